From an optimization exercise on the open Yosys and OpenROAD flow, aimed at small area; shortcuts taken in it are not production practice. RTL that was checked went through simulation tests only; none was proved equivalent to the original. Runs are listed by start time; runs that overlapped did not see each other's results, and the first one shown may already differ from the original design. The series may have gaps, and a smaller design here may also do less where the tests do not look. For runs 4, 6 and 7, only the layout was checked, not whether the RTL still works. The clock cells of runs 8 and 10 to 17 come from the design's own scripts or RTL, not from TritonCTS. The clock input has no modelled driver; a real chip could not lean on it and would need a root buffer or a full tree. Power and IR drop assume default switching activity.

`flow/design.v`:
```
`timescale 1ns / 1ps
module tick_gen(
    input               clk,         
    input               reset,       
    output reg          tick_1us     
);
    parameter COUNT_MAX = 50;
    reg [5:0] counter;  
    always @(posedge clk or posedge reset) begin
        if (reset) begin
            counter <= 6'd0;
            tick_1us <= 1'b0;
        end else begin
            if (counter >= COUNT_MAX - 1) begin
                counter <= 6'd0;
                tick_1us <= 1'b1;   
            end else begin
                counter <= counter + 1'b1;
                tick_1us <= 1'b0;   
            end
        end
    end
endmodule
`timescale 1ns / 1ps
module hscr04_controller(
    input               clk,         
    input               reset,       
    input               tick_1us,    
    input               btn_start,   
    output reg          trigger,     
    output reg          tick_start   
);
    localparam          IDLE = 2'b00;
    localparam          START = 2'b01;
    localparam          WAIT = 2'b10;
    reg [1:0]           state;
    reg [1:0]           next_state;
    reg [3:0]           trigger_counter;
    reg [19:0]          wait_counter;  
    parameter           WAIT_500MS = 2000;
    reg                 btn_start_r1, btn_start_r2;
    wire                btn_start_posedge;
    always @(posedge clk or posedge reset) begin
        if (reset) begin
            btn_start_r1 <= 1'b0;
            btn_start_r2 <= 1'b0;
        end else begin
            btn_start_r1 <= btn_start;
            btn_start_r2 <= btn_start_r1;
        end
    end
    assign btn_start_posedge = btn_start_r1 & ~btn_start_r2;
    always @(posedge clk or posedge reset) begin
        if (reset) begin
            state <= IDLE;
        end else begin
            state <= next_state;
        end
    end
    always @(*) begin
        next_state = state;
        case (state)
            IDLE: begin
                if (btn_start_posedge)
                    next_state = START;
            end
            START: begin
                if (trigger_counter >= 4'd10)  
                    next_state = WAIT;
            end
            WAIT: begin
                if (wait_counter >= WAIT_500MS)  
                    next_state = IDLE;
            end
            default: next_state = IDLE;
        endcase
    end
    always @(posedge clk or posedge reset) begin
        if (reset) begin
            trigger <= 1'b0;
            trigger_counter <= 4'd0;
            wait_counter <= 20'd0;
            tick_start <= 1'b0;
        end else begin
            tick_start <= 1'b0;
            case (state)
                IDLE: begin
                    trigger <= 1'b0;
                    trigger_counter <= 4'd0;
                    wait_counter <= 20'd0;
                    if (btn_start_posedge) begin
                        tick_start <= 1'b1;
                    end
                end
                START: begin
                    trigger <= 1'b1;  
                    if (tick_1us) begin
                        trigger_counter <= trigger_counter + 1'b1;
                    end
                end
                WAIT: begin
                    trigger <= 1'b0;  
                    trigger_counter <= 4'd0;
                    if (tick_1us) begin
                        wait_counter <= wait_counter + 1'b1;
                    end
                end
            endcase
        end
    end
endmodule
`timescale 1ns / 1ps
module dist_calculator(
    input               clk,         
    input               reset,       
    input               tick_1us,    
    input               echo,        
    input               tick_start,  
    output reg [15:0]   distance,
    output reg          done         
);
    localparam IDLE = 2'b00;
    localparam HIGH_LEVEL_COUNT = 2'b01;
    localparam DIST_CALC = 2'b10;
    localparam DONE_STATE = 2'b11;
    reg [1:0] state;
    reg [1:0] next_state;
    reg [19:0] echo_time_counter;  
    parameter ECHO_TIMEOUT = 38000;
    reg echo_reg1, echo_reg2;
    wire echo_rising, echo_falling;
    always @(posedge clk) begin
        if (reset) begin
            echo_reg1 <= 1'b0;
            echo_reg2 <= 1'b0;
        end else begin
            echo_reg1 <= echo;
            echo_reg2 <= echo_reg1;
        end
    end
    assign echo_rising = echo_reg1 & ~echo_reg2;    
    assign echo_falling = ~echo_reg1 & echo_reg2;   
    always @(posedge clk or posedge reset) begin
        if (reset) begin
            state <= IDLE;
        end else begin
            state <= next_state;
        end
    end
    always @(*) begin
        next_state = state;
        case (state)
            IDLE: begin
                if (tick_start)
                    next_state = HIGH_LEVEL_COUNT;
            end
            HIGH_LEVEL_COUNT: begin
                if ((echo_falling && echo_time_counter > 0) || echo_time_counter >= ECHO_TIMEOUT)
                    next_state = DIST_CALC;
            end
            DIST_CALC: begin
                next_state = DONE_STATE;
            end
            DONE_STATE: begin
                next_state = IDLE;
            end
            default: next_state = IDLE;
        endcase
    end
    always @(posedge clk or posedge reset) begin
        if (reset) begin
            echo_time_counter <= 20'd0;
            distance <= 16'd0;
            done <= 1'b0;
        end else begin
            case (state)
                IDLE: begin
                    echo_time_counter <= 20'd0;
                    done <= 1'b0;
                end
                HIGH_LEVEL_COUNT: begin
                    if (echo_reg1 && tick_1us) begin
                        echo_time_counter <= echo_time_counter + 1'b1;
                    end
                end
                DIST_CALC: begin
                if (echo_time_counter >= ECHO_TIMEOUT) begin
                    distance <= 16'd9999;
                end else begin
                    distance <= (echo_time_counter * 100) / (58 * 120);
                    end
                end
                DONE_STATE: begin
                    done <= 1'b1;
                end
            endcase
        end
    end
endmodule
`timescale 1ns / 1ps
module top_ultrasonic(
    input               clk,         
    input               reset,       
    input               btn_start,   
    input               echo,        
    output              trigger,     
    output [15:0]       distance,
    output              data_valid   
);
    wire                tick_1us;    
    wire                tick_start;  
    wire                done;        
    tick_gen U_Tick_Gen(
        .clk            (clk),
        .reset          (reset),
        .tick_1us       (tick_1us)
    );
    hscr04_controller U_CTRL(
        .clk            (clk),        
        .reset          (reset),      
        .tick_1us       (tick_1us),   
        .btn_start      (btn_start),  
        .trigger        (trigger),    
        .tick_start     (tick_start)  
    );
    dist_calculator U_Dist_Calc(
        .clk            (clk),
        .reset          (reset),
        .tick_1us       (tick_1us),
        .echo           (echo),
        .tick_start     (tick_start),
        .distance           (distance),
        .done           (data_valid)
    );
endmodule
`timescale 1ns / 1ps
module btn_debounce(
    input       i_btn, 
    input       clk,
    input       reset,
    output      o_btn
    );
    reg         [7:0] q_reg, q_next;  
    reg         edge_detect;
    wire        btn_debounce;
    parameter   SAMPLE_COUNT = 1000;
    reg         [$clog2(SAMPLE_COUNT)-1:0] counter;
    reg         r_1kHz;
    always @(posedge clk, posedge reset) begin
        if (reset) begin
            counter <= 0;
            r_1kHz <= 0;
        end else begin
            if (counter == SAMPLE_COUNT - 1) begin
                counter <= 0;
                r_1kHz <= 1'b1;
            end else begin  
                counter <= counter + 1;
                r_1kHz <= 1'b0;
            end
        end
    end
    always @(posedge clk, posedge reset) begin
        if (reset) begin
            q_reg <= 0;
        end else if (r_1kHz) q_reg <= q_next;
    end
    always @(i_btn, r_1kHz) begin  
        q_next = {i_btn,q_reg[7:1]};  
    end
    assign btn_debounce = &q_reg;
    always @(posedge clk, posedge reset) begin
        if (reset) begin
            edge_detect <= 1'b0;
        end else edge_detect <= btn_debounce;
    end
    assign o_btn = btn_debounce & (~edge_detect);
endmodule
`timescale 1ns / 1ps
module fnd_controller(
    input           clk,
    input           reset,
    input   [15:0]  data,
    output  [7:0]   fnd_font,
    output  [3:0]   fnd_comm
);
    wire    [3:0]   w_digit_1, w_digit_10, w_digit_100, w_digit_1000;
    wire    [3:0]   w_seg_sel;
    wire            w_clk_100Hz;
    wire    [3:0]   w_bcd;
    parameter       VDD = 4'hf, VSS = 0;
    clk_divider U_Clk_Divider(
        .clk        (clk),
        .reset      (reset),
        .o_clk      (w_clk_100Hz)
    );
    counter_8 U_Counter_8(
        .clk        (clk),
        .en         (w_clk_100Hz),
        .reset      (reset),
        .o_sel      (w_seg_sel)
    );
    decoder_3x8 U_Decoder_3x8(
        .seg_sel    (w_seg_sel),
        .seg_comm   (fnd_comm)
    );
    digit_splitter U_Dist_ds(
        .data       (data),
        .digit_1    (w_digit_1),
        .digit_10   (w_digit_10),
        .digit_100  (w_digit_100),
        .digit_1000 (w_digit_1000)
    );
    mux_8x1 U_MUX_8x1(
        .sel        (w_seg_sel),
        .x0         (w_digit_1),
        .x1         (w_digit_10),
        .x2         (w_digit_100),
        .x3         (w_digit_1000),
        .x4         (VDD),
        .x5         (VDD),
        .x6         (VDD),
        .x7         (VDD),
        .y          (w_bcd)
    );
    bcdtoseg U_bcdtoseg(
        .bcd        (w_bcd),  
        .seg        (fnd_font)
    );
endmodule
module bcdtoseg (
    input           [3:0] bcd,
    output          reg [7:0] seg
);
    always @(bcd) begin
        case (bcd)
            4'h0: seg = 8'hc0;
            4'h1: seg = 8'hf9;
            4'h2: seg = 8'ha4;
            4'h3: seg = 8'hb0;
            4'h4: seg = 8'h99;
            4'h5: seg = 8'h92;
            4'h6: seg = 8'h82;
            4'h7: seg = 8'hf8;
            4'h8: seg = 8'h80;
            4'h9: seg = 8'h90;
            4'ha: seg = 8'h88;
            4'hb: seg = 8'h83;
            4'hc: seg = 8'hc6;
            4'hd: seg = 8'ha1;
            4'he: seg = 8'h86;  
            4'hf: seg = 8'hff;  
            default: seg = 8'hff;
        endcase
    end
endmodule
module digit_splitter(
    input   [15:0]      data,
    output  [3:0]       digit_1, digit_10, digit_100, digit_1000
);
    assign          digit_1 = data % 10;
    assign          digit_10 = (data / 10) % 10;
    assign          digit_100 = (data / 100) % 10;
    assign          digit_1000 = (data / 1000) % 10;
endmodule
module mux_8x1 (
    input           [2:0] sel,
    input           [3:0] x0, x1, x2, x3, x4, x5, x6, x7,
    output          reg [3:0] y
);
    always @(*) begin
        case (sel)
            3'b000: y = x0; 
            3'b001: y = x1; 
            3'b010: y = x2; 
            3'b011: y = x3; 
            3'b100: y = x4;
            3'b101: y = x5;
            3'b110: y = x6;
            3'b111: y = x7; 
            default: y = 4'hf;
        endcase
    end
endmodule
module clk_divider #(parameter FCOUNT = 2500)(
    input           clk, reset,
    output          o_clk
);
    reg             [$clog2(FCOUNT)-1:0] r_counter;  
    reg             r_clk;
    assign          o_clk = r_clk;
    always @(posedge clk, posedge reset) begin
        if(reset) begin
            r_counter <= 0;  
            r_clk <= 1'b0;
        end else begin
            if (r_counter == FCOUNT - 1) begin  
                r_counter <= 0;
                r_clk <= 1'b1;  
            end else begin
                r_counter <= r_counter + 1;
                r_clk <= 1'b0;  
            end
        end
    end
endmodule
module counter_8 (
    input           clk, reset,
    input           en,
    output          [2:0] o_sel
);
    reg             [2:0] r_counter;
    assign          o_sel = r_counter;
    always @(posedge clk, posedge reset) begin
        if (reset) begin
            r_counter <= 0;
        end      
        else if (en) begin
            r_counter <= r_counter + 1;
        end  
    end
endmodule
module decoder_3x8 (
    input           [2:0] seg_sel,
    output          reg [3:0] seg_comm
);
    always @(*) begin
        case (seg_sel)
            3'b000 : seg_comm = 4'b1110;
            3'b001 : seg_comm = 4'b1101;
            3'b010 : seg_comm = 4'b1011;
            3'b011 : seg_comm = 4'b0111;
            3'b100 : seg_comm = 4'b1110;
            3'b101 : seg_comm = 4'b1101;
            3'b110 : seg_comm = 4'b1011;
            3'b111 : seg_comm = 4'b0111;
            default: seg_comm = 4'b1111;
        endcase
    end
endmodule
`timescale 1ns / 1ps
module ultrasonic(
    input               clk,
    input               rst,
    input               btn_start,
    input               echo,
    output              trigger,     
    output  [7:0]       fnd_font,
    output  [3:0]       fnd_comm
    );
    wire    [15:0]      distance;
    wire                done;
    wire                w_start;
    btn_debounce U_BTN(
        .clk            (clk),
        .reset          (rst),
        .i_btn          (btn_start), 
        .o_btn          (w_start)
    );
    top_ultrasonic U_UltraSonic(
        .clk            (clk),        
        .reset          (rst),      
        .btn_start      (w_start),  
        .echo           (echo),        
        .trigger        (trigger),     
        .distance           (distance),
        .data_valid     (done)  
    );
    fnd_controller U_FND_Ctrl_US(
        .clk            (clk),
        .reset          (rst),
        .data           (distance),
        .fnd_font       (fnd_font),
        .fnd_comm       (fnd_comm)
    );
endmodule
```
`flow/run.sh`:
```
#!/bin/bash
# synth_recipe.tcl (not shown) runs the flow's synth.tcl, then flattens the netlist and writes it again
# the make line also repeats each setting of config.mk as NAME=value (left out here)
make -C /OpenROAD-flow-scripts/flow DESIGN_CONFIG=/design/flow/config.mk WORK_HOME=/design/flow/orfs CLKGATE_MAP_FILE= SYNTH_SCRIPT=/design/flow/synth_recipe.tcl finish
```
`flow/config.mk`:
```
export PLATFORM = sky130hd
export DESIGN_NAME = ultrasonic
export DESIGN_NICKNAME = ultrasonic
export VERILOG_FILES = /design/flow/design.v
export SDC_FILE = /design/flow/constraint.sdc
export NUM_CORES = 4
export LEC_CHECK = 0
export CAP_MARGIN = 20
export CORE_MARGIN = 2
export CORE_UTILIZATION = 40
export SLEW_MARGIN = 20
```
`flow/constraint.sdc`:
```
create_clock -name core_clock -period 120.0 [get_ports {clk}]
set_input_delay 24.0000 -clock core_clock [delete_from_list [all_inputs] [get_ports {clk}]]
set_output_delay 24.0000 -clock core_clock [all_outputs]
set_load 0.01 [all_outputs]
```
==> results of run 1 <==
-- logic make-up (layout without fill, tap and decap cells) --
| family | after synthesis | after routing | synth area share |
|---|---|---|---|
| and+or+nand+nor | 2235 | 2235 | 0.311 |
| AOI/OAI and AO/OA | 1615 | 1615 | 0.301 |
| xor gates and xnor gates | 427 | 427 | 0.102 |
| buffers and inverters | 420 | 339 | 0.0448 |
| adders and majority gates | 346 | 346 | 0.121 |
| muxes | 153 | 153 | 0.0442 |
| DFF | 112 | 112 | 0.0760 |
| other | 2 | 18 | 0.000204 |
-- worst max-delay path, delay by kind of cell, from the launching register on --
family	cells	cell delay, ps
AND/OR/NAND/NOR	119	30710
buffers and inverters	14	2310
adder cells (fa/ha/maj)	31	9930
XOR/XNOR	2	460
multiplexers	12	4500
AO/OA/AOI/OAI	116	27490
flip-flops	1	420
-- cells in the mapped netlist, drive strengths merged, types with 20 or more instances --
master | instances | area [um2]
a2111oi | 22 | 231
a211o | 27 | 236
a211oi | 69 | 561
a21boi | 44 | 345
a21o | 73 | 548
a21oi | 368 | 1850
a31o | 29 | 254
a31oi | 66 | 425
and2 | 84 | 526
and3 | 83 | 519
and4 | 27 | 239
buf | 39 | 215
clkbuf | 107 | 402
dfrtp | 110 | 2750
ha | 325 | 4070
inv | 273 | 1020
mux2 | 57 | 649
mux2i | 95 | 951
nand2 | 456 | 1730
nand2b | 88 | 551
nand3 | 173 | 871
nand3b | 25 | 188
nand4 | 85 | 544
nor2 | 642 | 2420
nor2b | 69 | 432
nor3 | 187 | 1030
nor4 | 70 | 512
o211a | 24 | 240
o211ai | 59 | 477
o21a | 77 | 578
o21ai | 361 | 1820
o21bai | 20 | 150
o22ai | 34 | 219
o31a | 32 | 282
o31ai | 72 | 569
or2 | 60 | 375
or3 | 75 | 484
or4 | 33 | 251
xnor2 | 289 | 2530
xor2 | 138 | 1230
-- final cells by class --
cell class | count | share of cell area
Multi-Input combinational cell | 4794 | 0.843
Timing Repair Buffer | 49 | 0.0106
Clock inverter | 7 | 0.00241
Sequential cell | 112 | 0.0727
Tap cell | 1186 | 0.0386
Clock buffer | 9 | 0.00586
Inverter | 274 | 0.0269
-- stage by stage --
step | util | std cells | hold WS (ps) | instance area [um2]
detailed placement | 0.417 | 6414 | 362 | 38100
global route | 0.420 | 6431 | 401 | 38400
global placement | 0.417 | 6414 | 360 | 38100
floorplan | - | 5326 | 346 | 36800
finish | 0.420 | 6431 | 386 | 38400
CTS | 0.420 | 6430 | 386 | 38400
-- layout by cell type, fill, tap and decap left out, types with 95 or more instances in the layout --
cell       n
a21oi_1  367
dfrtp_1  110
ha_1     325
inv_1    268
mux2i_1   95
nand2_1  448
nand3_1  172
nor2_1   635
nor3_1   173
o21ai_0  330
xnor2_1  289
xor2_1   137
-- per-layer routing --
layer	global-route usage	vias to the layer above	routed length (um)	part of all wire
li1	-	19600	-	-
met1	0.342	18700	56600	0.48
met2	0.392	1211	51800	0.44
met3	0.0132	150	6010	0.051
met4	0.0552	0	2610	0.022
met5	0	-	0	0
-- worst min-delay path by stage --
| stage | endpoint | slack (ps) | startpoint | cells past startpoint |
|---|---|---|---|---|
| final | U_UltraSonic.U_CTRL.btn_start_r2 | 390 | U_UltraSonic.U_CTRL.btn_start_r1 | 0 |
| after global routing | U_UltraSonic.U_CTRL.btn_start_r2 | 400 | U_UltraSonic.U_CTRL.btn_start_r1 | 0 |
| after CTS | U_UltraSonic.U_CTRL.btn_start_r2 | 390 | U_UltraSonic.U_CTRL.btn_start_r1 | 0 |
| after detailed placement | U_UltraSonic.U_CTRL.btn_start_r2 | 360 | U_UltraSonic.U_CTRL.btn_start_r1 | 0 |
| after global placement | U_UltraSonic.U_CTRL.btn_start_r2 | 360 | U_UltraSonic.U_CTRL.btn_start_r1 | 0 |
| after floorplan | U_UltraSonic.U_CTRL.btn_start_r2 | 350 | U_UltraSonic.U_CTRL.btn_start_r1 | 0 |
==> summary.txt, run 1 <==
Slew Limit Fails = 0
synthesis-stage register bit count = 112
# port buffers = 15
GRT Overall Usage = 0.239
Die ar. = 94300 um2
multi-input logic area = 32400 um2
worst-margin pin slew = 1130 ps
Critical Path Fanout Max = 31
Worst setup startpoint = U_FND_Ctrl_US.U_Counter_8.r_counter[0]
Reg-to-Reg Start = U_UltraSonic.U_Dist_Calc.echo_time_counter[2]
sequential fraction of the synthesis area = 0.0760
Critical Path Most Common Cell = ha_1
layout net count = 5584
relative slew slack = 0.246
Reg clk slew, reported paths = 90 ps
worst hold path type = reg -> reg
WP data required = 96000 ps
number of diodes = 0
Initial Util = 0.402
Final Cycle Share = 0.837
CP max-delay cell = nor2_1
Core Area = 91400 um2
Fmax = 0.00996 GHz
vias in the first global route = 36500
setup ws final = 19610 ps
Arrival @ worst endpoint = 76390 ps
startpoint class of the critical path = flop
clock tree buffer depth = 2
number of flops mapped to enable cells by yosys = 0
Overflow after GRT = 0
CP Capture Type = output pin
1st-pass router iterations = 7
cell count after synthesis = 5310
CTS tree = built
final setup vio count = 0
CTS root buf = clkbuf_16
Post-CTS Resized = 0
number of core rows = 111
reg2reg path depth = 87
Largest regs = U_UltraSonic.U_CTRL.wait_counter: 20 flops, U_UltraSonic.U_Dist_Calc.echo_time_counter: 20 flops, U_UltraSonic.U_Dist_Calc.distance: 15 flops
width of the die = 307 um
Syn. warnings = 12
mean area per synthesized cell = 6.92 um2
max_cap viols = 0
fill count = 9628
Vias per Instance = 6.17
Final HPWL DP = 93800 um
Final ANT Viol Nets = 0
DR iter-0 viols = 3790
Final min period = 100390 ps
Placement Setup Slack = 21620 ps
drc violations = 0
layout cells sized above 1 = 0.0568
Die H = 307 um
Fin Clk Skew = 11.4 ps
routed wire length = 117000 um
Synth cell types = 140
crit path capture = fnd_font[3]
post-route setup TNS = 0 ps
final hold violation count = 0
CTS Hold Bufs = 0
RSZ-0062 raised after global routing = no
register area = 2790 um2
first-pass GRT wire length = 191000 um
CTS sink count = 112
H-tree levels = 3
Clock Latency Late Sink = 380 ps
DR WL/cell = 18.2 um
CTS buffer count = 9
total number of vias = 39700
Critical R2R Capture = U_UltraSonic.U_Dist_Calc.distance[0]
Reg2Reg Setup Slack = 90330 ps
ys async rst share = 0.982
Crit path largest cell delay = 800 ps
placer's final routability congestion estimate = 0.954
status = no timing/DRC/antenna violations
pin count of the biggest net entering global routing = 58
WS Path Type = reg -> out
mapped cell area = 36700 um2
initial antenna violation count = 1
synth-to-layout area growth = 4.60%
Most used DFF post-synth = dfrtp_1
Post-CTS Setup Inserts = 0
I/O pin count = 17
Power of run 1 is left out: the tool's default activity adds up to more than one toggle a clock period on the data nets, which glitch-free logic cannot reach.
==> run 2: changes to the inputs <==
==> flow/design.v (replaced) <==
`timescale 1ns / 1ps
module ultrasonic(
    input               clk,
    input               rst,
    input               btn_start,
    input               echo,
    output              trigger,
    output  [7:0]       fnd_font,
    output  [3:0]       fnd_comm
    );
    reg  [5:0] p;
    reg  [5:0] u;
    reg  [2:0] sel;
    wire tick    = p[5] & p[4] & p[1];       
    wire tick_nx = p[5] & p[4] & p[0];       
    wire u49     = u[5] & u[4] & u[0];
    wire khz     = tick & (sel[0] ? (u == 6'd9 || u == 6'd29 || u49)
                                  : (u == 6'd19 || u == 6'd39));
    wire p1      = (p == 6'd1);
    wire half    = p1 & (sel[0] ? (u == 6'd0 || u == 6'd20 || u == 6'd40)
                                : (u == 6'd10 || u == 6'd30));
    always @(posedge clk or posedge rst) begin
        if (rst) begin
            p <= 6'd0;
            u <= 6'd0;
            sel <= 3'd0;
        end else begin
            p <= tick ? 6'd1 : p + 6'd1;
            if (tick) begin
                u <= u49 ? 6'd0 : u + 6'd1;
                if (u49) sel <= sel + 3'd1;
            end
        end
    end
    reg  [3:0] d;
    wire press = d[3] & d[0];                
    always @(posedge clk or posedge rst) begin
        if (rst)
            d <= 4'd0;
        else if (khz)
            d <= btn_start ? (d[3] ? d : d + 4'd1) : 4'd0;
        else if (d[3] & ~d[1])
            d <= d + 4'd1;
    end
    reg        busy, trig_ph, trig_q;
    reg  [6:0] kcnt;
    wire start = press & ~busy;
    always @(posedge clk or posedge rst) begin
        if (rst) begin
            busy <= 1'b0;
            trig_ph <= 1'b0;
            trig_q <= 1'b0;
        end else begin
            trig_q <= trig_ph;
            if (start) begin
                busy <= 1'b1;
                trig_ph <= 1'b1;
            end else begin
                if (khz && kcnt == 7'd100) busy <= 1'b0;
                if (half) trig_ph <= 1'b0;
            end
        end
    end
    always @(posedge clk) begin
        if (start)
            kcnt <= 7'd0;
        else if (khz)
            kcnt <= kcnt + 7'd1;
    end
    assign trigger = trig_q;
    localparam DI = 2'd0, DH = 2'd1, DC = 2'd2, DD = 2'd3;
    reg  [1:0] ds;
    reg        e1, nz;
    reg  [6:0] f;
    reg  [3:0] q0, q1;
    reg  [2:0] q2;
    wire inc  = echo & tick_nx;
    wire tout = q2[2] & q2[0] & q1[2] & q0[2] & q0[0] & f[6] & f[2];   
    wire short_seg = (q0 == 4'd2 || q0 == 4'd4 || q0 == 4'd7 || q0 == 4'd9);
    wire fwrap = short_seg ? (f == 7'd68) : (f == 7'd69);
    always @(posedge clk or posedge rst) begin
        if (rst)
            ds <= DI;
        else case (ds)
            DI: if (start) ds <= DH;
            DH: if ((~echo & e1 & nz) | tout) ds <= DC;
            DC: ds <= DD;
            DD: ds <= DI;
        endcase
    end
    always @(posedge clk) begin
        e1 <= echo;
        if (ds == DI) begin
            nz <= 1'b0;
            f  <= 7'd0;
            q0 <= 4'd0;
            q1 <= 4'd0;
            q2 <= 3'd0;
        end else if (ds == DH && inc) begin
            nz <= 1'b1;
            if (fwrap) begin
                f <= 7'd0;
                if (q0 == 4'd9) begin
                    q0 <= 4'd0;
                    if (q1 == 4'd9) begin
                        q1 <= 4'd0;
                        q2 <= q2 + 3'd1;
                    end else
                        q1 <= q1 + 4'd1;
                end else
                    q0 <= q0 + 4'd1;
            end else
                f <= f + 7'd1;
        end
    end
    reg  [3:0] r0, r1;
    reg  [2:0] r2;
    reg        r9;                           
    always @(posedge clk or posedge rst) begin
        if (rst) begin
            r0 <= 4'd0;
            r1 <= 4'd0;
            r2 <= 3'd0;
            r9 <= 1'b0;
        end else if (ds == DD) begin
            r0 <= q0;
            r1 <= q1;
            r2 <= q2;
            r9 <= tout;
        end
    end
    reg  [3:0] dig;
    always @(*) begin
        if (r9)
            dig = 4'd9;
        else case (sel[1:0])
            2'd0: dig = r0;
            2'd1: dig = r1;
            2'd2: dig = {1'b0, r2};
            default: dig = 4'd0;
        endcase
    end
    reg  [6:0] seg;
    always @(*) begin
        case (dig)
            4'd0: seg = 7'h40;
            4'd1: seg = 7'h79;
            4'd2: seg = 7'h24;
            4'd3: seg = 7'h30;
            4'd4: seg = 7'h19;
            4'd5: seg = 7'h12;
            4'd6: seg = 7'h02;
            4'd7: seg = 7'h78;
            4'd8: seg = 7'h00;
            4'd9: seg = 7'h10;
            default: seg = 7'bxxxxxxx;
        endcase
    end
    assign fnd_font = {1'b1, sel[2] ? 7'h7f : seg};
    assign fnd_comm = ~(4'b0001 << sel[1:0]);
endmodule
==> summary.txt, run 2 <==
status = no timing/DRC/antenna violations
Overflow after GRT = 0
mux contribution to synthesized area = 0.0595
Largest regs = f: 7 flops, kcnt: 7 flops
Critical R2R Capture = kcnt[6]
width of the die = 97.7 um
Final min period = 27050 ps
first-pass GRT wire length = 11700 um
Synth Area in Adders = 0.0891
post-route setup TNS = 0 ps
Post-CTS Resized = 0
Clock Latency Late Sink = 340 ps
most frequent cells after synthesis = nor2_1, nand2_1, dfrtp_1, dfxtp_1, ha_1
Final Cycle Share = 0.225
CP Capture Type = output pin
CP max-delay cell = clkdlybuf4s50_1
Final HPWL DP = 4750 um
CTS Hold Bufs = 0
Critical Path Fanout Max = 6
Initial Util = 0.408
sequential fraction of the synthesis area = 0.411
Reg2Reg Setup Slack = 117450 ps
Arrival @ worst endpoint = 3050 ps
synthesis-stage register bit count = 63
Crit path largest cell delay = 530 ps
fill count = 856
GRT Overall Usage = 0.149
Die H = 97.7 um
ys async rst share = 0.571
final setup vio count = 0
hold path depth = 0
number of diodes = 0
hold_sp = trig_ph
register area = 1440 um2
cell count after synthesis = 386
clock tree buffer depth = 2
CTS tree = built
Largest delay share family, worst path = buffers and inverters
routed wire length = 6570 um
worst hold path type = reg -> reg
synth-to-layout area growth = 12.4%
mean area per synthesized cell = 9.09 um2
reg2reg path depth = 6
CTS sink count = 63
DR iter-0 viols = 82
max_cap viols = 0
multi-input logic area = 1910 um2
DR WL/cell = 12.9 um
most frequent cells in the layout = nor2_1, nand2_1, dfrtp_1
compound-cell area share of the yosys netlist = 0.129
worst-margin pin slew = 755 ps
Most used DFF post-synth = dfrtp_1
pin count of the biggest net entering global routing = 37
main combinational cell family by area after synthesis = simple AND/OR/NAND/NOR gates
number of flops mapped to enable cells by yosys = 0
Post-CTS Setup Inserts = 0
RSZ-0062 raised after global routing = no
Die ar. = 9540 um2
layout net count = 427
Synth cell types = 52
vias in the first global route = 2570
H-tree levels = 3
1st-pass router iterations = 5
# port buffers = 15
Vias per Instance = 5.27
layout cells sized above 1 = 0.0893
most frequent cell after synthesis = nor2_1
final hold violation count = 0
CTS buffer count = 9
xor/xnor share of the synthesized area = 0.0620
commonest non-fill, non-tap cell in the layout = nor2_1
placer's final routability congestion estimate = 0.861
Post-Synth Simple-Gate Area = 0.204
Fmax = 0.0370 GHz
hold worst-path end = trig_q
CTS root buf = clkbuf_8
CP cell instances = inv_1, ha_1, a222oi_1, nor3_1, inv_1, ha_1, o21ai_0, a21o_1, clkdlybuf4s50_1
Slew Limit Fails = 0
WS Path Type = reg -> out
Core Area = 8590 um2
Final ANT Viol Nets = 0
number of core rows = 34
I/O pin count = 17
drc violations = 0
synth top area cells = dfrtp_1, dfxtp_1, ha_1, nor2_1, mux2_2
top cell type's share of synthesized area = 0.257
mapped cell area = 3510 um2
Reg clk slew, reported paths = 60 ps
total number of vias = 2692
WP data required = 96000 ps
Reg-to-Reg Start = u[2]
relative slew slack = 0.495
Buf/Inv on CP = 3
Syn. warnings = 1
startpoint class of the critical path = flop
initial antenna violation count = 0
area leader, netlist = dfrtp_1
Fin Clk Skew = 10.1 ps
[run 2: cell types whose count changed after synthesis, moves of 248 or more]
cell     before  now
nand2_1     450   42
o21ai_0     331   21
inv_1       271   23
nor2_1      638   46
xnor2_1     289   10
ha_1        325   25
a21oi_1     367   12
[run 2: kinds of logic after synthesis]
logic type      Yosys count
buf+inv                  38
compound gates           67
fa+ha+maj                25
mux                      19
flops                    63
simple gates            149
other cells               1
xor+xnor                 24
[run 2: layer usage]
layer	share of wire	up-vias	track usage
li1	-	1361	-
met1	0.48	1289	0.188
met2	0.48	38	0.246
met3	0.035	4	0.0475
met4	0.0087	0	0.0417
met5	0	-	0
[run 2: area by class of cell]
| cell class | instances | share of cell area |
|---|---|---|
| clock buffer | 12 | 0.0368 |
| clock inverter | 4 | 0.0174 |
| inverter | 23 | 0.0219 |
| multi-input combinational | 285 | 0.484 |
| sequential | 63 | 0.365 |
| tap | 108 | 0.0343 |
| timing repair buffer | 16 | 0.0400 |
[run 2: worst max path at each step]
| stage | start | cells past startpoint | end | slack [ps] |
|---|---|---|---|---|
| floorplan | sel[0] | 10 | fnd_font[6] | 93990 |
| global placement | sel[0] | 11 | fnd_font[6] | 93400 |
| detailed placement | sel[0] | 9 | fnd_font[3] | 93320 |
| CTS | sel[0] | 9 | fnd_font[3] | 92940 |
| global route | sel[0] | 9 | fnd_font[3] | 92710 |
| finish | sel[0] | 9 | fnd_font[3] | 92950 |
[run 2: metrics by stage]
step | instance area, um2 | worst slack (ps) | std cells | utilization | hold slack [ps]
5_1_grt | 3940 | 92710 | 511 | 0.459 | 410
6_report | 3940 | 92950 | 511 | 0.459 | 385
3_3_place_gp | 3730 | 93400 | 495 | 0.434 | 366
3_5_place_dp | 3730 | 93320 | 495 | 0.434 | 376
4_1_cts | 3940 | 92940 | 511 | 0.459 | 391
2_1_floorplan | 3510 | 93990 | 386 | - | 354
Power of run 2 is not shown: the default activity estimate is doubtful for this run.
==> run 3: changes to the inputs <==
==> flow/design.v (replaced) <==
`timescale 1ns / 1ps
module us_timebase(
    input            clk,
    input            rst,
    output           tick,
    output           tick_nx,    
    output           khz,
    output           half,       
    output reg [2:0] sel
);
    reg  [5:0] p;
    reg  [5:0] u;
    assign tick    = p[5] & p[4] & p[1];       
    assign tick_nx = p[5] & p[4] & p[0];       
    wire   u49     = u[5] & u[4] & u[0];
    assign khz     = tick & (sel[0] ? (u == 6'd9 || u == 6'd29 || u49)
                                    : (u == 6'd19 || u == 6'd39));
    assign half    = (p == 6'd1) & (sel[0] ? (u == 6'd0 || u == 6'd20 || u == 6'd40)
                                           : (u == 6'd10 || u == 6'd30));
    function [5:0] inc6(input [5:0] x);
        integer i; reg c;
        begin
            c = 1'b1;
            for (i = 0; i < 6; i = i + 1) begin
                inc6[i] = x[i] ^ c;
                c = c & x[i];
            end
        end
    endfunction
    always @(posedge clk or posedge rst) begin
        if (rst) begin
            p <= 6'd0;
            u <= 6'd0;
            sel <= 3'd0;
        end else begin
            p <= tick ? 6'd1 : inc6(p);
            if (tick) begin
                u <= u49 ? 6'd0 : inc6(u);
                if (u49) sel <= {sel[2] ^ (sel[1] & sel[0]), sel[1] ^ sel[0], ~sel[0]};
            end
        end
    end
endmodule
`timescale 1ns / 1ps
module us_ctrl(
    input      clk,
    input      rst,
    input      khz,
    input      half,
    input      press,
    output     start,
    output     trigger
);
    reg        busy, trig_ph, trig_q;
    reg  [6:0] kcnt;
    assign start = press & ~busy;
    assign trigger = trig_q;
    always @(posedge clk or posedge rst) begin
        if (rst) begin
            busy <= 1'b0;
            trig_ph <= 1'b0;
            trig_q <= 1'b0;
        end else begin
            trig_q <= trig_ph;
            if (start) begin
                busy <= 1'b1;
                trig_ph <= 1'b1;
            end else begin
                if (khz && kcnt == 7'd100) busy <= 1'b0;
                if (half) trig_ph <= 1'b0;
            end
        end
    end
    function [6:0] inc7(input [6:0] x);
        integer i; reg c;
        begin
            c = 1'b1;
            for (i = 0; i < 7; i = i + 1) begin
                inc7[i] = x[i] ^ c;
                c = c & x[i];
            end
        end
    endfunction
    always @(posedge clk) begin
        if (start)
            kcnt <= 7'd0;
        else if (khz)
            kcnt <= inc7(kcnt);
    end
endmodule
`timescale 1ns / 1ps
module us_dist(
    input         clk,
    input         rst,
    input         start,
    input         echo,
    input         tick_nx,
    output [10:0] q,
    output        tout,
    output        load
);
    localparam DI = 2'd0, DH = 2'd1, DC = 2'd2, DD = 2'd3;
    reg  [1:0] ds;
    reg        e1, nz;
    reg  [6:0] f;
    reg  [3:0] q0, q1;
    reg  [2:0] q2;
    assign q = {q2, q1, q0};
    assign load = (ds == DD);
    wire inc  = echo & tick_nx;
    assign tout = q2[2] & q2[0] & q1[2] & q0[2] & q0[0] & f[6] & f[2];   
    wire short_seg = (q0 == 4'd2 || q0 == 4'd4 || q0 == 4'd7 || q0 == 4'd9);
    wire fwrap = short_seg ? (f == 7'd68) : (f == 7'd69);
    function [6:0] inc7(input [6:0] x);
        integer i; reg c;
        begin
            c = 1'b1;
            for (i = 0; i < 7; i = i + 1) begin
                inc7[i] = x[i] ^ c;
                c = c & x[i];
            end
        end
    endfunction
    always @(posedge clk or posedge rst) begin
        if (rst)
            ds <= DI;
        else case (ds)
            DI: if (start) ds <= DH;
            DH: if ((~echo & e1 & nz) | tout) ds <= DC;
            DC: ds <= DD;
            DD: ds <= DI;
        endcase
    end
    wire [3:0] q0i = inc7({3'b0, q0});
    wire [3:0] q1i = inc7({3'b0, q1});
    wire [2:0] q2i = inc7({4'b0, q2});
    always @(posedge clk) begin
        e1 <= echo;
        if (ds == DI) begin
            nz <= 1'b0;
            f  <= 7'd0;
            q0 <= 4'd0;
            q1 <= 4'd0;
            q2 <= 3'd0;
        end else if (ds == DH && inc) begin
            nz <= 1'b1;
            if (fwrap) begin
                f <= 7'd0;
                if (q0 == 4'd9) begin
                    q0 <= 4'd0;
                    if (q1 == 4'd9) begin
                        q1 <= 4'd0;
                        q2 <= q2i;
                    end else
                        q1 <= q1i;
                end else
                    q0 <= q0i;
            end else
                f <= inc7(f);
        end
    end
endmodule
`timescale 1ns / 1ps
module us_button(
    input      clk,
    input      rst,
    input      khz,
    input      btn,
    output     press
);
    reg  [3:0] d;
    assign press = d[3] & d[0];                
    wire [3:0] d1 = {d[3] ^ (d[2] & d[1] & d[0]), d[2] ^ (d[1] & d[0]), d[1] ^ d[0], ~d[0]};
    always @(posedge clk or posedge rst) begin
        if (rst)
            d <= 4'd0;
        else if (khz)
            d <= btn ? (d[3] ? d : d1) : 4'd0;
        else if (d[3] & ~d[1])
            d <= d1;
    end
endmodule
`timescale 1ns / 1ps
module us_display(
    input         clk,
    input         rst,
    input         load,
    input  [10:0] q,
    input         tout,
    input  [2:0]  sel,
    output [7:0]  fnd_font,
    output [3:0]  fnd_comm
);
    reg  [3:0] r0, r1;
    reg  [2:0] r2;
    reg        r9;
    always @(posedge clk or posedge rst) begin
        if (rst) begin
            r0 <= 4'd0;
            r1 <= 4'd0;
            r2 <= 3'd0;
            r9 <= 1'b0;
        end else if (load) begin
            {r2, r1, r0} <= q;
            r9 <= tout;
        end
    end
    reg  [3:0] dig;
    always @(*) begin
        if (r9)
            dig = 4'd9;
        else case (sel[1:0])
            2'd0: dig = r0;
            2'd1: dig = r1;
            2'd2: dig = {1'b0, r2};
            default: dig = 4'd0;
        endcase
    end
    reg  [6:0] seg;
    always @(*) begin
        case (dig)
            4'd0: seg = 7'h40;
            4'd1: seg = 7'h79;
            4'd2: seg = 7'h24;
            4'd3: seg = 7'h30;
            4'd4: seg = 7'h19;
            4'd5: seg = 7'h12;
            4'd6: seg = 7'h02;
            4'd7: seg = 7'h78;
            4'd8: seg = 7'h00;
            4'd9: seg = 7'h10;
            default: seg = 7'h7f;
        endcase
    end
    assign fnd_font = {1'b1, sel[2] ? 7'h7f : seg};
    assign fnd_comm = ~(4'b0001 << sel[1:0]);
endmodule
`timescale 1ns / 1ps
module ultrasonic(
    input               clk,
    input               rst,
    input               btn_start,
    input               echo,
    output              trigger,
    output  [7:0]       fnd_font,
    output  [3:0]       fnd_comm
    );
    wire tick, tick_nx, khz, half, press, start, load, tout;
    wire [2:0] sel;
    wire [10:0] q;
    us_timebase U_TB(.clk(clk), .rst(rst), .tick(tick), .tick_nx(tick_nx),
                     .khz(khz), .half(half), .sel(sel));
    us_button   U_BTN(.clk(clk), .rst(rst), .khz(khz), .btn(btn_start), .press(press));
    us_ctrl     U_CTRL(.clk(clk), .rst(rst), .khz(khz), .half(half), .press(press),
                       .start(start), .trigger(trigger));
    us_dist     U_DIST(.clk(clk), .rst(rst), .start(start), .echo(echo), .tick_nx(tick_nx),
                       .q(q), .tout(tout), .load(load));
    us_display  U_DISP(.clk(clk), .rst(rst), .load(load), .q(q), .tout(tout), .sel(sel),
                       .fnd_font(fnd_font), .fnd_comm(fnd_comm));
endmodule
==> flow/flow/run.sh (new file) <==
#!/bin/bash
# Own layout flow: the standard synthesis, then an area-oriented ABC re-mapping
# of the combinational logic only (registers, their names and cell types are
# kept as the standard synthesis made them), then the standard layout steps
# with smaller port buffers and a clock tree without dummy loads.
set -euo pipefail
export DONT_USE_LIST="$(cat flow/dont_use.txt)"
W=$(pwd)
R=$W/orfs/results/$FLOW_PLATFORM/ultrasonic/base
bash standard.sh "$R/1_2_yosys.v" > synth_standard.log 2>&1
cp "$R/1_2_yosys.v" "$W/standard_netlist.v"
yosys -c "$W/flow/reopt.tcl" > reopt.log 2>&1
cp "$W/reopt_netlist.v" "$R/1_2_yosys.v"
bash standard.sh \
  "BUFFER_PORTS_ARGS=-buffer_cell sky130_fd_sc_hd__buf_1" \
  "CTS_ARGS=-sink_clustering_enable -repair_clock_nets -dont_use_dummy_load -buf_list sky130_fd_sc_hd__clkbuf_4" \
  finish > layout.log 2>&1
==> flow/flow/area.abc (new file) <==
strash
dc2
dch -f
amap
topo
==> flow/flow/dont_use.txt (new file) <==
sky130_fd_sc_hd__probe_p_8 sky130_fd_sc_hd__probec_p_8 sky130_fd_sc_hd__lpflow_bleeder_1 sky130_fd_sc_hd__lpflow_clkbufkapwr_1 sky130_fd_sc_hd__lpflow_clkbufkapwr_16 sky130_fd_sc_hd__lpflow_clkbufkapwr_2 sky130_fd_sc_hd__lpflow_clkbufkapwr_4 sky130_fd_sc_hd__lpflow_clkbufkapwr_8 sky130_fd_sc_hd__lpflow_clkinvkapwr_1 sky130_fd_sc_hd__lpflow_clkinvkapwr_16 sky130_fd_sc_hd__lpflow_clkinvkapwr_2 sky130_fd_sc_hd__lpflow_clkinvkapwr_4 sky130_fd_sc_hd__lpflow_clkinvkapwr_8 sky130_fd_sc_hd__lpflow_decapkapwr_12 sky130_fd_sc_hd__lpflow_decapkapwr_3 sky130_fd_sc_hd__lpflow_decapkapwr_4 sky130_fd_sc_hd__lpflow_decapkapwr_6 sky130_fd_sc_hd__lpflow_decapkapwr_8 sky130_fd_sc_hd__lpflow_inputiso0n_1 sky130_fd_sc_hd__lpflow_inputiso0p_1 sky130_fd_sc_hd__lpflow_inputiso1n_1 sky130_fd_sc_hd__lpflow_inputiso1p_1 sky130_fd_sc_hd__lpflow_inputisolatch_1 sky130_fd_sc_hd__lpflow_isobufsrc_1 sky130_fd_sc_hd__lpflow_isobufsrc_16 sky130_fd_sc_hd__lpflow_isobufsrc_2 sky130_fd_sc_hd__lpflow_isobufsrc_4 sky130_fd_sc_hd__lpflow_isobufsrc_8 sky130_fd_sc_hd__lpflow_isobufsrckapwr_16 sky130_fd_sc_hd__lpflow_lsbuf_lh_hl_isowell_tap_1 sky130_fd_sc_hd__lpflow_lsbuf_lh_hl_isowell_tap_2 sky130_fd_sc_hd__lpflow_lsbuf_lh_hl_isowell_tap_4 sky130_fd_sc_hd__lpflow_lsbuf_lh_isowell_4 sky130_fd_sc_hd__lpflow_lsbuf_lh_isowell_tap_1 sky130_fd_sc_hd__lpflow_lsbuf_lh_isowell_tap_2 sky130_fd_sc_hd__lpflow_lsbuf_lh_isowell_tap_4 
==> flow/flow/reopt.tcl (new file) <==
# Re-map the combinational logic of the standard synthesis netlist for area.
# The flip-flop instances are kept untouched (same names, same cells).
yosys -import
set lib $::env(FLOW_HOME)/platforms/sky130hd/lib/sky130_fd_sc_hd__tt_025C_1v80.lib
set dont_use {}
foreach c $::env(DONT_USE_LIST) { lappend dont_use -dont_use $c }
read_liberty -ignore_miss_func $lib
read_verilog standard_netlist.v
hierarchy -top $::env(FLOW_TOP)
setattr -mod -set keep_hierarchy 1 sky130_fd_sc_hd__df*
flatten
opt_clean
abc -liberty $lib {*}$dont_use -script [file join [pwd] flow area.abc]
opt_clean -purge
hilomap -singleton -hicell sky130_fd_sc_hd__conb_1 HI -locell sky130_fd_sc_hd__conb_1 LO
insbuf -buf sky130_fd_sc_hd__buf_4 A X
splitnets
opt_clean -purge
blackbox sky130_fd_sc_hd__*
tee -o reopt_stat.txt stat -liberty $lib
write_verilog -noattr -nohex -nodec reopt_netlist.v
==> flow/standard.sh (new file) <==
#!/bin/bash
# synth_recipe.tcl (not shown) runs the flow's synth.tcl, then flattens the netlist and writes it again
# the make line also repeats each setting of config.mk as NAME=value (left out here)
make -C /OpenROAD-flow-scripts/flow DESIGN_CONFIG=/design/flow/config.mk WORK_HOME=/design/flow/orfs CLKGATE_MAP_FILE= SYNTH_SCRIPT=/design/flow/synth_recipe.tcl "${@:-finish}"
removed: flow/run.sh
==> summary.txt, run 3 <==
status = no timing/DRC/antenna violations
Vias per Instance = 5.22
RSZ-0062 raised after global routing = no
WS Path Type = reg -> out
total number of vias = 2319
Post-CTS Resized = 0
drc violations = 0
placed cell count = 435
startpoint class of the critical path = flop
I/O pin count = 17
Final ANT Viol Nets = 0
final hold violation count = 0
Die H = 87.5 um
Final min period = 26680 ps
Fin Clk Skew = 32.7 ps
Reg2Reg Setup Slack = 115930 ps
mapped cell area = 2790 um2
placer's final routability congestion estimate = 0.900
mean area per synthesized cell = 8.21 um2
Final Cycle Share = 0.222
Syn. warnings = 5
CP max-delay cell = dfrtp_1
CTS tree = built
layout net count = 370
Slew Limit Fails = 0
Fmax = 0.0375 GHz
Crit path largest cell delay = 450 ps
Finished Layout Cells = 444
CP Capture Type = output pin
Arrival @ worst endpoint = 2680 ps
Die ar. = 7660 um2
cell count after synthesis = 340
Post-CTS Setup Inserts = 0
commonest non-fill, non-tap cell in the layout = nor2_1
Overflow after GRT = 0
vias in the first global route = 2167
worst-margin pin slew = 818 ps
worst hold path type = reg -> reg
CTS buffer count = 9
Final HPWL DP = 4130 um
width of the die = 87.5 um
layout cells sized above 1 = 0.0302
CP cell instances = clkinv_1, nor2_1, clkinv_1, o221ai_1, nor2_1, a221oi_1, o41ai_1, buf_1
DR iter-0 viols = 81
CTS sink count = 63
Peak VDD IR = 5.00 uV
# port buffers = 15
most frequent cells in the layout = nor2_1, clkinv_1, dfrtp_1
pin count of the biggest net entering global routing = 37
final setup vio count = 0
Core Area = 6760 um2
synth-to-layout area growth = 8.21%
DR WL/cell = 12.5 um
GRT Overall Usage = 0.163
Critical Path Fanout Max = 7
post-route setup TNS = 0 ps
clock tree buffer depth = 2
Largest regs = U_CTRL.kcnt: 7 flops, U_DIST.f: 7 flops
number of diodes = 0
CTS Hold Bufs = 0
Total Power = 0.0393 mW
routed wire length = 5550 um
CTS root buf = clkbuf_4
1st-pass router iterations = 5
fill count = 661
Power Dens Cells = 13.0 nW/um2
H-tree levels = 3
initial antenna violation count = 0
WP data required = 96000 ps
Clock Latency Late Sink = 400 ps
number of core rows = 30
leakage = 1.16 nW
relative slew slack = 0.451
first-pass GRT wire length = 9670 um
Initial Util = 0.413
Reg clk slew, reported paths = 100 ps
max_cap viols = 0
[run 3: per-layer routing]
layer,up-vias,routed length [um],global-route usage,part of all wire
met5,-,0,0,0
met4,0,90,0.0951,0.016
met3,8,206,0.0351,0.037
met2,47,2420,0.240,0.44
met1,1044,2840,0.220,0.51
li1,1220,-,-,-
[run 3: critical path, delay by kind of cell, from the launching register on]
kind / cells / cell delay, ps
simple gates: 2 / 380
compound gates: 3 / 980
buf+inv: 3 / 480
flops: 1 / 450
[run 3: worst paths after layout]
path                                startpoint        endpoint  cells past startpoint
worst max-delay path               U_TB.sel[0]     fnd_font[0]                      8
worst min-delay path            U_CTRL.trig_ph   U_CTRL.trig_q                      0
worst max register to register       U_TB.p[1]  U_CTRL.kcnt[6]                     17
worst min register to register  U_CTRL.trig_ph   U_CTRL.trig_q                      0
max in group asynchronous                  rst    U_DIST.ds[0]                      3
min in group asynchronous                  rst       U_TB.u[1]                      3
[run 3: power by group]
group / total (mW) / internal, mW / leakage (nW) / switching (mW)
Combinational: 0.00601 / 0.00152 / 0.439 / 0.00449
Clock: 0.00987 / 0.00348 / 0.0414 / 0.00638
Sequential: 0.0235 / 0.0225 / 0.677 / 0.000937
Total: 0.0393 / 0.0275 / 1.16 / 0.0118
[run 3: layout make-up]
cell class	instances	area, um2	area share
Inverter	54	203	0.0671
Tap cell	80	100	0.0332
Sequential cell	63	1440	0.477
Multi-Input combinational cell	222	1140	0.379
Clock buffer	9	67.6	0.0224
Timing Repair Buffer	16	63.8	0.0211
[run 3: per-stage QoR]
step	utilization	hold slack, ps	instance area (um2)	setup slack, ps
CTS	0.447	399	3020	93310
global placement	0.436	368	2950	93830
floorplan	-	361	2790	94050
finish	0.447	395	3020	93320
global route	0.447	407	3020	93000
detailed placement	0.437	373	2950	93730
==> run 4: changes to the inputs <==
--- a/flow/design.v
+++ b/flow/design.v
@@ -11,30 +11,27 @@
     reg  [5:0] p;
-    reg  [5:0] u;
-    assign tick    = p[5] & p[4] & p[1];       
-    assign tick_nx = p[5] & p[4] & p[0];       
-    wire   u49     = u[5] & u[4] & u[0];
-    assign khz     = tick & (sel[0] ? (u == 6'd9 || u == 6'd29 || u49)
-                                    : (u == 6'd19 || u == 6'd39));
-    assign half    = (p == 6'd1) & (sel[0] ? (u == 6'd0 || u == 6'd20 || u == 6'd40)
-                                           : (u == 6'd10 || u == 6'd30));
-    function [5:0] inc6(input [5:0] x);
-        integer i; reg c;
-        begin
-            c = 1'b1;
-            for (i = 0; i < 6; i = i + 1) begin
-                inc6[i] = x[i] ^ c;
-                c = c & x[i];
-            end
-        end
-    endfunction
+    reg  [3:0] u0;
+    reg  [2:0] u1;
+    assign tick    = ~p[4] & p[3] & p[2] & ~p[1] & p[0];      
+    assign tick_nx = p[5] & ~p[3] & p[2] & ~p[0];             
+    wire   p1      = ~p[5] & p[4] & ~p[2] & p[1];             
+    wire   u0_9    = u0[3] & u0[0];
+    wire   u0_0    = ~u0[3] & ~u0[2] & ~u0[1] & ~u0[0];
+    wire   odd     = u1[0] ^ sel[0];
+    assign khz     = tick & u0_9 & odd;
+    assign half    = p1 & u0_0 & odd;
+    wire   scan    = tick & u0_9 & u1[2];
     always @(posedge clk or posedge rst) begin
         if (rst) begin
-            p <= 6'd0;
-            u <= 6'd0;
+            p <= 6'd9;
+            u0 <= 4'd0;
+            u1 <= 3'd0;
             sel <= 3'd0;
         end else begin
-            p <= tick ? 6'd1 : inc6(p);
+            p <= {p[4], p[3], p[2] & ~tick, p[1], p[0], p[5] ^ p[0]};
             if (tick) begin
-                u <= u49 ? 6'd0 : inc6(u);
-                if (u49) sel <= {sel[2] ^ (sel[1] & sel[0]), sel[1] ^ sel[0], ~sel[0]};
+                u0 <= u0_9 ? 4'd0 : {u0[3] ^ (u0[2] & u0[1] & u0[0]), u0[2] ^ (u0[1] & u0[0]), u0[1] ^ u0[0], ~u0[0]};
+                if (u0_9)
+                    u1 <= u1[2] ? 3'd0 : {u1[1] & u1[0], u1[1] ^ u1[0], ~u1[0]};
+                if (scan)
+                    sel <= {sel[2] ^ (sel[1] & sel[0]), sel[1] ^ sel[0], ~sel[0]};
             end
--- a/flow/flow/run.sh
+++ b/flow/flow/run.sh
@@ -15,3 +15,3 @@
   "BUFFER_PORTS_ARGS=-buffer_cell sky130_fd_sc_hd__buf_1" \
-  "CTS_ARGS=-sink_clustering_enable -repair_clock_nets -dont_use_dummy_load -buf_list sky130_fd_sc_hd__clkbuf_4" \
+  "CTS_ARGS=-sink_clustering_enable -repair_clock_nets -dont_use_dummy_load -sink_clustering_size 40 -sink_clustering_max_diameter 150 -buf_list sky130_fd_sc_hd__clkbuf_4" \
   finish > layout.log 2>&1
==> summary.txt, run 4 <==
Syn. warnings = 5
drc violations = 0
Total Power = 0.0388 mW
commonest non-fill, non-tap cell in the layout = clkinv_1
pin count of the biggest net entering global routing = 20
number of core rows = 30
relative slew slack = 0.418
CTS Hold Bufs = 0
CTS tree = built
leakage = 1.11 nW
Vias per Instance = 5.20
post-route setup TNS = 0 ps
I/O pin count = 17
Fmax = 0.0376 GHz
final setup vio count = 0
status = no timing/DRC/antenna violations
CP Capture Type = output pin
Critical Path Fanout Max = 7
final hold violation count = 0
DR iter-0 viols = 150
Initial Util = 0.408
GRT Overall Usage = 0.164
Core Area = 6720 um2
Final ANT Viol Nets = 0
number of diodes = 0
CTS root buf = clkbuf_4
CTS buffer count = 9
Final Cycle Share = 0.222
cell count after synthesis = 324
Clock Latency Late Sink = 400 ps
WS Path Type = reg -> out
Peak VDD IR = 7.00 uV
total number of vias = 2224
CP cell instances = clkinv_1, nand2_1, o22ai_1, a31oi_1, nor2_1, nor2_1, nor2_1, o21ai_0, o21bai_1, buf_1
CP max-delay cell = a31oi_1
vias in the first global route = 2141
routed wire length = 5360 um
Arrival @ worst endpoint = 2610 ps
Worst setup startpoint = U_TB.sel[0]
1st-pass router iterations = 4
Reg clk slew, reported paths = 100 ps
max_cap viols = 0
Reg-to-Reg Start = U_TB.p[3]
clock tree buffer depth = 2
mapped cell area = 2740 um2
H-tree levels = 3
RSZ-0062 raised after global routing = no
most frequent cells in the layout = clkinv_1, nor2_1, dfrtp_1
Critical Path Most Common Cell = nor2_1
layout net count = 354
Final min period = 26610 ps
Final HPWL DP = 4080 um
WP data required = 96000 ps
worst-margin pin slew = 867 ps
Post-CTS Resized = 0
startpoint class of the critical path = flop
Largest regs = U_CTRL.kcnt: 7 flops, U_DIST.f: 7 flops, U_TB.p: 6 flops
hold_sp = U_TB.p[4]
width of the die = 86.8 um
Power Dens Cells = 13.1 nW/um2
first-pass GRT wire length = 9680 um
layout cells sized above 1 = 0.0345
# port buffers = 15
placer's final routability congestion estimate = 0.838
Overflow after GRT = 0
Die H = 86.8 um
Crit path largest cell delay = 470 ps
Slew Limit Fails = 0
mean area per synthesized cell = 8.46 um2
Fin Clk Skew = 32.0 ps
synth-to-layout area growth = 8.17%
CTS sink count = 64
DR WL/cell = 12.5 um
initial antenna violation count = 0
worst hold path type = reg -> reg
Post-CTS Setup Inserts = 0
Die ar. = 7530 um2
==> run 4: cell count changes in the layout (fill, tap and decap cells not counted), moves of 4 or more <==
cell,delta
o22ai_1,+9
nor2_1,-14
a211oi_1,-4
nand2_1,-11
o21ai_0,-6
nor3_1,+6
and2_0,+4
==> run 4: per-stage QoR <==
stage / cells / utilization / setup slack [ps] / cell area [um2] / hold slack (ps)
after floorplan: 324 / - / 94010 / 2740 / 361
after global placement: 419 / 0.431 / 93990 / 2900 / 365
after detailed placement: 419 / 0.431 / 93830 / 2900 / 370
after CTS: 428 / 0.441 / 93370 / 2960 / 394
after global routing: 428 / 0.441 / 93080 / 2960 / 416
final: 428 / 0.441 / 93390 / 2960 / 392
==> run 4: where the power goes <==
group | switching (mW) | leakage, nW | internal [mW]
combinational | 0.00407 | 0.369 | 0.00154
sequential | 0.000811 | 0.700 | 0.0225
clock | 0.00638 | 0.0414 | 0.00348
==> run 4: critical path: cells and delay by family, from the launching register on <==
| kind | cells | cell delay [ps] |
|---|---|---|
| simple gates | 4 | 530 |
| compound gates | 4 | 940 |
| flops | 1 | 400 |
| buf+inv | 2 | 350 |
==> run 4: worst paths after layout <==
path                                       end  slack, ps  cells after the start
max in group asynchronous            U_TB.p[3]      95750                      3
min in group asynchronous           U_TB.u1[1]      23570                      2
worst max register to register  U_CTRL.kcnt[6]     116750                     14
worst min register to register       U_TB.p[5]        390                      0
worst min-delay path                 U_TB.p[5]        390                      0
worst max-delay path               fnd_font[3]      93390                     10
==> run 4: area by class of cell <==
cell class              instances  area [um2]
clock buffers                   9        67.6
multi-input cells             203        1050
repair buffers                 16        63.8
inverters                      56         210
well taps                      80         100
flip-flops and latches         64        1470
fillers                       677        3750
==> run 4: routing by layer <==
layer  vias to the layer above  part of all wire  GRT usage
met5                         -                 0          0
met4                         0             0.024     0.0724
met3                        11             0.038     0.0581
met2                        38              0.44      0.241
met1                      1010              0.50      0.218
li1                       1165                 -          -
==> run 5: changes to the inputs <==
--- a/flow/design.v
+++ b/flow/design.v
@@ -16,4 +16,4 @@
     wire   p1      = ~p[5] & p[4] & ~p[2] & p[1];             
-    wire   u0_9    = u0[3] & u0[0];
-    wire   u0_0    = ~u0[3] & ~u0[2] & ~u0[1] & ~u0[0];
+    wire   u0_9    = u0[3] & ~u0[2];
+    wire   u0_0    = ~u0[2] & ~u0[1];
     wire   odd     = u1[0] ^ sel[0];
@@ -25,3 +25,3 @@
             p <= 6'd9;
-            u0 <= 4'd0;
+            u0 <= 4'b0000;
             u1 <= 3'd0;
@@ -31,3 +31,3 @@
             if (tick) begin
-                u0 <= u0_9 ? 4'd0 : {u0[3] ^ (u0[2] & u0[1] & u0[0]), u0[2] ^ (u0[1] & u0[0]), u0[1] ^ u0[0], ~u0[0]};
+                u0 <= {(~u0[3] & u0[1] & ~u0[0]) | (u0[3] & ~u0[1]), (~u0[3] & ~u0[0]) | (~u0[3] & u0[1]), u0[2], ~u0[1]};
                 if (u0_9)
@@ -107,5 +107,9 @@
     wire inc  = echo & tick_nx;
-    assign tout = q2[2] & q2[0] & q1[2] & q0[2] & q0[0] & f[6] & f[2];   
-    wire short_seg = (q0 == 4'd2 || q0 == 4'd4 || q0 == 4'd7 || q0 == 4'd9);
-    wire fwrap = short_seg ? (f == 7'd68) : (f == 7'd69);
+    wire f68 = f[6] & f[5] & f[4] & f[2];
+    wire f69 = f[6] & f[5] & f[3] & ~f[1] & ~f[0];
+    assign tout = q2[1] & ~q2[0] & q1[2] & q1[1] & q0[1] & ~q0[0] & f68;
+    wire short_seg = (~q0[2] & q0[1]) | (q0[1] & q0[0]);     
+    wire q0_9 = q0[3] & ~q0[2];
+    wire q1_9 = q1[3] & ~q1[2];
+    wire fwrap = short_seg ? f68 : f69;
     function [6:0] inc7(input [6:0] x);
@@ -130,5 +134,5 @@
     end
-    wire [3:0] q0i = inc7({3'b0, q0});
-    wire [3:0] q1i = inc7({3'b0, q1});
-    wire [2:0] q2i = inc7({4'b0, q2});
+    wire [3:0] q0i = {(~q0[3] & q0[1] & ~q0[0]) | (q0[3] & ~q0[1]), (~q0[3] & ~q0[0]) | (~q0[3] & q0[1]), q0[2], ~q0[1]};
+    wire [3:0] q1i = {(~q1[3] & q1[1] & ~q1[0]) | (q1[3] & ~q1[1]), (~q1[3] & ~q1[0]) | (~q1[3] & q1[1]), q1[2], ~q1[1]};
+    wire [2:0] q2i = {~q2[0] | q2[1], q2[2], ~q2[1]};
     always @(posedge clk) begin
@@ -138,5 +142,5 @@
             f  <= 7'd0;
-            q0 <= 4'd0;
-            q1 <= 4'd0;
-            q2 <= 3'd0;
+            q0 <= 4'b0000;
+            q1 <= 4'b0000;
+            q2 <= 3'b000;
         end else if (ds == DH && inc) begin
@@ -145,13 +149,9 @@
                 f <= 7'd0;
-                if (q0 == 4'd9) begin
-                    q0 <= 4'd0;
-                    if (q1 == 4'd9) begin
-                        q1 <= 4'd0;
-                        q2 <= q2i;
-                    end else
-                        q1 <= q1i;
-                end else
-                    q0 <= q0i;
+                q0 <= q0i;
+                if (q0_9) begin
+                    q1 <= q1i;
+                    if (q1_9) q2 <= q2i;
+                end
             end else
-                f <= inc7(f);
+                f <= {f[5:0], ~(f[6] ^ f[0])};
         end
@@ -168,11 +168,11 @@
     reg  [3:0] d;
-    assign press = d[3] & d[0];                
-    wire [3:0] d1 = {d[3] ^ (d[2] & d[1] & d[0]), d[2] ^ (d[1] & d[0]), d[1] ^ d[0], ~d[0]};
+    assign press = d[3] & d[1];                
     always @(posedge clk or posedge rst) begin
         if (rst)
-            d <= 4'd0;
-        else if (khz)
-            d <= btn ? (d[3] ? d : d1) : 4'd0;
-        else if (d[3] & ~d[1])
-            d <= d1;
+            d <= 4'b0000;
+        else
+            d <= {(~khz & d[3] & ~d[1]) | (khz & btn & d[2] & ~d[1]),
+                  (~khz & d[2]) | (khz & btn & d[0]),
+                  (~khz & d[1]) | (d[3] & ~d[2]) | (khz & btn & ~d[2]),
+                  (~khz & d[0]) | (khz & btn & ~d[3] & ~d[1]) | (khz & btn & ~d[3] & d[2])};
     end
@@ -195,5 +195,5 @@
         if (rst) begin
-            r0 <= 4'd0;
-            r1 <= 4'd0;
-            r2 <= 3'd0;
+            r0 <= 4'b0000;
+            r1 <= 4'b0000;
+            r2 <= 3'b000;
             r9 <= 1'b0;
@@ -207,3 +207,3 @@
         if (r9)
-            dig = 4'd9;
+            dig = 4'b1011;
         else case (sel[1:0])
@@ -212,21 +212,12 @@
             2'd2: dig = {1'b0, r2};
-            default: dig = 4'd0;
+            default: dig = 4'b0000;
         endcase
     end
-    reg  [6:0] seg;
-    always @(*) begin
-        case (dig)
-            4'd0: seg = 7'h40;
-            4'd1: seg = 7'h79;
-            4'd2: seg = 7'h24;
-            4'd3: seg = 7'h30;
-            4'd4: seg = 7'h19;
-            4'd5: seg = 7'h12;
-            4'd6: seg = 7'h02;
-            4'd7: seg = 7'h78;
-            4'd8: seg = 7'h00;
-            4'd9: seg = 7'h10;
-            default: seg = 7'h7f;
-        endcase
-    end
+    wire [6:0] seg = {(~dig[2] & ~dig[0]) | (~dig[1] & dig[0]),
+                      (~dig[3] & ~dig[2] & dig[1]) | (~dig[3] & dig[2] & ~dig[1]),
+                      (~dig[3] & dig[1] & ~dig[0]) | (~dig[3] & dig[2]) | (dig[3] & ~dig[2]),
+                      (~dig[2] & dig[1] & ~dig[0]) | (dig[2] & dig[0]),
+                      ~dig[3] & ~dig[2] & dig[0],
+                      dig[2] & dig[1] & ~dig[0],
+                      dig[2] & dig[0]};
     assign fnd_font = {1'b1, sel[2] ? 7'h7f : seg};
==> summary.txt, run 5 <==
status = no timing/DRC/antenna violations
pin count of the biggest net entering global routing = 38
Reg-to-Reg Start = U_DIST.ds[1]
Fmax = 0.0369 GHz
setup ws final = 92870 ps
Hold Slack = 390 ps
Layout Utilization = 0.448
multi-input logic area = 927 um2
Overflow after GRT = 0
Final ANT Viol Nets = 0
Arrival @ worst endpoint = 27450 ps
I/O pin count = 17
final hold violation count = 0
Initial Util = 0.413
first-pass GRT wire length = 8530 um
hold path depth = 0
synth-to-layout area growth = 8.44%
Critical R2R Capture = U_DIST.q2[0]
layout cells sized above 1 = 0.0369
layout net count = 331
fill count = 628
Worst setup startpoint = echo
number of core rows = 29
post-route setup TNS = 0 ps
Die H = 84.8 um
P_int = 0.0265 mW
Final Cycle Share = 0.226
Total Power = 0.0368 mW
H-tree levels = 3
CTS Hold Bufs = 0
Placement Setup Slack = 92490 ps
Slew Limit Fails = 0
CTS root buf = clkbuf_4
Critical Path Most Common Cell = clkinv_1
DP Area = 2760 um2
DR WL/cell = 12.1 um
placed cell count = 393
initial antenna violation count = 0
Power Dens Cells = 13.0 nW/um2
Reg clk slew, reported paths = 110 ps
startpoint class of the critical path = primary input
Largest regs = U_CTRL.kcnt: 7 flops, U_DIST.f: 7 flops, U_TB.p: 6 flops
CP cell instances = buf_1, nand2_1, nor4_1, clkinv_1, nor3_1, a41oi_1, nor2_1, clkinv_1, nor3_1, clkinv_1, nor3_1, clkinv_1, a221oi_1
Post-CTS Resized = 0
Finished Layout Cells = 402
leakage = 1.11 nW
Clock Latency Late Sink = 400 ps
WP data required = 120320 ps
WS Path Type = in -> reg
Core Area = 6310 um2
register area = 1470 um2
Syn. warnings = 5
commonest non-fill, non-tap cell in the layout = clkinv_1
Final min period = 27130 ps
# port buffers = 15
Post-CTS Setup Inserts = 0
clock network fraction of design power = 0.268
vias in the first global route = 1929
Final HPWL DP = 3620 um
RSZ-0062 raised after global routing = no
NetSw = 0.0103 mW
worst-margin pin slew = 1010 ps
GRT Overall Usage = 0.149
Critical Path Fanout Max = 10
hold worst-path end = U_TB.p[2]
worst hold path type = reg -> reg
max_cap viols = 0
cell count after synthesis = 301
final setup vio count = 0
CTS sink count = 64
Die ar. = 7190 um2
hold_sp = U_TB.p[1]
Fin Clk Skew = 42.3 ps
CTS buffer count = 9
most frequent cells in the layout = clkinv_1, nor2_1, dfrtp_1
clock tree buffer depth = 2
drc violations = 0
CP Capture Type = flop
design area = 2830 um2
CP max-delay cell = nor4_1
width of the die = 84.8 um
Reg power frac = 0.609
combinational power share = 0.123
Sw Ratio = 0.280
mapped cell area = 2610 um2
DR iter-0 viols = 153
Vias per Instance = 5.12
placer's final routability congestion estimate = 0.867
CTS tree = built
reg2reg path depth = 12
relative slew slack = 0.320
total number of vias = 2059
Peak VDD IR = 4.47 uV
routed wire length = 4870 um
Crit path largest cell delay = 760 ps
number of diodes = 0
Reg2Reg Setup Slack = 115980 ps
mean area per synthesized cell = 8.67 um2
1st-pass router iterations = 5
==> run 5: worst max path at each step <==
stage                   end  slack, ps  cells after the start
2_1_floorplan  U_DIST.q2[1]      93140                     12
3_3_place_gp   U_DIST.q2[1]      92610                     13
3_5_place_dp   U_DIST.q2[1]      92490                     13
4_1_cts        U_DIST.q2[0]      92930                     13
5_1_grt        U_DIST.q2[0]      92300                     13
6_report       U_DIST.q2[0]      92870                     13
==> run 5: critical path, delay by kind of cell <==
kind,cells,cell delay [ps]
buf+inv,5,1190
compound gates,2,360
simple gates,6,1890
==> run 5: layout make-up <==
cell class / instances / area share
tap: 77 / 0.0340
multi-input combinational: 181 / 0.328
clock buffer: 9 / 0.0239
timing repair buffer: 16 / 0.0225
sequential: 64 / 0.519
inverter: 55 / 0.0729
==> run 5: layer usage <==
layer,track usage,vias to the layer above,share of wire
met5,0,-,0
met4,0.0779,0,0.020
met3,0.0433,12,0.047
met2,0.213,43,0.42
met1,0.206,923,0.51
li1,-,1081,-
==> run 5: power by group through the flow <==
| stage | Sequential [mW] | Combinational [mW] | Clock [mW] |
|---|---|---|---|
| finish | 0.0224 | 0.00452 | 0.00987 |
| global placement | 0.0228 | 0.00458 | 0 |
| global route | 0.0225 | 0.00514 | 0.0111 |
| detailed placement | 0.0228 | 0.00462 | 0 |
| floorplan | 0.0228 | 0.00332 | 0 |
| CTS | 0.0224 | 0.00460 | 0.0104 |
==> run 6: changes to the inputs <==
--- a/flow/design.v
+++ b/flow/design.v
@@ -7,3 +7,4 @@
     output           khz,
-    output           half,       
+    output           k3,         
+    output           h2,         
     output reg [2:0] sel
@@ -15,3 +16,4 @@
     assign tick_nx = p[5] & ~p[3] & p[2] & ~p[0];             
-    wire   p1      = ~p[5] & p[4] & ~p[2] & p[1];             
+    wire   p2      = p[5] & ~p[3] & p[2] & p[1] & p[0];       
+    wire   p3      = ~p[4] & p[3] & p[2] & p[1] & ~p[0];      
     wire   u0_9    = u0[3] & ~u0[2];
@@ -20,3 +22,4 @@
     assign khz     = tick & u0_9 & odd;
-    assign half    = p1 & u0_0 & odd;
+    assign k3      = p3 & u0_0 & ~odd;
+    assign h2      = p2 & u0_0 & odd;
     wire   scan    = tick & u0_9 & u1[2];
@@ -45,3 +48,4 @@
     input      khz,
-    input      half,
+    input      k3,
+    input      h2,
     input      press,
@@ -50,3 +54,3 @@
 );
-    reg        busy, trig_ph, trig_q;
+    reg        busy, trig_q;
     reg  [6:0] kcnt;
@@ -57,13 +61,12 @@
             busy <= 1'b0;
-            trig_ph <= 1'b0;
             trig_q <= 1'b0;
         end else begin
-            trig_q <= trig_ph;
-            if (start) begin
+            if (start)
                 busy <= 1'b1;
-                trig_ph <= 1'b1;
-            end else begin
-                if (khz && kcnt == 7'd100) busy <= 1'b0;
-                if (half) trig_ph <= 1'b0;
-            end
+            else if (khz && kcnt == 7'd100)
+                busy <= 1'b0;
+            if (busy && kcnt == 7'd0 && k3)
+                trig_q <= 1'b1;
+            else if (h2)
+                trig_q <= 1'b0;
         end
@@ -235,3 +238,3 @@
     );
-    wire tick, tick_nx, khz, half, press, start, load, tout;
+    wire tick, tick_nx, khz, k3, h2, press, start, load, tout;
     wire [2:0] sel;
@@ -239,5 +242,5 @@
     us_timebase U_TB(.clk(clk), .rst(rst), .tick(tick), .tick_nx(tick_nx),
-                     .khz(khz), .half(half), .sel(sel));
+                     .khz(khz), .k3(k3), .h2(h2), .sel(sel));
     us_button   U_BTN(.clk(clk), .rst(rst), .khz(khz), .btn(btn_start), .press(press));
-    us_ctrl     U_CTRL(.clk(clk), .rst(rst), .khz(khz), .half(half), .press(press),
+    us_ctrl     U_CTRL(.clk(clk), .rst(rst), .khz(khz), .k3(k3), .h2(h2), .press(press),
                        .start(start), .trigger(trigger));
--- a/flow/flow/run.sh
+++ b/flow/flow/run.sh
@@ -15,3 +15,3 @@
   "BUFFER_PORTS_ARGS=-buffer_cell sky130_fd_sc_hd__buf_1" \
-  "CTS_ARGS=-sink_clustering_enable -repair_clock_nets -dont_use_dummy_load -sink_clustering_size 40 -sink_clustering_max_diameter 150 -buf_list sky130_fd_sc_hd__clkbuf_4" \
+  "CTS_ARGS=-sink_clustering_enable -repair_clock_nets -dont_use_dummy_load -buf_list sky130_fd_sc_hd__clkbuf_4" \
   finish > layout.log 2>&1
==> flow/flow/area.abc (replaced) <==
strash
&get -n
&deepsyn -T 60
&put
dch -f
amap
topo
==> summary.txt, run 6 <==
# port buffers = 15
most frequent cells in the layout = clkinv_1, nor2_1, dfrtp_1
clock tree buffer depth = 2
WP data required = 96000 ps
layout cells sized above 1 = 0.0383
commonest non-fill, non-tap cell in the layout = clkinv_1
design area = 2780 um2
Fmax = 0.0382 GHz
DR iter-0 viols = 134
mapped cell area = 2560 um2
first-pass GRT wire length = 8220 um
Hold Slack = 383 ps
Final HPWL DP = 3460 um
number of core rows = 29
I/O pin count = 17
final setup vio count = 0
Reg-to-Reg Start = U_TB.p[0]
Reg clk slew, reported paths = 100 ps
initial antenna violation count = 0
startpoint class of the critical path = flop
mean area per synthesized cell = 8.86 um2
relative slew slack = 0.369
Critical Path Fanout Max = 6
hold_sp = U_TB.p[4]
hold path depth = 0
fill count = 631
CP Capture Type = output pin
Post-CTS Resized = 0
Initial Util = 0.408
width of the die = 84.0 um
GRT Overall Usage = 0.147
1st-pass router iterations = 4
WS Path Type = reg -> out
pin count of the biggest net entering global routing = 37
Layout Utilization = 0.443
CTS sink count = 63
DP Area = 2710 um2
Slew Limit Fails = 0
Overflow after GRT = 0
Critical R2R Capture = U_CTRL.kcnt[6]
Fin Clk Skew = 38.0 ps
Power Dens Cells = 14.7 nW/um2
Finished Layout Cells = 390
Die ar. = 7060 um2
final hold violation count = 0
worst-margin pin slew = 939 ps
reg2reg path depth = 15
routed wire length = 4720 um
Final min period = 26150 ps
CTS Hold Bufs = 0
CTS root buf = clkbuf_4
number of diodes = 0
synth-to-layout area growth = 8.60%
DR WL/cell = 12.1 um
register area = 1440 um2
vias in the first global route = 1743
Final Cycle Share = 0.218
CTS tree = built
placed cell count = 381
Total Power = 0.0410 mW
Peak VDD IR = 6.84 uV
Post-CTS Setup Inserts = 0
multi-input logic area = 911 um2
cell count after synthesis = 289
drc violations = 0
hold worst-path end = U_TB.p[5]
RSZ-0062 raised after global routing = no
Placement Setup Slack = 94240 ps
leakage = 1.07 nW
Vias per Instance = 5.04
status = no timing/DRC/antenna violations
setup ws final = 93850 ps
placer's final routability congestion estimate = 0.807
layout net count = 319
Die H = 84.0 um
max_cap viols = 0
Core Area = 6280 um2
Arrival @ worst endpoint = 2150 ps
worst hold path type = reg -> reg
Largest regs = U_CTRL.kcnt: 7 flops, U_DIST.f: 7 flops, U_TB.p: 6 flops
Final ANT Viol Nets = 0
post-route setup TNS = 0 ps
H-tree levels = 3
Clock Latency Late Sink = 390 ps
Syn. warnings = 5
Reg2Reg Setup Slack = 116260 ps
total number of vias = 1967
CTS buffer count = 9
run 6: where the power goes:
group | switching (mW) | total (mW) | internal [mW]
Sequential | 0.00140 | 0.0238 | 0.0224
Clock | 0.00631 | 0.00980 | 0.00349
Combinational | 0.00501 | 0.00746 | 0.00245
Total | 0.0127 | 0.0410 | 0.0283
run 6: worst max-delay path by stage:
stage               slack, ps   startpoint           to
floorplan               94370  U_TB.sel[0]  fnd_font[6]
global placement        94290  U_TB.sel[0]  fnd_font[3]
detailed placement      94240  U_TB.sel[0]  fnd_font[1]
CTS                     93800  U_TB.sel[0]  fnd_font[1]
global route            93610  U_TB.sel[0]  fnd_font[1]
finish                  93850  U_TB.sel[0]  fnd_font[1]
run 6: layout make-up:
type                       count  area share
tap                           77      0.0346
timing repair buffer          16      0.0229
sequential                    63       0.519
inverter                      53      0.0715
clock buffer                   9      0.0243
multi-input combinational    172       0.327
run 6: layer usage:
metal	GRT usage	vias up	routed length, um
li1	-	1043	-
met1	0.221	889	2550
met2	0.193	28	1960
met3	0.0346	7	123
met4	0.0792	0	81
met5	0	-	0
run 6: worst max-delay path: stages, from the launching register on:
cell,delay (ps)
dfrtp_1,440
clkinv_1,180
nand2_1,150
o22ai_1,90
a21oi_1,250
nor2b_1,240
clkinv_1,100
o21ai_0,170
buf_1,170
==> run 7: changes to the inputs <==
--- a/flow/flow/run.sh
+++ b/flow/flow/run.sh
@@ -15,3 +15,3 @@
   "BUFFER_PORTS_ARGS=-buffer_cell sky130_fd_sc_hd__buf_1" \
-  "CTS_ARGS=-sink_clustering_enable -repair_clock_nets -dont_use_dummy_load -buf_list sky130_fd_sc_hd__clkbuf_4" \
+  "CTS_ARGS=-sink_clustering_enable -repair_clock_nets -dont_use_dummy_load -sink_clustering_size 20 -sink_clustering_max_diameter 100 -root_buf sky130_fd_sc_hd__clkbuf_8 -buf_list sky130_fd_sc_hd__clkbuf_4" \
   finish > layout.log 2>&1
==> summary.txt, run 7 <==
I/O pin count = 17
Critical Path Fanout Max = 6
Vias per Instance = 5.07
Sw Ratio = 0.294
Critical Path Most Common Cell = clkinv_1
DR iter-0 viols = 111
commonest non-fill, non-tap cell in the layout = clkinv_1
most frequent cells in the layout = clkinv_1, nor2_1, dfrtp_1
drc violations = 0
worst-margin pin slew = 932 ps
Reg2Reg Setup Slack = 116270 ps
Power Dens Cells = 15.7 nW/um2
CTS root buf = clkbuf_8
number of diodes = 0
mean area per synthesized cell = 8.86 um2
hold_sp = U_TB.p[4]
final hold violation count = 0
Reg-to-Reg Start = U_TB.p[0]
worst hold path type = reg -> reg
Overflow after GRT = 0
CTS Hold Bufs = 0
clock network fraction of design power = 0.300
layout cells sized above 1 = 0.0383
Reg power frac = 0.533
Stages on worst setup path = 8
Peak VDD IR = 6.95 uV
Die ar. = 7060 um2
Worst setup startpoint = U_TB.sel[0]
P_int = 0.0315 mW
startpoint class of the critical path = flop
crit path capture = fnd_font[1]
total number of vias = 1977
reg2reg path depth = 15
first-pass GRT wire length = 8240 um
final setup vio count = 0
1st-pass router iterations = 4
GRT Overall Usage = 0.148
Arrival @ worst endpoint = 2090 ps
Largest regs = U_CTRL.kcnt: 7 flops, U_DIST.f: 7 flops, U_TB.p: 6 flops
Final ANT Viol Nets = 0
post-route setup TNS = 0 ps
Fin Clk Skew = 20.1 ps
placer's final routability congestion estimate = 0.807
Reg clk slew, reported paths = 70 ps
CTS buffer count = 9
Total Power = 0.0446 mW
vias in the first global route = 1737
Final min period = 26090 ps
WS Path Type = reg -> out
Die H = 84.0 um
Critical R2R Capture = U_CTRL.kcnt[6]
Slew Limit Fails = 0
Crit path largest cell delay = 430 ps
Buf/Inv on CP = 3
routed wire length = 4710 um
Final Cycle Share = 0.217
clock tree buffer depth = 2
CTS tree = built
NetSw = 0.0131 mW
CP cell instances = clkinv_1, nand2_1, o22ai_1, a21oi_1, nor2b_1, clkinv_1, o21ai_0, buf_1
fill count = 619
max_cap viols = 0
Initial Util = 0.408
Largest delay share family, worst path = compound AO/OA/AOI/OAI gates
Post-CTS Setup Inserts = 0
Fmax = 0.0383 GHz
Core Area = 6280 um2
initial antenna violation count = 0
CP Capture Type = output pin
CP max-delay cell = dfrtp_1
relative slew slack = 0.374
Post-CTS Resized = 0
combinational power share = 0.167
H-tree levels = 3
# port buffers = 15
mapped cell area = 2560 um2
CTS sink count = 63
WP data required = 96000 ps
layout net count = 319
DR WL/cell = 12.1 um
width of the die = 84.0 um
number of core rows = 29
RSZ-0062 raised after global routing = no
leakage = 1.09 nW
synth-to-layout area growth = 10.8%
Syn. warnings = 5
status = no timing/DRC/antenna violations
cell count after synthesis = 289
Clock Latency Late Sink = 330 ps
pin count of the biggest net entering global routing = 37
Final HPWL DP = 3460 um
==> run 7: how the worst min path moves through the flow <==
stage	end	slack (ps)	depth (start not counted)
2_1_floorplan	U_TB.p[5]	350	0
3_3_place_gp	U_TB.p[5]	350	0
3_5_place_dp	U_TB.p[5]	370	0
4_1_cts	U_TB.p[5]	380	0
5_1_grt	U_TB.p[5]	400	0
6_report	U_TB.p[5]	380	0
==> run 7: layout make-up <==
type	count	area (um2)	share of cell area
inverter	53	199	0.0701
sequential	63	1440	0.509
multi-input combinational	172	911	0.321
timing repair buffer	16	63.8	0.0225
clock buffer	9	124	0.0437
tap	77	96.3	0.0340
==> run 7: through the flow <==
step | setup slack (ps) | instances | cell area [um2] | hold slack [ps] | util
6_report | 93910 | 390 | 2840 | 376 | 0.452
5_1_grt | 93680 | 390 | 2840 | 399 | 0.452
4_1_cts | 93880 | 390 | 2840 | 375 | 0.452
3_5_place_dp | 94240 | 381 | 2710 | 365 | 0.432
3_3_place_gp | 94290 | 381 | 2710 | 353 | 0.432
2_1_floorplan | 94370 | 289 | 2560 | 346 | -
==> run 7: power by group through the flow <==
stage          clock, mW  combinational, mW  sequential [mW]
2_1_floorplan          0            0.00576           0.0236
3_3_place_gp           0            0.00731           0.0242
3_5_place_dp           0            0.00746           0.0242
4_1_cts           0.0140            0.00748           0.0238
5_1_grt           0.0151            0.00852           0.0240
6_report          0.0134            0.00745           0.0238
==> run 7: metal layers <==
layer	part of all wire	global-route usage	up-vias	wire length, um
met5	0	0	-	0
met4	0.022	0.0792	0	102
met3	0.032	0.0376	9	153
met2	0.41	0.192	31	1940
met1	0.54	0.223	894	2520
li1	-	-	1043	-
==> run 8: changes to the inputs <==
--- a/flow/design.v
+++ b/flow/design.v
@@ -56,2 +56,4 @@
     reg  [6:0] kcnt;
+    wire       kcnt_0   = ~kcnt[4] & ~kcnt[3] & ~kcnt[2] & ~kcnt[1] & ~kcnt[0];
+    wire       kcnt_100 = kcnt[6] & ~kcnt[3] & ~kcnt[2] & ~kcnt[1] & ~kcnt[0];
     assign start = press & ~busy;
@@ -65,5 +67,5 @@
                 busy <= 1'b1;
-            else if (khz && kcnt == 7'd100)
+            else if (khz && kcnt_100)
                 busy <= 1'b0;
-            if (busy && kcnt == 7'd0 && k3)
+            if (busy && kcnt_0 && k3)
                 trig_q <= 1'b1;
@@ -73,12 +75,2 @@
     end
-    function [6:0] inc7(input [6:0] x);
-        integer i; reg c;
-        begin
-            c = 1'b1;
-            for (i = 0; i < 7; i = i + 1) begin
-                inc7[i] = x[i] ^ c;
-                c = c & x[i];
-            end
-        end
-    endfunction
     always @(posedge clk) begin
@@ -87,3 +79,3 @@
         else if (khz)
-            kcnt <= inc7(kcnt);
+            kcnt <= {kcnt[5:0], ~(kcnt[6] ^ kcnt[3])};
     end
--- a/flow/flow/run.sh
+++ b/flow/flow/run.sh
@@ -4,3 +4,3 @@
 # kept as the standard synthesis made them), then the standard layout steps
-# with smaller port buffers and a clock tree without dummy loads.
+# with smaller port buffers and a one-level clock tree (flow/cts_hook.tcl).
 set -euo pipefail
@@ -15,3 +15,3 @@
   "BUFFER_PORTS_ARGS=-buffer_cell sky130_fd_sc_hd__buf_1" \
-  "CTS_ARGS=-sink_clustering_enable -repair_clock_nets -dont_use_dummy_load -sink_clustering_size 20 -sink_clustering_max_diameter 100 -root_buf sky130_fd_sc_hd__clkbuf_8 -buf_list sky130_fd_sc_hd__clkbuf_4" \
+  "PRE_CTS_TCL=$W/flow/cts_hook.tcl" \
   finish > layout.log 2>&1
==> flow/flow/cts_hook.tcl (new file) <==
# Clock tree: the flip-flops are split into 2 x 2 groups by position
# (2 equal-size columns along x, each cut into 2 equal-size groups
# along y) and each group gets one clock buffer of type clkbuf_8 at its centre,
# driven by the clock port. This replaces TritonCTS's H-tree; the design is
# small enough for one level of buffers.
rename clock_tree_synthesis orfs_clock_tree_synthesis
proc clock_tree_synthesis { args } {
  set block [ord::get_db_block]
  set dbu [$block getDbUnitsPerMicron]
  set ffs {}
  foreach inst [$block getInsts] {
    if { [string match "sky130_fd_sc_hd__df*" [[$inst getMaster] getName]] } {
      set loc [$inst getLocation]
      lappend ffs [list [lindex $loc 0] [lindex $loc 1] [$inst getName]]
    }
  }
  set ffs [lsort -real -index 0 $ffs]
  set n [llength $ffs]
  set cols 2
  set rows 2
  set k 0
  for { set c 0 } { $c < $cols } { incr c } {
    set col [lrange $ffs [expr { $c * $n / $cols }] [expr { ($c + 1) * $n / $cols - 1 }]]
    set col [lsort -real -index 1 $col]
    set m [llength $col]
    for { set r 0 } { $r < $rows } { incr r } {
      set grp [lrange $col [expr { $r * $m / $rows }] [expr { ($r + 1) * $m / $rows - 1 }]]
      set sx 0.0
      set sy 0.0
      set pins {}
      foreach f $grp {
        set sx [expr { $sx + [lindex $f 0] }]
        set sy [expr { $sy + [lindex $f 1] }]
        lappend pins [get_pins "[lindex $f 2]/CLK"]
      }
      set g [llength $grp]
      set x [expr { $sx / $g / $dbu }]
      set y [expr { $sy / $g / $dbu }]
      puts "clock buffer $k for $g flip-flops at $x $y"
      insert_buffer -buffer_cell sky130_fd_sc_hd__clkbuf_8 -net clk -load_pins $pins \
        -location [list $x $y] -buffer_name clkbuf_$k -net_name clk_$k
      incr k
    }
  }
}
--- a/flow/flow/reopt.tcl
+++ b/flow/flow/reopt.tcl
@@ -15,3 +15,3 @@
 hilomap -singleton -hicell sky130_fd_sc_hd__conb_1 HI -locell sky130_fd_sc_hd__conb_1 LO
-insbuf -buf sky130_fd_sc_hd__buf_4 A X
+insbuf -buf sky130_fd_sc_hd__buf_1 A X
 splitnets
==> summary.txt, run 8 <==
status = no timing/DRC/antenna violations
Die H = 83.5 um
Fmax = 0.0385 GHz
register area = 1440 um2
mapped cell area = 2530 um2
RSZ-0062 raised after global routing = no
first-pass GRT wire length = 8250 um
busiest layer in global routing = met1
WS Path Type = reg -> out
Final min period = 26010 ps
vias in the first global route = 1756
commonest non-fill, non-tap cell in the layout = clkinv_1
pin count of the biggest net entering global routing = 37
WP data required = 96000 ps
Crit path largest cell delay = 470 ps
Critical Path Fanout Max = 7
Critical Path Most Common Cell = nor2_1
post-route setup TNS = 0 ps
CP max-delay cell = dfrtp_1
Arrival @ worst endpoint = 2010 ps
Syn. warnings = 5
layout cells sized above 1 = 0.0231
final setup vio count = 0
Reg clk slew, reported paths = 100 ps
I/O pin count = 17
placer's final routability congestion estimate = 0.857
Vias per Instance = 5.13
GRT Overall Usage = 0.135
most frequent cells in the layout = clkinv_1, nor2_1, dfrtp_1
Slew Limit Fails = 0
Fin Clk Skew = 7.99 ps
max_cap viols = 0
Largest regs = U_CTRL.kcnt: 7 flops, U_DIST.f: 7 flops, U_TB.p: 6 flops
fill count = 606
1st-pass router iterations = 4
startpoint class of the critical path = flop
Initial Util = 0.419
Largest delay share family, worst path = simple AND/OR/NAND/NOR gates
drc violations = 0
width of the die = 83.5 um
CTS Hold Bufs = 0
Post-CTS Resized = 0
initial antenna violation count = 0
Final Cycle Share = 0.217
final hold violation count = 0
met3 Use GR = 0.0119
total number of vias = 1939
Die ar. = 6970 um2
worst hold path type = reg -> reg
multi-input logic area = 851 um2
Core Area = 6030 um2
number of diodes = 0
worst-margin pin slew = 624 ps
Final HPWL DP = 3470 um
Buf/Inv on CP = 2
met2 Use GR = 0.211
met1 GRT Util = 0.213
Overflow after GRT = 0
Clock Latency Late Sink = 150 ps
DR iter-0 viols = 105
layout net count = 309
Final ANT Viol Nets = 0
CP cell instances = nor2_1, a221oi_1, nor2_1, clkinv_1, nor2_1, o22ai_1, o21ai_0, buf_1
mean area per synthesized cell = 8.90 um2
routed wire length = 4620 um
cell count after synthesis = 284
relative slew slack = 0.580
# port buffers = 15
Post-CTS Setup Inserts = 0
synth-to-layout area growth = 8.27%
number of core rows = 28
CP Capture Type = output pin
DR WL/cell = 12.2 um
-- run 8: final cells by class, clock buffers not listed --
cell class,instances,share of cell area
inverters,61,0.0837
multi-input cells,159,0.311
flip-flops and latches,63,0.528
well taps,75,0.0343
repair buffers,16,0.0233
-- run 8: worst paths after layout --
kind                        startpoint             end  slack [ps]  cells after the start
setup / recovery           U_TB.sel[0]     fnd_font[3]       93990                      8
hold reg to reg              U_TB.p[4]       U_TB.p[5]         380                      0
hold / removal               U_TB.p[4]       U_TB.p[5]         380                      0
setup reg to reg             U_TB.p[0]  U_CTRL.kcnt[4]      117240                     10
min in group asynchronous          rst      U_TB.u0[3]       23900                      3
max in group asynchronous          rst       U_TB.p[0]       95760                      3
-- run 8: routing by layer --
metal,part of all wire,vias up
met5,0,-
met4,0.011,0
met3,0.042,5
met2,0.42,30
met1,0.53,895
li1,-,1009
-- run 8: per-stage QoR --
stage	setup WS, ps	instances	hold WS [ps]	instance area, um2	utilization
after CTS	93800	378	371	2740	0.454
after floorplan	94190	284	346	2530	-
after global placement	93900	374	352	2680	0.445
final	93990	378	378	2740	0.454
after detailed placement	93800	374	371	2680	0.445
after global routing	93650	378	390	2740	0.454
-- run 8: worst reg2reg max path, cell delays in order, from the launching register on --
cell	delay [ps]
dfstp_2	580
clkinv_1	110
nor4_1	580
clkinv_1	260
nor2_1	190
nand2_1	140
clkinv_1	80
nand2_1	100
clkinv_1	130
or2_0	340
o22ai_1	130
Power of run 8 is not shown: the default activity estimate is doubtful for this run.
==> run 9: changes to the inputs <==
--- a/flow/flow/run.sh
+++ b/flow/flow/run.sh
@@ -4,3 +4,3 @@
 # kept as the standard synthesis made them), then the standard layout steps
-# with smaller port buffers and a one-level clock tree (flow/cts_hook.tcl).
+# with smaller port buffers and a clock tree without dummy loads.
 set -euo pipefail
@@ -15,3 +15,3 @@
   "BUFFER_PORTS_ARGS=-buffer_cell sky130_fd_sc_hd__buf_1" \
-  "PRE_CTS_TCL=$W/flow/cts_hook.tcl" \
+  "CTS_ARGS=-sink_clustering_enable -repair_clock_nets -dont_use_dummy_load -buf_list sky130_fd_sc_hd__clkbuf_4" \
   finish > layout.log 2>&1
removed: flow/flow/cts_hook.tcl
==> summary.txt, run 9 <==
status = no timing/DRC/antenna violations
initial antenna violation count = 0
relative slew slack = 0.575
Reg2Reg Setup Slack = 117230 ps
CTS buffer count = 9
Core Area = 6030 um2
Final Cycle Share = 0.218
total number of vias = 1965
hold_sp = U_TB.p[4]
Final HPWL DP = 3470 um
Fmax = 0.0381 GHz
Final min period = 26210 ps
DP Area = 2680 um2
1st-pass router iterations = 4
design area = 2750 um2
worst hold path type = reg -> reg
Largest regs = U_CTRL.kcnt: 7 flops, U_DIST.f: 7 flops, U_TB.p: 6 flops
most frequent cells in the layout = clkinv_1, nor2_1, dfrtp_1
cell count after synthesis = 284
max_cap viols = 0
CTS tree = built
vias in the first global route = 1814
Die ar. = 6970 um2
placer's final routability congestion estimate = 0.857
hold path depth = 0
Critical Path Fanout Max = 7
DR WL/cell = 12.3 um
Syn. warnings = 5
Layout Utilization = 0.456
pin count of the biggest net entering global routing = 37
commonest non-fill, non-tap cell in the layout = clkinv_1
clock tree buffer depth = 2
CTS sink count = 63
Reg-to-Reg Start = U_TB.p[0]
drc violations = 0
Initial Util = 0.419
Slew Limit Fails = 0
H-tree levels = 3
mapped cell area = 2530 um2
Reg clk slew, reported paths = 90 ps
CTS root buf = clkbuf_4
Die H = 83.5 um
Clock Latency Late Sink = 390 ps
first-pass GRT wire length = 8380 um
RSZ-0062 raised after global routing = no
width of the die = 83.5 um
DR iter-0 viols = 84
GRT Overall Usage = 0.151
Fin Clk Skew = 20.4 ps
final setup vio count = 0
routed wire length = 4700 um
CP Capture Type = output pin
reg2reg path depth = 10
number of diodes = 0
number of core rows = 28
startpoint class of the critical path = flop
# port buffers = 15
layout net count = 314
WP data required = 96000 ps
layout cells sized above 1 = 0.0390
Post-CTS Setup Inserts = 0
Hold Slack = 387 ps
worst-margin pin slew = 632 ps
mean area per synthesized cell = 8.90 um2
synth-to-layout area growth = 8.76%
post-route setup TNS = 0 ps
Critical R2R Capture = U_CTRL.kcnt[4]
final hold violation count = 0
Final ANT Viol Nets = 0
Overflow after GRT = 0
WS Path Type = reg -> out
hold worst-path end = U_TB.p[5]
Post-CTS Resized = 0
I/O pin count = 17
Vias per Instance = 5.13
Arrival @ worst endpoint = 2210 ps
CTS Hold Bufs = 0
-- run 9: worst max path at each step --
stage / start / endpoint / slack (ps)
2_1_floorplan: echo / U_DIST.q2[2] / 94190
6_report: U_TB.sel[0] / fnd_font[3] / 93790
4_1_cts: U_TB.sel[0] / fnd_font[3] / 93760
3_3_place_gp: echo / U_DIST.q2[2] / 93900
3_5_place_dp: echo / U_DIST.q2[2] / 93800
5_1_grt: U_TB.sel[0] / fnd_font[3] / 93510
-- run 9: routing by layer --
metal,up-vias,share of wire,track usage
met2,35,0.41,0.210
met1,895,0.53,0.215
met3,12,0.039,0.0356
li1,1023,-,-
met4,0,0.023,0.0836
met5,-,0,0
-- run 9: critical path: stages (launching register included) --
cell and delay [ps]:
dfrtp_1 460, nor2_1 340, a221oi_1 180, nor2_1 170
clkinv_1 100, nor2_1 160, o22ai_1 120, o21ai_0 160
buf_1 160
-- run 9: cell type report --
cell class,instances,area (um2)
fillers,607,3280
multi-input cells,159,851
repair buffers,16,63.8
flip-flops and latches,63,1440
inverters,61,229
clock buffers,9,67.6
well taps,75,93.8
-- run 9: per-stage QoR --
stage	setup WS (ps)	cells
2_1_floorplan	94190	284
3_3_place_gp	93900	374
3_5_place_dp	93800	374
4_1_cts	93760	383
5_1_grt	93510	383
6_report	93790	383
Power of run 9 is not shown: the default activity estimate is doubtful for this run.
==> run 10: changes to the inputs <==
--- a/flow/design.v
+++ b/flow/design.v
@@ -7,4 +7,3 @@
     output           khz,
-    output           k3,         
-    output           h2,         
+    output           trig_win,   
     output reg [2:0] sel
@@ -16,4 +15,4 @@
     assign tick_nx = p[5] & ~p[3] & p[2] & ~p[0];             
-    wire   p2      = p[5] & ~p[3] & p[2] & p[1] & p[0];       
-    wire   p3      = ~p[4] & p[3] & p[2] & p[1] & ~p[0];      
+    wire   p12     = (~p[5] & p[4] & ~p[2] & p[1]) | (p[5] & ~p[3] & p[2] & p[1] & p[0]);
+    wire   p123    = p12 | (~p[4] & p[3] & p[2] & p[1] & ~p[0]);
     wire   u0_9    = u0[3] & ~u0[2];
@@ -22,4 +21,3 @@
     assign khz     = tick & u0_9 & odd;
-    assign k3      = p3 & u0_0 & ~odd;
-    assign h2      = p2 & u0_0 & odd;
+    assign trig_win = odd ? (u0_0 & p12) : ~(u0_0 & p123);
     wire   scan    = tick & u0_9 & u1[2];
@@ -48,4 +46,3 @@
     input      khz,
-    input      k3,
-    input      h2,
+    input      trig_win,
     input      press,
@@ -54,3 +51,3 @@
 );
-    reg        busy, trig_q;
+    reg        busy;
     reg  [6:0] kcnt;
@@ -59,3 +56,3 @@
     assign start = press & ~busy;
-    assign trigger = trig_q;
+    assign trigger = busy & kcnt_0 & trig_win;
     always @(posedge clk or posedge rst) begin
@@ -63,3 +60,2 @@
             busy <= 1'b0;
-            trig_q <= 1'b0;
         end else begin
@@ -69,6 +65,2 @@
                 busy <= 1'b0;
-            if (busy && kcnt_0 && k3)
-                trig_q <= 1'b1;
-            else if (h2)
-                trig_q <= 1'b0;
         end
@@ -95,3 +87,3 @@
     reg  [1:0] ds;
-    reg        e1, nz;
+    reg        e1;
     reg  [6:0] f;
@@ -100,2 +92,3 @@
     assign q = {q2, q1, q0};
+    wire nz = ~(~q2[2] & ~q2[1] & q2[0]);
     assign load = (ds == DD);
@@ -135,3 +128,2 @@
         if (ds == DI) begin
-            nz <= 1'b0;
             f  <= 7'd0;
@@ -139,5 +131,5 @@
             q1 <= 4'b0000;
-            q2 <= 3'b000;
+            q2 <= 3'b001;
         end else if (ds == DH && inc) begin
-            nz <= 1'b1;
+            if (~nz) q2 <= 3'b000;
             if (fwrap) begin
@@ -187,3 +179,3 @@
     reg  [2:0] r2;
-    reg        r9;
+    wire       r9 = ~r2[2] & ~r2[1] & r2[0];
     always @(posedge clk or posedge rst) begin
@@ -193,6 +185,4 @@
             r2 <= 3'b000;
-            r9 <= 1'b0;
         end else if (load) begin
-            {r2, r1, r0} <= q;
-            r9 <= tout;
+            {r2, r1, r0} <= {tout ? 3'b001 : q[10:8], q[7:0]};
         end
@@ -230,3 +220,3 @@
     );
-    wire tick, tick_nx, khz, k3, h2, press, start, load, tout;
+    wire tick, tick_nx, khz, trig_win, press, start, load, tout;
     wire [2:0] sel;
@@ -234,5 +224,5 @@
     us_timebase U_TB(.clk(clk), .rst(rst), .tick(tick), .tick_nx(tick_nx),
-                     .khz(khz), .k3(k3), .h2(h2), .sel(sel));
+                     .khz(khz), .trig_win(trig_win), .sel(sel));
     us_button   U_BTN(.clk(clk), .rst(rst), .khz(khz), .btn(btn_start), .press(press));
-    us_ctrl     U_CTRL(.clk(clk), .rst(rst), .khz(khz), .k3(k3), .h2(h2), .press(press),
+    us_ctrl     U_CTRL(.clk(clk), .rst(rst), .khz(khz), .trig_win(trig_win), .press(press),
                        .start(start), .trigger(trigger));
--- a/flow/flow/run.sh
+++ b/flow/flow/run.sh
@@ -4,3 +4,3 @@
 # kept as the standard synthesis made them), then the standard layout steps
-# with smaller port buffers and a clock tree without dummy loads.
+# with smaller port buffers and a one-level clock tree (flow/cts_hook.tcl).
 set -euo pipefail
@@ -15,3 +15,3 @@
   "BUFFER_PORTS_ARGS=-buffer_cell sky130_fd_sc_hd__buf_1" \
-  "CTS_ARGS=-sink_clustering_enable -repair_clock_nets -dont_use_dummy_load -buf_list sky130_fd_sc_hd__clkbuf_4" \
+  "PRE_CTS_TCL=$W/flow/cts_hook.tcl" \
   finish > layout.log 2>&1
==> flow/flow/cts_hook.tcl (new file) <==
# Clock tree: the flip-flops are split into 2 x 2 groups by position
# (2 equal-size columns along x, each cut into 2 equal-size groups
# along y) and each group gets one clock buffer of type clkbuf_8 at its centre,
# driven by the clock port. This replaces TritonCTS's H-tree; the design is
# small enough for one level of buffers.
rename clock_tree_synthesis orfs_clock_tree_synthesis
proc clock_tree_synthesis { args } {
  set block [ord::get_db_block]
  set dbu [$block getDbUnitsPerMicron]
  set ffs {}
  foreach inst [$block getInsts] {
    if { [string match "sky130_fd_sc_hd__df*" [[$inst getMaster] getName]] } {
      set loc [$inst getLocation]
      lappend ffs [list [lindex $loc 0] [lindex $loc 1] [$inst getName]]
    }
  }
  set ffs [lsort -real -index 0 $ffs]
  set n [llength $ffs]
  set cols 2
  set rows 2
  set k 0
  for { set c 0 } { $c < $cols } { incr c } {
    set col [lrange $ffs [expr { $c * $n / $cols }] [expr { ($c + 1) * $n / $cols - 1 }]]
    set col [lsort -real -index 1 $col]
    set m [llength $col]
    for { set r 0 } { $r < $rows } { incr r } {
      set grp [lrange $col [expr { $r * $m / $rows }] [expr { ($r + 1) * $m / $rows - 1 }]]
      set sx 0.0
      set sy 0.0
      set pins {}
      foreach f $grp {
        set sx [expr { $sx + [lindex $f 0] }]
        set sy [expr { $sy + [lindex $f 1] }]
        lappend pins [get_pins "[lindex $f 2]/CLK"]
      }
      set g [llength $grp]
      set x [expr { $sx / $g / $dbu }]
      set y [expr { $sy / $g / $dbu }]
      puts "clock buffer $k for $g flip-flops at $x $y"
      insert_buffer -buffer_cell sky130_fd_sc_hd__clkbuf_8 -net clk -load_pins $pins \
        -location [list $x $y] -buffer_name clkbuf_$k -net_name clk_$k
      incr k
    }
  }
}
==> summary.txt, run 10 <==
number of diodes = 0
CP cell instances = buf_1, nand3_1, nor3_1, clkinv_1, nor2_1, clkinv_1, nor3_1, clkinv_1, nor3_1, clkinv_1, nand2_1, nor2_1, a21oi_1
first-pass GRT wire length = 8230 um
Finished Layout Cells = 384
max_cap viols = 0
Power Dens Cells = 14.3 nW/um2
final hold violation count = 0
final setup vio count = 0
Total Power = 0.0384 mW
Core Area = 5960 um2
1st-pass router iterations = 4
status = no timing/DRC/antenna violations
worst-margin pin slew = 513 ps
Layout Utilization = 0.452
cell count after synthesis = 290
post-route setup TNS = 0 ps
Post-CTS Setup Inserts = 0
Final min period = 26290 ps
Hold Slack = 409 ps
# port buffers = 15
WS Path Type = in -> reg
Largest regs = U_CTRL.kcnt: 7 flops, U_DIST.f: 7 flops, U_TB.p: 6 flops
RSZ-0062 raised after global routing = no
drc violations = 0
number of core rows = 28
leakage = 1.03 nW
Post-CTS Resized = 0
most frequent cells in the layout = clkinv_1, nor2_1, dfrtp_1
Critical Path Most Common Cell = clkinv_1
GRT Overall Usage = 0.133
Placement Setup Slack = 93540 ps
Fin Clk Skew = 5.14 ps
Initial Util = 0.417
CP max-delay cell = nor3_1
DR iter-0 viols = 99
Reg clk slew, reported paths = 90 ps
Critical Path Fanout Max = 7
mean area per synthesized cell = 8.57 um2
routed wire length = 4490 um
DR WL/cell = 11.7 um
relative slew slack = 0.658
Crit path largest cell delay = 340 ps
initial antenna violation count = 0
design area = 2690 um2
layout cells sized above 1 = 0.0227
CP Capture Type = flop
placed cell count = 380
total number of vias = 1930
mapped cell area = 2480 um2
CTS Hold Bufs = 0
Buf/Inv on CP = 5
synth-to-layout area growth = 8.41%
placer's final routability congestion estimate = 0.831
Die H = 82.8 um
WP data required = 120090 ps
layout net count = 315
commonest non-fill, non-tap cell in the layout = clkinv_1
Die ar. = 6860 um2
I/O pin count = 17
Vias per Instance = 5.03
Final HPWL DP = 3370 um
Syn. warnings = 5
fill count = 585
startpoint class of the critical path = primary input
Overflow after GRT = 0
DP Area = 2640 um2
Clock Latency Late Sink = 150 ps
Largest delay share family, worst path = simple AND/OR/NAND/NOR gates
pin count of the biggest net entering global routing = 35
Arrival @ worst endpoint = 26380 ps
Final Cycle Share = 0.219
width of the die = 82.8 um
Fmax = 0.0380 GHz
Final ANT Viol Nets = 0
Peak VDD IR = 7.56 uV
Slew Limit Fails = 0
vias in the first global route = 1834
worst hold path type = reg -> reg
setup ws final = 93710 ps
[run 10: worst paths after layout]
kind                       startpoint              to  slack [ps]  cells after the start
max                              echo    U_DIST.q2[0]       93710                     13
min                         U_TB.p[3]       U_TB.p[4]         410                      0
max reg2reg                 U_TB.p[3]  U_CTRL.kcnt[6]      117100                     11
min reg2reg                 U_TB.p[3]       U_TB.p[4]         410                      0
max in group asynchronous         rst       U_TB.p[3]       95760                      3
min in group asynchronous         rst     U_CTRL.busy       23890                      3
[run 10: routing by layer]
layer  vias up  GRT usage  part of all wire  wire length, um
met1       872      0.206              0.54             2440
met3         6    0.00795             0.030              134
li1       1024          -                 -                -
met2        28      0.210              0.41             1850
met4         0     0.0238             0.014               63
met5         -          0                 0                0
[run 10: report_power, final]
part           internal (mW)  switching [mW]
combinational        0.00258         0.00458
clock                0.00308         0.00507
sequential            0.0219         0.00118
total                 0.0276          0.0108
[run 10: cell type report, clock buffers not listed]
class,instances,area [um2],area share
flip-flops and latches,60,1370,0.510
repair buffers,16,63.8,0.0237
well taps,75,93.8,0.0348
multi-input cells,174,901,0.334
inverters,55,206,0.0766
[run 10: worst reg2reg max path, stage by stage (launching register included)]
cell and delay [ps]:
dfstp_2 540, clkinv_1 80, nor2_1 210, nand3_1 100
nor2_1 270, clkinv_1 200, nor2_1 170, nand2_1 150
nor2_1 330, clkinv_1 190, or2_0 370, o22ai_1 200
==> run 11: changes to the inputs <==
--- a/flow/flow/cts_hook.tcl
+++ b/flow/flow/cts_hook.tcl
@@ -1,3 +1,3 @@
-# Clock tree: the flip-flops are split into 2 x 2 groups by position
-# (2 equal-size columns along x, each cut into 2 equal-size groups
+# Clock tree: the flip-flops are split into 3 x 1 groups by position
+# (3 equal-size columns along x, each cut into 1 equal-size groups
 # along y) and each group gets one clock buffer of type clkbuf_8 at its centre,
@@ -18,4 +18,4 @@
   set n [llength $ffs]
-  set cols 2
-  set rows 2
+  set cols 3
+  set rows 1
   set k 0
--- a/flow/config.mk
+++ b/flow/config.mk
@@ -9,3 +9,4 @@
 export CORE_MARGIN = 2
-export CORE_UTILIZATION = 40
+export CORE_UTILIZATION = 65
+export PLACE_DENSITY = 0.75
 export SLEW_MARGIN = 20
==> summary.txt, run 11 <==
RSZ-0062 raised after global routing = no
Overflow after GRT = 0
DR iter-0 viols = 82
Critical Path Most Common Cell = clkinv_1
max_cap viols = 0
first-pass GRT wire length = 7770 um
relative slew slack = 0.599
startpoint class of the critical path = primary input
CP max-delay cell = nor3_1
Finished Layout Cells = 356
NetSw = 0.0108 mW
Critical Path Fanout Max = 7
register area = 1370 um2
1st-pass router iterations = 4
design area = 2650 um2
Final HPWL DP = 3340 um
synth-to-layout area growth = 6.50%
Largest regs = U_CTRL.kcnt: 7 flops, U_DIST.f: 7 flops, U_TB.p: 6 flops
Peak VDD IR = 14.7 uV
most frequent cells in the layout = clkinv_1, nor2_1, dfrtp_1
routed wire length = 4340 um
Arrival @ worst endpoint = 26410 ps
WS Path Type = in -> reg
Post-CTS Resized = 0
Final Cycle Share = 0.219
cell count after synthesis = 290
fill count = 305
Fmax = 0.0380 GHz
number of diodes = 0
placer's final routability congestion estimate = 0.755
final setup vio count = 0
layout cells sized above 1 = 0.0195
final hold violation count = 0
status = no timing/DRC/antenna violations
initial antenna violation count = 0
multi-input logic area = 901 um2
# port buffers = 15
WP data required = 120120 ps
Post-CTS Setup Inserts = 0
combinational power share = 0.200
commonest non-fill, non-tap cell in the layout = clkinv_1
vias in the first global route = 1839
Vias per Instance = 5.49
mean area per synthesized cell = 8.57 um2
I/O pin count = 17
Initial Util = 0.679
P_int = 0.0268 mW
Sw Ratio = 0.287
Fin Clk Skew = 16.0 ps
Slew Limit Fails = 0
post-route setup TNS = 0 ps
width of the die = 65.8 um
Crit path largest cell delay = 350 ps
CTS Hold Bufs = 0
drc violations = 0
layout net count = 314
total number of vias = 1954
Die H = 65.8 um
clock network fraction of design power = 0.188
Buf/Inv on CP = 5
Core Area = 3660 um2
worst-margin pin slew = 602 ps
Final min period = 26290 ps
Syn. warnings = 5
Hold Slack = 409 ps
DR WL/cell = 12.2 um
pin count of the biggest net entering global routing = 35
number of core rows = 22
CP Capture Type = flop
DP Area = 2610 um2
Power Dens Cells = 14.2 nW/um2
Final ANT Viol Nets = 0
Largest delay share family, worst path = simple AND/OR/NAND/NOR gates
Reg clk slew, reported paths = 120 ps
mapped cell area = 2480 um2
Reg power frac = 0.612
placed cell count = 353
leakage = 1.02 nW
worst hold path type = reg -> reg
CP cell instances = buf_1, nand3_1, nor3_1, clkinv_1, nor2_1, clkinv_1, nor3_1, clkinv_1, nor3_1, clkinv_1, nand2_1, nor2_1, a21oi_1
Die ar. = 4330 um2
GRT Overall Usage = 0.219
Clock Latency Late Sink = 170 ps
[run 11: changes by cell type in the layout (fill, tap and decap cells not counted), sizes merged]
cell,before,now
clkbuf,4,3
[run 11: cell type report, clock buffers not listed]
cell class,instances,share of cell area
Sequential cell,60,0.519
Multi-Input combinational cell,174,0.340
Inverter,55,0.0780
Timing Repair Buffer,16,0.0241
Tap cell,48,0.0227
[run 11: metrics by stage]
stage	setup WS (ps)	util	power (mW)
after CTS	93500	0.723	0.0363
after global routing	93400	0.723	0.0398
after global placement	93670	0.712	0.0306
final	93710	0.723	0.0376
after detailed placement	93520	0.712	0.0309
after floorplan	94030	-	0.0290
[run 11: path summary, 6_finish.rpt]
path,from,end,slack (ps),cells after the start
worst min register to register,U_TB.p[3],U_TB.p[4],410,0
max in group asynchronous,rst,U_TB.p[0],95790,3
min in group asynchronous,rst,U_TB.u0[3],23860,3
worst max-delay path,echo,U_DIST.q2[0],93710,13
worst max register to register,U_DIST.ds[1],U_DIST.q2[0],117110,12
worst min-delay path,U_TB.p[3],U_TB.p[4],410,0
[run 11: layer usage]
metal	vias up	track usage	wire length [um]
met5	-	0	0
met4	0	0.0104	22
met3	2	0.0102	95
met2	24	0.393	2040
met1	895	0.312	2170
li1	1033	-	-
[run 11: power groups by stage]
stage	sequential (mW)	combinational [mW]	clock [mW]
2_1_floorplan	0.0231	0.00590	0
3_3_place_gp	0.0234	0.00716	0
3_5_place_dp	0.0235	0.00749	0
4_1_cts	0.0235	0.00753	0.00533
5_1_grt	0.0232	0.00875	0.00783
6_report	0.0230	0.00751	0.00708
[run 11: worst register-to-register path: stages (launching register included)]
cell and delay (ps):
dfrtp_1 430, nand2b_1 180, nor3_1 320, clkinv_1 200
nor2_1 180, clkinv_1 190, nor3_1 350, clkinv_1 210
nor3_1 350, clkinv_1 150, nand2_1 130, nor2_1 60
a21oi_1 100
==> run 12: changes to the inputs <==
==> flow/flow/area.abc (replaced) <==
strash
&get -n
&deepsyn -T 60
&put
dch -f
map -a -B 0
mfs2 -W 10
strash
dch -f
amap
topo
--- a/flow/flow/cts_hook.tcl
+++ b/flow/flow/cts_hook.tcl
@@ -1,3 +1,3 @@
-# Clock tree: the flip-flops are split into 3 x 1 groups by position
-# (3 equal-size columns along x, each cut into 1 equal-size groups
+# Clock tree: the flip-flops are split into 2 x 2 groups by position
+# (2 equal-size columns along x, each cut into 2 equal-size groups
 # along y) and each group gets one clock buffer of type clkbuf_8 at its centre,
@@ -18,4 +18,4 @@
   set n [llength $ffs]
-  set cols 3
-  set rows 1
+  set cols 2
+  set rows 2
   set k 0
==> summary.txt, run 12 <==
layout net count = 313
CTS Hold Bufs = 0
mean area per synthesized cell = 8.55 um2
Initial Util = 0.673
mapped cell area = 2460 um2
Syn. warnings = 5
synth-to-layout area growth = 7.11%
CP Capture Type = flop
design area = 2640 um2
RSZ-0062 raised after global routing = no
most frequent cells in the layout = clkinv_1, nor2_1, dfrtp_1
Vias per Instance = 5.49
DR WL/cell = 12.3 um
worst hold path type = reg -> reg
cell count after synthesis = 288
initial antenna violation count = 0
Post-CTS Resized = 0
Largest regs = U_CTRL.kcnt: 7 flops, U_DIST.f: 7 flops, U_TB.p: 6 flops
WP data required = 120090 ps
GRT Overall Usage = 0.224
placer's final routability congestion estimate = 0.852
layout cells sized above 1 = 0.0228
final setup vio count = 0
CP max-delay cell = nor4_1
Final ANT Viol Nets = 0
Die ar. = 4300 um2
vias in the first global route = 1786
relative slew slack = 0.472
Critical Path Fanout Max = 5
number of core rows = 22
reg2reg path depth = 11
Crit path largest cell delay = 440 ps
first-pass GRT wire length = 7760 um
post-route setup TNS = 0 ps
Final Cycle Share = 0.217
DP Area = 2580 um2
Hold Slack = 397 ps
Slew Limit Fails = 0
Final min period = 26050 ps
hold path depth = 0
commonest non-fill, non-tap cell in the layout = clkinv_1
# port buffers = 15
pin count of the biggest net entering global routing = 35
DR iter-0 viols = 141
Final HPWL DP = 3300 um
WS Path Type = in -> reg
status = no timing/DRC/antenna violations
Post-CTS Setup Inserts = 0
number of diodes = 0
max_cap viols = 0
Arrival @ worst endpoint = 26130 ps
Clock Latency Late Sink = 150 ps
Core Area = 3660 um2
Fin Clk Skew = 6.58 ps
routed wire length = 4350 um
startpoint class of the critical path = primary input
CP cell instances = buf_1, nand3_1, nor4_1, clkinv_1, nor2_1, clkinv_1, nor2_1, nand2_1, nor2_1, nand2_1, nand2_1, nor2_1, a21oi_1
worst-margin pin slew = 784 ps
Overflow after GRT = 0
final hold violation count = 0
Die H = 65.6 um
I/O pin count = 17
width of the die = 65.6 um
Reg clk slew, reported paths = 90 ps
drc violations = 0
1st-pass router iterations = 4
Fmax = 0.0384 GHz
total number of vias = 1949
Critical Path Most Common Cell = nor2_1
[run 12: final timing paths]
path | startpoint | to | slack (ps)
worst max-delay path | echo | U_DIST.q2[0] | 93950
worst min-delay path | U_TB.p[3] | U_TB.p[4] | 400
worst max register to register | U_TB.p[3] | U_CTRL.kcnt[5] | 116790
worst min register to register | U_TB.p[3] | U_TB.p[4] | 400
max in group asynchronous | rst | U_TB.p[3] | 95770
min in group asynchronous | rst | U_TB.u1[1] | 23890
[run 12: area by class of cell, clock buffers not listed]
type | count | area (um2)
fill | 277 | 1020
inverter | 55 | 206
multi-input combinational | 172 | 878
sequential | 60 | 1370
tap | 48 | 60.1
timing repair buffer | 16 | 63.8
[run 12: per-layer routing]
layer	part of all wire	track usage
met1	0.49	0.328
met2	0.46	0.372
met3	0.038	0.0205
met4	0.012	0.0339
met5	0	0
[run 12: stage by stage]
stage | util | setup slack (ps) | std cells
global placement | 0.705 | 94010 | 351
detailed placement | 0.705 | 93840 | 351
CTS | 0.720 | 93830 | 355
floorplan | - | 94330 | 288
global route | 0.720 | 93560 | 355
finish | 0.720 | 93950 | 355
[run 12: critical path: cells and delay by family]
kind / cells / cell delay [ps]
AND/OR/NAND/NOR: 9 / 1520
AO/OA/AOI/OAI: 1 / 100
buffers and inverters: 3 / 510
Power of run 12 is not shown: the default activity estimate is doubtful for this run.
==> run 13: changes to the inputs <==
--- a/flow/design.v
+++ b/flow/design.v
@@ -17,4 +17,4 @@
     wire   p123    = p12 | (~p[4] & p[3] & p[2] & p[1] & ~p[0]);
-    wire   u0_9    = u0[3] & ~u0[2];
-    wire   u0_0    = ~u0[2] & ~u0[1];
+    wire   u0_9    = ~u0[2] & u0[1] & u0[0];
+    wire   u0_0    = ~u0[3] & ~u0[1] & ~u0[0];
     wire   odd     = u1[0] ^ sel[0];
@@ -22,3 +22,3 @@
     assign trig_win = odd ? (u0_0 & p12) : ~(u0_0 & p123);
-    wire   scan    = tick & u0_9 & u1[2];
+    wire   scan    = tick & u0_9 & u1[2] & u1[1];
     always @(posedge clk or posedge rst) begin
@@ -32,5 +32,5 @@
             if (tick) begin
-                u0 <= {(~u0[3] & u0[1] & ~u0[0]) | (u0[3] & ~u0[1]), (~u0[3] & ~u0[0]) | (~u0[3] & u0[1]), u0[2], ~u0[1]};
+                u0 <= {~u0[2] & ~u0[0], u0[3], ~u0[1], u0[2]};
                 if (u0_9)
-                    u1 <= u1[2] ? 3'd0 : {u1[1] & u1[0], u1[1] ^ u1[0], ~u1[0]};
+                    u1 <= {u1[0], ~u1[2] & ~u1[1], ~u1[1] & ~u1[0]};
                 if (scan)
--- a/flow/flow/reopt.tcl
+++ b/flow/flow/reopt.tcl
@@ -9,3 +9,3 @@
 hierarchy -top $::env(FLOW_TOP)
-setattr -mod -set keep_hierarchy 1 sky130_fd_sc_hd__df*
+setattr -mod -set keep_hierarchy 1 sky130_fd_sc_hd__*df* sky130_fd_sc_hd__*dl*
 flatten
==> summary.txt, run 13 <==
status = no timing/DRC/antenna violations
DR top layer = met4
Reg clk slew, reported paths = 90 ps
multi-input logic area = 902 um2
mean area per synthesized cell = 8.65 um2
max_cap viols = 0
Vias per Instance = 5.63
pin count of the biggest net entering global routing = 26
CTS Hold Bufs = 0
WS Path Type = reg -> out
vias in the first global route = 1763
most frequent cells in the layout = clkinv_1, nor2_1, dfrtp_1
Post-CTS Setup Inserts = 0
Largest regs = U_CTRL.kcnt: 7 flops, U_DIST.f: 7 flops, U_TB.p: 6 flops
layout cells sized above 1 = 0.0228
Slew Limit Fails = 0
cell count after synthesis = 288
first-pass GRT wire length = 7800 um
Final Cycle Share = 0.217
initial antenna violation count = 0
number of core rows = 22
final setup vio count = 0
Clock Latency Late Sink = 150 ps
final hold violation count = 0
WP data required = 96000 ps
worst hold path type = reg -> reg
CP max-delay cell = dfrtp_1
worst-margin pin slew = 611 ps
RSZ-0062 raised after global routing = no
Final min period = 26020 ps
Core Area = 3660 um2
startpoint class of the critical path = flop
WL met2 = 2000 um
placer's final routability congestion estimate = 0.840
Final ANT Viol Nets = 0
Post-CTS Resized = 0
DRT met1 WL = 2270 um
routed wire length = 4530 um
commonest non-fill, non-tap cell in the layout = clkinv_1
Die ar. = 4340 um2
met3 wire length = 185 um
Final HPWL DP = 3530 um
Overflow after GRT = 0
GRT Overall Usage = 0.223
Critical Path Most Common Cell = clkinv_1
CP Capture Type = output pin
register area = 1370 um2
# port buffers = 15
Fmax = 0.0384 GHz
DR WL/cell = 12.7 um
Arrival @ worst endpoint = 2020 ps
I/O pin count = 17
number of diodes = 0
layout net count = 313
total number of vias = 2000
relative slew slack = 0.588
Crit path largest cell delay = 450 ps
1st-pass router iterations = 6
fill count = 288
post-route setup TNS = 0 ps
mapped cell area = 2490 um2
Syn. warnings = 5
Die H = 65.9 um
width of the die = 65.9 um
Fin Clk Skew = 7.32 ps
synth-to-layout area growth = 7.04%
DR iter-0 viols = 131
drc violations = 0
CP cell instances = clkinv_1, nand2_1, nor2_1, a221oi_1, clkinv_1, o311ai_0, buf_1
Critical Path Fanout Max = 6
Initial Util = 0.680
-- run 13: layer usage --
| metal | GRT usage | vias up |
|---|---|---|
| met3 | 0.0136 | 7 |
| met5 | 0 | - |
| met4 | 0.0391 | 0 |
| met1 | 0.328 | 926 |
| li1 | - | 1032 |
| met2 | 0.370 | 35 |
-- run 13: layout make-up, clock buffers not listed --
| class | count | area share |
|---|---|---|
| flip-flops and latches | 60 | 0.515 |
| multi-input cells | 171 | 0.338 |
| inverters | 56 | 0.0789 |
| repair buffers | 16 | 0.0239 |
| well taps | 48 | 0.0225 |
-- run 13: path summary, 6_finish.rpt --
kind	slack [ps]	startpoint	end	cells past startpoint
min in group asynchronous	23740	rst	U_TB.sel[1]	2
max in group asynchronous	95620	rst	U_TB.p[3]	3
setup / recovery	93980	U_TB.sel[0]	fnd_font[6]	7
hold / removal	390	U_TB.p[4]	U_TB.p[5]	0
hold reg to reg	390	U_TB.p[4]	U_TB.p[5]	0
setup reg to reg	116900	U_TB.p[0]	U_CTRL.kcnt[6]	10
-- run 13: per-stage QoR --
step / cell area (um2) / cells / hold WS [ps] / setup slack (ps) / util
floorplan: 2490 / 288 / 361 / 94270 / -
global placement: 2610 / 351 / 367 / 93980 / 0.713
detailed placement: 2610 / 351 / 372 / 93830 / 0.713
CTS: 2670 / 355 / 372 / 93850 / 0.728
global route: 2670 / 355 / 417 / 93770 / 0.728
finish: 2670 / 355 / 393 / 93980 / 0.728
-- run 13: critical path, delay by kind of cell, from the launching register on --
family                 cells  cell delay [ps]
buffers and inverters      3              560
flip-flops                 1              450
AND/OR/NAND/NOR            2              190
AO/OA/AOI/OAI              2              670
Power of run 13 is not shown: the default activity estimate is doubtful for this run.
==> run 14: changes to the inputs <==
--- a/flow/design.v
+++ b/flow/design.v
@@ -13,6 +13,6 @@
     reg  [2:0] u1;
-    assign tick    = ~p[4] & p[3] & p[2] & ~p[1] & p[0];      
-    assign tick_nx = p[5] & ~p[3] & p[2] & ~p[0];             
-    wire   p12     = (~p[5] & p[4] & ~p[2] & p[1]) | (p[5] & ~p[3] & p[2] & p[1] & p[0]);
-    wire   p123    = p12 | (~p[4] & p[3] & p[2] & p[1] & ~p[0]);
+    assign tick    = ~p[4] & ~p[2] & ~p[1] & ~p[0];           
+    assign tick_nx = ~p[5] & ~p[3] & ~p[1] & ~p[0];           
+    wire   p12     = ~p[5] & ~p[4] & ~p[3] & p[1];
+    wire   p123    = (~p[5] & ~p[4] & ~p[3] & ~p[2]) | (~p[5] & ~p[4] & p[2] & p[1] & p[0]);
     wire   u0_9    = ~u0[2] & u0[1] & u0[0];
@@ -25,3 +25,3 @@
         if (rst) begin
-            p <= 6'd9;
+            p <= 6'd1;
             u0 <= 4'b0000;
@@ -30,3 +30,3 @@
         end else begin
-            p <= {p[4], p[3], p[2] & ~tick, p[1], p[0], p[5] ^ p[0]};
+            p <= {p[4], p[3] & ~tick, p[2], p[1], p[0] | tick, p[5] ^ p[0]};
             if (tick) begin
--- a/flow/flow/cts_hook.tcl
+++ b/flow/flow/cts_hook.tcl
@@ -1,3 +1,3 @@
-# Clock tree: the flip-flops are split into 2 x 2 groups by position
-# (2 equal-size columns along x, each cut into 2 equal-size groups
+# Clock tree: the flip-flops are split into 3 x 1 groups by position
+# (3 equal-size columns along x, each cut into 1 equal-size groups
 # along y) and each group gets one clock buffer of type clkbuf_8 at its centre,
@@ -18,4 +18,4 @@
   set n [llength $ffs]
-  set cols 2
-  set rows 2
+  set cols 3
+  set rows 1
   set k 0
--- a/flow/config.mk
+++ b/flow/config.mk
@@ -9,4 +9,4 @@
 export CORE_MARGIN = 2
-export CORE_UTILIZATION = 65
-export PLACE_DENSITY = 0.75
+export CORE_UTILIZATION = 80
+export PLACE_DENSITY = 0.88
 export SLEW_MARGIN = 20
==> summary.txt, run 14 <==
status = no timing/DRC/antenna violations
Overflow after GRT = 0
most frequent cells in the layout = clkinv_1, nor2_1, dfrtp_1
Largest regs = U_CTRL.kcnt: 7 flops, U_DIST.f: 7 flops, U_TB.p: 6 flops
Critical Path Fanout Max = 6
Layout Utilization = 0.870
Power Dens Cells = 15.5 nW/um2
Hold Slack = 416 ps
commonest non-fill, non-tap cell in the layout = clkinv_1
Peak VDD IR = 14.2 uV
setup ws final = 93960 ps
leakage = 1.00 nW
Fin Clk Skew = 6.83 ps
Slew Limit Fails = 0
CTS Hold Bufs = 0
WP data required = 120050 ps
relative slew slack = 0.666
WL met2 = 2260 um
worst hold path type = reg -> reg
# port buffers = 15
final hold violation count = 0
layout net count = 312
routed wire length = 4560 um
WS Path Type = in -> reg
Crit path largest cell delay = 270 ps
mapped cell area = 2470 um2
Final min period = 26040 ps
Reg-to-Reg Start = U_DIST.q0[2]
Vias per Instance = 5.88
DRT met1 WL = 2100 um
synth-to-layout area growth = 5.77%
fill count = 164
CP Capture Type = flop
pin count of the biggest net entering global routing = 35
Final ANT Viol Nets = 0
met3 wire length = 139 um
Syn. warnings = 5
Final Cycle Share = 0.217
number of diodes = 0
Worst setup startpoint = echo
DR WL/cell = 13.5 um
multi-input logic area = 873 um2
initial antenna violation count = 0
number of core rows = 20
Final HPWL DP = 3520 um
Die ar. = 3550 um2
Post-CTS Setup Inserts = 0
Die H = 59.6 um
Initial Util = 0.823
hold_sp = U_TB.p[4]
mean area per synthesized cell = 8.58 um2
CP max-delay cell = nor3_1
GRT Overall Usage = 0.275
DR iter-0 viols = 143
Placement Setup Slack = 93810 ps
I/O pin count = 17
Reg clk slew, reported paths = 110 ps
drc violations = 0
layout cells sized above 1 = 0.0163
Fmax = 0.0384 GHz
Total Power = 0.0404 mW
vias in the first global route = 1782
first-pass GRT wire length = 7680 um
Arrival @ worst endpoint = 26100 ps
DR top layer = met4
width of the die = 59.6 um
Clock Latency Late Sink = 170 ps
CP cell instances = buf_1, nand4_1, nor3_1, clkinv_1, nor2_1, clkinv_1, nor3_1, clkinv_1, nor2_1, nand2_1, nand2_1, o22ai_1
register area = 1370 um2
Core Area = 3000 um2
max_cap viols = 0
cell count after synthesis = 288
placer's final routability congestion estimate = 0.844
post-route setup TNS = 0 ps
worst-margin pin slew = 501 ps
startpoint class of the critical path = primary input
RSZ-0062 raised after global routing = no
1st-pass router iterations = 4
Critical Path Most Common Cell = clkinv_1
Post-CTS Resized = 0
total number of vias = 1994
final setup vio count = 0
[run 14: changes by cell type in the layout (fill, tap and decap cells not counted), sizes merged, moves of 2 or more]
cell	previous run	this run
a31oi	0	4
clkinv	56	59
nor2	41	43
nor4b	3	0
o21a	4	2
o21ai	21	17
o22ai	27	25
o32ai	1	4
or2	7	5
[run 14: power breakdown]
part           switching [mW]  internal [mW]
clock                 0.00467        0.00234
sequential            0.00151         0.0224
combinational         0.00612        0.00342
total                  0.0123         0.0281
[run 14: through the flow]
| step | instance area, um2 | std cells |
|---|---|---|
| finish | 2610 | 339 |
| global placement | 2570 | 336 |
| CTS | 2610 | 339 |
| floorplan | 2470 | 288 |
| global route | 2610 | 339 |
| detailed placement | 2570 | 336 |
[run 14: layout make-up, clock buffers not listed]
cell class	count	area share
multi-input cells	168	0.334
well taps	33	0.0158
inverters	59	0.0847
flip-flops and latches	60	0.525
repair buffers	16	0.0244
[run 14: final timing paths]
check,to,slack (ps),depth (start not counted)
setup / recovery,U_DIST.q2[2],93960,12
hold / removal,U_TB.p[5],420,0
setup reg to reg,U_DIST.q2[2],117240,13
hold reg to reg,U_TB.p[5],420,0
max in group asynchronous,U_TB.p[0],95800,3
min in group asynchronous,U_TB.u1[1],23870,3
[run 14: worst max-delay path: cells and delay by family]
| kind | cells | cell delay (ps) |
|---|---|---|
| AND/OR/NAND/NOR | 7 | 1290 |
| buffers and inverters | 4 | 710 |
| AO/OA/AOI/OAI | 1 | 100 |
[run 14: layer usage]
| layer | vias up | track usage |
|---|---|---|
| li1 | 1023 | - |
| met4 | 0 | 0.0603 |
| met3 | 9 | 0.0197 |
| met5 | - | 0 |
| met1 | 920 | 0.387 |
| met2 | 42 | 0.471 |
==> run 15: changes to the inputs <==
--- a/flow/flow/run.sh
+++ b/flow/flow/run.sh
@@ -2,3 +2,3 @@
 # Own layout flow: the standard synthesis, then an area-oriented ABC re-mapping
-# of the combinational logic only (registers, their names and cell types are
+# (four seeds, smallest kept) of the combinational logic only (registers, their names and cell types are
 # kept as the standard synthesis made them), then the standard layout steps
@@ -11,4 +11,22 @@
 cp "$R/1_2_yosys.v" "$W/standard_netlist.v"
-yosys -c "$W/flow/reopt.tcl" > reopt.log 2>&1
-cp "$W/reopt_netlist.v" "$R/1_2_yosys.v"
+# four ABC runs with different deepsyn seeds; keep the smallest netlist
+for s in 1 2 3 4; do
+  mkdir -p "$W/reopt_$s"
+  sed "s/&deepsyn -T 60/\&deepsyn -T 60 -S $s/" "$W/flow/area.abc" > "$W/reopt_$s/area.abc"
+  (cd "$W/reopt_$s" && STD_NETLIST="$W/standard_netlist.v" REOPT_SCRIPT="$W/reopt_$s/area.abc" \
+    yosys -c "$W/flow/reopt.tcl" > "$W/reopt_$s.log" 2>&1) &
+done
+wait
+best=""
+best_area=""
+for s in 1 2 3 4; do
+  a=$(awk '/Chip area/ {print $NF}' "$W/reopt_$s/reopt_stat.txt" 2>/dev/null || true)
+  [[ -n "$a" && -s "$W/reopt_$s/reopt_netlist.v" ]] || continue
+  if [[ -z "$best" ]] || awk -v a="$a" -v b="$best_area" 'BEGIN { exit !(a < b) }'; then
+    best=$s
+    best_area=$a
+  fi
+done
+echo "reopt: seed $best, area $best_area" > reopt_choice.log
+cp "$W/reopt_$best/reopt_netlist.v" "$R/1_2_yosys.v"
 bash standard.sh \
--- a/flow/flow/reopt.tcl
+++ b/flow/flow/reopt.tcl
@@ -2,2 +2,4 @@
 # The flip-flop instances are kept untouched (same names, same cells).
+# Inputs: STD_NETLIST, REOPT_SCRIPT (ABC script); writes reopt_stat.txt and
+# reopt_netlist.v in the current folder.
 yosys -import
@@ -7,3 +9,3 @@
 read_liberty -ignore_miss_func $lib
-read_verilog standard_netlist.v
+read_verilog $::env(STD_NETLIST)
 hierarchy -top $::env(FLOW_TOP)
@@ -12,3 +14,3 @@
 opt_clean
-abc -liberty $lib {*}$dont_use -script [file join [pwd] flow area.abc]
+abc -liberty $lib {*}$dont_use -script $::env(REOPT_SCRIPT)
 opt_clean -purge
==> summary.txt, run 15 <==
Fmax = 0.0380 GHz
first-pass GRT wire length = 7440 um
width of the die = 59.5 um
Arrival @ worst endpoint = 26350 ps
Critical Path Fanout Max = 7
Fin Clk Skew = 3.63 ps
Overflow after GRT = 0
synth-to-layout area growth = 5.79%
most frequent cells in the layout = clkinv_1, nor2_1, dfrtp_1
Final HPWL DP = 3320 um
Final min period = 26280 ps
total number of vias = 2006
Largest regs = U_CTRL.kcnt: 7 flops, U_DIST.f: 7 flops, U_TB.p: 6 flops
final hold violation count = 0
placed cell count = 332
post-route setup TNS = 0 ps
routed wire length = 4540 um
Syn. warnings = 5
Buf/Inv on CP = 4
GRT Overall Usage = 0.264
Core Area = 3000 um2
I/O pin count = 17
Hold Slack = 419 ps
Crit path largest cell delay = 420 ps
Post-CTS Resized = 0
pin count of the biggest net entering global routing = 35
CTS Hold Bufs = 0
Slew Limit Fails = 0
relative slew slack = 0.576
worst hold path type = reg -> reg
Reg clk slew, reported paths = 110 ps
Post-CTS Setup Inserts = 0
setup ws final = 93720 ps
WP data required = 120070 ps
final setup vio count = 0
Largest delay share family, worst path = simple AND/OR/NAND/NOR gates
Clock Latency Late Sink = 170 ps
busiest layer in global routing = met2
CP max-delay cell = nor3_1
fill count = 172
RSZ-0062 raised after global routing = no
DR iter-0 viols = 124
Final Cycle Share = 0.219
Finished Layout Cells = 335
Initial Util = 0.821
startpoint class of the critical path = primary input
# port buffers = 15
Final ANT Viol Nets = 0
DP Area = 2570 um2
DR WL/cell = 13.6 um
CP cell instances = buf_1, nand4_1, nor3_1, clkinv_1, or2_0, nor3_1, clkinv_1, nor3_1, clkinv_1, o21a_1
WS Path Type = in -> reg
mapped cell area = 2460 um2
worst-margin pin slew = 630 ps
number of diodes = 0
drc violations = 0
commonest non-fill, non-tap cell in the layout = clkinv_1
placer's final routability congestion estimate = 0.804
max_cap viols = 0
status = no timing/DRC/antenna violations
Vias per Instance = 5.99
initial antenna violation count = 0
1st-pass router iterations = 4
layout net count = 308
mean area per synthesized cell = 8.68 um2
Placement Setup Slack = 93610 ps
cell count after synthesis = 284
leakage = 0.987 nW
CP Capture Type = flop
Power Dens Cells = 15.7 nW/um2
Die ar. = 3540 um2
number of core rows = 20
Peak VDD IR = 14.2 uV
met3 Use GR = 0.0262
Die H = 59.5 um
met2 Use GR = 0.452
met1 GRT Util = 0.374
design area = 2610 um2
vias in the first global route = 1782
layout cells sized above 1 = 0.0166
[run 15: layout make-up, clock buffers not listed]
cell class / count / area, um2 / share of cell area
tap: 33 / 41.3 / 0.0158
timing repair buffer: 16 / 63.8 / 0.0245
inverter: 55 / 206 / 0.0792
multi-input combinational: 168 / 882 / 0.338
sequential: 60 / 1370 / 0.526
[run 15: worst reg2reg max path: stages, from the launching register on]
cell,delay (ps)
dfrtp_1,500
nand2b_1,220
nor3_1,260
clkinv_1,190
or2_0,370
nor3_1,420
clkinv_1,260
nor3_1,330
clkinv_1,180
o21a_1,190
[run 15: worst paths after layout]
kind / endpoint / startpoint / cells after the start / slack, ps
max in group asynchronous: U_TB.p[0] / rst / 3 / 95810
min: U_TB.p[5] / U_TB.p[4] / 0 / 420
max reg2reg: U_DIST.q2[0] / U_DIST.ds[1] / 9 / 117020
min reg2reg: U_TB.p[5] / U_TB.p[4] / 0 / 420
max: U_DIST.q2[0] / echo / 10 / 93720
min in group asynchronous: U_TB.sel[0] / rst / 3 / 23870
[run 15: power breakdown]
| part | internal, mW | switching [mW] |
|---|---|---|
| clock | 0.00234 | 0.00471 |
| combinational | 0.00353 | 0.00600 |
| sequential | 0.0223 | 0.00206 |
| total | 0.0282 | 0.0128 |
[run 15: metrics by stage]
stage,power (mW),utilization
3_3_place_gp,0.0336,0.855
2_1_floorplan,0.0315,-
4_1_cts,0.0395,0.868
6_report,0.0409,0.868
3_5_place_dp,0.0340,0.855
5_1_grt,0.0433,0.868
[run 15: routing by layer]
layer / share of wire / up-vias / wire, um
met1: 0.47 / 946 / 2120
met5: 0 / - / 0
li1: - / 1008 / -
met2: 0.49 / 48 / 2220
met3: 0.033 / 4 / 150
met4: 0.0095 / 0 / 43
==> run 16: changes to the inputs <==
--- a/flow/design.v
+++ b/flow/design.v
@@ -85,3 +85,3 @@
 );
-    localparam DI = 2'd0, DH = 2'd1, DC = 2'd2, DD = 2'd3;
+    localparam DI = 2'd0, DH = 2'd2, DC = 2'd3, DD = 2'd1;
     reg  [1:0] ds;
@@ -95,4 +95,4 @@
     wire inc  = echo & tick_nx;
-    wire f68 = f[6] & f[5] & f[4] & f[2];
-    wire f69 = f[6] & f[5] & f[3] & ~f[1] & ~f[0];
+    wire f68 = f[6] & f[4] & f[3] & f[0];
+    wire f69 = f[6] & f[5] & f[4] & ~f[3] & f[1];
     assign tout = q2[1] & ~q2[0] & q1[2] & q1[1] & q0[1] & ~q0[0] & f68;
@@ -142,3 +142,3 @@
             end else
-                f <= {f[5:0], ~(f[6] ^ f[0])};
+                f <= {f[5:0], ~(f[6] ^ f[2])};
         end
==> summary.txt, run 16 <==
total number of vias = 2012
number of diodes = 0
Post-CTS Setup Inserts = 0
layout net count = 308
Reg clk slew, reported paths = 110 ps
Die ar. = 3510 um2
final setup vio count = 0
Die H = 59.2 um
Syn. warnings = 5
Overflow after GRT = 0
WP data required = 96000 ps
placer's final routability congestion estimate = 0.848
Fmax = 0.0385 GHz
Arrival @ worst endpoint = 1990 ps
pin count of the biggest net entering global routing = 35
final hold violation count = 0
setup ws final = 94010 ps
startpoint class of the critical path = flop
Fin Clk Skew = 10.3 ps
initial antenna violation count = 0
WS Path Type = reg -> out
max_cap viols = 0
first-pass GRT wire length = 7640 um
mean area per synthesized cell = 8.59 um2
Clock Latency Late Sink = 170 ps
Largest regs = U_CTRL.kcnt: 7 flops, U_DIST.f: 7 flops, U_TB.p: 6 flops
Placement Setup Slack = 94010 ps
width of the die = 59.2 um
vias in the first global route = 1830
number of core rows = 20
Final Cycle Share = 0.217
drc violations = 0
I/O pin count = 17
Vias per Instance = 6.01
Slew Limit Fails = 0
DR WL/cell = 14.0 um
layout cells sized above 1 = 0.0199
worst hold path type = reg -> reg
CP Capture Type = output pin
Final HPWL DP = 3440 um
cell count after synthesis = 284
post-route setup TNS = 0 ps
Core Area = 2980 um2
relative slew slack = 0.487
synth-to-layout area growth = 5.95%
Post-CTS Resized = 0
# port buffers = 15
1st-pass router iterations = 4
status = no timing/DRC/antenna violations
Finished Layout Cells = 335
Critical Path Fanout Max = 6
Final ANT Viol Nets = 0
GRT Overall Usage = 0.274
CTS Hold Bufs = 0
DR iter-0 viols = 128
mapped cell area = 2440 um2
Final min period = 25990 ps
RSZ-0062 raised after global routing = no
worst-margin pin slew = 762 ps
commonest non-fill, non-tap cell in the layout = clkinv_1
routed wire length = 4680 um
most frequent cells in the layout = clkinv_1, nor2_1, dfrtp_1
placed cell count = 332
fill count = 164
Initial Util = 0.819
[run 16: through the flow]
stage	util	area, um2	hold slack, ps
global placement	0.853	2540	386
floorplan	-	2440	376
detailed placement	0.853	2540	389
finish	0.868	2580	428
CTS	0.867	2580	401
global route	0.868	2580	438
[run 16: final timing paths]
| kind | startpoint | cells past startpoint | end | slack [ps] |
|---|---|---|---|---|
| max | U_TB.sel[0] | 8 | fnd_font[3] | 94010 |
| min | U_TB.p[4] | 0 | U_TB.p[5] | 430 |
| max reg2reg | U_TB.p[1] | 9 | U_CTRL.kcnt[6] | 117420 |
| min reg2reg | U_TB.p[4] | 0 | U_TB.p[5] | 430 |
| max in group asynchronous | rst | 3 | U_TB.p[0] | 95820 |
| min in group asynchronous | rst | 3 | U_TB.u0[2] | 23860 |
[run 16: area by class of cell, clock buffers not listed]
type / instances / area (um2) / share of cell area
Sequential cell: 60 / 1370 / 0.531
Multi-Input combinational cell: 168 / 860 / 0.333
Tap cell: 33 / 41.3 / 0.0160
Inverter: 55 / 206 / 0.0799
Timing Repair Buffer: 16 / 63.8 / 0.0247
[run 16: per-layer routing]
layer / track usage / part of all wire
met1: 0.378 / 0.46
met2: 0.480 / 0.50
met3: 0.0197 / 0.030
met4: 0.0487 / 0.0090
met5: 0 / 0
[run 16: critical path, stage by stage, from the launching register on]
cell      delay, ps
dfrtp_1         390
clkinv_1        150
nor2_1          320
a221oi_1        130
nor2_1          180
clkinv_1        150
o21ai_0         250
a21o_1          120
buf_1           140
Power of run 16 is not shown: the default activity estimate is doubtful for this run.
==> run 17: changes to the inputs <==
--- a/flow/flow/run.sh
+++ b/flow/flow/run.sh
@@ -2,3 +2,3 @@
 # Own layout flow: the standard synthesis, then an area-oriented ABC re-mapping
-# (four seeds, smallest kept) of the combinational logic only (registers, their names and cell types are
+# (eight runs, smallest kept) of the combinational logic only (registers, their names and cell types are
 # kept as the standard synthesis made them), then the standard layout steps
@@ -11,13 +11,18 @@
 cp "$R/1_2_yosys.v" "$W/standard_netlist.v"
-# four ABC runs with different deepsyn seeds; keep the smallest netlist
-for s in 1 2 3 4; do
-  mkdir -p "$W/reopt_$s"
-  sed "s/&deepsyn -T 60/\&deepsyn -T 60 -S $s/" "$W/flow/area.abc" > "$W/reopt_$s/area.abc"
-  (cd "$W/reopt_$s" && STD_NETLIST="$W/standard_netlist.v" REOPT_SCRIPT="$W/reopt_$s/area.abc" \
-    yosys -c "$W/flow/reopt.tcl" > "$W/reopt_$s.log" 2>&1) &
+# eight ABC runs (two scripts, four deepsyn seeds each, four at a time);
+# keep the smallest netlist
+for batch in 1 2; do
+  for s in 1 2 3 4; do
+    k=$(( (batch - 1) * 4 + s ))
+    mkdir -p "$W/reopt_$k"
+    if [[ $batch == 1 ]]; then abc_in="$W/flow/area.abc"; else abc_in="$W/flow/area2.abc"; fi
+    sed "s/&deepsyn -T 60/\&deepsyn -T 60 -S $s/" "$abc_in" > "$W/reopt_$k/area.abc"
+    (cd "$W/reopt_$k" && STD_NETLIST="$W/standard_netlist.v" REOPT_SCRIPT="$W/reopt_$k/area.abc" \
+      yosys -c "$W/flow/reopt.tcl" > "$W/reopt_$k.log" 2>&1) &
+  done
+  wait
 done
-wait
 best=""
 best_area=""
-for s in 1 2 3 4; do
+for s in 1 2 3 4 5 6 7 8; do
   a=$(awk '/Chip area/ {print $NF}' "$W/reopt_$s/reopt_stat.txt" 2>/dev/null || true)
==> flow/flow/area2.abc (new file) <==
strash
&get -n
&deepsyn -T 60
&put
dch -f
map -a -B 0
mfs2 -W 10
strash
dch -f
map -a -B 0
mfs2 -W 10
strash
dch -f
amap
topo
--- a/flow/config.mk
+++ b/flow/config.mk
@@ -9,4 +9,4 @@
 export CORE_MARGIN = 2
-export CORE_UTILIZATION = 80
-export PLACE_DENSITY = 0.88
+export CORE_UTILIZATION = 75
+export PLACE_DENSITY = 0.85
 export SLEW_MARGIN = 20
==> summary.txt, run 17 <==
Initial Util = 0.789
hold path depth = 0
1st-pass router iterations = 4
DR WL/cell = 13.8 um
Reg clk slew, reported paths = 110 ps
CTS Hold Bufs = 0
layout cells sized above 1 = 0.0168
status = no timing/DRC/antenna violations
first-pass GRT wire length = 7720 um
placer's final routability congestion estimate = 0.815
Reg-to-Reg Start = U_TB.p[1]
commonest non-fill, non-tap cell in the layout = clkinv_1
Syn. warnings = 5
pin count of the biggest net entering global routing = 35
reg2reg path depth = 9
total number of vias = 1982
design area = 2580 um2
Arrival @ worst endpoint = 2100 ps
most frequent cells in the layout = clkinv_1, nor2_1, dfrtp_1
register area = 1370 um2
fill count = 207
Critical Path Fanout Max = 6
# port buffers = 15
cell count after synthesis = 279
mapped cell area = 2430 um2
Final ANT Viol Nets = 0
Core Area = 3080 um2
post-route setup TNS = 0 ps
CP Capture Type = output pin
placed cell count = 338
Clock Latency Late Sink = 160 ps
Die ar. = 3710 um2
Post-CTS Setup Inserts = 0
startpoint class of the critical path = flop
worst-margin pin slew = 1000 ps
initial antenna violation count = 0
Reg2Reg Setup Slack = 117430 ps
Fmax = 0.0383 GHz
synth-to-layout area growth = 6.44%
WS Path Type = reg -> out
Final min period = 26100 ps
drc violations = 0
routed wire length = 4690 um
number of diodes = 0
vias in the first global route = 1841
Critical R2R Capture = U_CTRL.kcnt[1]
Fin Clk Skew = 5.26 ps
max_cap viols = 0
RSZ-0062 raised after global routing = no
Finished Layout Cells = 341
multi-input logic area = 846 um2
I/O pin count = 17
hold worst-path end = U_TB.p[5]
Vias per Instance = 5.81
Overflow after GRT = 0
width of the die = 60.9 um
Final HPWL DP = 3690 um
final hold violation count = 0
DP Area = 2540 um2
DR iter-0 viols = 142
layout net count = 303
Die H = 60.9 um
Post-CTS Resized = 0
GRT Overall Usage = 0.270
hold_sp = U_TB.p[4]
number of core rows = 20
relative slew slack = 0.330
Slew Limit Fails = 0
Final Cycle Share = 0.218
final setup vio count = 0
Largest regs = U_CTRL.kcnt: 7 flops, U_DIST.f: 7 flops, U_TB.p: 6 flops
WP data required = 96000 ps
mean area per synthesized cell = 8.70 um2
worst hold path type = reg -> reg
## run 17: changes by cell type in the layout (fill, tap and decap cells not counted), moves of 3 or more
cell      delta
nor2_1       -6
a221oi_1     -3
a222oi_1     +3
nand2_1      +3
## run 17: final cells by class, clock buffers not listed
type                    count  area share
repair buffers             16      0.0247
multi-input cells         163       0.327
inverters                  55      0.0799
well taps                  44      0.0213
flip-flops and latches     60       0.531
## run 17: worst max path at each step
stage | startpoint | endpoint | slack (ps) | depth (start not counted)
after global placement | echo | U_DIST.q2[0] | 94070 | 11
after floorplan | U_TB.sel[0] | fnd_font[2] | 94270 | 8
after global routing | U_TB.sel[0] | fnd_font[6] | 93640 | 9
after CTS | echo | U_DIST.q2[2] | 93880 | 10
final | U_TB.sel[0] | fnd_font[4] | 93900 | 9
after detailed placement | echo | U_DIST.q2[0] | 93900 | 11
## run 17: worst max-delay path: stages (launching register included)
cell	delay (ps)
dfrtp_1	450
clkinv_1	150
nand2_1	120
clkinv_1	110
a222oi_1	520
nand2_1	150
clkinv_1	80
nor2_1	40
o21ai_0	150
buf_1	170
## run 17: per-stage QoR
step | util | hold WS, ps | setup slack, ps
detailed placement | 0.826 | 399 | 93900
CTS | 0.840 | 398 | 93880
floorplan | - | 376 | 94270
finish | 0.840 | 422 | 93900
global route | 0.840 | 442 | 93640
global placement | 0.826 | 396 | 94070
## run 17: routing by layer
| layer | up-vias | part of all wire | GRT usage |
|---|---|---|---|
| li1 | 995 | - | - |
| met1 | 936 | 0.44 | 0.364 |
| met2 | 47 | 0.51 | 0.492 |
| met3 | 4 | 0.034 | 0.0192 |
| met4 | 0 | 0.0085 | 0.0404 |
| met5 | - | 0 | 0 |
Power of run 17 is not shown: the default activity estimate is doubtful for this run.

==> static timing again, ports no longer ideal <==
The results above use ideal ports. As a check the final layouts listed here were re-extracted and re-timed, cells and wires unchanged.
Step 1 sets driving cells, clkbuf_16 on the clock port and buf_2 on the other inputs (assumed; they add their load-dependent delay and slew).
Step 2 times the ports against the registers' clock, not the clock port: input delays grow and output delays shrink by t, the midpoint of the rising clock arrivals with the driver on.
Three values: ideal ports, drivers, drivers and shift; two values: the first two.
run | t, ns | setup WS [ns] | worst setup path after step 2 | worst data-port slew with drivers (ns)
run 1 | 0.427 | 19.612 / 19.558 / 19.985 | register to output | 0.04
run 2 | 0.365 | 92.948 / 92.916 / 93.281 | register to output | 0.04
run 3 | 0.408 | 93.325 / 93.297 / 93.706 | register to output | 0.03
run 4 | 0.409 | 93.393 / 93.365 / 93.774 | register to output | 0.03
run 5 | 0.411 | 92.869 / 92.871 / 92.460 | input to register | 0.03
run 6 | 0.396 | 93.849 / 93.822 / 94.218 | register to output | 0.03
run 7 | 0.348 | 93.909 / 93.881 / 94.229 | register to output | 0.03
run 8 | 0.208 | 93.993 / 93.936 / 93.835 | input to register | 0.03
run 9 | 0.406 | 93.787 / 93.760 / 93.840 | input to register | 0.03
run 10 | 0.206 | 93.714 / 93.743 / 93.537 | input to register | 0.03
run 11 | 0.204 | 93.709 / 93.727 / 93.523 | input to register | 0.03
run 12 | 0.198 | 93.952 / 93.906 / 93.769 | input to register | 0.04
run 13 | 0.204 | 93.979 / 93.921 / 93.836 | input to register | 0.04
run 14 | 0.208 | 93.957 / 93.937 / 93.770 | input to register | 0.03
run 15 | 0.206 | 93.719 / 93.735 / 93.529 | input to register | 0.03
run 16 | 0.208 | 94.008 / 93.964 / 93.919 | input to register | 0.03
run 17 | 0.205 | 93.897 / 93.854 / 93.844 | input to register | 0.03
After both steps setup and hold are still met in every run listed. The setup slack of run 5, which loses most, moves by +0.002 ns with the drivers and by -0.409 ns with both steps.
